From an optimization exercise on the open Yosys and OpenROAD flow, aimed at small area and a short achievable clock period; shortcuts taken in it are not production practice.
RTL that was checked went through simulation tests only; none was proved equivalent to the original.
Runs are listed by start time; runs that overlapped did not see each other's results, and the first one shown may already differ from the original design.
Some runs may be left out. An edit can pass the tests and still lose a function that they never use.
Function not checked in runs 2 to 4 and 6: the RTL went through the layout flow alone.
Power and IR drop assume default switching activity.

### run.sh
#!/bin/bash
# synth_recipe.tcl (not shown) runs the flow's synth.tcl, then flattens the netlist and writes it again
# the make line also repeats each setting of config.mk as NAME=value (left out here)
make -C /OpenROAD-flow-scripts/flow DESIGN_CONFIG=/design/flow/config.mk WORK_HOME=/design/flow/orfs CLKGATE_MAP_FILE= SYNTH_SCRIPT=/design/flow/synth_recipe.tcl finish
### config.mk
export PLATFORM = sky130hd
export DESIGN_NAME = Parallel_filter
export DESIGN_NICKNAME = Parallel_filter
export VERILOG_FILES = /design/flow/design.v
export SDC_FILE = /design/flow/constraint.sdc
export NUM_CORES = 4
export LEC_CHECK = 0
export CAP_MARGIN = 20
export CORE_MARGIN = 2
export CORE_UTILIZATION = 40
export SLEW_MARGIN = 20
### constraint.sdc
create_clock -name core_clock -period 30.0 [get_ports {clk}]
set_input_delay 6.0000 -clock core_clock [delete_from_list [all_inputs] [get_ports {clk}]]
set_output_delay 6.0000 -clock core_clock [all_outputs]
set_load 0.01 [all_outputs]
### design.v
`timescale 1ns / 1ps
module Compare_and_Swap
(
input [7:0] Pixel_1,Pixel_2,Pixel_3,  
output [7:0] H,M,L  
    );
wire [7:0] temp[2:0];  
assign temp[0] = (Pixel_1 > Pixel_2) ? Pixel_1 : Pixel_2;
assign temp[1] = (Pixel_1 > Pixel_2) ? Pixel_2 : Pixel_1;
assign temp[2] = (temp[1] > Pixel_3) ? temp[1] : Pixel_3;
assign L = (temp[1] > Pixel_3) ? Pixel_3 : temp[1];
assign H = (temp[0] > temp[2]) ? temp[0] : temp[2];
assign M = (temp[0] > temp[2]) ? temp[2] : temp[0];
endmodule
`timescale 1ns / 1ps
module Systolic_Array
(
input [7:0] X1,X2,X3,X4,X5,X6,X7,X8,X9,  
output [7:0] Median  
    );
wire [7:0] temp[10:0];  
assign temp[0] = (X1 > X4) ? X1 : X4;
assign temp[1] = (X2 > X5) ? X2 : X5;
assign temp[2] = (X2 > X5) ? X5 : X2;
assign temp[3] = (X9 > X6) ? X6 : X9;
assign temp[4] = (temp[0] > X7) ? temp[0] : X7;
assign temp[5] = (temp[2] < X8) ? X8 : temp[2];
assign temp[6] = (temp[3] < X3) ? temp[3] : X3;
assign temp[7] = (temp[1] > temp[5]) ? temp[5] : temp[1];
assign temp[8] = (temp[4] < temp[7]) ? temp[7] : temp[4];
assign temp[9] = (temp[4] < temp[7]) ? temp[4] : temp[7];
assign temp[10] = (temp[9] < temp[6]) ? temp[6] : temp[9];
assign Median = (temp[8] < temp[10]) ? temp[8] : temp[10];
endmodule
`timescale 1ns / 1ps
module Parallel_filter
(
input [7:0] I_00,I_01,I_02,I_03,I_10,I_11,I_12,I_13,  
input clk,rst, 
output [7:0] P1,P2,P3,P4  
    );
reg [7:0] H_0,M_0,L_0,H_1,M_1,L_1,H_2,M_2,L_2,H_3,M_3,L_3;  
wire [7:0] Hw_0,Mw_0,Lw_0,Hw_1,Mw_1,Lw_1,Hw_2,Mw_2,Lw_2,Hw_3,Mw_3,Lw_3;   
Compare_and_Swap E0(I_00,I_01,I_02,Hw_0,Mw_0,Lw_0);
Compare_and_Swap E1(I_10,I_11,I_12,Hw_1,Mw_1,Lw_1);
Compare_and_Swap E2(I_01,I_02,I_03,Hw_2,Mw_2,Lw_2);
Compare_and_Swap E3(I_11,I_12,I_13,Hw_3,Mw_3,Lw_3);
always @(posedge clk)
begin
H_0 <= Hw_0;
M_0 <= Mw_0;
L_0 <= Lw_0;
H_1 <= Hw_1;
M_1 <= Mw_1;
L_1 <= Lw_1;
H_2 <= Hw_2;
M_2 <= Mw_2;
L_2 <= Lw_2;
H_3 <= Hw_3;
M_3 <= Mw_3;
L_3 <= Lw_3;
end
Systolic_Array N4(L_3,M_3,H_3, L_2, M_2, H_2,Lw_2,Mw_2,Hw_2,P3);  
Systolic_Array N3(L_1,M_1,H_1, L_0, M_0, H_0,Lw_0,Mw_0,Hw_0,P1);  
Systolic_Array N2(L_3,M_3,H_3,Lw_3,Mw_3,Hw_3,Lw_2,Mw_2,Hw_2,P4);  
Systolic_Array N1(L_1,M_1,H_1,Lw_1,Mw_1,Hw_1,Lw_0,Mw_0,Hw_0,P2);  
endmodule
==> flow_metrics.env, run 1 <==
export IMPL_status="timing/DRC/antenna clean"
export IMPL_hold_depth=3
export IMPL_clock_path_buffers=2
export IMPL_async_flop_share_pct=0
export IMPL_port_buffers=96
export IMPL_netlist_area_sq_mm=0.01934
export IMPL_drt_wirelength_per_cell_um=18.40
export IMPL_area_delta_synth_final_pct=14.51
export IMPL_rsz0062_at_grt="yes"
export IMPL_syn_nets=3103
export IMPL_vias=19620
export IMPL_cts_buffers=9
export IMPL_synth_ff_type="dfxtp_1"
export IMPL_fmax_ghz=0.03457
export IMPL_drive_gt1_share_pct=10.77
export IMPL_cts_sinks=96
export IMPL_io_pin_count=98
export IMPL_startpoint_type="input port"
export IMPL_drc=0
export IMPL_grt_start_max_net_pins=30
export IMPL_crit_type="in2out"
export IMPL_yosysUniqueCellTypes=100
export IMPL_start_util_pct=40.52
export IMPL_whs_ns=6.223
export IMPL_cp_max_fo=17
export IMPL_min_to="L_1[1]$_DFF_P_"
export IMPL_min_from="I_12[1]"
export IMPL_slowest_delay_ns=0.55
export IMPL_ys_ff_latch=96
export IMPL_root_buffer="clkbuf_16"
export IMPL_required_ns=24.00
export IMPL_drv_slew=0
export IMPL_num_rows=80
export IMPL_synth_enable_flop_cells=0
export IMPL_htree_levels=3
export IMPL_period_needed_ns=28.92
export IMPL_slew_headroom_pct=28.06
export IMPL_initialDrtViolationCount=1346
export IMPL_hp_class="in2reg"
export IMPL_gp_congestion=0.9499
export IMPL_overflow=0
export IMPL_avgSynthCellArea_sq_um=7.286
export IMPL_path_clk_slew_ns=0.08
export IMPL_synthCells=2655
export IMPL_grt_first_pass_wirelength_mm=97.31
export IMPL_path_depth=82
export IMPL_dr_pass1_iters=7
export IMPL_end_kind="output pin"
export IMPL_vias_per_cell=5.770
export IMPL_fin_crit_sh_pct=96.42
export IMPL_ant_nets=0
export IMPL_dp_slack_ns=-0.2684
export IMPL_hpwl_mm=52.61
export IMPL_die_y_um=223.9
export IMPL_grt_use_total_pct=24.26
export IMPL_arrival_ns=22.92
export IMPL_diodes=0
export IMPL_yosys_warnings=3
export IMPL_hold_buffers=0
export IMPL_grt_pass1_vias=18290
export IMPL_setup_ws_ns=1.075
export IMPL_cts_tree="yes"
export IMPL_die_area_sq_mm=0.05014
export IMPL_antenna_found_initial=0
export IMPL_hold_violations=0
export IMPL_tightest_slew_ns=1.072
export IMPL_final_nets=3229
export IMPL_routed_wl_mm=62.56
export IMPL_cp_num_buf_inv=10
export IMPL_die_w_um=223.9
export IMPL_ys_seq_area_share_pct=9.935
export IMPL_maxCapViolations=0
export IMPL_crit_slowest_cell="clkdlybuf4s50_1"
export IMPL_coreArea_sq_mm=0.04775
export IMPL_crit_family="compound AO/OA/AOI/OAI gates"
export IMPL_setup_viol=0
cells by family (layout without fill, tap and decap cells):
logic type	Yosys count	after routing	share of synthesized area, %
buf+inv	405	536	8.059
mux	240	240	12.99
simple gates	721	721	17.75
flops	96	96	9.935
compound gates	803	803	26.17
fa+ha+maj	385	385	24.87
xor+xnor	5	5	0.2264
worst max path at each step:
stage                     startpoint  endpoint  slack [ns]
after floorplan              I_11[1]     P2[3]        0.68
after global placement       I_12[1]     P4[0]        0.09
after detailed placement     I_12[1]     P4[0]       -0.27
after CTS                    I_11[5]     P2[0]        0.02
after global routing         I_12[7]     P4[0]       -0.14
final                        I_12[3]     P4[0]        1.08
sequential cells by signal, indices dropped and copies added, names as in the netlist:
signal	count
H_0	8
H_1	8
H_2	8
H_3	8
L_0	8
L_1	8
L_2	8
L_3	8
M_0	8
M_1	8
M_2	8
M_3	8
Yosys cell counts, drive strengths merged (8+ instances only):
library cell	n	area, sq um
ha	382	4780
inv	319	1197
o21ai	264	1325
a21oi	234	1194
nand2	233	874.6
nor2	189	711.9
mux2i	160	1602
dfxtp	96	1922
mux2	80	912.1
a21o	74	555.5
nand3	64	320.3
o21a	58	435.4
clkbuf	56	210.2
nor2b	41	256.5
nand2b	38	237.7
nand4	36	225.2
buf	29	147.6
nor3	26	130.1
and3	24	150.1
a31oi	19	140.1
a211oi	18	150.2
o211ai	18	135.1
a21boi	15	116.4
or3	12	80.08
a211o	11	96.34
and4	11	98.84
o31ai	11	101.3
or2	11	68.82
and2	10	62.56
nor4	10	62.56
a2111oi	8	113.9
layout make-up:
| cell class | instances | area [sq um] |
|---|---|---|
| multi-input combinational | 2154 | 16160 |
| sequential | 96 | 1922 |
| inverter | 320 | 1201 |
| clock buffer | 9 | 225.2 |
| tap | 615 | 769.5 |
| timing repair buffer | 200 | 1782 |
| fill | 4819 | 25590 |
| clock inverter | 7 | 96.34 |
metrics by stage:
step	setup TNS (ns)	cell area [sq um]	utilization [%]	std cells
after floorplan	0	19340	-	2655
after global placement	0	21360	44.73	3357
after detailed placement	-1.241	21360	44.73	3357
after CTS	0	21680	45.41	3373
after global routing	-0.5713	22150	46.39	3401
final	0	22150	46.39	3401
layer usage:
metal | vias to the layer above | GRT usage [%] | share of wire (%)
li1 | 9819 | - | -
met1 | 9312 | 33.05 | 47
met2 | 423 | 40.97 | 46
met3 | 69 | 2.361 | 4.5
met4 | 0 | 6.000 | 1.8
met5 | - | 0 | 0
what timing repair did:
item | in CTS | in global routing
endpoints found under the setup margin | 16 | 24
pin swaps | 0 | 13
gates resized for setup | 5 | 75
buffers inserted | 0 | 26
cloned | 0 | 1
cells in the final DEF (no fill, tap or decap), types with 23 or more instances in the layout:
cell type	n
mux2_2	74
a21o_1	74
a21oi_1	215
o21ai_0	232
nor3_1	23
clkdlybuf4s50_1	90
ha_1	382
buf_4	98
inv_1	317
nor2b_1	40
o21a_1	58
and3_1	24
nand4_1	36
nand2b_1	38
mux2i_1	158
nand2_1	228
o21ai_1	28
nand3_1	63
dfxtp_1	96
nor2_1	184
Power of run 1 is not shown: default switching activity piles up to over one toggle a cycle in this logic, so the estimate is an artifact.
==> run 2: changes to the inputs <==
==> design.v (replaced) <==
module Compare_and_Swap
(
input  [7:0] a, b,
output       gt
);
wire [7:0] g = a & ~b;     
wire [7:0] e = ~(a ^ b);   
assign gt = g[7] | e[7] & (g[6] | e[6] & (g[5] | e[5] & (g[4] | e[4] &
           (g[3] | e[3] & (g[2] | e[2] & (g[1] | e[1] & g[0]))))));
endmodule
module Systolic_Array
(
input        clk,
input  [7:0] LC, MC, HC, LD, MD, HD,
output [7:0] Pa, Pb
);
reg [7:0] LAB, HAB, mAB, MAB, LB, MB, HB;
wire c_lcd, c_hcd, c_mcd;
Compare_and_Swap k0 (LC, LD, c_lcd);    
Compare_and_Swap k1 (HC, HD, c_hcd);    
Compare_and_Swap k2 (MC, MD, c_mcd);    
wire [7:0] LCD = c_lcd ? LC : LD;       
wire [7:0] HCD = c_hcd ? HD : HC;       
wire [7:0] mCD = c_mcd ? MD : MC;
wire [7:0] MCD = c_mcd ? MC : MD;
always @(posedge clk) begin
  LAB <= LCD; HAB <= HCD; mAB <= mCD; MAB <= MCD;
  LB <= LD; MB <= MD; HB <= HD;
end
wire bl_c, bl_d;
Compare_and_Swap k3 (LB, LC, bl_c);
Compare_and_Swap k4 (LB, LD, bl_d);
wire [7:0] lo_b = (bl_c & bl_d) ? LB : LCD;
wire bh_c, bh_d;
Compare_and_Swap k5 (HC, HB, bh_c);     
Compare_and_Swap k6 (HD, HB, bh_d);     
wire [7:0] hi_b = (bh_c & bh_d) ? HB : HCD;
wire bm_c, bm_d;
Compare_and_Swap k7 (MB, MC, bm_c);
Compare_and_Swap k8 (MB, MD, bm_d);
wire [7:0] md_b = (bm_c ^ bm_d) ? MB : ((bm_c & bm_d) ? MCD : mCD);
med3 f0 (lo_b, md_b, hi_b, Pb);
wire al, ah, am_lo, am_hi;
Compare_and_Swap k9  (LAB, LC, al);      
Compare_and_Swap k10 (HC, HAB, ah);      
Compare_and_Swap k11 (mAB, MC, am_lo);   
Compare_and_Swap k12 (MC, MAB, am_hi);   
wire [7:0] lo_a = al ? LAB : LC;
wire [7:0] hi_a = ah ? HAB : HC;
wire [7:0] md_a = am_lo ? mAB : (am_hi ? MAB : MC);
med3 f1 (lo_a, md_a, hi_a, Pa);
endmodule
module med3
(
input  [7:0] x, y, z,
output [7:0] m
);
wire xy, yz, xz;
Compare_and_Swap c0 (x, y, xy);
Compare_and_Swap c1 (y, z, yz);
Compare_and_Swap c2 (x, z, xz);
wire sel_y = ~(xy ^ yz);
wire sel_x = ~sel_y & ~(xz ^ yz);
assign m = sel_y ? y : (sel_x ? x : z);
endmodule
module Parallel_filter
(
input [7:0] I_00,I_01,I_02,I_03,I_10,I_11,I_12,I_13,
input clk,rst,
output [7:0] P1,P2,P3,P4
);
wire [7:0] LC0, MC0, HC0, LC1, MC1, HC1, LD0, MD0, HD0, LD1, MD1, HD1;
sort_col sc (I_00, I_01, I_02, I_03, LC0, MC0, HC0, LC1, MC1, HC1);
sort_col sd (I_10, I_11, I_12, I_13, LD0, MD0, HD0, LD1, MD1, HD1);
Systolic_Array top (clk, LC0, MC0, HC0, LD0, MD0, HD0, P1, P2);
Systolic_Array bot (clk, LC1, MC1, HC1, LD1, MD1, HD1, P3, P4);
endmodule
module sort_col
(
input  [7:0] r0, r1, r2, r3,
output [7:0] L0, M0, H0, L1, M1, H1
);
wire g01, g02, g12, g31, g32;
Compare_and_Swap c0 (r0, r1, g01);
Compare_and_Swap c1 (r0, r2, g02);
Compare_and_Swap c2 (r1, r2, g12);
Compare_and_Swap c3 (r3, r1, g31);
Compare_and_Swap c4 (r3, r2, g32);
sort3 s0 (r0, r1, r2, g01, g02, g12, L0, M0, H0);
sort3 s1 (r3, r1, r2, g31, g32, g12, L1, M1, H1);
endmodule
module sort3
(
input  [7:0] x, y, z,
input        gxy, gxz, gyz,
output [7:0] L, M, H
);
wire x_hi = gxy & gxz;
wire x_lo = ~gxy & ~gxz;
wire y_hi = ~gxy & gyz;
wire y_lo = gxy & ~gyz;
assign H = x_hi ? x : (y_hi ? y : z);
assign L = x_lo ? x : (y_lo ? y : z);
assign M = (~x_hi & ~x_lo) ? x : ((~y_hi & ~y_lo) ? y : z);
endmodule
==> flow_metrics.env, run 2 <==
export IMPL_yosys_area_top_type="ha_1"
export IMPL_maxCapViolations=0
export IMPL_end_kind="output pin"
export IMPL_final_common_cell="ha_1"
export IMPL_fin_crit_sh_pct=73.04
export IMPL_crit_slowest_cell="a21oi_1"
export IMPL_slowest_delay_ns=0.76
export IMPL_cts_buffers=9
export IMPL_cts_resized=0
export IMPL_root_buffer="clkbuf_16"
export IMPL_rsz0062_at_grt="no"
export IMPL_hold_buffers=0
export IMPL_synth_enable_flop_cells=0
export IMPL_final_nets=2410
export IMPL_die_y_um=201.4
export IMPL_diodes=0
export IMPL_yosys_warnings=1
export IMPL_slew_headroom_pct=21.14
export IMPL_path_clk_slew_ns=0.08
export IMPL_hpwl_mm=39.35
export IMPL_avgSynthCellArea_sq_um=8.076
export IMPL_arrival_ns=15.91
export IMPL_die_area_sq_mm=0.04056
export IMPL_synthCells=1930
export IMPL_coreArea_sq_mm=0.03856
export IMPL_clock_path_buffers=2
export IMPL_cp_num_buf_inv=5
export IMPL_grt_use_total_pct=23.44
export IMPL_area_delta_synth_final_pct=10.65
export IMPL_gp_congestion=0.9030
export IMPL_drive_gt1_share_pct=4.332
export IMPL_ant_nets=0
export IMPL_cp_max_fo=16
export IMPL_yosysUniqueCellTypes=92
export IMPL_initialDrtViolationCount=1104
export IMPL_overflow=0
export IMPL_synth_ff_type="dfxtp_1"
export IMPL_ys_seq_area_share_pct=14.39
export IMPL_ys_ff_latch=112
export IMPL_hold_violations=0
export IMPL_routed_wl_mm=48.18
export IMPL_async_flop_share_pct=0
export IMPL_final_cell_mix="ha_1, inv_1, mux2i_1"
export IMPL_netlist_area_sq_mm=0.01559
export IMPL_syn_nets=2360
export IMPL_num_rows=72
export IMPL_drv_slew=0
export IMPL_synthTopCellsByCount="ha_1, inv_1, mux2i_1"
export IMPL_grt_first_pass_wirelength_mm=74.98
export IMPL_drc=0
export IMPL_cts_sinks=112
export IMPL_dr_pass1_iters=9
export IMPL_synth_area_leaders="ha_1, dfxtp_1, mux2i_1"
export IMPL_cts_setup_buffers=0
export IMPL_min_to="top.HB[4]$_DFF_P_"
export IMPL_io_pin_count=98
export IMPL_start_util_pct=40.42
export IMPL_fmax_ghz=0.04564
export IMPL_vias_per_cell=5.630
export IMPL_cp_common_cell="ha_1"
export IMPL_crit_type="in2out"
export IMPL_htree_levels=3
export IMPL_period_needed_ns=21.91
export IMPL_port_buffers=96
export IMPL_startpoint_type="input port"
export IMPL_yosysTopAreaCellShare_pct=29.22
export IMPL_tightest_slew_ns=1.171
export IMPL_grt_start_max_net_pins=25
export IMPL_die_w_um=201.4
export IMPL_drt_wirelength_per_cell_um=19.25
export IMPL_required_ns=24.00
export IMPL_final_util_pct=44.73
export IMPL_vias=14090
export IMPL_hp_class="in2reg"
export IMPL_status="timing/DRC/antenna clean"
export IMPL_hold_depth=3
export IMPL_setup_viol=0
export IMPL_grt_pass1_vias=13870
export IMPL_cts_tree="yes"
export IMPL_antenna_found_initial=0
export IMPL_synth_most_common_cell="ha_1"
export IMPL_min_from="I_10[4]"
export IMPL_setup_tns_ns=0
export IMPL_crit_family="compound AO/OA/AOI/OAI gates"
-- run 2: cell count changes after synthesis, moves of 29 or more --
cell     delta
nand3_1    -40
inv_1      -85
o21ai_0    -99
nor2_1     -51
a21o_1     -29
nand2_1    -99
mux2_2     -57
a21oi_1    -82
-- run 2: cells by family after synthesis --
logic type	after synthesis	share of synthesized area, %
flops	112	14.39
compound gates	534	22.53
mux	197	13.36
simple gates	422	12.58
xor+xnor	5	0.4255
buf+inv	295	7.434
fa+ha+maj	365	29.28
-- run 2: layout make-up --
| type | instances | area (sq um) |
|---|---|---|
| clock inverter | 6 | 68.82 |
| inverter | 235 | 882.1 |
| sequential | 112 | 2242 |
| tap | 518 | 648.1 |
| multi-input combinational | 1523 | 12190 |
| clock buffer | 10 | 229.0 |
| fill | 3898 | 21310 |
| timing repair buffer | 99 | 983.4 |
-- run 2: how the worst max path moves through the flow --
| stage | from | to | slack, ns | cells after the start |
|---|---|---|---|---|
| final | I_12[1] | P4[1] | 8.09 | 36 |
| after global routing | I_12[1] | P4[1] | 7.44 | 36 |
| after CTS | I_12[1] | P4[1] | 8.21 | 36 |
| after detailed placement | I_12[1] | P4[0] | 8.22 | 36 |
| after global placement | I_12[1] | P4[0] | 8.44 | 36 |
| after floorplan | I_02[1] | P4[0] | 10.96 | 41 |
-- run 2: tightest hold or removal path: stages --
cell             delay, ns
clkdlybuf4s50_1       0.60
a21oi_1               0.14
inv_1                 0.10
-- run 2: layer usage --
metal	global-route usage [%]	up-vias	routed length, um
met5	0	-	0
met2	36.56	413	20560
met4	7.537	0	1256
li1	-	7036	-
met3	3.272	64	2862
met1	33.16	6580	23500
-- run 2: metrics by stage --
step | hold slack, ns | setup WS (ns) | instance area [sq um] | std cells
CTS | 6.506 | 8.211 | 17240 | 2503
global placement | 6.870 | 8.439 | 16940 | 2487
floorplan | 6.126 | 10.96 | 15590 | 1930
finish | 6.515 | 8.088 | 17250 | 2503
detailed placement | 6.894 | 8.219 | 16940 | 2487
global route | 6.535 | 7.438 | 17250 | 2503
Power of run 2 is not shown: the default activity estimate is doubtful for this run.
==> run 3: changes to the inputs <==
==> design.v (replaced) <==
module Compare_and_Swap
(
input  [7:0] a, b,
output       gt
);
wire [7:0] g = a & ~b;    
wire [7:0] p = a | ~b;    
assign gt = g[7] | p[7] & (g[6] | p[6] & (g[5] | p[5] & (g[4] | p[4] &
           (g[3] | p[3] & (g[2] | p[2] & (g[1] | p[1] & g[0]))))));
endmodule
module Systolic_Array
(
input        clk,
input  [7:0] LC, MC, HC, LD, MD, HD,
output [7:0] Pa, Pb
);
reg [7:0] LA, MA, HA, LB, MB, HB;
always @(posedge clk) begin
  LA <= LC; MA <= MC; HA <= HC;
  LB <= LD; MB <= MD; HB <= HD;
end
wire g_l, g_h, g_m;
Compare_and_Swap k0 (LB, LC, g_l);
Compare_and_Swap k1 (HB, HC, g_h);
Compare_and_Swap k2 (MB, MC, g_m);
wire [7:0] Lx = g_l ? LB : LC;    
wire [7:0] Hn = g_h ? HC : HB;    
wire [7:0] Mn = g_m ? MC : MB;    
wire [7:0] Mx = g_m ? MB : MC;    
win3 wa (LA, MA, HA, Lx, Hn, Mn, Mx, Pa);
win3 wb (LD, MD, HD, Lx, Hn, Mn, Mx, Pb);
endmodule
module win3
(
input  [7:0] L, M, H, Lx, Hn, Mn, Mx,
output [7:0] P
);
wire gl, gh, m_lo, m_hi;
Compare_and_Swap c0 (L, Lx, gl);
Compare_and_Swap c1 (Hn, H, gh);
Compare_and_Swap c2 (Mn, M, m_lo);    
Compare_and_Swap c3 (M, Mx, m_hi);    
wire [7:0] lo = gl ? L : Lx;
wire [7:0] hi = gh ? H : Hn;
wire [7:0] md = m_lo ? Mn : (m_hi ? Mx : M);
med3 f (lo, md, hi, P);
endmodule
module med3
(
input  [7:0] x, y, z,
output [7:0] m
);
wire xy, yz, xz;
Compare_and_Swap c0 (x, y, xy);
Compare_and_Swap c1 (y, z, yz);
Compare_and_Swap c2 (x, z, xz);
wire sel_y = ~(xy ^ yz);
wire sel_x = ~sel_y & ~(xz ^ yz);
assign m = sel_y ? y : (sel_x ? x : z);
endmodule
module Parallel_filter
(
input [7:0] I_00,I_01,I_02,I_03,I_10,I_11,I_12,I_13,
input clk,rst,
output [7:0] P1,P2,P3,P4
);
wire [7:0] LC0, MC0, HC0, LC1, MC1, HC1, LD0, MD0, HD0, LD1, MD1, HD1;
sort_col sc (I_00, I_01, I_02, I_03, LC0, MC0, HC0, LC1, MC1, HC1);
sort_col sd (I_10, I_11, I_12, I_13, LD0, MD0, HD0, LD1, MD1, HD1);
Systolic_Array top (clk, LC0, MC0, HC0, LD0, MD0, HD0, P1, P2);
Systolic_Array bot (clk, LC1, MC1, HC1, LD1, MD1, HD1, P3, P4);
endmodule
module sort_col
(
input  [7:0] r0, r1, r2, r3,
output [7:0] L0, M0, H0, L1, M1, H1
);
wire g01, g02, g12, g31, g32;
Compare_and_Swap c0 (r0, r1, g01);
Compare_and_Swap c1 (r0, r2, g02);
Compare_and_Swap c2 (r1, r2, g12);
Compare_and_Swap c3 (r3, r1, g31);
Compare_and_Swap c4 (r3, r2, g32);
sort3 s0 (r0, r1, r2, g01, g02, g12, L0, M0, H0);
sort3 s1 (r3, r1, r2, g31, g32, g12, L1, M1, H1);
endmodule
module sort3
(
input  [7:0] x, y, z,
input        gxy, gxz, gyz,
output [7:0] L, M, H
);
wire x_hi = gxy & gxz;
wire x_lo = ~gxy & ~gxz;
wire y_hi = ~gxy & gyz;
wire y_lo = gxy & ~gyz;
assign H = x_hi ? x : (y_hi ? y : z);
assign L = x_lo ? x : (y_lo ? y : z);
assign M = (~x_hi & ~x_lo) ? x : ((~y_hi & ~y_lo) ? y : z);
endmodule
--- a/config.mk
+++ b/config.mk
@@ -5,6 +5,7 @@
 export SDC_FILE = /design/flow/constraint.sdc
 export NUM_CORES = 4
 export LEC_CHECK = 0
+export ABC_AREA = 1
 export CAP_MARGIN = 20
 export CORE_MARGIN = 2
 export CORE_UTILIZATION = 40
==> flow_metrics.env, run 3 <==
export IMPL_status="timing/DRC/antenna clean"
export IMPL_setup_tns_ns=0
export IMPL_cp_common_cell="nand2_1"
export IMPL_ys_ff_latch=96
export IMPL_antenna_found_initial=2
export IMPL_cts_resized=0
export IMPL_grt_pass1_vias=13760
export IMPL_drv_slew=0
export IMPL_coreArea_sq_mm=0.03262
export IMPL_required_ns=24.00
export IMPL_tightest_slew_ns=1.143
export IMPL_initialDrtViolationCount=1507
export IMPL_post_place_cells=2903
export IMPL_use_met2_pct=40.09
export IMPL_port_buffers=96
export IMPL_end_kind="output pin"
export IMPL_rsz0062_at_grt="no"
export IMPL_drt_wirelength_per_cell_um=15.62
export IMPL_cp_max_fo=14
export IMPL_grt_start_max_net_pins=21
export IMPL_cp_num_buf_inv=9
export IMPL_area_delta_synth_final_pct=10.91
export IMPL_fin_crit_sh_pct=65.13
export IMPL_crit_family="simple AND/OR/NAND/NOR gates"
export IMPL_grt_use_total_pct=26.03
export IMPL_synth_most_common_cell="nand2_1"
export IMPL_hold_buffers=0
export IMPL_io_pin_count=98
export IMPL_final_cell_mix="nand2_1, inv_1, nand3_1"
export IMPL_dr_pass1_iters=6
export IMPL_hp_class="in2reg"
export IMPL_gp_congestion=0.9652
export IMPL_synthTopCellsByCount="nand2_1, inv_1, nand3_1"
export IMPL_cts_buffers=9
export IMPL_regArea_sq_mm=0.001922
export IMPL_slew_headroom_pct=22.97
export IMPL_yosysUniqueCellTypes=45
export IMPL_grt_first_pass_wirelength_mm=71.26
export IMPL_vias_per_cell=5.370
export IMPL_yosysTopAreaCellShare_pct=26.12
export IMPL_crit_slowest_cell="o21ai_0"
export IMPL_period_needed_ns=19.54
export IMPL_async_flop_share_pct=0
export IMPL_root_buffer="clkbuf_16"
export IMPL_synthCells=2425
export IMPL_ant_nets=0
export IMPL_num_rows=66
export IMPL_ys_seq_area_share_pct=14.48
export IMPL_synth_ff_type="dfxtp_1"
export IMPL_vias=15680
export IMPL_grt_use_met1_pct=39.08
export IMPL_yosys_area_top_type="nand2_1"
export IMPL_htree_levels=3
export IMPL_top_usage_layer="met2"
export IMPL_drive_gt1_share_pct=8.962
export IMPL_die_y_um=186.2
export IMPL_yosys_warnings=1
export IMPL_clock_path_buffers=2
export IMPL_netlist_area_sq_mm=0.01328
export IMPL_synth_enable_flop_cells=0
export IMPL_synth_area_leaders="nand2_1, dfxtp_1, inv_1"
export IMPL_routed_wl_mm=45.61
export IMPL_crit_type="in2out"
export IMPL_maxCapViolations=0
export IMPL_cts_tree="yes"
export IMPL_cts_setup_buffers=0
export IMPL_die_w_um=186.2
export IMPL_fmax_ghz=0.05118
export IMPL_hold_violations=0
export IMPL_multi_input_area_sq_mm=0.009276
export IMPL_hpwl_mm=36.67
export IMPL_start_util_pct=40.70
export IMPL_n_fill_cell=3534
export IMPL_path_clk_slew_ns=0.07
export IMPL_final_common_cell="nand2_1"
export IMPL_use_met3_pct=3.271
export IMPL_avgSynthCellArea_sq_um=5.475
export IMPL_cts_sinks=96
export IMPL_final_nets=2554
export IMPL_fin_cells=2920
export IMPL_drc=0
export IMPL_die_area_sq_mm=0.03466
export IMPL_slowest_delay_ns=0.80
export IMPL_arrival_ns=13.54
export IMPL_overflow=0
export IMPL_syn_nets=2507
export IMPL_setup_viol=0
export IMPL_startpoint_type="input port"
-- run 3: changes by cell type after synthesis, sizes merged, moves of 54 or more --
cell and delta:
nand3 +279, o21ai +71, inv +195, mux2i -173, o211ai +72, nand2 +839, a21oi -136, ha -348
o22ai +54, nor2 -115
-- run 3: metrics by stage --
step                      cell area (sq um)  hold WS [ns]  utilization, %  setup slack [ns]
after global routing                  14720         6.410           45.14             9.863
final                                 14730         6.404           45.14             10.46
after global placement                14390         6.770           44.12             10.74
after floorplan                       13280         6.121               -             13.31
after detailed placement              14390         6.761           44.12             10.67
after CTS                             14720         6.387           45.14             10.66
-- run 3: area by class of cell --
| cell class | count | share of cell area [%] |
|---|---|---|
| sequential | 96 | 13.05 |
| inverter | 439 | 11.34 |
| clock buffer | 12 | 1.742 |
| multi-input combinational | 1829 | 63.00 |
| tap | 442 | 3.756 |
| antenna | 1 | 0.01699 |
| timing repair buffer | 97 | 6.577 |
| clock inverter | 4 | 0.5183 |
-- run 3: cell families after synthesis --
| family | Yosys count | share of synthesized area (%) |
|---|---|---|
| flops | 96 | 14.48 |
| simple gates | 1363 | 45.81 |
| fa+ha+maj | 16 | 1.508 |
| compound gates | 450 | 22.55 |
| buf+inv | 500 | 15.65 |
-- run 3: tightest hold or removal path: stages --
cell	delay, ns
clkdlybuf4s50_1	0.48
nand2_1	0.11
nand2_1	0.10
-- run 3: worst paths after layout --
path | startpoint | to | slack (ns) | depth (start not counted)
max | I_01[1] | P3[5] | 10.46 | 52
min | I_03[2] | bot.MA[2]$_DFF_P_ | 6.40 | 3
-- run 3: layer usage --
layer	part of all wire [%]	wire length, um
met5	0.029	13
met2	42	19270
met3	7.8	3541
met4	0.91	413
met1	49	22370
Power of run 3 is not shown: the default activity estimate is doubtful for this run.
==> run 4: changes to the inputs <==
--- a/config.mk
+++ b/config.mk
@@ -8,5 +8,5 @@
 export ABC_AREA = 1
 export CAP_MARGIN = 20
 export CORE_MARGIN = 2
-export CORE_UTILIZATION = 40
+export CORE_UTILIZATION = 70
 export SLEW_MARGIN = 20
==> flow_metrics.env, run 4 <==
export IMPL_area_delta_synth_final_pct=8.652
export IMPL_syn_nets=2507
export IMPL_gp_congestion=1.008
export IMPL_diodes=0
export IMPL_hpwl_mm=34.26
export IMPL_async_flop_share_pct=0
export IMPL_fin_crit_sh_pct=64.82
export IMPL_avgSynthCellArea_sq_um=5.475
export IMPL_rsz0062_at_grt="no"
export IMPL_drc=0
export IMPL_cp_common_cell="nand2_1"
export IMPL_drt_wirelength_per_cell_um=16.00
export IMPL_initialDrtViolationCount=1979
export IMPL_antenna_found_initial=0
export IMPL_path_clk_slew_ns=0.07
export IMPL_cts_buffers=9
export IMPL_cts_resized=0
export IMPL_startpoint="I_01[1]"
export IMPL_status="timing/DRC/antenna clean"
export IMPL_synthTopCellsByCount="nand2_1, inv_1, nand3_1"
export IMPL_cp_max_fo=20
export IMPL_grt_start_max_net_pins=21
export IMPL_final_nets=2553
export IMPL_hp_class="in2reg"
export IMPL_port_buffers=96
export IMPL_arrival_ns=13.45
export IMPL_dr_pass1_iters=7
export IMPL_die_w_um=141.7
export IMPL_vias=16380
export IMPL_grt_first_pass_wirelength_mm=68.17
export IMPL_grt_pass1_vias=14310
export IMPL_hold_buffers=0
export IMPL_whs_ns=6.345
export IMPL_final_common_cell="nand2_1"
export IMPL_routed_wl_mm=43.35
export IMPL_setup_tns_ns=0
export IMPL_tightest_slew_ns=1.094
export IMPL_post_place_cells=2694
export IMPL_start_util_pct=71.21
export IMPL_period_needed_ns=19.45
export IMPL_crit_slowest_cell="clkdlybuf4s50_1"
export IMPL_slowest_delay_ns=0.72
export IMPL_grt_use_total_pct=41.64
export IMPL_fin_cells=2709
export IMPL_synthCells=2425
export IMPL_coreArea_sq_mm=0.01864
export IMPL_yosysTopAreaCellShare_pct=26.12
export IMPL_drv_slew=0
export IMPL_ys_ff_latch=96
export IMPL_final_cell_mix="nand2_1, inv_1, nand3_1"
export IMPL_slew_headroom_pct=26.32
export IMPL_root_buffer="clkbuf_16"
export IMPL_crit_type="in2out"
export IMPL_htree_levels=3
export IMPL_vias_per_cell=6.047
export IMPL_fmax_ghz=0.05142
export IMPL_required_ns=24.00
export IMPL_synth_enable_flop_cells=0
export IMPL_hold_violations=0
export IMPL_overflow=0
export IMPL_hold_depth=3
export IMPL_clock_path_buffers=2
export IMPL_yosysUniqueCellTypes=45
export IMPL_num_rows=50
export IMPL_synth_most_common_cell="nand2_1"
export IMPL_die_area_sq_mm=0.02008
export IMPL_startpoint_type="input port"
export IMPL_synth_ff_type="dfxtp_1"
export IMPL_setup_viol=0
export IMPL_yosys_warnings=1
export IMPL_synth_area_leaders="nand2_1, dfxtp_1, inv_1"
export IMPL_end_kind="output pin"
export IMPL_ant_nets=0
export IMPL_io_pin_count=98
export IMPL_yosys_area_top_type="nand2_1"
export IMPL_cts_sinks=96
export IMPL_crit_end="P4[2]"
export IMPL_die_y_um=141.7
export IMPL_maxCapViolations=0
export IMPL_drive_gt1_share_pct=8.929
export IMPL_cts_setup_buffers=0
export IMPL_cts_tree="yes"
export IMPL_netlist_area_sq_mm=0.01328
export IMPL_ys_seq_area_share_pct=14.48
[run 4: cell counts after synthesis]
Identical to the previous run, type by type.
[run 4: metal layers]
layer	vias to the layer above	share of wire (%)	GRT usage, %
li1	7944	-	-
met1	7259	41	57.84
met2	1046	42	63.16
met3	131	14	9.821
met4	0	2.7	14.42
met5	-	0	0
[run 4: metrics by stage]
step	utilization, %	area (sq um)	setup WS [ns]
floorplan	-	13280	13.31
global placement	75.75	14120	10.97
detailed placement	75.75	14120	10.79
CTS	77.38	14430	10.76
global route	77.38	14430	9.855
finish	77.38	14430	10.55
[run 4: critical path: cells and delay by family]
family          cells  cell delay (ns)
compound gates     13             2.06
buf+inv            10             2.61
fa+ha+maj           1             0.37
simple gates       25             2.40
[run 4: area by class of cell]
class / count / area, sq um
Sequential cell: 96 / 1922
Inverter: 439 / 1670
Clock buffer: 10 / 239.0
Tap cell: 234 / 292.8
Multi-Input combinational cell: 1829 / 9276
Timing Repair Buffer: 96 / 960.9
Clock inverter: 5 / 63.81
Fill cell: 1566 / 4218
[run 4: worst min-delay path by stage]
stage | slack [ns] | startpoint | end
2_1_floorplan | 6.12 | I_00[0] | top.HA[0]$_DFF_P_
3_3_place_gp | 6.72 | I_03[2] | bot.MA[2]$_DFF_P_
3_5_place_dp | 6.71 | I_03[2] | bot.MA[2]$_DFF_P_
4_1_cts | 6.34 | I_03[2] | bot.MA[2]$_DFF_P_
5_1_grt | 6.38 | I_03[2] | bot.MA[2]$_DFF_P_
6_report | 6.34 | I_03[2] | bot.MA[2]$_DFF_P_
[run 4: kinds of logic (layout without fill, tap and decap cells)]
family          count (synthesis)  count (layout)  share of synthesized area, %
flops                          96              96                         14.48
buf+inv                       500             550                         15.65
compound gates                450             450                         22.55
simple gates                 1363            1363                         45.81
fa+ha+maj                      16              16                         1.508
Power of run 4 is not shown: the default activity estimate is doubtful for this run.
==> run 5: changes to the inputs <==
--- a/design.v
+++ b/design.v
@@ -15,35 +15,43 @@
 output [7:0] Pa, Pb
 );
 reg [7:0] LA, MA, HA, LB, MB, HB;
+reg       lAB, mAB, hAB;              
+wire lCD, mCD, hCD;
+Compare_and_Swap k0 (LC, LD, lCD);
+Compare_and_Swap k1 (MC, MD, mCD);
+Compare_and_Swap k2 (HC, HD, hCD);
 always @(posedge clk) begin
   LA <= LC; MA <= MC; HA <= HC;
   LB <= LD; MB <= MD; HB <= HD;
+  lAB <= lCD; mAB <= mCD; hAB <= hCD;
 end
-wire g_l, g_h, g_m;
-Compare_and_Swap k0 (LB, LC, g_l);
-Compare_and_Swap k1 (HB, HC, g_h);
-Compare_and_Swap k2 (MB, MC, g_m);
-wire [7:0] Lx = g_l ? LB : LC;    
-wire [7:0] Hn = g_h ? HC : HB;    
-wire [7:0] Mn = g_m ? MC : MB;    
-wire [7:0] Mx = g_m ? MB : MC;    
-win3 wa (LA, MA, HA, Lx, Hn, Mn, Mx, Pa);
-win3 wb (LD, MD, HD, Lx, Hn, Mn, Mx, Pb);
+wire lAC, lBC, lBD, mAC, mBC, mBD, hAC, hBC, hBD;
+Compare_and_Swap k3 (LA, LC, lAC);
+Compare_and_Swap k4 (LB, LC, lBC);
+Compare_and_Swap k5 (LB, LD, lBD);
+Compare_and_Swap k6 (MA, MC, mAC);
+Compare_and_Swap k7 (MB, MC, mBC);
+Compare_and_Swap k8 (MB, MD, mBD);
+Compare_and_Swap k9 (HA, HC, hAC);
+Compare_and_Swap k10 (HB, HC, hBC);
+Compare_and_Swap k11 (HB, HD, hBD);
+wire [7:0] loa, mda, hia, lob, mdb, hib;
+sel3 sa (LA, MA, HA, LB, MB, HB, LC, MC, HC, lAB, lAC, lBC, mAB, mAC, mBC, hAB, hAC, hBC, loa, mda, hia);
+sel3 sb (LB, MB, HB, LC, MC, HC, LD, MD, HD, lBC, lBD, lCD, mBC, mBD, mCD, hBC, hBD, hCD, lob, mdb, hib);
+med3 fa (loa, mda, hia, Pa);
+med3 fb (lob, mdb, hib, Pb);
 endmodule
-module win3
+module sel3
 (
-input  [7:0] L, M, H, Lx, Hn, Mn, Mx,
-output [7:0] P
+input  [7:0] Lx, Mx, Hx, Ly, My, Hy, Lz, Mz, Hz,
+input        lxy, lxz, lyz, mxy, mxz, myz, hxy, hxz, hyz,
+output [7:0] lo, md, hi
 );
-wire gl, gh, m_lo, m_hi;
-Compare_and_Swap c0 (L, Lx, gl);
-Compare_and_Swap c1 (Hn, H, gh);
-Compare_and_Swap c2 (Mn, M, m_lo);    
-Compare_and_Swap c3 (M, Mx, m_hi);    
-wire [7:0] lo = gl ? L : Lx;
-wire [7:0] hi = gh ? H : Hn;
-wire [7:0] md = m_lo ? Mn : (m_hi ? Mx : M);
-med3 f (lo, md, hi, P);
+assign lo = (lxy & lxz) ? Lx : ((~lxy & lyz) ? Ly : Lz);
+assign hi = (~hxy & ~hxz) ? Hx : ((hxy & ~hyz) ? Hy : Hz);
+wire sy = ~(mxy ^ myz);
+wire sx = ~(mxz ^ myz);
+assign md = sy ? My : (sx ? Mx : Mz);
 endmodule
 module med3
 (
@@ -55,7 +63,7 @@
 Compare_and_Swap c1 (y, z, yz);
 Compare_and_Swap c2 (x, z, xz);
 wire sel_y = ~(xy ^ yz);
-wire sel_x = ~sel_y & ~(xz ^ yz);
+wire sel_x = ~(xz ^ yz);
 assign m = sel_y ? y : (sel_x ? x : z);
 endmodule
 module Parallel_filter
--- a/config.mk
+++ b/config.mk
@@ -8,5 +8,5 @@
 export ABC_AREA = 1
 export CAP_MARGIN = 20
 export CORE_MARGIN = 2
-export CORE_UTILIZATION = 70
+export CORE_UTILIZATION = 40
 export SLEW_MARGIN = 20
==> flow_metrics.env, run 5 <==
export IMPL_fin_crit_sh_pct=62.67
export IMPL_dr_pass1_iters=5
export IMPL_vias_per_cell=5.423
export IMPL_netlist_area_sq_mm=0.01426
export IMPL_min_from="I_10[2]"
export IMPL_coreArea_sq_mm=0.03531
export IMPL_ant_nets=0
export IMPL_path_clk_slew_ns=0.07
export IMPL_end_kind="output pin"
export IMPL_initialDrtViolationCount=1390
export IMPL_hold_violations=0
export IMPL_cts_setup_buffers=0
export IMPL_crit_type="in2out"
export IMPL_maxCapViolations=0
export IMPL_hold_buffers=0
export IMPL_drive_gt1_share_pct=12.17
export IMPL_num_rows=69
export IMPL_use_met2_pct=49.19
export IMPL_cp_max_fo=14
export IMPL_vias=16410
export IMPL_use_met3_pct=2.837
export IMPL_cts_sinks=102
export IMPL_setup_tns_ns=0
export IMPL_cts_resized=0
export IMPL_htree_levels=3
export IMPL_synthTopCellsByCount="nand2_1, inv_1, nand3_1"
export IMPL_cts_tree="yes"
export IMPL_arrival_ns=12.80
export IMPL_grt_use_total_pct=27.80
export IMPL_final_nets=2642
export IMPL_crit_slowest_cell="o21ai_0"
export IMPL_required_ns=24.00
export IMPL_synth_most_common_cell="nand2_1"
export IMPL_grt_first_pass_wirelength_mm=81.11
export IMPL_syn_nets=2593
export IMPL_die_w_um=192.8
export IMPL_yosys_area_top_type="nand2_1"
export IMPL_synthCells=2511
export IMPL_drc=0
export IMPL_die_y_um=192.8
export IMPL_routed_wl_mm=51.99
export IMPL_synth_ff_type="dfxtp_1"
export IMPL_ys_seq_area_share_pct=14.32
export IMPL_tightest_slew_ns=1.050
export IMPL_period_needed_ns=18.80
export IMPL_yosysUniqueCellTypes=52
export IMPL_ys_ff_latch=102
export IMPL_root_buffer="clkbuf_16"
export IMPL_hpwl_mm=42.04
export IMPL_yosysTopAreaCellShare_pct=24.11
export IMPL_status="timing/DRC/antenna clean"
export IMPL_io_pin_count=98
export IMPL_slowest_delay_ns=0.98
export IMPL_antenna_found_initial=0
export IMPL_grt_use_met1_pct=35.29
export IMPL_rsz0062_at_grt="no"
export IMPL_slew_headroom_pct=29.26
export IMPL_drt_wirelength_per_cell_um=17.19
export IMPL_grt_pass1_vias=14800
export IMPL_synth_enable_flop_cells=0
export IMPL_gp_congestion=0.9260
export IMPL_cts_buffers=9
export IMPL_die_area_sq_mm=0.03717
export IMPL_synth_area_leaders="nand2_1, dfxtp_1, nand3_1"
export IMPL_drv_slew=0
export IMPL_top_usage_layer="met2"
export IMPL_startpoint="I_02[2]"
export IMPL_hp_class="in2reg"
export IMPL_clock_path_buffers=2
export IMPL_diodes=0
export IMPL_yosys_warnings=1
export IMPL_startpoint_type="input port"
export IMPL_fmax_ghz=0.05319
export IMPL_grt_start_max_net_pins=18
export IMPL_start_util_pct=40.38
export IMPL_cp_common_cell="nand2_1"
export IMPL_final_cell_mix="nand2_1, inv_1, nand3_1"
export IMPL_n_fill_cell=3835
export IMPL_setup_viol=0
export IMPL_async_flop_share_pct=0
export IMPL_avgSynthCellArea_sq_um=5.678
export IMPL_area_delta_synth_final_pct=9.486
export IMPL_final_common_cell="nand2_1"
export IMPL_overflow=0
export IMPL_port_buffers=96
[run 5: cell count changes after synthesis, sizes merged, moves of 13 or more]
| cell | delta |
|---|---|
| nand2 | +16 |
| clkbuf | -18 |
| o22ai | +13 |
| buf | +15 |
| nor2 | +13 |
| inv | +14 |
| or2 | -30 |
| nand3 | +61 |
[run 5: worst paths after layout]
check / end / depth (start not counted)
setup / recovery: P3[0] / 33
hold / removal: top.MB[2]$_DFF_P_ / 3
[run 5: critical path: cells and delay by family]
kind | cells | cell delay, ns
AOI/OAI and AO/OA | 13 | 2.92
buffers and inverters | 7 | 1.96
and+or+nand+nor | 12 | 1.50
adders and majority gates | 1 | 0.39
[run 5: per-stage QoR]
| stage | instances | util [%] | cell area, sq um | setup slack, ns | hold WS (ns) |
|---|---|---|---|---|---|
| 2_1_floorplan | 2511 | - | 14260 | 14.01 | 6.125 |
| 3_3_place_gp | 3010 | 43.34 | 15300 | 11.43 | 6.780 |
| 3_5_place_dp | 3010 | 43.34 | 15300 | 11.32 | 6.789 |
| 4_1_cts | 3025 | 44.21 | 15610 | 11.30 | 6.389 |
| 5_1_grt | 3025 | 44.21 | 15610 | 10.67 | 6.445 |
| 6_report | 3025 | 44.21 | 15610 | 11.20 | 6.415 |
[run 5: layer usage]
| layer | wire length (um) | vias up |
|---|---|---|
| met5 | 0 | - |
| met4 | 1349 | 0 |
| met3 | 2584 | 65 |
| met2 | 25410 | 526 |
| met1 | 22650 | 7514 |
| li1 | - | 8300 |
[run 5: cells by family (layout without fill, tap and decap cells)]
family / after synthesis / after routing / share of synthesized area [%]
DFF: 102 / 102 / 14.32
and+or+nand+nor: 1423 / 1423 / 46.15
AOI/OAI and AO/OA: 463 / 463 / 22.67
muxes: 3 / 3 / 0.2106
buffers and inverters: 504 / 557 / 15.25
adders and majority gates: 16 / 16 / 1.404
[run 5: layout make-up]
| cell class | instances | area, sq um | area share, % |
|---|---|---|---|
| clock inverters | 4 | 55.05 | 0.3526 |
| clock buffers | 11 | 252.7 | 1.619 |
| well taps | 461 | 576.8 | 3.695 |
| repair buffers | 96 | 960.9 | 6.155 |
| multi-input cells | 1905 | 10040 | 64.33 |
| flip-flops and latches | 102 | 2042 | 13.08 |
| inverters | 446 | 1682 | 10.77 |
Power of run 5 is not shown: the default activity estimate is doubtful for this run.
==> run 6: changes to the inputs <==
--- a/design.v
+++ b/design.v
@@ -15,43 +15,35 @@
 output [7:0] Pa, Pb
 );
 reg [7:0] LA, MA, HA, LB, MB, HB;
-reg       lAB, mAB, hAB;              
-wire lCD, mCD, hCD;
-Compare_and_Swap k0 (LC, LD, lCD);
-Compare_and_Swap k1 (MC, MD, mCD);
-Compare_and_Swap k2 (HC, HD, hCD);
 always @(posedge clk) begin
   LA <= LC; MA <= MC; HA <= HC;
   LB <= LD; MB <= MD; HB <= HD;
-  lAB <= lCD; mAB <= mCD; hAB <= hCD;
 end
-wire lAC, lBC, lBD, mAC, mBC, mBD, hAC, hBC, hBD;
-Compare_and_Swap k3 (LA, LC, lAC);
-Compare_and_Swap k4 (LB, LC, lBC);
-Compare_and_Swap k5 (LB, LD, lBD);
-Compare_and_Swap k6 (MA, MC, mAC);
-Compare_and_Swap k7 (MB, MC, mBC);
-Compare_and_Swap k8 (MB, MD, mBD);
-Compare_and_Swap k9 (HA, HC, hAC);
-Compare_and_Swap k10 (HB, HC, hBC);
-Compare_and_Swap k11 (HB, HD, hBD);
-wire [7:0] loa, mda, hia, lob, mdb, hib;
-sel3 sa (LA, MA, HA, LB, MB, HB, LC, MC, HC, lAB, lAC, lBC, mAB, mAC, mBC, hAB, hAC, hBC, loa, mda, hia);
-sel3 sb (LB, MB, HB, LC, MC, HC, LD, MD, HD, lBC, lBD, lCD, mBC, mBD, mCD, hBC, hBD, hCD, lob, mdb, hib);
-med3 fa (loa, mda, hia, Pa);
-med3 fb (lob, mdb, hib, Pb);
+wire g_l, g_h, g_m;
+Compare_and_Swap k0 (LB, LC, g_l);
+Compare_and_Swap k1 (HB, HC, g_h);
+Compare_and_Swap k2 (MB, MC, g_m);
+wire [7:0] Lx = g_l ? LB : LC;    
+wire [7:0] Hn = g_h ? HC : HB;    
+wire [7:0] Mn = g_m ? MC : MB;    
+wire [7:0] Mx = g_m ? MB : MC;    
+win3 wa (LA, MA, HA, Lx, Hn, Mn, Mx, Pa);
+win3 wb (LD, MD, HD, Lx, Hn, Mn, Mx, Pb);
 endmodule
-module sel3
+module win3
 (
-input  [7:0] Lx, Mx, Hx, Ly, My, Hy, Lz, Mz, Hz,
-input        lxy, lxz, lyz, mxy, mxz, myz, hxy, hxz, hyz,
-output [7:0] lo, md, hi
+input  [7:0] L, M, H, Lx, Hn, Mn, Mx,
+output [7:0] P
 );
-assign lo = (lxy & lxz) ? Lx : ((~lxy & lyz) ? Ly : Lz);
-assign hi = (~hxy & ~hxz) ? Hx : ((hxy & ~hyz) ? Hy : Hz);
-wire sy = ~(mxy ^ myz);
-wire sx = ~(mxz ^ myz);
-assign md = sy ? My : (sx ? Mx : Mz);
+wire gl, gh, m_lo, m_hi;
+Compare_and_Swap c0 (L, Lx, gl);
+Compare_and_Swap c1 (Hn, H, gh);
+Compare_and_Swap c2 (Mn, M, m_lo);    
+Compare_and_Swap c3 (M, Mx, m_hi);    
+wire [7:0] lo = gl ? L : Lx;
+wire [7:0] hi = gh ? H : Hn;
+wire [7:0] md = m_lo ? Mn : (m_hi ? Mx : M);
+med3 f (lo, md, hi, P);
 endmodule
 module med3
 (
@@ -63,7 +55,7 @@
 Compare_and_Swap c1 (y, z, yz);
 Compare_and_Swap c2 (x, z, xz);
 wire sel_y = ~(xy ^ yz);
-wire sel_x = ~(xz ^ yz);
+wire sel_x = ~sel_y & ~(xz ^ yz);
 assign m = sel_y ? y : (sel_x ? x : z);
 endmodule
 module Parallel_filter
==> flow/run.sh (new file) <==
#!/bin/bash
set -euo pipefail
W=$PWD
export MY_ABC_SCRIPT=$W/flow/area.abc
sed "s#SYNTH_SCRIPT=[^ ]*#SYNTH_SCRIPT=$W/flow/my_synth.tcl#" standard.sh > my_standard.sh
grep -q "SYNTH_SCRIPT=$W/flow/my_synth.tcl" my_standard.sh
bash my_standard.sh > make_flow.log 2>&1
==> flow/area.abc (new file) <==
strash
dch
map -a -B 0.9
topo
dnsize
==> flow/my_synth.tcl (new file) <==
proc synth {args} { yosys synth -nofsm -noshare {*}$args }
proc extract_fa {args} { puts "my_synth: extract_fa skipped" }
proc abc {args} {
  set out {}
  set skip 0
  foreach a $args {
    if {$skip} { lappend out $::env(MY_ABC_SCRIPT); set skip 0; continue }
    if {$a eq "-script"} { set skip 1 }
    lappend out $a
  }
  puts "my_synth: abc $out"
  yosys abc {*}$out
}
source $::env(SCRIPTS_DIR)/synth.tcl
# left out here: clear keep_hierarchy, flatten, clean up, hide names made inside functions, write 1_2_yosys.v
==> standard.sh (new file) <==
#!/bin/bash
# synth_recipe.tcl (not shown) runs the flow's synth.tcl, then flattens the netlist and writes it again
# the make line also repeats each setting of config.mk as NAME=value (left out here)
make -C /OpenROAD-flow-scripts/flow DESIGN_CONFIG=/design/flow/config.mk WORK_HOME=/design/flow/orfs CLKGATE_MAP_FILE= SYNTH_SCRIPT=/design/flow/synth_recipe.tcl "${@:-finish}"
--- a/config.mk
+++ b/config.mk
@@ -5,7 +5,6 @@
 export SDC_FILE = /design/flow/constraint.sdc
 export NUM_CORES = 4
 export LEC_CHECK = 0
-export ABC_AREA = 1
 export CAP_MARGIN = 20
 export CORE_MARGIN = 2
 export CORE_UTILIZATION = 40
removed: run.sh
==> flow_metrics.env, run 6 <==
export IMPL_status="timing/DRC/antenna clean"
export IMPL_drv_slew=0
export IMPL_vias=12690
export IMPL_arrival_ns=17.99
export IMPL_routed_wl_mm=36.97
export IMPL_required_ns=24.00
export IMPL_netlist_area_sq_mm=0.01000
export IMPL_dr_pass1_iters=6
export IMPL_crit_family="compound AO/OA/AOI/OAI gates"
export IMPL_hpwl_mm=29.76
export IMPL_end_kind="output pin"
export IMPL_yosysUniqueCellTypes=22
export IMPL_yosys_warnings=1
export IMPL_die_y_um=162.2
export IMPL_avgSynthCellArea_sq_um=5.830
export IMPL_final_nets=1894
export IMPL_cts_tree="yes"
export IMPL_final_cell_mix="o21ai_0, clkinv_1, nand2_1"
export IMPL_setup_tns_ns=0
export IMPL_overflow=0
export IMPL_num_rows=57
export IMPL_synth_ff_type="dfxtp_1"
export IMPL_synth_most_common_cell="o21ai_0"
export IMPL_fin_crit_sh_pct=79.96
export IMPL_slowest_delay_ns=0.81
export IMPL_path_clk_slew_ns=0.07
export IMPL_grt_pass1_vias=11060
export IMPL_synthCells=1716
export IMPL_dp_slack_ns=6.294
export IMPL_cp_common_cell="o21ai_0"
export IMPL_grt_start_max_net_pins=18
export IMPL_cts_sinks=96
export IMPL_crit_slowest_cell="clkdlybuf4s50_1"
export IMPL_period_needed_ns=23.99
export IMPL_coreArea_sq_mm=0.02446
export IMPL_drive_gt1_share_pct=1.309
export IMPL_diodes=0
export IMPL_vias_per_cell=5.884
export IMPL_port_buffers=96
export IMPL_initialDrtViolationCount=1066
export IMPL_syn_nets=1782
export IMPL_setup_viol=0
export IMPL_fmax_ghz=0.04169
export IMPL_io_pin_count=98
export IMPL_cp_num_buf_inv=13
export IMPL_clock_path_buffers=2
export IMPL_die_w_um=162.2
export IMPL_ant_nets=0
export IMPL_synth_enable_flop_cells=0
export IMPL_whs_ns=6.368
export IMPL_tightest_slew_ns=1.046
export IMPL_cts_resized=0
export IMPL_ys_seq_area_share_pct=19.21
export IMPL_antenna_found_initial=0
export IMPL_die_area_sq_mm=0.02629
export IMPL_yosys_area_top_type="o21ai_0"
export IMPL_grt_use_total_pct=27.48
export IMPL_area_delta_synth_final_pct=17.06
export IMPL_cp_max_fo=16
export IMPL_cts_setup_buffers=0
export IMPL_synth_area_leaders="o21ai_0, dfxtp_1, clkinv_1"
export IMPL_grt_first_pass_wirelength_mm=58.26
export IMPL_async_flop_share_pct=0
export IMPL_hold_buffers=0
export IMPL_start_util_pct=40.90
export IMPL_drc=0
export IMPL_synthTopCellsByCount="o21ai_0, clkinv_1, nand2_1"
export IMPL_hold_violations=0
export IMPL_htree_levels=3
export IMPL_maxCapViolations=0
export IMPL_root_buffer="clkbuf_16"
export IMPL_crit_type="in2out"
export IMPL_rsz0062_at_grt="no"
export IMPL_startpoint_type="input port"
export IMPL_ys_ff_latch=96
export IMPL_hp_class="in2reg"
export IMPL_final_common_cell="o21ai_0"
export IMPL_final_util_pct=47.87
export IMPL_cts_buffers=9
export IMPL_drt_wirelength_per_cell_um=17.14
export IMPL_setup_ws_ns=6.013
export IMPL_gp_congestion=0.9559
export IMPL_yosysTopAreaCellShare_pct=22.21
export IMPL_slew_headroom_pct=29.54
## run 6: cell count changes after synthesis, sizes merged, moves of 34 or more
cell / change
clkinv: +348
a31oi: +34
nand3: -361
a21oi: +51
buf: -54
o211ai: -41
o221ai: +73
inv: -444
o21ai: +224
nand2: -657
## run 6: logic make-up (layout without fill, tap and decap cells)
kind of cell | count (synthesis) | after routing | synth area share (%)
flip-flops | 96 | 96 | 19.21
AO/OA/AOI/OAI | 851 | 851 | 50.88
AND/OR/NAND/NOR | 404 | 404 | 15.33
XOR/XNOR | 4 | 4 | 0.3502
adder cells (fa/ha/maj) | 11 | 11 | 1.101
buffers and inverters | 350 | 467 | 13.13
## run 6: path summary, 6_finish.rpt
path | from | to | slack [ns] | cells after the start
worst max-delay path | I_02[2] | P4[0] | 6.01 | 62
worst min-delay path | I_03[0] | bot.LA[0]$_DFF_P_ | 6.37 | 3
## run 6: layer usage
metal  routed length, um  GRT usage, %  part of all wire [%]
met5                   0             0                     0
met4                1094         9.091                   3.0
met3                1908         3.218                   5.2
met2               18040         49.65                    49
met1               15920         33.82                    43
## run 6: cell type report
cell class | instances | area, sq um
Tap cell | 324 | 405.4
Inverter | 350 | 1314
Multi-Input combinational cell | 1270 | 6769
Clock buffer | 10 | 229.0
Timing Repair Buffer | 101 | 998.5
Sequential cell | 96 | 1922
Fill cell | 2552 | 12750
Clock inverter | 6 | 73.82
## run 6: worst min-delay path, stage by stage
cell	delay (ns)
clkdlybuf4s50_1	0.51
a221oi_1	0.12
clkinv_1	0.06
## run 6: stage by stage
stage / area, sq um / cells
6_report: 11710 / 2157
5_1_grt: 11710 / 2157
4_1_cts: 11710 / 2157
3_5_place_dp: 11410 / 2141
3_3_place_gp: 11410 / 2141
2_1_floorplan: 10000 / 1716
Power of run 6 is not shown: the default activity estimate is doubtful for this run.
==> run 7: changes to the inputs <==
--- a/design.v
+++ b/design.v
@@ -15,35 +15,43 @@
 output [7:0] Pa, Pb
 );
 reg [7:0] LA, MA, HA, LB, MB, HB;
+reg       lAB, mAB, hAB;              
+wire lCD, mCD, hCD;
+Compare_and_Swap k0 (LC, LD, lCD);
+Compare_and_Swap k1 (MC, MD, mCD);
+Compare_and_Swap k2 (HC, HD, hCD);
 always @(posedge clk) begin
   LA <= LC; MA <= MC; HA <= HC;
   LB <= LD; MB <= MD; HB <= HD;
+  lAB <= lCD; mAB <= mCD; hAB <= hCD;
 end
-wire g_l, g_h, g_m;
-Compare_and_Swap k0 (LB, LC, g_l);
-Compare_and_Swap k1 (HB, HC, g_h);
-Compare_and_Swap k2 (MB, MC, g_m);
-wire [7:0] Lx = g_l ? LB : LC;    
-wire [7:0] Hn = g_h ? HC : HB;    
-wire [7:0] Mn = g_m ? MC : MB;    
-wire [7:0] Mx = g_m ? MB : MC;    
-win3 wa (LA, MA, HA, Lx, Hn, Mn, Mx, Pa);
-win3 wb (LD, MD, HD, Lx, Hn, Mn, Mx, Pb);
+wire lAC, lBC, lBD, mAC, mBC, mBD, hAC, hBC, hBD;
+Compare_and_Swap k3 (LA, LC, lAC);
+Compare_and_Swap k4 (LB, LC, lBC);
+Compare_and_Swap k5 (LB, LD, lBD);
+Compare_and_Swap k6 (MA, MC, mAC);
+Compare_and_Swap k7 (MB, MC, mBC);
+Compare_and_Swap k8 (MB, MD, mBD);
+Compare_and_Swap k9 (HA, HC, hAC);
+Compare_and_Swap k10 (HB, HC, hBC);
+Compare_and_Swap k11 (HB, HD, hBD);
+wire [7:0] loa, mda, hia, lob, mdb, hib;
+sel3 sa (LA, MA, HA, LB, MB, HB, LC, MC, HC, lAB, lAC, lBC, mAB, mAC, mBC, hAB, hAC, hBC, loa, mda, hia);
+sel3 sb (LB, MB, HB, LC, MC, HC, LD, MD, HD, lBC, lBD, lCD, mBC, mBD, mCD, hBC, hBD, hCD, lob, mdb, hib);
+med3 fa (loa, mda, hia, Pa);
+med3 fb (lob, mdb, hib, Pb);
 endmodule
-module win3
+module sel3
 (
-input  [7:0] L, M, H, Lx, Hn, Mn, Mx,
-output [7:0] P
+input  [7:0] Lx, Mx, Hx, Ly, My, Hy, Lz, Mz, Hz,
+input        lxy, lxz, lyz, mxy, mxz, myz, hxy, hxz, hyz,
+output [7:0] lo, md, hi
 );
-wire gl, gh, m_lo, m_hi;
-Compare_and_Swap c0 (L, Lx, gl);
-Compare_and_Swap c1 (Hn, H, gh);
-Compare_and_Swap c2 (Mn, M, m_lo);    
-Compare_and_Swap c3 (M, Mx, m_hi);    
-wire [7:0] lo = gl ? L : Lx;
-wire [7:0] hi = gh ? H : Hn;
-wire [7:0] md = m_lo ? Mn : (m_hi ? Mx : M);
-med3 f (lo, md, hi, P);
+assign lo = (lxy & lxz) ? Lx : ((~lxy & lyz) ? Ly : Lz);
+assign hi = (~hxy & ~hxz) ? Hx : ((hxy & ~hyz) ? Hy : Hz);
+wire sy = ~(mxy ^ myz);
+wire sx = ~(mxz ^ myz);
+assign md = sy ? My : (sx ? Mx : Mz);
 endmodule
 module med3
 (
@@ -55,7 +63,7 @@
 Compare_and_Swap c1 (y, z, yz);
 Compare_and_Swap c2 (x, z, xz);
 wire sel_y = ~(xy ^ yz);
-wire sel_x = ~sel_y & ~(xz ^ yz);
+wire sel_x = ~(xz ^ yz);
 assign m = sel_y ? y : (sel_x ? x : z);
 endmodule
 module Parallel_filter
==> flow_metrics.env, run 7 <==
export IMPL_tightest_slew_ns=1.149
export IMPL_synth_xor_area_share_pct=0.2551
export IMPL_startpoint_type="input port"
export IMPL_async_flop_share_pct=0
export IMPL_final_cell_mix="o21ai_0, clkinv_1, nand2_1"
export IMPL_yosys_warnings=1
export IMPL_fmax_ghz=0.04525
export IMPL_grt_pass1_vias=11350
export IMPL_synthTopCellsByCount="o21ai_0, clkinv_1, nand2_1"
export IMPL_drv_slew=0
export IMPL_routed_wl_mm=39.12
export IMPL_synth_area_leaders="dfxtp_1, o21ai_0, clkinv_1"
export IMPL_io_pin_count=98
export IMPL_use_met3_pct=6.002
export IMPL_cp_common_cell="o21ai_0"
export IMPL_grt_use_total_pct=28.65
export IMPL_status="timing/DRC/antenna clean"
export IMPL_required_ns=24.00
export IMPL_port_buffers=96
export IMPL_cp_max_fo=15
export IMPL_setup_viol=0
export IMPL_yosys_area_share_simple_pct=11.88
export IMPL_crit_type="in2out"
export IMPL_gp_congestion=0.9801
export IMPL_top_usage_layer="met1"
export IMPL_hold_violations=0
export IMPL_initialDrtViolationCount=1334
export IMPL_cts_resized=0
export IMPL_root_buffer="clkbuf_16"
export IMPL_fin_crit_sh_pct=73.66
export IMPL_synth_most_common_cell="o21ai_0"
export IMPL_use_met2_pct=40.70
export IMPL_grt_first_pass_wirelength_mm=61.22
export IMPL_coreArea_sq_mm=0.02525
export IMPL_grt_start_max_net_pins=18
export IMPL_hold_buffers=0
export IMPL_final_common_cell="o21ai_0"
export IMPL_syn_nets=1751
export IMPL_dr_pass1_iters=6
export IMPL_synthCells=1685
export IMPL_whs_ns=6.500
export IMPL_hp_class="in2reg"
export IMPL_setup_tns_ns=0
export IMPL_regArea_sq_mm=0.002042
export IMPL_antenna_found_initial=2
export IMPL_crit_slowest_cell="o21ai_0"
export IMPL_synth_enable_flop_cells=0
export IMPL_vias_per_cell=6.173
export IMPL_maxCapViolations=0
export IMPL_path_clk_slew_ns=0.07
export IMPL_slowest_delay_ns=0.81
export IMPL_htree_levels=3
export IMPL_drc=0
export IMPL_cts_setup_buffers=0
export IMPL_cts_buffers=9
export IMPL_die_w_um=164.5
export IMPL_yosys_area_top_type="dfxtp_1"
export IMPL_drive_gt1_share_pct=2.374
export IMPL_post_place_cells=2125
export IMPL_synth_top_family_by_area="compound AO/OA/AOI/OAI gates"
export IMPL_cts_sinks=102
export IMPL_yosysUniqueCellTypes=22
export IMPL_end_kind="output pin"
export IMPL_fin_cells=2142
export IMPL_ys_ff_latch=102
export IMPL_overflow=0
export IMPL_synth_compound_area_share_pct=54.31
export IMPL_ant_nets=0
export IMPL_area_delta_synth_final_pct=17.51
export IMPL_n_fill_cell=2640
export IMPL_hpwl_mm=31.89
export IMPL_cts_tree="yes"
export IMPL_netlist_area_sq_mm=0.01030
export IMPL_vias=13220
export IMPL_synth_ff_type="dfxtp_1"
export IMPL_num_rows=58
export IMPL_final_nets=1873
export IMPL_rsz0062_at_grt="no"
export IMPL_grt_use_met1_pct=42.02
export IMPL_muxShareOfSynthArea_pct=0
export IMPL_synthAdderAreaFrac_pct=0.9718
export IMPL_period_needed_ns=22.10
export IMPL_die_area_sq_mm=0.02705
export IMPL_avgSynthCellArea_sq_um=6.113
export IMPL_slew_headroom_pct=22.58
export IMPL_ys_seq_area_share_pct=19.83
export IMPL_die_y_um=164.5
export IMPL_arrival_ns=16.10
export IMPL_clock_path_buffers=2
export IMPL_yosysTopAreaCellShare_pct=19.83
export IMPL_multi_input_area_sq_mm=0.006949
export IMPL_start_util_pct=40.78
export IMPL_drt_wirelength_per_cell_um=18.26
## run 7: cell types whose count changed after synthesis, moves of 6 or more
cell | before | now
nand2_1 | 333 | 237
o21ai_0 | 444 | 397
o211ai_1 | 49 | 93
o221ai_1 | 108 | 137
a21oi_1 | 73 | 87
a22oi_1 | 18 | 28
or2_2 | 4 | 13
o21a_1 | 8 | 16
o2bb2ai_1 | 8 | 0
dfxtp_1 | 96 | 102
## run 7: worst max-delay path, delay by kind of cell
kind	cells	cell delay, ns
adders and majority gates	1	0.18
and+or+nand+nor	7	1.91
AOI/OAI and AO/OA	29	4.95
buffers and inverters	10	3.05
## run 7: final timing paths
kind,from,end,cells after the start,slack [ns]
worst min-delay path,I_10[7],top.HB[7]$_DFF_P_,2,6.50
worst max-delay path,I_11[2],P2[0],47,7.90
## run 7: layer usage
layer	share of wire, %	vias up	wire, um
met3	8.6	78	3382
met2	40	525	15710
met5	0	-	0
met4	3.5	0	1388
li1	-	6561	-
met1	48	6059	18640
## run 7: cells by family after synthesis
group / after synthesis
adder cells (fa/ha/maj): 10
buffers and inverters: 350
AO/OA/AOI/OAI: 905
flip-flops: 102
AND/OR/NAND/NOR: 315
XOR/XNOR: 3
## run 7: layout make-up
type	count	area share, %
clock buffers	10	1.892
well taps	330	3.412
repair buffers	111	8.849
clock inverters	5	0.6823
multi-input cells	1233	57.42
flip-flops and latches	102	16.87
diodes	1	0.02068
inverters	350	10.85
## run 7: stage by stage
step	setup slack (ns)	utilization, %	instance area [sq um]
detailed placement	8.144	46.64	11780
floorplan	11.26	-	10300
global route	6.810	47.91	12100
global placement	8.171	46.64	11780
finish	7.901	47.92	12100
CTS	8.141	47.87	12090
Power of run 7 is not shown: the default activity estimate is doubtful for this run.
==> run 8: changes to the inputs <==
==> flow/run.sh (replaced) <==
#!/bin/bash
set -euo pipefail
W=$PWD
export MY_ABC_SCRIPT=$W/flow/area.abc
sed "s#SYNTH_SCRIPT=[^ ]*#SYNTH_SCRIPT=$W/flow/my_synth.tcl#" standard.sh > my_standard.sh
grep -q "SYNTH_SCRIPT=$W/flow/my_synth.tcl" my_standard.sh
bash my_standard.sh BUFFER_PORTS_ARGS='-buffer_cell sky130_fd_sc_hd__buf_1' finish > make_flow.log 2>&1
==> flow_metrics.env, run 8 <==
export IMPL_synth_enable_flop_cells=0
export IMPL_die_area_sq_mm=0.02705
export IMPL_syn_nets=1751
export IMPL_slowest_delay_ns=0.76
export IMPL_grt_use_total_pct=27.78
export IMPL_area_delta_synth_final_pct=11.30
export IMPL_cts_sinks=102
export IMPL_grt_pass1_vias=11270
export IMPL_cp_common_cell="o21ai_0"
export IMPL_coreArea_sq_mm=0.02525
export IMPL_period_needed_ns=21.31
export IMPL_die_y_um=164.5
export IMPL_setup_viol=0
export IMPL_rsz0062_at_grt="no"
export IMPL_antenna_found_initial=1
export IMPL_path_depth=49
export IMPL_drt_wirelength_per_cell_um=17.91
export IMPL_hold_depth=2
export IMPL_drv_slew=0
export IMPL_overflow=0
export IMPL_n_fill_cell=2762
export IMPL_cts_resized=0
export IMPL_drc=0
export IMPL_hpwl_mm=30.98
export IMPL_yosysUniqueCellTypes=22
export IMPL_multi_input_area_sq_mm=0.006944
export IMPL_hp_class="in2reg"
export IMPL_final_common_cell="o21ai_0"
export IMPL_htree_levels=3
export IMPL_path_clk_slew_ns=0.07
export IMPL_grt_start_max_net_pins=18
export IMPL_grt_first_pass_wirelength_mm=59.97
export IMPL_netlist_area_sq_mm=0.01030
export IMPL_clock_path_buffers=2
export IMPL_fin_crit_sh_pct=71.03
export IMPL_yosys_area_top_type="dfxtp_1"
export IMPL_hold_buffers=0
export IMPL_crit_type="in2out"
export IMPL_vias=13260
export IMPL_slew_headroom_pct=23.66
export IMPL_yosys_warnings=1
export IMPL_arrival_ns=15.31
export IMPL_io_pin_count=98
export IMPL_die_w_um=164.5
export IMPL_avgSynthCellArea_sq_um=6.113
export IMPL_start_util_pct=40.78
export IMPL_final_cell_mix="o21ai_0, clkinv_1, nand2_1"
export IMPL_regArea_sq_mm=0.002042
export IMPL_ys_ff_latch=102
export IMPL_initialDrtViolationCount=1208
export IMPL_ys_seq_area_share_pct=19.83
export IMPL_num_rows=58
export IMPL_root_buffer="clkbuf_16"
export IMPL_end_kind="output pin"
export IMPL_port_buffers=96
export IMPL_hold_violations=0
export IMPL_drive_gt1_share_pct=2.104
export IMPL_status="timing/DRC/antenna clean"
export IMPL_required_ns=24.00
export IMPL_yosysTopAreaCellShare_pct=19.83
export IMPL_synth_area_leaders="dfxtp_1, o21ai_0, clkinv_1"
export IMPL_cp_num_buf_inv=10
export IMPL_vias_per_cell=6.200
export IMPL_crit_family="compound AO/OA/AOI/OAI gates"
export IMPL_dr_pass1_iters=5
export IMPL_synthCells=1685
export IMPL_maxCapViolations=0
export IMPL_cp_max_fo=15
export IMPL_cts_buffers=9
export IMPL_fmax_ghz=0.04693
export IMPL_gp_congestion=0.9503
export IMPL_crit_slowest_cell="o21ai_0"
export IMPL_tightest_slew_ns=1.133
export IMPL_routed_wl_mm=38.30
export IMPL_synth_most_common_cell="o21ai_0"
export IMPL_startpoint_type="input port"
export IMPL_setup_tns_ns=0
export IMPL_ant_nets=0
export IMPL_synth_ff_type="dfxtp_1"
export IMPL_synthTopCellsByCount="o21ai_0, clkinv_1, nand2_1"
export IMPL_cts_tree="yes"
export IMPL_async_flop_share_pct=0
export IMPL_final_nets=1867
export IMPL_cts_setup_buffers=0
==> run 8: cell count changes in the layout (fill, tap and decap cells not counted), sizes merged <==
cell / previous run / this run
clkdlybuf4s50: 96 / 0
buf: 15 / 105
clkbuf: 10 / 12
bufinv: 2 / 1
clkinv: 352 / 351
clkinvlp: 0 / 1
diode: 1 / 2
==> run 8: cell families after synthesis <==
family	count (synthesis)	synth area share [%]
xor gates and xnor gates	3	0.2551
buffers and inverters	350	12.76
DFF	102	19.83
adders and majority gates	10	0.9719
and+or+nand+nor	315	11.88
AOI/OAI and AO/OA	905	54.31
==> run 8: per-layer routing <==
metal  track usage, %  up-vias  part of all wire, %
li1                 -     6580                    -
met1            41.49     6024                   48
met2            41.52      591                   41
met3            4.495       60                  8.7
met4            6.403        0                  2.0
met5                0        -                    0
==> run 8: final timing paths <==
path | startpoint | end | slack (ns)
worst min-delay path | I_10[7] | top.HB[7]$_DFF_P_ | 6.11
worst max-delay path | I_12[2] | P2[7] | 8.69
==> run 8: layout make-up <==
cell class / count / share of cell area (%)
inverters: 350 / 11.46
well taps: 330 / 3.602
repair buffers: 105 / 3.733
flip-flops and latches: 102 / 17.81
diodes: 2 / 0.04366
multi-input cells: 1233 / 60.58
clock buffers: 12 / 2.325
clock inverters: 4 / 0.4475
==> run 8: through the flow <==
stage          cells  cell area (sq um)  worst slack [ns]  util, %  hold WS (ns)
3_5_place_dp    2120              11140             8.958    44.11         6.468
5_1_grt         2136              11460             7.585    45.37         6.119
3_3_place_gp    2120              11140             9.024    44.11         6.476
6_report        2138              11460             8.691    45.39         6.112
2_1_floorplan   1685              10300             11.26        -         6.159
4_1_cts         2136              11460             8.913    45.37         6.093
Power of run 8 is not shown: the default activity estimate is doubtful for this run.
==> run 9: changes to the inputs <==
==> flow/run.sh (replaced) <==
#!/bin/bash
set -euo pipefail
W=$PWD
export MY_ABC_SCRIPT=$W/flow/area.abc
sed "s#SYNTH_SCRIPT=[^ ]*#SYNTH_SCRIPT=$W/flow/my_synth.tcl#" standard.sh > my_standard.sh
grep -q "SYNTH_SCRIPT=$W/flow/my_synth.tcl" my_standard.sh
bash my_standard.sh BUFFER_PORTS_ARGS='-buffer_cell sky130_fd_sc_hd__buf_2' finish > make_flow.log 2>&1
==> flow_metrics.env, run 9 <==
export IMPL_status="timing/DRC/antenna clean"
export IMPL_final_util_pct=45.95
export IMPL_min_to="top.HB[7]$_DFF_P_"
export IMPL_vias_per_cell=6.099
export IMPL_port_buffers=96
export IMPL_hold_buffers=0
export IMPL_io_pin_count=98
export IMPL_synth_ff_type="dfxtp_1"
export IMPL_antenna_found_initial=2
export IMPL_ant_nets=0
export IMPL_cts_tree="yes"
export IMPL_hp_class="in2reg"
export IMPL_area_delta_synth_final_pct=12.66
export IMPL_cts_sinks=102
export IMPL_required_ns=24.00
export IMPL_yosys_warnings=1
export IMPL_yosys_area_top_type="dfxtp_1"
export IMPL_startpoint_type="input port"
export IMPL_synth_most_common_cell="o21ai_0"
export IMPL_cts_buffers=9
export IMPL_netlist_area_sq_mm=0.01030
export IMPL_rsz0062_at_grt="no"
export IMPL_coreArea_sq_mm=0.02525
export IMPL_arrival_ns=15.08
export IMPL_ys_seq_area_share_pct=19.83
export IMPL_slowest_delay_ns=0.77
export IMPL_fmax_ghz=0.04745
export IMPL_final_common_cell="o21ai_0"
export IMPL_crit_type="in2out"
export IMPL_clock_path_buffers=2
export IMPL_die_y_um=164.5
export IMPL_cp_max_fo=15
export IMPL_drc=0
export IMPL_yosysUniqueCellTypes=22
export IMPL_grt_pass1_vias=11130
export IMPL_htree_levels=3
export IMPL_gp_congestion=0.9598
export IMPL_ys_ff_latch=102
export IMPL_grt_start_max_net_pins=21
export IMPL_hold_violations=0
export IMPL_syn_nets=1751
export IMPL_maxCapViolations=0
export IMPL_setup_viol=0
export IMPL_yosysTopAreaCellShare_pct=19.83
export IMPL_period_needed_ns=21.08
export IMPL_initialDrtViolationCount=1132
export IMPL_num_rows=58
export IMPL_end_kind="output pin"
export IMPL_tightest_slew_ns=1.096
export IMPL_synthCells=1685
export IMPL_setup_tns_ns=0
export IMPL_final_cell_mix="o21ai_0, clkinv_1, nand2_1"
export IMPL_die_w_um=164.5
export IMPL_n_fill_cell=2708
export IMPL_cts_resized=0
export IMPL_cts_setup_buffers=0
export IMPL_slew_headroom_pct=26.46
export IMPL_hold_depth=2
export IMPL_avgSynthCellArea_sq_um=6.113
export IMPL_grt_first_pass_wirelength_mm=59.24
export IMPL_synth_enable_flop_cells=0
export IMPL_cp_num_buf_inv=10
export IMPL_min_from="I_10[7]"
export IMPL_crit_slowest_cell="o21ai_0"
export IMPL_root_buffer="clkbuf_16"
export IMPL_synthTopCellsByCount="o21ai_0, clkinv_1, nand2_1"
export IMPL_overflow=0
export IMPL_drive_gt1_share_pct=7.526
export IMPL_dr_pass1_iters=6
export IMPL_synth_area_leaders="dfxtp_1, o21ai_0, clkinv_1"
export IMPL_start_util_pct=40.78
export IMPL_fin_crit_sh_pct=70.25
export IMPL_path_clk_slew_ns=0.08
export IMPL_crit_family="compound AO/OA/AOI/OAI gates"
export IMPL_drt_wirelength_per_cell_um=17.87
export IMPL_async_flop_share_pct=0
export IMPL_drv_slew=0
export IMPL_grt_use_total_pct=27.69
export IMPL_cp_common_cell="o21ai_0"
export IMPL_final_nets=1868
export IMPL_routed_wl_mm=38.20
export IMPL_hpwl_mm=30.92
export IMPL_die_area_sq_mm=0.02705
export IMPL_vias=13040
-- run 9: layout make-up --
cell class | count | area (sq um) | share of cell area [%]
Multi-Input combinational cell | 1233 | 6949 | 59.89
Sequential cell | 102 | 2042 | 17.60
Inverter | 350 | 1314 | 11.32
Timing Repair Buffer | 106 | 555.5 | 4.788
Tap cell | 330 | 412.9 | 3.558
Clock buffer | 9 | 225.2 | 1.941
Clock inverter | 7 | 102.6 | 0.8842
Antenna cell | 1 | 2.502 | 0.02157
-- run 9: cells by family after synthesis --
logic type	synth area share [%]
and+or+nand+nor	11.88
xor gates and xnor gates	0.2551
adders and majority gates	0.9719
buffers and inverters	12.76
AOI/OAI and AO/OA	54.31
DFF	19.83
-- run 9: per-layer routing --
layer | global-route usage (%) | vias up | part of all wire (%)
met1 | 40.60 | 5911 | 48
met5 | 0 | - | 0.045
met4 | 8.893 | 2 | 2.9
met2 | 39.71 | 512 | 40
met3 | 6.328 | 62 | 9.1
li1 | - | 6552 | -
-- run 9: worst max path at each step --
stage	end	start	slack [ns]	depth (start not counted)
2_1_floorplan	P2[7]	I_11[2]	11.26	47
3_3_place_gp	P2[0]	I_11[2]	9.23	47
3_5_place_dp	P2[7]	I_11[2]	9.17	49
4_1_cts	P2[7]	I_11[2]	9.17	49
5_1_grt	P2[7]	I_11[2]	7.68	49
6_report	P2[7]	I_11[2]	8.92	49
-- run 9: stage by stage --
step	hold WS (ns)	setup WS [ns]	cell area [sq um]	instances
after detailed placement	6.397	9.172	11270	2121
final	6.022	8.924	11600	2138
after floorplan	6.159	11.26	10300	1685
after global placement	6.400	9.226	11270	2121
after CTS	6.027	9.174	11600	2137
after global routing	6.045	7.681	11600	2137
Power of run 9 is not shown: the default activity estimate is doubtful for this run.
==> run 10: changes to the inputs <==
==> flow/run.sh (replaced) <==
#!/bin/bash
set -euo pipefail
W=$PWD
export MY_ABC_SCRIPT=$W/flow/area.abc
sed "s#SYNTH_SCRIPT=[^ ]*#SYNTH_SCRIPT=$W/flow/my_synth.tcl#" standard.sh > my_standard.sh
grep -q "SYNTH_SCRIPT=$W/flow/my_synth.tcl" my_standard.sh
bash my_standard.sh BUFFER_PORTS_ARGS='-buffer_cell sky130_fd_sc_hd__buf_1' SETUP_SLACK_MARGIN=11 finish > make_flow.log 2>&1
==> flow_metrics.env, run 10 <==
export IMPL_yosysUniqueCellTypes=22
export IMPL_hold_buffers=0
export IMPL_wl_met2_mm=18.70
export IMPL_crit_slowest_cell="a31oi_1"
export IMPL_wl_met1_mm=19.34
export IMPL_final_common_cell="o21ai_0"
export IMPL_tightest_slew_ns=1.187
export IMPL_drv_slew=0
export IMPL_synth_most_common_cell="o21ai_0"
export IMPL_ys_ff_latch=102
export IMPL_required_ns=24.00
export IMPL_synth_enable_flop_cells=0
export IMPL_routed_wl_met3_mm=3.857
export IMPL_gp_congestion=0.9503
export IMPL_coreArea_sq_mm=0.02525
export IMPL_avgSynthCellArea_sq_um=6.113
export IMPL_end_kind="output pin"
export IMPL_cp_common_cell="o21ai_0"
export IMPL_muxShareOfSynthArea_pct=0
export IMPL_cts_sinks=102
export IMPL_routed_wl_mm=42.72
export IMPL_cts_buffers=9
export IMPL_drc=0
export IMPL_async_flop_share_pct=0
export IMPL_synth_compound_area_share_pct=54.31
export IMPL_grt_use_total_pct=28.84
export IMPL_area_delta_synth_final_pct=35.19
export IMPL_yosysTopAreaCellShare_pct=19.83
export IMPL_crit_family="compound AO/OA/AOI/OAI gates"
export IMPL_hpwl_mm=30.98
export IMPL_num_rows=58
export IMPL_drive_gt1_share_pct=24.16
export IMPL_maxCapViolations=0
export IMPL_synth_area_leaders="dfxtp_1, o21ai_0, clkinv_1"
export IMPL_hold_depth=3
export IMPL_syn_nets=1751
export IMPL_synth_xor_area_share_pct=0.2551
export IMPL_htree_levels=3
export IMPL_setup_viol=0
export IMPL_clock_path_buffers=2
export IMPL_path_clk_slew_ns=0.08
export IMPL_path_depth=43
export IMPL_cp_num_buf_inv=10
export IMPL_drt_wirelength_per_cell_um=18.63
export IMPL_die_area_sq_mm=0.02705
export IMPL_vias=14230
export IMPL_synthTopCellsByCount="o21ai_0, clkinv_1, nand2_1"
export IMPL_hp_class="in2reg"
export IMPL_arrival_ns=12.69
export IMPL_synth_top_family_by_area="compound AO/OA/AOI/OAI gates"
export IMPL_port_buffers=96
export IMPL_synthCells=1685
export IMPL_n_fill_cell=2501
export IMPL_fin_cells=2293
export IMPL_grt_first_pass_wirelength_mm=62.23
export IMPL_yosys_area_share_simple_pct=11.88
export IMPL_synthAdderAreaFrac_pct=0.9718
export IMPL_final_cell_mix="o21ai_0, clkinv_1, nand2_1"
export IMPL_yosys_area_top_type="dfxtp_1"
export IMPL_startpoint_type="input port"
export IMPL_overflow=0
export IMPL_root_buffer="clkbuf_16"
export IMPL_status="timing/DRC/antenna clean"
export IMPL_yosys_warnings=1
export IMPL_fmax_ghz=0.05351
export IMPL_dr_pass1_iters=6
export IMPL_ys_seq_area_share_pct=19.83
export IMPL_grt_pass1_vias=11670
export IMPL_post_place_cells=2120
export IMPL_fin_crit_sh_pct=62.29
export IMPL_synth_ff_type="dfxtp_1"
export IMPL_initialDrtViolationCount=1501
export IMPL_slew_headroom_pct=20.36
export IMPL_cts_tree="yes"
export IMPL_setup_tns_ns=0
export IMPL_antenna_found_initial=1
export IMPL_io_pin_count=98
export IMPL_cp_max_fo=11
export IMPL_final_nets=2023
export IMPL_grt_start_max_net_pins=18
export IMPL_rsz0062_at_grt="no"
export IMPL_netlist_area_sq_mm=0.01030
export IMPL_hold_violations=0
export IMPL_start_util_pct=40.78
export IMPL_ant_nets=0
export IMPL_crit_type="in2out"
export IMPL_vias_per_cell=6.207
export IMPL_die_w_um=164.5
export IMPL_period_needed_ns=18.69
export IMPL_die_y_um=164.5
export IMPL_slowest_delay_ns=0.52
export IMPL_dr_max_layer_used="met4"
run 10: cell counts after synthesis:
No cell type changed its count.
run 10: what timing repair did:
action,in CTS,in global routing
gates resized for setup,209,308
setup buffers,36,110
endpoints found under the setup margin,32,32
cloned,0,10
pin swaps,14,52
run 10: path summary, 6_finish.rpt:
kind / endpoint / startpoint / slack (ns)
worst max-delay path: P4[4] / I_01[2] / 11.31
worst min-delay path: bot.HB[1]$_DFF_P_ / I_12[1] / 6.01
run 10: worst min-delay path: cells and delay by family:
kind / cells / cell delay (ns)
buffers and inverters: 2 / 0.22
AOI/OAI and AO/OA: 1 / 0.12
run 10: cell families after synthesis:
| kind of cell | count (synthesis) |
|---|---|
| compound gates | 905 |
| simple gates | 315 |
| fa+ha+maj | 10 |
| buf+inv | 350 |
| xor+xnor | 3 |
| flops | 102 |
run 10: area by class of cell:
cell class                      count  area (sq um)  area share [%]
Antenna cell                        1         2.502         0.01797
Clock buffer                       12         266.5           1.914
Clock inverter                      4         51.30          0.3684
Inverter                          350          1436           10.32
Multi-Input combinational cell   1241          8048           57.79
Sequential cell                   102          2042           14.66
Tap cell                          330         412.9           2.965
Timing Repair Buffer              252          1660           11.92
Timing Repair inverter              1         5.005         0.03594
run 10: routing by layer:
layer  vias up  track usage [%]
li1       6896                -
met1      6550            42.35
met2       709            43.76
met3        77            4.822
met4         0            6.917
met5         -                0
run 10: per-stage QoR:
step	setup slack, ns	hold WS, ns	instance area, sq um	util, %
after floorplan	11.26	6.159	10300	-
after global placement	9.024	6.476	11140	44.11
after detailed placement	8.958	6.468	11140	44.11
after CTS	10.99	6.004	12350	48.91
after global routing	10.79	6.024	13920	55.13
final	11.31	6.014	13920	55.14
Power of run 10 is not shown: the default activity estimate is doubtful for this run.
==> run 11: changes to the inputs <==
==> flow/run.sh (replaced) <==
#!/bin/bash
set -euo pipefail
W=$PWD
export MY_ABC_SCRIPT=$W/flow/area.abc
sed "s#SYNTH_SCRIPT=[^ ]*#SYNTH_SCRIPT=$W/flow/my_synth.tcl#" standard.sh > my_standard.sh
grep -q "SYNTH_SCRIPT=$W/flow/my_synth.tcl" my_standard.sh
bash my_standard.sh BUFFER_PORTS_ARGS='-buffer_cell sky130_fd_sc_hd__buf_1' SETUP_SLACK_MARGIN=9.5 finish > make_flow.log 2>&1
==> flow_metrics.env, run 11 <==
export IMPL_netlist_area_sq_mm=0.01030
export IMPL_fin_crit_sh_pct=66.18
export IMPL_synth_most_common_cell="o21ai_0"
export IMPL_root_buffer="clkbuf_16"
export IMPL_slew_headroom_pct=23.31
export IMPL_path_clk_slew_ns=0.07
export IMPL_startpoint_type="input port"
export IMPL_initialDrtViolationCount=1284
export IMPL_cts_sinks=102
export IMPL_ys_ff_latch=102
export IMPL_io_pin_count=98
export IMPL_yosys_warnings=1
export IMPL_drive_gt1_share_pct=8.932
export IMPL_dr_pass1_iters=6
export IMPL_async_flop_share_pct=0
export IMPL_cts_tree="yes"
export IMPL_drv_slew=0
export IMPL_hp_class="in2reg"
export IMPL_antenna_found_initial=1
export IMPL_cp_max_fo=12
export IMPL_synthTopCellsByCount="o21ai_0, clkinv_1, nand2_1"
export IMPL_grt_pass1_vias=11290
export IMPL_tightest_slew_ns=1.138
export IMPL_synth_enable_flop_cells=0
export IMPL_gp_congestion=0.9503
export IMPL_synth_area_leaders="dfxtp_1, o21ai_0, clkinv_1"
export IMPL_hpwl_mm=30.98
export IMPL_syn_nets=1751
export IMPL_final_nets=1897
export IMPL_grt_first_pass_wirelength_mm=60.01
export IMPL_drt_wirelength_per_cell_um=18.10
export IMPL_start_util_pct=40.78
export IMPL_rsz0062_at_grt="yes"
export IMPL_yosysUniqueCellTypes=22
export IMPL_final_cell_mix="o21ai_0, clkinv_1, nand2_1"
export IMPL_hold_violations=0
export IMPL_fmax_ghz=0.05037
export IMPL_synthCells=1685
export IMPL_ant_nets=0
export IMPL_synth_ff_type="dfxtp_1"
export IMPL_period_needed_ns=19.85
export IMPL_hold_depth=3
export IMPL_slowest_delay_ns=0.38
export IMPL_port_buffers=96
export IMPL_routed_wl_mm=39.22
export IMPL_final_common_cell="o21ai_0"
export IMPL_area_delta_synth_final_pct=17.15
export IMPL_arrival_ns=13.85
export IMPL_grt_use_total_pct=27.79
export IMPL_drc=0
export IMPL_required_ns=24.00
export IMPL_avgSynthCellArea_sq_um=6.113
export IMPL_yosysTopAreaCellShare_pct=19.83
export IMPL_setup_tns_ns=0
export IMPL_crit_end="P4[6]"
export IMPL_startpoint="I_01[0]"
export IMPL_crit_type="in2out"
export IMPL_die_w_um=164.5
export IMPL_vias=13360
export IMPL_setup_viol=0
export IMPL_grt_start_max_net_pins=18
export IMPL_num_rows=58
export IMPL_die_area_sq_mm=0.02705
export IMPL_ys_seq_area_share_pct=19.83
export IMPL_regArea_sq_mm=0.002042
export IMPL_htree_levels=3
export IMPL_multi_input_area_sq_mm=0.007282
export IMPL_cp_common_cell="o21ai_0"
export IMPL_clock_path_buffers=2
export IMPL_die_y_um=164.5
export IMPL_cts_buffers=9
export IMPL_status="timing/DRC/antenna clean"
export IMPL_vias_per_cell=6.165
export IMPL_whs_ns=6.061
export IMPL_end_kind="output pin"
export IMPL_crit_slowest_cell="a31oi_2"
export IMPL_hold_buffers=0
export IMPL_yosys_area_top_type="dfxtp_1"
export IMPL_n_fill_cell=2727
export IMPL_maxCapViolations=0
export IMPL_overflow=0
export IMPL_coreArea_sq_mm=0.02525
## run 11: timing repair
action | in CTS | in global routing
endpoints found under the hold margin | 0 | 0
pin swaps | 0 | 8
resized for setup | 23 | 114
cloned | 0 | 2
buffers inserted | 0 | 28
setup endpoints to repair | 25 | 32
## run 11: cell type report
cell class / instances / area share [%]
inverters: 350 / 11.27
repair buffers: 133 / 5.382
multi-input cells: 1235 / 60.35
diodes: 1 / 0.02074
well taps: 330 / 3.422
clock inverters: 4 / 0.4251
clock buffers: 12 / 2.209
flip-flops and latches: 102 / 16.92
## run 11: layer usage
metal / up-vias / global-route usage, % / share of wire (%)
met5: - / 0 / 0
met4: 0 / 6.798 / 1.9
met3: 58 / 4.621 / 8.6
met2: 600 / 41.37 / 42
met1: 6090 / 41.41 / 47
li1: 6611 / - / -
## run 11: critical path, delay by kind of cell
family	cells	cell delay, ns
simple gates	5	0.83
buf+inv	10	1.94
compound gates	35	5.03
## run 11: worst min-delay path by stage
stage	start	endpoint	slack [ns]
global placement	I_10[7]	top.HB[7]$_DFF_P_	6.48
detailed placement	I_10[7]	top.HB[7]$_DFF_P_	6.47
CTS	I_10[7]	top.HB[7]$_DFF_P_	6.09
global route	I_00[1]	top.MA[1]$_DFF_P_	6.10
floorplan	I_12[0]	top.LB[0]$_DFF_P_	6.16
finish	I_00[1]	top.MA[1]$_DFF_P_	6.06
## run 11: logic make-up (layout without fill, tap and decap cells)
| kind of cell | Yosys count | in the layout | share of synthesized area [%] |
|---|---|---|---|
| AO/OA/AOI/OAI | 905 | 905 | 54.31 |
| XOR/XNOR | 3 | 3 | 0.2551 |
| adder cells (fa/ha/maj) | 10 | 10 | 0.9719 |
| buffers and inverters | 350 | 499 | 12.76 |
| flip-flops | 102 | 102 | 19.83 |
| other | 0 | 1 | 0 |
| AND/OR/NAND/NOR | 315 | 317 | 11.88 |
## run 11: stage by stage
step	area (sq um)	cells	setup WS, ns	utilization (%)
floorplan	10300	1685	11.26	-
global placement	11140	2120	9.024	44.11
detailed placement	11140	2120	8.958	44.11
CTS	11490	2136	9.526	45.51
global route	12060	2166	9.355	47.77
finish	12070	2167	10.15	47.78
Power of run 11 is not shown: the default activity estimate is doubtful for this run.
==> run 12: changes to the inputs <==
==> flow/run.sh (replaced) <==
#!/bin/bash
set -euo pipefail
W=$PWD
export MY_ABC_SCRIPT=$W/flow/area.abc
sed "s#SYNTH_SCRIPT=[^ ]*#SYNTH_SCRIPT=$W/flow/my_synth.tcl#" standard.sh > my_standard.sh
grep -q "SYNTH_SCRIPT=$W/flow/my_synth.tcl" my_standard.sh
bash my_standard.sh BUFFER_PORTS_ARGS='-buffer_cell sky130_fd_sc_hd__buf_1' finish > make_flow.log 2>&1
==> flow/area.abc (replaced) <==
strash
dch
map -a
topo
buffer -p
upsize -c -D 5000
dnsize -c -D 5000
==> flow_metrics.env, run 12 <==
export IMPL_hold_buffers=0
export IMPL_fin_area_sq_mm=0.01239
export IMPL_synth_ff_type="dfxtp_1"
export IMPL_routed_wl_mm=39.72
export IMPL_num_rows=61
export IMPL_synth_area_leaders="dfxtp_1, nand2_1, inv_1"
export IMPL_crit_family="compound AO/OA/AOI/OAI gates"
export IMPL_yosys_area_top_type="dfxtp_1"
export IMPL_muxShareOfSynthArea_pct=0
export IMPL_synth_most_common_cell="nand2_1"
export IMPL_fin_cells=2298
export IMPL_die_w_um=172.8
export IMPL_yosysTopAreaCellShare_pct=17.91
export IMPL_final_common_cell="nand2_1"
export IMPL_drc=0
export IMPL_grt_use_total_pct=25.46
export IMPL_setup_ws_ns=10.36
export IMPL_fmax_ghz=0.05092
export IMPL_ys_ff_latch=102
export IMPL_io_pin_count=98
export IMPL_final_nets=1980
export IMPL_dp_slack_ns=10.53
export IMPL_rsz0062_at_grt="no"
export IMPL_yosysUniqueCellTypes=55
export IMPL_drt_wirelength_per_cell_um=17.28
export IMPL_cts_setup_buffers=0
export IMPL_hpwl_mm=32.19
export IMPL_tightest_slew_ns=1.085
export IMPL_htree_levels=3
export IMPL_cp_num_buf_inv=7
export IMPL_setup_tns_ns=0
export IMPL_dr_pass1_iters=7
export IMPL_final_cell_mix="nand2_1, inv_1, o21ai_1"
export IMPL_cts_buffers=9
export IMPL_netlist_area_sq_mm=0.01140
export IMPL_async_flop_share_pct=0
export IMPL_hold_violations=0
export IMPL_dpl_cell_area_sq_mm=0.01205
export IMPL_avgSynthCellArea_sq_um=6.210
export IMPL_initialDrtViolationCount=1439
export IMPL_path_clk_slew_ns=0.07
export IMPL_vias=13400
export IMPL_coreArea_sq_mm=0.02793
export IMPL_crit_type="in2out"
export IMPL_min_to="bot.HB[3]$_DFF_P_"
export IMPL_synthAdderAreaFrac_pct=0.8341
export IMPL_synthTopCellsByCount="nand2_1, inv_1, o21ai_1"
export IMPL_cts_resized=0
export IMPL_fin_crit_sh_pct=65.46
export IMPL_syn_nets=1902
export IMPL_antenna_found_initial=1
export IMPL_vias_per_cell=5.830
export IMPL_synth_top_family_by_area="compound AO/OA/AOI/OAI gates"
export IMPL_setup_viol=0
export IMPL_arrival_ns=13.64
export IMPL_required_ns=24.00
export IMPL_drv_slew=0
export IMPL_status="timing/DRC/antenna clean"
export IMPL_clock_path_buffers=2
export IMPL_cts_tree="yes"
export IMPL_yosys_warnings=1
export IMPL_grt_start_max_net_pins=17
export IMPL_crit_slowest_cell="a311oi_1"
export IMPL_ys_seq_area_share_pct=17.91
export IMPL_synth_xor_area_share_pct=0.4280
export IMPL_die_y_um=172.8
export IMPL_slew_headroom_pct=27.18
export IMPL_cts_sinks=102
export IMPL_slowest_delay_ns=0.80
export IMPL_overflow=0
export IMPL_synth_enable_flop_cells=0
export IMPL_die_area_sq_mm=0.02987
export IMPL_cp_max_fo=12
export IMPL_synthCells=1836
export IMPL_yosys_area_share_simple_pct=19.17
export IMPL_grt_first_pass_wirelength_mm=61.98
export IMPL_port_buffers=96
export IMPL_period_needed_ns=19.64
export IMPL_drive_gt1_share_pct=10.95
export IMPL_hold_depth=3
export IMPL_min_from="I_13[3]"
export IMPL_hp_class="in2reg"
export IMPL_start_util_pct=40.81
export IMPL_post_place_cells=2280
export IMPL_grt_pass1_vias=11640
export IMPL_ant_nets=0
export IMPL_synth_compound_area_share_pct=48.01
export IMPL_gp_congestion=0.9241
export IMPL_maxCapViolations=0
export IMPL_startpoint_type="input port"
export IMPL_root_buffer="clkbuf_16"
export IMPL_end_kind="output pin"
export IMPL_area_delta_synth_final_pct=8.681
## run 12: cell count changes after synthesis, moves of 34 or more
| cell | before | now |
|---|---|---|
| o21ai_1 | 0 | 167 |
| nand2_1 | 237 | 280 |
| o211ai_1 | 93 | 59 |
| nor2_1 | 58 | 139 |
| inv_2 | 0 | 76 |
| inv_1 | 0 | 268 |
| o221ai_1 | 137 | 68 |
| a21oi_1 | 87 | 148 |
| clkinv_1 | 350 | 3 |
| o21ai_0 | 397 | 119 |
## run 12: stage by stage
stage,hold WS [ns],utilization (%)
floorplan,6.165,-
global placement,6.433,43.12
detailed placement,6.426,43.15
CTS,6.048,44.30
global route,6.081,44.34
finish,6.064,44.36
## run 12: logic make-up after synthesis
group	count (synthesis)
AO/OA/AOI/OAI	840
adder cells (fa/ha/maj)	9
XOR/XNOR	3
flip-flops	102
buffers and inverters	387
AND/OR/NAND/NOR	495
## run 12: cell type report
type | count | area, sq um
fill | 3041 | 15540
multi-input combinational | 1347 | 7809
sequential | 102 | 2042
inverter | 350 | 1321
tap | 378 | 473.0
timing repair buffer | 104 | 417.9
clock buffer | 10 | 239.0
clock inverter | 5 | 83.83
antenna | 2 | 5.005
## run 12: how the worst max path moves through the flow
stage / start / endpoint / slack, ns / cells past startpoint
2_1_floorplan: I_01[1] / P3[6] / 12.64 / 51
3_3_place_gp: I_12[1] / P2[3] / 10.52 / 45
3_5_place_dp: I_12[1] / P2[3] / 10.53 / 45
4_1_cts: I_12[1] / P2[3] / 10.52 / 45
5_1_grt: I_12[1] / P2[5] / 9.60 / 46
6_report: I_12[1] / P2[5] / 10.36 / 45
## run 12: routing by layer
metal	wire length, um	global-route usage, %
met5	0	0
met4	646	6.638
met3	2855	4.156
met2	16680	37.97
met1	19530	37.74
Power of run 12 is not shown: the default activity estimate is doubtful for this run.
==> run 13: changes to the inputs <==
==> flow/run.sh (replaced) <==
#!/bin/bash
# Own flow: the standard layout (standard.sh) with these changes:
#  - port buffers: buf_1 instead of the default pick.
#  - clock tree: no dummy loads, smaller clock buffers.
# Every tool's output stays in orfs/logs/ and make_flow.log.
set -euo pipefail
W=$PWD
export MY_ABC_SCRIPT=$W/flow/area.abc
sed "s#SYNTH_SCRIPT=[^ ]*#SYNTH_SCRIPT=$W/flow/my_synth.tcl#" standard.sh > my_standard.sh
grep -q "SYNTH_SCRIPT=$W/flow/my_synth.tcl" my_standard.sh
EXTRA=(
  "BUFFER_PORTS_ARGS=-buffer_cell sky130_fd_sc_hd__buf_1"
  "CTS_ARGS=-sink_clustering_enable -repair_clock_nets -dont_use_dummy_load -buf_list {sky130_fd_sc_hd__clkbuf_4 sky130_fd_sc_hd__clkbuf_8}"
)
[[ -f flow/extra.txt ]] && mapfile -t -O ${#EXTRA[@]} EXTRA < flow/extra.txt
bash my_standard.sh "${EXTRA[@]}" finish > make_flow.log 2>&1
==> flow/area.abc (replaced) <==
strash
dch
map -a -B 0.9
topo
dnsize
==> flow_metrics.env, run 13 <==
export IMPL_setup_tns_ns=0
export IMPL_grt_start_max_net_pins=18
export IMPL_antenna_found_initial=1
export IMPL_period_needed_ns=21.36
export IMPL_hpwl_mm=30.98
export IMPL_synthTopCellsByCount="o21ai_0, clkinv_1, nand2_1"
export IMPL_yosysUniqueCellTypes=22
export IMPL_hold_depth=3
export IMPL_grt_first_pass_wirelength_mm=59.75
export IMPL_die_y_um=164.5
export IMPL_maxCapViolations=0
export IMPL_num_rows=58
export IMPL_avgSynthCellArea_sq_um=6.113
export IMPL_clock_path_buffers=2
export IMPL_fin_crit_sh_pct=71.21
export IMPL_io_pin_count=98
export IMPL_drc=0
export IMPL_area_delta_synth_final_pct=9.391
export IMPL_synth_ff_type="dfxtp_1"
export IMPL_drv_slew=0
export IMPL_slowest_delay_ns=0.78
export IMPL_root_buffer="clkbuf_8"
export IMPL_required_ns=24.00
export IMPL_final_nets=1867
export IMPL_htree_levels=3
export IMPL_cts_setup_buffers=0
export IMPL_gp_congestion=0.9503
export IMPL_vias=13110
export IMPL_vias_per_cell=6.154
export IMPL_cts_buffers=9
export IMPL_dr_pass1_iters=6
export IMPL_final_common_cell="o21ai_0"
export IMPL_hp_class="in2reg"
export IMPL_yosys_area_top_type="dfxtp_1"
export IMPL_synthCells=1685
export IMPL_dp_slack_ns=8.958
export IMPL_die_w_um=164.5
export IMPL_drive_gt1_share_pct=1.723
export IMPL_netlist_area_sq_mm=0.01030
export IMPL_grt_use_total_pct=27.71
export IMPL_hold_buffers=0
export IMPL_overflow=0
export IMPL_routed_wl_mm=38.07
export IMPL_coreArea_sq_mm=0.02525
export IMPL_min_to="top.LA[4]$_DFF_P_"
export IMPL_path_clk_slew_ns=0.10
export IMPL_slew_headroom_pct=26.78
export IMPL_synth_most_common_cell="o21ai_0"
export IMPL_cts_sinks=102
export IMPL_rsz0062_at_grt="no"
export IMPL_final_cell_mix="o21ai_0, clkinv_1, nand2_1"
export IMPL_crit_type="in2out"
export IMPL_synth_area_leaders="dfxtp_1, o21ai_0, clkinv_1"
export IMPL_hold_violations=0
export IMPL_drt_wirelength_per_cell_um=17.87
export IMPL_tightest_slew_ns=1.087
export IMPL_startpoint_type="input port"
export IMPL_yosys_warnings=1
export IMPL_end_kind="output pin"
export IMPL_cp_common_cell="o21ai_0"
export IMPL_status="timing/DRC/antenna clean"
export IMPL_arrival_ns=15.36
export IMPL_synth_enable_flop_cells=0
export IMPL_cp_max_fo=15
export IMPL_initialDrtViolationCount=1102
export IMPL_port_buffers=96
export IMPL_ant_nets=0
export IMPL_ys_seq_area_share_pct=19.83
export IMPL_crit_slowest_cell="o21ai_0"
export IMPL_cts_resized=0
export IMPL_fmax_ghz=0.04681
export IMPL_setup_ws_ns=8.636
export IMPL_die_area_sq_mm=0.02705
export IMPL_cts_tree="yes"
export IMPL_grt_pass1_vias=11240
export IMPL_yosysTopAreaCellShare_pct=19.83
export IMPL_ys_ff_latch=102
export IMPL_syn_nets=1751
export IMPL_min_from="I_00[4]"
export IMPL_setup_viol=0
export IMPL_async_flop_share_pct=0
export IMPL_start_util_pct=40.78
## run 13: area by class of cell
cell class              count  area [sq um]
well taps                 330         412.9
repair buffers            105         427.9
fillers                  2793         13990
diodes                      1         2.502
flip-flops and latches    102          2042
inverters                 350          1314
clock buffers               9         123.9
multi-input cells        1233          6944
## run 13: worst max-delay path, delay by kind of cell
kind	cells	cell delay, ns
buffers and inverters	10	2.47
and+or+nand+nor	7	1.75
AOI/OAI and AO/OA	32	4.78
adders and majority gates	1	0.35
## run 13: worst max-delay path by stage
stage,startpoint,end,slack (ns),cells after the start
6_report,I_12[2],P2[7],8.64,50
4_1_cts,I_12[2],P2[7],8.94,49
2_1_floorplan,I_11[2],P2[7],11.26,47
3_3_place_gp,I_12[2],P2[7],9.02,49
5_1_grt,I_12[2],P2[7],7.59,49
3_5_place_dp,I_12[2],P2[7],8.96,49
## run 13: cells by family after synthesis
logic type	Yosys count	share of synthesized area, %
compound gates	905	54.31
xor+xnor	3	0.2551
fa+ha+maj	10	0.9719
buf+inv	350	12.76
flops	102	19.83
simple gates	315	11.88
## run 13: per-stage QoR
stage,util [%],instances,cell area [sq um],hold WS [ns]
after floorplan,-,1685,10300,6.159
after global placement,44.11,2120,11140,6.476
after detailed placement,44.11,2120,11140,6.468
after CTS,44.60,2129,11260,6.060
after global routing,44.60,2129,11260,6.085
final,44.61,2130,11270,6.087
## run 13: layer usage
layer,part of all wire [%],track usage [%],vias up
li1,-,-,6565
met1,48,41.51,5950
met2,42,41.14,543
met3,8.4,4.470,50
met4,1.8,6.680,0
met5,0,0,-
Power of run 13 is not shown: the default activity estimate is doubtful for this run.
==> run 14: changes to the inputs <==
==> flow/run.sh (replaced) <==
#!/bin/bash
set -euo pipefail
W=$PWD
export MY_ABC_SCRIPT=$W/flow/area.abc
sed "s#SYNTH_SCRIPT=[^ ]*#SYNTH_SCRIPT=$W/flow/my_synth.tcl#" standard.sh > my_standard.sh
grep -q "SYNTH_SCRIPT=$W/flow/my_synth.tcl" my_standard.sh
bash my_standard.sh BUFFER_PORTS_ARGS='-buffer_cell sky130_fd_sc_hd__buf_1' finish > make_flow.log 2>&1
==> flow/area.abc (replaced) <==
strash
dch
map -a
topo
buffer -p
upsize -c -D 6000
dnsize -c -D 6000
==> flow_metrics.env, run 14 <==
export IMPL_die_area_sq_mm=0.02842
export IMPL_vias=13430
export IMPL_crit_slowest_cell="nor2_1"
export IMPL_cts_setup_buffers=0
export IMPL_overflow=0
export IMPL_root_buffer="clkbuf_16"
export IMPL_ys_ff_latch=102
export IMPL_cp_common_cell="o21ai_0"
export IMPL_cts_buffers=9
export IMPL_crit_type="in2out"
export IMPL_tightest_slew_ns=1.092
export IMPL_cts_resized=0
export IMPL_whs_ns=5.998
export IMPL_io_pin_count=98
export IMPL_startpoint_type="input port"
export IMPL_hold_depth=3
export IMPL_syn_nets=1902
export IMPL_yosys_warnings=1
export IMPL_drc=0
export IMPL_cts_sinks=102
export IMPL_setup_tns_ns=0
export IMPL_drt_wirelength_per_cell_um=17.42
export IMPL_grt_use_total_pct=27.06
export IMPL_fin_area_sq_mm=0.01183
export IMPL_rsz0062_at_grt="no"
export IMPL_final_cell_mix="inv_1, nand2_1, o21ai_0"
export IMPL_synth_ff_type="dfxtp_1"
export IMPL_num_rows=60
export IMPL_dp_slack_ns=9.852
export IMPL_avgSynthCellArea_sq_um=5.901
export IMPL_diodes=0
export IMPL_dr_pass1_iters=6
export IMPL_synth_area_leaders="dfxtp_1, o21ai_0, inv_1"
export IMPL_clock_path_buffers=2
export IMPL_end_kind="output pin"
export IMPL_hold_buffers=0
export IMPL_coreArea_sq_mm=0.02680
export IMPL_arrival_ns=14.31
export IMPL_cp_max_fo=16
export IMPL_ys_seq_area_share_pct=18.85
export IMPL_fin_crit_sh_pct=67.71
export IMPL_setup_ws_ns=9.686
export IMPL_cts_tree="yes"
export IMPL_vias_per_cell=5.926
export IMPL_grt_first_pass_wirelength_mm=62.13
export IMPL_hold_violations=0
export IMPL_yosysUniqueCellTypes=46
export IMPL_period_needed_ns=20.31
export IMPL_setup_viol=0
export IMPL_synthCells=1836
export IMPL_async_flop_share_pct=0
export IMPL_path_depth=56
export IMPL_crit_family="compound AO/OA/AOI/OAI gates"
export IMPL_fmax_ghz=0.04923
export IMPL_netlist_area_sq_mm=0.01083
export IMPL_synthTopCellsByCount="inv_1, nand2_1, o21ai_0"
export IMPL_yosys_area_top_type="dfxtp_1"
export IMPL_hpwl_mm=32.02
export IMPL_drv_slew=0
export IMPL_dpl_cell_area_sq_mm=0.01154
export IMPL_routed_wl_mm=39.48
export IMPL_grt_pass1_vias=11840
export IMPL_area_delta_synth_final_pct=9.158
export IMPL_die_y_um=168.6
export IMPL_port_buffers=96
export IMPL_synth_most_common_cell="inv_1"
export IMPL_ant_nets=0
export IMPL_required_ns=24.00
export IMPL_n_fill_cell=2874
export IMPL_status="timing/DRC/antenna clean"
export IMPL_yosysTopAreaCellShare_pct=18.85
export IMPL_slew_headroom_pct=26.40
export IMPL_die_w_um=168.6
export IMPL_maxCapViolations=0
export IMPL_final_common_cell="inv_1"
export IMPL_final_nets=1986
export IMPL_hp_class="in2reg"
export IMPL_drive_gt1_share_pct=4.987
export IMPL_start_util_pct=40.42
export IMPL_grt_start_max_net_pins=19
export IMPL_synth_enable_flop_cells=0
export IMPL_htree_levels=3
export IMPL_cp_num_buf_inv=9
export IMPL_path_clk_slew_ns=0.08
export IMPL_slowest_delay_ns=0.53
export IMPL_initialDrtViolationCount=1210
export IMPL_gp_congestion=0.9833
export IMPL_antenna_found_initial=0
[run 14: stage by stage]
stage / utilization [%] / instances
after floorplan: - / 1836
after global placement: 43.08 / 2250
after detailed placement: 43.08 / 2250
after CTS: 44.13 / 2266
after global routing: 44.13 / 2266
final: 44.13 / 2266
[run 14: worst paths after layout]
kind,start,to,slack (ns)
setup / recovery,I_01[1],P1[3],9.69
hold / removal,I_10[7],top.MB[7]$_DFF_P_,6.00
[run 14: metal layers]
metal / share of wire, % / vias up / global-route usage, %
li1: - / 6713 / -
met1: 42 / 6143 / 33.85
met2: 48 / 500 / 47.04
met3: 5.8 / 73 / 3.554
met4: 3.9 / 0 / 10.98
met5: 0 / - / 0
[run 14: tightest hold or removal path, delay by kind of cell]
family                 cells  cell delay [ns]
buffers and inverters      1             0.11
and+or+nand+nor            1             0.11
AOI/OAI and AO/OA          1             0.09
[run 14: logic make-up after synthesis]
group / share of synthesized area (%)
AOI/OAI and AO/OA: 47.86
buffers and inverters: 13.80
adders and majority gates: 0.8546
xor gates and xnor gates: 0.2426
and+or+nand+nor: 18.40
DFF: 18.85
[run 14: cell type report]
| cell class | instances | area, sq um | share of cell area, % |
|---|---|---|---|
| Clock buffer | 9 | 225.2 | 1.904 |
| Clock inverter | 7 | 56.30 | 0.4761 |
| Inverter | 350 | 1314 | 11.11 |
| Multi-Input combinational cell | 1347 | 7297 | 61.70 |
| Sequential cell | 102 | 2042 | 17.27 |
| Tap cell | 341 | 426.7 | 3.608 |
| Timing Repair Buffer | 110 | 465.4 | 3.936 |
Power of run 14 is not shown: the default activity estimate is doubtful for this run.
==> run 15: changes to the inputs <==
==> flow/run.sh (replaced) <==
#!/bin/bash
# Own flow: the standard layout (standard.sh) with these changes:
#  - port buffers: buf_1 instead of the default pick.
#  - clock tree: no dummy loads, smaller clock buffers.
# Every tool's output stays in orfs/logs/ and make_flow.log.
set -euo pipefail
W=$PWD
export MY_ABC_SCRIPT=$W/flow/area.abc
sed "s#SYNTH_SCRIPT=[^ ]*#SYNTH_SCRIPT=$W/flow/my_synth.tcl#" standard.sh > my_standard.sh
grep -q "SYNTH_SCRIPT=$W/flow/my_synth.tcl" my_standard.sh
EXTRA=(
  "BUFFER_PORTS_ARGS=-buffer_cell sky130_fd_sc_hd__buf_1"
  "CTS_ARGS=-sink_clustering_enable -repair_clock_nets -dont_use_dummy_load -buf_list {sky130_fd_sc_hd__clkbuf_4 sky130_fd_sc_hd__clkbuf_8}"
)
[[ -f flow/extra.txt ]] && mapfile -t -O ${#EXTRA[@]} EXTRA < flow/extra.txt
bash my_standard.sh "${EXTRA[@]}" finish > make_flow.log 2>&1
==> flow/area.abc (replaced) <==
strash
dch
map -a -B 0.9
topo
dnsize
==> flow/extra.txt (new file) <==
SETUP_SLACK_MARGIN=9.5
==> flow_metrics.env, run 15 <==
export IMPL_num_rows=58
export IMPL_hold_depth=3
export IMPL_synthCells=1685
export IMPL_min_to="top.MA[1]$_DFF_P_"
export IMPL_overflow=0
export IMPL_hp_class="in2reg"
export IMPL_initialDrtViolationCount=1249
export IMPL_synth_top_family_by_area="compound AO/OA/AOI/OAI gates"
export IMPL_synth_area_leaders="dfxtp_1, o21ai_0, clkinv_1"
export IMPL_grt_start_max_net_pins=18
export IMPL_whs_ns=6.017
export IMPL_die_y_um=164.5
export IMPL_end_kind="output pin"
export IMPL_drc=0
export IMPL_synth_enable_flop_cells=0
export IMPL_synth_xor_area_share_pct=0.2551
export IMPL_crit_slowest_cell="a31oi_1"
export IMPL_cp_common_cell="o21ai_0"
export IMPL_min_from="I_00[1]"
export IMPL_ant_nets=0
export IMPL_grt_first_pass_wirelength_mm=59.80
export IMPL_muxShareOfSynthArea_pct=0
export IMPL_required_ns=24.00
export IMPL_coreArea_sq_mm=0.02525
export IMPL_tightest_slew_ns=1.117
export IMPL_synthTopCellsByCount="o21ai_0, clkinv_1, nand2_1"
export IMPL_drt_wirelength_per_cell_um=18.06
export IMPL_gp_congestion=0.9503
export IMPL_dr_pass1_iters=6
export IMPL_vias_per_cell=6.180
export IMPL_maxCapViolations=0
export IMPL_cts_sinks=102
export IMPL_fin_crit_sh_pct=65.94
export IMPL_setup_viol=0
export IMPL_syn_nets=1751
export IMPL_cts_tree="yes"
export IMPL_clock_path_buffers=2
export IMPL_ys_seq_area_share_pct=19.83
export IMPL_cp_max_fo=12
export IMPL_fmax_ghz=0.05055
export IMPL_area_delta_synth_final_pct=15.09
export IMPL_yosysUniqueCellTypes=22
export IMPL_grt_pass1_vias=11240
export IMPL_startpoint_type="input port"
export IMPL_port_buffers=96
export IMPL_yosys_area_top_type="dfxtp_1"
export IMPL_synthAdderAreaFrac_pct=0.9718
export IMPL_antenna_found_initial=1
export IMPL_vias=13340
export IMPL_hold_violations=0
export IMPL_final_nets=1895
export IMPL_synth_compound_area_share_pct=54.31
export IMPL_crit_type="in2out"
export IMPL_root_buffer="clkbuf_8"
export IMPL_routed_wl_mm=38.98
export IMPL_slew_headroom_pct=24.72
export IMPL_ys_ff_latch=102
export IMPL_htree_levels=3
export IMPL_period_needed_ns=19.78
export IMPL_final_common_cell="o21ai_0"
export IMPL_hpwl_mm=30.98
export IMPL_synth_ff_type="dfxtp_1"
export IMPL_status="timing/DRC/antenna clean"
export IMPL_grt_use_total_pct=27.73
export IMPL_async_flop_share_pct=0
export IMPL_arrival_ns=13.78
export IMPL_avgSynthCellArea_sq_um=6.113
export IMPL_die_area_sq_mm=0.02705
export IMPL_drive_gt1_share_pct=8.484
export IMPL_io_pin_count=98
export IMPL_synth_most_common_cell="o21ai_0"
export IMPL_netlist_area_sq_mm=0.01030
export IMPL_slowest_delay_ns=0.45
export IMPL_path_clk_slew_ns=0.11
export IMPL_cts_buffers=9
export IMPL_drv_slew=0
export IMPL_final_cell_mix="o21ai_0, clkinv_1, nand2_1"
export IMPL_yosys_area_share_simple_pct=11.88
export IMPL_yosys_warnings=1
export IMPL_rsz0062_at_grt="yes"
export IMPL_setup_tns_ns=0
export IMPL_start_util_pct=40.78
export IMPL_hold_buffers=0
export IMPL_yosysTopAreaCellShare_pct=19.83
export IMPL_die_w_um=164.5
run 15: cell types whose count changed in the layout (fill, tap and decap cells not counted), moves of 33 or more:
cell / previous run / this run
a21oi_1: 154 / 87
o211ai_1: 60 / 93
clkinv_1: 2 / 324
inv_1: 325 / 0
nor2_1: 150 / 41
o21ai_1: 45 / 12
nand2_1: 287 / 219
o221ai_1: 69 / 136
o21ai_0: 253 / 375
run 15: worst max-delay path: cells and delay by family:
kind	cells	cell delay (ns)
adder cells (fa/ha/maj)	1	0.38
AO/OA/AOI/OAI	29	4.29
AND/OR/NAND/NOR	6	1.39
buffers and inverters	8	1.72
run 15: logic make-up (layout without fill, tap and decap cells):
kind of cell,count (synthesis),in the layout
AOI/OAI and AO/OA,905,905
xor gates and xnor gates,3,3
adders and majority gates,10,10
buffers and inverters,350,490
DFF,102,102
other,0,1
and+or+nand+nor,315,317
run 15: layout make-up:
class                      instances  area, sq um
fill                            2739        13400
multi-input combinational       1235         7278
sequential                       102         2042
timing repair buffer             131        634.4
inverter                         350         1360
antenna                            1        2.502
tap                              330        412.9
clock buffer                       9        123.9
run 15: metal layers:
layer / part of all wire [%] / wire [um] / up-vias / GRT usage [%]
met5: 0 / 0 / - / 0
met4: 1.9 / 757 / 0 / 6.166
met3: 8.7 / 3392 / 54 / 4.445
met2: 42 / 16280 / 582 / 41.42
met1: 48 / 18550 / 6077 / 41.54
li1: - / - / 6623 / -
run 15: how the worst max path moves through the flow:
stage                  from     to  depth (start not counted)
CTS                 I_01[0]  P4[5]                         50
finish              I_02[1]  P2[0]                         44
global placement    I_12[2]  P2[7]                         49
floorplan           I_11[2]  P2[7]                         47
detailed placement  I_12[2]  P2[7]                         49
global route        I_01[0]  P1[1]                         50
run 15: through the flow:
stage | setup slack [ns] | util [%] | instance area [sq um] | std cells
6_report | 10.22 | 46.94 | 11850 | 2158
5_1_grt | 9.357 | 46.93 | 11850 | 2157
4_1_cts | 9.526 | 44.73 | 11300 | 2129
3_5_place_dp | 8.958 | 44.11 | 11140 | 2120
3_3_place_gp | 9.024 | 44.11 | 11140 | 2120
2_1_floorplan | 11.26 | - | 10300 | 1685
run 15: repair_timing:
item                                    in CTS  in global routing
endpoints found under the setup margin      25                 32
pin swaps                                    0                  7
gates resized for setup                     21                116
gates cloned                                 0                  2
setup buffers                                0                 26
Power of run 15 is not shown: the default activity estimate is doubtful for this run.
==> run 16: changes to the inputs <==
--- a/design.v
+++ b/design.v
@@ -47,11 +47,12 @@
 input        lxy, lxz, lyz, mxy, mxz, myz, hxy, hxz, hyz,
 output [7:0] lo, md, hi
 );
-assign lo = (lxy & lxz) ? Lx : ((~lxy & lyz) ? Ly : Lz);
-assign hi = (~hxy & ~hxz) ? Hx : ((hxy & ~hyz) ? Hy : Hz);
-wire sy = ~(mxy ^ myz);
-wire sx = ~(mxz ^ myz);
-assign md = sy ? My : (sx ? Mx : Mz);
+wire ax = lxy & lxz,    ay = ~lxy & lyz,    az = ~lxz & ~lyz;    
+wire bx = ~hxy & ~hxz,  by = hxy & ~hyz,    bz = hxz & hyz;      
+wire cx = mxy ^ mxz,    cy = ~mxy ^ myz,    cz = mxz ^ myz;      
+assign lo = ({8{ax}} & Lx) | ({8{ay}} & Ly) | ({8{az}} & Lz);
+assign hi = ({8{bx}} & Hx) | ({8{by}} & Hy) | ({8{bz}} & Hz);
+assign md = ({8{cx}} & Mx) | ({8{cy}} & My) | ({8{cz}} & Mz);
 endmodule
 module med3
 (
@@ -62,9 +63,8 @@
 Compare_and_Swap c0 (x, y, xy);
 Compare_and_Swap c1 (y, z, yz);
 Compare_and_Swap c2 (x, z, xz);
-wire sel_y = ~(xy ^ yz);
-wire sel_x = ~(xz ^ yz);
-assign m = sel_y ? y : (sel_x ? x : z);
+wire sx = xy ^ xz, sy = ~xy ^ yz, sz = xz ^ yz;
+assign m = ({8{sx}} & x) | ({8{sy}} & y) | ({8{sz}} & z);
 endmodule
 module Parallel_filter
 (
@@ -98,11 +98,10 @@
 input        gxy, gxz, gyz,
 output [7:0] L, M, H
 );
-wire x_hi = gxy & gxz;
-wire x_lo = ~gxy & ~gxz;
-wire y_hi = ~gxy & gyz;
-wire y_lo = gxy & ~gyz;
-assign H = x_hi ? x : (y_hi ? y : z);
-assign L = x_lo ? x : (y_lo ? y : z);
-assign M = (~x_hi & ~x_lo) ? x : ((~y_hi & ~y_lo) ? y : z);
+wire hx = gxy & gxz,    hy = ~gxy & gyz,    hz = ~gxz & ~gyz;
+wire lx = ~gxy & ~gxz,  ly = gxy & ~gyz,    lz = gxz & gyz;
+wire mx = gxy ^ gxz,    my = ~gxy ^ gyz,    mz = gxz ^ gyz;
+assign H = ({8{hx}} & x) | ({8{hy}} & y) | ({8{hz}} & z);
+assign L = ({8{lx}} & x) | ({8{ly}} & y) | ({8{lz}} & z);
+assign M = ({8{mx}} & x) | ({8{my}} & y) | ({8{mz}} & z);
 endmodule
==> flow/area.abc (replaced) <==
strash
dch -f
amap
topo
upsize -D 6000
dnsize -D 6000
removed: flow/extra.txt
==> flow_metrics.env, run 16 <==
export IMPL_synth_most_common_cell="clkinv_1"
export IMPL_path_depth=46
export IMPL_ys_ff_latch=102
export IMPL_powerDensity_mw_per_mm2=101.7
export IMPL_n_fill_cell=2626
export IMPL_dpl_cell_area_sq_mm=0.01075
export IMPL_max_vdd_ir_drop_v=0.00004662
export IMPL_synth_ff_type="dfxtp_1"
export IMPL_multi_input_area_sq_mm=0.006656
export IMPL_maxCapViolations=0
export IMPL_synthCells=1441
export IMPL_root_buffer="clkbuf_8"
export IMPL_cts_sinks=102
export IMPL_coreArea_sq_mm=0.02425
export IMPL_post_place_cells=1878
export IMPL_die_y_um=161.0
export IMPL_drc=0
export IMPL_hpwl_mm=30.95
export IMPL_area_delta_synth_final_pct=10.53
export IMPL_hp_class="in2reg"
export IMPL_die_area_sq_mm=0.02591
export IMPL_avgSynthCellArea_sq_um=6.839
export IMPL_port_buffers=96
export IMPL_end_kind="output pin"
export IMPL_routed_wl_mm=38.76
export IMPL_ys_seq_area_share_pct=20.72
export IMPL_final_nets=1634
export IMPL_grt_use_total_pct=28.84
export IMPL_startpoint_type="input port"
export IMPL_path_clk_slew_ns=0.09
export IMPL_arrival_ns=14.31
export IMPL_regArea_sq_mm=0.002042
export IMPL_yosysTopAreaCellShare_pct=20.72
export IMPL_slew_headroom_pct=21.02
export IMPL_hold_buffers=0
export IMPL_io_pin_count=98
export IMPL_synth_area_leaders="dfxtp_1, clkinv_1, a21oi_1"
export IMPL_overflow=0
export IMPL_yosys_area_top_type="dfxtp_1"
export IMPL_cp_num_buf_inv=6
export IMPL_final_cell_mix="clkinv_1, a21oi_1, nand2_1"
export IMPL_cp_common_cell="a21oi_1"
export IMPL_cts_resized=0
export IMPL_fmax_ghz=0.04924
export IMPL_crit_slowest_cell="a222oi_1"
export IMPL_num_rows=57
export IMPL_cp_max_fo=9
export IMPL_netlist_area_sq_mm=0.009854
export IMPL_status="timing/DRC/antenna clean"
export IMPL_setup_tns_ns=0
export IMPL_grt_start_max_net_pins=17
export IMPL_hold_depth=3
export IMPL_fin_total_pwr_mw=1.107
export IMPL_hold_violations=0
export IMPL_leakagePower_nw=3.735
export IMPL_final_common_cell="clkinv_1"
export IMPL_dr_pass1_iters=9
export IMPL_fin_area_sq_mm=0.01089
export IMPL_cts_buffers=9
export IMPL_rsz0062_at_grt="no"
export IMPL_htree_levels=3
export IMPL_crit_family="compound AO/OA/AOI/OAI gates"
export IMPL_fin_cells=1890
export IMPL_clock_path_buffers=2
export IMPL_period_needed_ns=20.31
export IMPL_setup_viol=0
export IMPL_drv_slew=0
export IMPL_antenna_found_initial=0
export IMPL_cts_setup_buffers=0
export IMPL_initialDrtViolationCount=1964
export IMPL_ant_nets=0
export IMPL_required_ns=24.00
export IMPL_diodes=0
export IMPL_synthTopCellsByCount="clkinv_1, a21oi_1, nand2_1"
export IMPL_start_util_pct=40.64
export IMPL_die_w_um=161.0
export IMPL_drt_wirelength_per_cell_um=20.51
export IMPL_syn_nets=1507
export IMPL_slowest_delay_ns=0.90
export IMPL_final_util_pct=44.92
export IMPL_grt_pass1_vias=11070
export IMPL_drive_gt1_share_pct=7.727
export IMPL_fin_crit_sh_pct=67.70
export IMPL_synth_enable_flop_cells=0
export IMPL_grt_first_pass_wirelength_mm=60.84
export IMPL_yosys_warnings=1
export IMPL_vias=12620
export IMPL_vias_per_cell=6.675
export IMPL_tightest_slew_ns=1.185
export IMPL_crit_type="in2out"
export IMPL_gp_congestion=0.9798
export IMPL_cts_tree="yes"
export IMPL_yosysUniqueCellTypes=33
export IMPL_async_flop_share_pct=0
run 16: routing by layer:
| metal | global-route usage (%) | vias to the layer above | part of all wire, % |
|---|---|---|---|
| met5 | 0 | - | 0 |
| met4 | 7.062 | 0 | 1.8 |
| met3 | 4.416 | 48 | 9.2 |
| met2 | 44.97 | 661 | 44 |
| met1 | 41.60 | 5969 | 45 |
| li1 | - | 5937 | - |
run 16: worst paths after layout:
kind,from,slack (ns),to
setup / recovery,I_12[2],9.69,P2[0]
hold / removal,I_13[0],6.06,bot.LB[0]$_DFF_P_
run 16: stage by stage:
step | setup WS (ns) | hold WS (ns)
after floorplan | 12.19 | 6.163
after global placement | 10.10 | 6.451
after detailed placement | 10.07 | 6.444
after CTS | 10.03 | 6.021
after global routing | 8.990 | 6.061
final | 9.689 | 6.060
run 16: final cells by class:
class                   instances  area share (%)
repair buffers                116           4.664
inverters                     308           10.61
clock buffers                   9           1.137
multi-input cells            1031           61.11
well taps                     324           3.722
flip-flops and latches        102           18.75
run 16: kinds of logic after synthesis:
| kind of cell | Yosys count | share of synthesized area [%] |
|---|---|---|
| compound gates | 793 | 57.83 |
| simple gates | 238 | 9.713 |
| buf+inv | 308 | 11.73 |
| flops | 102 | 20.72 |
run 16: tightest hold or removal path, stage by stage:
cell and delay (ns):
buf_1 0.16, a222oi_1 0.18, clkinv_1 0.07
run 16: power breakdown:
part / total [mW] / switching, mW / internal, mW
combinational: 0.851 / 0.569 / 0.282
clock: 0.0736 / 0.0465 / 0.0271
sequential: 0.183 / 0.0207 / 0.162
total: 1.11 / 0.636 / 0.471
==> run 17: changes to the inputs <==
--- a/design.v
+++ b/design.v
@@ -47,12 +47,11 @@
 input        lxy, lxz, lyz, mxy, mxz, myz, hxy, hxz, hyz,
 output [7:0] lo, md, hi
 );
-wire ax = lxy & lxz,    ay = ~lxy & lyz,    az = ~lxz & ~lyz;    
-wire bx = ~hxy & ~hxz,  by = hxy & ~hyz,    bz = hxz & hyz;      
-wire cx = mxy ^ mxz,    cy = ~mxy ^ myz,    cz = mxz ^ myz;      
-assign lo = ({8{ax}} & Lx) | ({8{ay}} & Ly) | ({8{az}} & Lz);
-assign hi = ({8{bx}} & Hx) | ({8{by}} & Hy) | ({8{bz}} & Hz);
-assign md = ({8{cx}} & Mx) | ({8{cy}} & My) | ({8{cz}} & Mz);
+assign lo = (lxy & lxz) ? Lx : ((~lxy & lyz) ? Ly : Lz);
+assign hi = (~hxy & ~hxz) ? Hx : ((hxy & ~hyz) ? Hy : Hz);
+wire sy = ~(mxy ^ myz);
+wire sx = ~(mxz ^ myz);
+assign md = sy ? My : (sx ? Mx : Mz);
 endmodule
 module med3
 (
@@ -63,8 +62,9 @@
 Compare_and_Swap c0 (x, y, xy);
 Compare_and_Swap c1 (y, z, yz);
 Compare_and_Swap c2 (x, z, xz);
-wire sx = xy ^ xz, sy = ~xy ^ yz, sz = xz ^ yz;
-assign m = ({8{sx}} & x) | ({8{sy}} & y) | ({8{sz}} & z);
+wire sel_y = ~(xy ^ yz);
+wire sel_x = ~(xz ^ yz);
+assign m = sel_y ? y : (sel_x ? x : z);
 endmodule
 module Parallel_filter
 (
@@ -98,10 +98,11 @@
 input        gxy, gxz, gyz,
 output [7:0] L, M, H
 );
-wire hx = gxy & gxz,    hy = ~gxy & gyz,    hz = ~gxz & ~gyz;
-wire lx = ~gxy & ~gxz,  ly = gxy & ~gyz,    lz = gxz & gyz;
-wire mx = gxy ^ gxz,    my = ~gxy ^ gyz,    mz = gxz ^ gyz;
-assign H = ({8{hx}} & x) | ({8{hy}} & y) | ({8{hz}} & z);
-assign L = ({8{lx}} & x) | ({8{ly}} & y) | ({8{lz}} & z);
-assign M = ({8{mx}} & x) | ({8{my}} & y) | ({8{mz}} & z);
+wire x_hi = gxy & gxz;
+wire x_lo = ~gxy & ~gxz;
+wire y_hi = ~gxy & gyz;
+wire y_lo = gxy & ~gyz;
+assign H = x_hi ? x : (y_hi ? y : z);
+assign L = x_lo ? x : (y_lo ? y : z);
+assign M = (~x_hi & ~x_lo) ? x : ((~y_hi & ~y_lo) ? y : z);
 endmodule
==> flow/extra.txt (new file) <==
SETUP_SLACK_MARGIN=10.5
==> flow_metrics.env, run 17 <==
export IMPL_setup_ws_ns=10.75
export IMPL_overflow=0
export IMPL_dp_slack_ns=10.13
export IMPL_root_buffer="clkbuf_8"
export IMPL_start_util_pct=40.40
export IMPL_yosys_area_top_type="o22ai_1"
export IMPL_htree_levels=3
export IMPL_cp_max_fo=9
export IMPL_setup_viol=0
export IMPL_synth_most_common_cell="o22ai_1"
export IMPL_slowest_delay_ns=0.65
export IMPL_final_common_cell="o22ai_1"
export IMPL_setup_tns_ns=0
export IMPL_cts_buffers=9
export IMPL_yosysTopAreaCellShare_pct=22.08
export IMPL_area_delta_synth_final_pct=25.99
export IMPL_antenna_found_initial=0
export IMPL_crit_type="in2out"
export IMPL_avgSynthCellArea_sq_um=6.586
export IMPL_hold_buffers=0
export IMPL_hp_class="in2reg"
export IMPL_final_cell_mix="o22ai_1, clkinv_1, nor2_1"
export IMPL_ys_ff_latch=102
export IMPL_multi_input_area_sq_mm=0.007745
export IMPL_status="timing/DRC/antenna clean"
export IMPL_syn_nets=1602
export IMPL_grt_pass1_vias=11200
export IMPL_maxCapViolations=0
export IMPL_ant_nets=0
export IMPL_yosysUniqueCellTypes=42
export IMPL_cp_num_buf_inv=8
export IMPL_n_fill_cell=2533
export IMPL_cp_common_cell="a21oi_1"
export IMPL_ys_seq_area_share_pct=20.19
export IMPL_cts_tree="yes"
export IMPL_drv_slew=0
export IMPL_tightest_slew_ns=1.172
export IMPL_drive_gt1_share_pct=22.49
export IMPL_fin_crit_sh_pct=64.16
export IMPL_grt_start_max_net_pins=17
export IMPL_routed_wl_mm=41.44
export IMPL_final_nets=1811
export IMPL_regArea_sq_mm=0.002042
export IMPL_diodes=0
export IMPL_cts_sinks=102
export IMPL_synth_enable_flop_cells=0
export IMPL_dr_pass1_iters=9
export IMPL_coreArea_sq_mm=0.02504
export IMPL_hold_violations=0
export IMPL_vias=13510
export IMPL_rsz0062_at_grt="yes"
export IMPL_synthTopCellsByCount="o22ai_1, clkinv_1, nor2_1"
export IMPL_die_w_um=163.0
export IMPL_drt_wirelength_per_cell_um=19.99
export IMPL_crit_slowest_cell="a222oi_1"
export IMPL_drc=0
export IMPL_period_needed_ns=19.25
export IMPL_die_y_um=163.0
export IMPL_hpwl_mm=31.38
export IMPL_crit_family="compound AO/OA/AOI/OAI gates"
export IMPL_yosys_warnings=1
export IMPL_io_pin_count=98
export IMPL_synth_area_leaders="o22ai_1, dfxtp_1, clkinv_1"
export IMPL_port_buffers=96
export IMPL_slew_headroom_pct=21.89
export IMPL_synth_ff_type="dfxtp_1"
export IMPL_gp_congestion=0.9734
export IMPL_path_clk_slew_ns=0.11
export IMPL_startpoint_type="input port"
export IMPL_fmax_ghz=0.05195
export IMPL_grt_use_total_pct=28.25
export IMPL_end_kind="output pin"
export IMPL_synthCells=1536
export IMPL_vias_per_cell=6.518
export IMPL_initialDrtViolationCount=1660
export IMPL_async_flop_share_pct=0
export IMPL_num_rows=58
export IMPL_netlist_area_sq_mm=0.01012
export IMPL_die_area_sq_mm=0.02658
export IMPL_grt_first_pass_wirelength_mm=60.38
export IMPL_clock_path_buffers=2
export IMPL_required_ns=24.00
export IMPL_arrival_ns=13.25
[run 17: cell types whose count changed after synthesis, sizes merged, moves of 44 or more]
cell	change
o22ai	+278
o21ai	-86
nor2	+82
nand2	-54
a222oi	-53
o22a	-49
o221ai	-44
[run 17: cell families after synthesis]
group / count (synthesis) / synth area share [%]
compound gates: 845 / 56.40
buf+inv: 325 / 12.11
flops: 102 / 20.19
simple gates: 264 / 11.30
[run 17: per-stage QoR]
step / cell area [sq um] / util, % / hold WS, ns / instances
6_report: 12740 / 50.90 / 6.003 / 2073
5_1_grt: 12740 / 50.90 / 5.987 / 2073
4_1_cts: 11200 / 44.74 / 6.055 / 1977
3_5_place_dp: 10900 / 43.55 / 6.451 / 1964
3_3_place_gp: 10900 / 43.55 / 6.429 / 1964
2_1_floorplan: 10120 / - / 6.163 / 1536
[run 17: routing by layer]
layer | wire length (um) | vias up | global-route usage [%]
met5 | 0 | - | 0
met4 | 1479 | 0 | 10.94
met3 | 2645 | 95 | 3.073
met2 | 19580 | 674 | 47.28
met1 | 17740 | 6247 | 37.31
li1 | - | 6495 | -
[run 17: area by class of cell]
| cell class | count | area share, % |
|---|---|---|
| multi-input cells | 1112 | 60.77 |
| flip-flops and latches | 102 | 16.02 |
| inverters | 325 | 10.08 |
| repair buffers | 194 | 8.875 |
| well taps | 330 | 3.240 |
| clock buffers | 9 | 0.9719 |
| repair inverters | 1 | 0.03927 |
[run 17: repair_timing]
action | CTS | global route
setup endpoints to repair | 32 | 32
pin swaps | 2 | 47
setup buffers | 4 | 91
gates cloned | 0 | 4
gates resized for setup | 28 | 192
[run 17: path summary, 6_finish.rpt]
check / start / to / slack, ns / cells after the start
setup / recovery: I_01[1] / P2[4] / 10.75 / 48
hold / removal: I_03[0] / bot.MA[0]$_DFF_P_ / 6.00 / 3
Power of run 17 is not shown: the default activity estimate is doubtful for this run.
==> run 18: changes to the inputs <==
removed: flow/extra.txt
==> flow_metrics.env, run 18 <==
export IMPL_end_kind="output pin"
export IMPL_root_buffer="clkbuf_8"
export IMPL_cts_resized=0
export IMPL_path_clk_slew_ns=0.08
export IMPL_grt_use_total_pct=28.11
export IMPL_cts_sinks=102
export IMPL_status="timing/DRC/antenna clean"
export IMPL_synth_enable_flop_cells=0
export IMPL_yosys_warnings=1
export IMPL_final_util_pct=44.07
export IMPL_cts_buffers=9
export IMPL_drv_slew=0
export IMPL_die_w_um=163.0
export IMPL_fin_area_sq_mm=0.01103
export IMPL_dr_pass1_iters=6
export IMPL_synth_ff_type="dfxtp_1"
export IMPL_vias=12800
export IMPL_clock_path_buffers=2
export IMPL_synth_most_common_cell="o22ai_1"
export IMPL_drc=0
export IMPL_die_y_um=163.0
export IMPL_setup_tns_ns=0
export IMPL_netlist_area_sq_mm=0.01012
export IMPL_yosys_area_top_type="o22ai_1"
export IMPL_coreArea_sq_mm=0.02504
export IMPL_vias_per_cell=6.482
export IMPL_drt_wirelength_per_cell_um=19.81
export IMPL_slowest_delay_ns=0.70
export IMPL_cts_tree="yes"
export IMPL_cp_num_buf_inv=8
export IMPL_overflow=0
export IMPL_grt_start_max_net_pins=17
export IMPL_gp_congestion=0.9734
export IMPL_fin_crit_sh_pct=66.98
export IMPL_final_nets=1712
export IMPL_num_rows=58
export IMPL_post_place_cells=1964
export IMPL_required_ns=24.00
export IMPL_cp_common_cell="inv_2"
export IMPL_tightest_slew_ns=1.135
export IMPL_synthTopCellsByCount="o22ai_1, clkinv_1, nor2_1"
export IMPL_diodes=0
export IMPL_yosysTopAreaCellShare_pct=22.08
export IMPL_fin_cells=1974
export IMPL_antenna_found_initial=0
export IMPL_start_util_pct=40.40
export IMPL_synth_area_leaders="o22ai_1, dfxtp_1, clkinv_1"
export IMPL_maxCapViolations=0
export IMPL_slew_headroom_pct=24.35
export IMPL_crit_slowest_cell="o22ai_1"
export IMPL_ant_nets=0
export IMPL_port_buffers=96
export IMPL_period_needed_ns=20.09
export IMPL_area_delta_synth_final_pct=9.066
export IMPL_crit_family="compound AO/OA/AOI/OAI gates"
export IMPL_avgSynthCellArea_sq_um=6.586
export IMPL_hold_buffers=0
export IMPL_htree_levels=3
export IMPL_rsz0062_at_grt="no"
export IMPL_cp_max_fo=12
export IMPL_hold_violations=0
export IMPL_yosysUniqueCellTypes=42
export IMPL_setup_viol=0
export IMPL_ys_seq_area_share_pct=20.19
export IMPL_drive_gt1_share_pct=8.333
export IMPL_hpwl_mm=31.38
export IMPL_dpl_cell_area_sq_mm=0.01090
export IMPL_final_common_cell="o22ai_1"
export IMPL_cts_setup_buffers=0
export IMPL_async_flop_share_pct=0
export IMPL_syn_nets=1602
export IMPL_ys_ff_latch=102
export IMPL_hp_class="in2reg"
export IMPL_grt_pass1_vias=11080
export IMPL_crit_type="in2out"
export IMPL_routed_wl_mm=39.11
export IMPL_synthCells=1536
export IMPL_final_cell_mix="o22ai_1, clkinv_1, nor2_1"
export IMPL_initialDrtViolationCount=1659
export IMPL_grt_first_pass_wirelength_mm=60.06
export IMPL_die_area_sq_mm=0.02658
export IMPL_arrival_ns=14.09
export IMPL_startpoint_type="input port"
export IMPL_fmax_ghz=0.04977
export IMPL_io_pin_count=98
-- run 18: path summary, 6_finish.rpt --
kind | from | to | slack (ns) | cells after the start
min | I_13[3] | bot.MB[3]$_DFF_P_ | 6.06 | 3
max | I_02[2] | P3[5] | 9.91 | 44
-- run 18: layer usage --
metal | vias to the layer above | track usage, % | share of wire, %
met3 | 68 | 2.996 | 6.4
li1 | 6299 | - | -
met2 | 598 | 47.71 | 47
met5 | - | 0 | 0
met1 | 5831 | 37.43 | 44
met4 | 0 | 8.769 | 2.8
-- run 18: through the flow --
stage                     worst slack (ns)  hold slack (ns)
after floorplan                      12.13            6.163
after global placement               10.19            6.429
after detailed placement             10.13            6.451
after CTS                            10.08            6.055
after global routing                 9.256            6.099
final                                9.907            6.065
-- run 18: cell type report --
class | instances | area (sq um)
Multi-Input combinational cell | 1109 | 6849
Inverter | 325 | 1225
Timing Repair Buffer | 99 | 380.4
Clock buffer | 9 | 123.9
Fill cell | 2684 | 14000
Tap cell | 330 | 412.9
Sequential cell | 102 | 2042
-- run 18: tightest hold or removal path, stage by stage --
cell,delay [ns]
buf_1,0.13
o22ai_1,0.20
clkinv_1,0.07
-- run 18: cell families (layout without fill, tap and decap cells) --
family / Yosys count / after routing / synth area share [%]
flops: 102 / 102 / 20.19
compound gates: 845 / 845 / 56.40
buf+inv: 325 / 433 / 12.11
simple gates: 264 / 264 / 11.30
Power of run 18 is not shown: the default activity estimate is doubtful for this run.
==> run 19: changes to the inputs <==
--- a/design.v
+++ b/design.v
@@ -47,11 +47,12 @@
 input        lxy, lxz, lyz, mxy, mxz, myz, hxy, hxz, hyz,
 output [7:0] lo, md, hi
 );
-assign lo = (lxy & lxz) ? Lx : ((~lxy & lyz) ? Ly : Lz);
-assign hi = (~hxy & ~hxz) ? Hx : ((hxy & ~hyz) ? Hy : Hz);
-wire sy = ~(mxy ^ myz);
-wire sx = ~(mxz ^ myz);
-assign md = sy ? My : (sx ? Mx : Mz);
+wire ax = lxy & lxz,    ay = ~lxy & lyz,    az = ~lxz & ~lyz;    
+wire bx = ~hxy & ~hxz,  by = hxy & ~hyz,    bz = hxz & hyz;      
+wire cx = mxy ^ mxz,    cy = ~mxy ^ myz,    cz = mxz ^ myz;      
+assign lo = ({8{ax}} & Lx) | ({8{ay}} & Ly) | ({8{az}} & Lz);
+assign hi = ({8{bx}} & Hx) | ({8{by}} & Hy) | ({8{bz}} & Hz);
+assign md = ({8{cx}} & Mx) | ({8{cy}} & My) | ({8{cz}} & Mz);
 endmodule
 module med3
 (
@@ -62,9 +63,8 @@
 Compare_and_Swap c0 (x, y, xy);
 Compare_and_Swap c1 (y, z, yz);
 Compare_and_Swap c2 (x, z, xz);
-wire sel_y = ~(xy ^ yz);
-wire sel_x = ~(xz ^ yz);
-assign m = sel_y ? y : (sel_x ? x : z);
+wire sx = xy ^ xz, sy = ~xy ^ yz, sz = xz ^ yz;
+assign m = ({8{sx}} & x) | ({8{sy}} & y) | ({8{sz}} & z);
 endmodule
 module Parallel_filter
 (
@@ -98,11 +98,10 @@
 input        gxy, gxz, gyz,
 output [7:0] L, M, H
 );
-wire x_hi = gxy & gxz;
-wire x_lo = ~gxy & ~gxz;
-wire y_hi = ~gxy & gyz;
-wire y_lo = gxy & ~gyz;
-assign H = x_hi ? x : (y_hi ? y : z);
-assign L = x_lo ? x : (y_lo ? y : z);
-assign M = (~x_hi & ~x_lo) ? x : ((~y_hi & ~y_lo) ? y : z);
+wire hx = gxy & gxz,    hy = ~gxy & gyz,    hz = ~gxz & ~gyz;
+wire lx = ~gxy & ~gxz,  ly = gxy & ~gyz,    lz = gxz & gyz;
+wire mx = gxy ^ gxz,    my = ~gxy ^ gyz,    mz = gxz ^ gyz;
+assign H = ({8{hx}} & x) | ({8{hy}} & y) | ({8{hz}} & z);
+assign L = ({8{lx}} & x) | ({8{ly}} & y) | ({8{lz}} & z);
+assign M = ({8{mx}} & x) | ({8{my}} & y) | ({8{mz}} & z);
 endmodule
==> flow/area.abc (replaced) <==
strash
dc2
dch -f
amap
topo
upsize -D 6000
dnsize -D 6000
==> flow_metrics.env, run 19 <==
export IMPL_status="timing/DRC/antenna clean"
export IMPL_dr_pass1_iters=15
export IMPL_netlist_area_sq_mm=0.009769
export IMPL_ys_seq_area_share_pct=20.90
export IMPL_maxCapViolations=0
export IMPL_syn_nets=1451
export IMPL_cts_sinks=102
export IMPL_hp_class="in2reg"
export IMPL_dp_slack_ns=10.11
export IMPL_fin_area_sq_mm=0.01090
export IMPL_hold_violations=0
export IMPL_grt_first_pass_wirelength_mm=59.59
export IMPL_cp_max_fo=9
export IMPL_clock_path_buffers=2
export IMPL_pwr_share_comb_pct=76.7
export IMPL_synthTopCellsByCount="clkinv_1, a21oi_1, dfxtp_1"
export IMPL_crit_type="in2out"
export IMPL_final_cell_mix="clkinv_1, a21oi_1, dfxtp_1"
export IMPL_synth_enable_flop_cells=0
export IMPL_cp_common_cell="a21oi_1"
export IMPL_max_vdd_ir_drop_v=0.00007644
export IMPL_num_rows=57
export IMPL_routed_wl_mm=37.38
export IMPL_yosys_area_top_type="dfxtp_1"
export IMPL_cts_buffers=9
export IMPL_overflow=0
export IMPL_setup_ws_ns=9.837
export IMPL_io_pin_count=98
export IMPL_root_buffer="clkbuf_8"
export IMPL_drv_slew=0
export IMPL_powerDensity_mw_per_mm2=101.7
export IMPL_switching_power_mw=0.6333
export IMPL_synth_area_leaders="dfxtp_1, a222oi_1, a21oi_1"
export IMPL_arrival_ns=14.16
export IMPL_slew_headroom_pct=21.86
export IMPL_path_clk_slew_ns=0.11
export IMPL_yosysTopAreaCellShare_pct=20.90
export IMPL_vias=12140
export IMPL_cts_resized=0
export IMPL_required_ns=24.00
export IMPL_vias_per_cell=6.570
export IMPL_diodes=0
export IMPL_fin_crit_sh_pct=67.21
export IMPL_setup_tns_ns=0
export IMPL_fin_total_pwr_mw=1.109
export IMPL_period_needed_ns=20.16
export IMPL_gp_congestion=0.9642
export IMPL_whs_ns=6.045
export IMPL_grt_pass1_vias=10970
export IMPL_routed_wl_met3_mm=3.022
export IMPL_internal_power_mw=0.4753
export IMPL_fmax_ghz=0.04960
export IMPL_p_clk_share_pct=6.6
export IMPL_wl_met1_mm=16.59
export IMPL_synth_ff_type="dfxtp_1"
export IMPL_slowest_delay_ns=0.78
export IMPL_yosysUniqueCellTypes=42
export IMPL_initialDrtViolationCount=1918
export IMPL_ys_ff_latch=102
export IMPL_drive_gt1_share_pct=9.186
export IMPL_avgSynthCellArea_sq_um=7.054
export IMPL_startpoint_type="input port"
export IMPL_grt_use_total_pct=28.30
export IMPL_rsz0062_at_grt="no"
export IMPL_seqPwrFrac_pct=16.6
export IMPL_coreArea_sq_mm=0.02418
export IMPL_end_kind="output pin"
export IMPL_leakagePower_nw=3.734
export IMPL_drc=0
export IMPL_dpl_cell_area_sq_mm=0.01074
export IMPL_die_w_um=160.3
export IMPL_sw_frac_of_total_pct=57.13
export IMPL_port_buffers=96
export IMPL_die_y_um=160.3
export IMPL_grt_start_max_net_pins=19
export IMPL_ant_nets=0
export IMPL_area_delta_synth_final_pct=11.54
export IMPL_cts_tree="yes"
export IMPL_final_common_cell="clkinv_1"
export IMPL_htree_levels=3
export IMPL_synth_most_common_cell="clkinv_1"
export IMPL_final_nets=1592
export IMPL_crit_slowest_cell="a222oi_1"
export IMPL_tightest_slew_ns=1.172
export IMPL_hold_buffers=0
export IMPL_dr_max_layer_used="met4"
export IMPL_cts_setup_buffers=0
export IMPL_start_util_pct=40.41
export IMPL_synthCells=1385
export IMPL_drt_wirelength_per_cell_um=20.23
export IMPL_setup_viol=0
export IMPL_yosys_warnings=1
export IMPL_antenna_found_initial=0
export IMPL_wl_met2_mm=17.15
export IMPL_async_flop_share_pct=0
export IMPL_die_area_sq_mm=0.02569
export IMPL_hpwl_mm=29.83
-- run 19: kinds of logic after synthesis --
logic type / count (synthesis) / synth area share [%]
compound gates: 769 / 58.30
flops: 102 / 20.90
simple gates: 225 / 9.670
buf+inv: 289 / 11.13
-- run 19: worst paths after layout --
check / startpoint / to / cells past startpoint
worst max-delay path: I_02[1] / P4[2] / 45
worst min-delay path: I_13[0] / bot.HB[0]$_DFF_P_ / 3
-- run 19: cell type report --
class,instances,area [sq um]
fill,2571,13280
multi-input combinational,994,6640
sequential,102,2042
inverter,289,1087
timing repair buffer,130,598.1
tap,324,405.4
clock buffer,9,123.9
-- run 19: metal layers --
layer	vias to the layer above	GRT usage, %
met5	-	0
met4	0	6.757
met1	5677	38.85
li1	5828	-
met3	50	4.442
met2	586	46.58
-- run 19: power groups by stage --
stage	registers [mW]	clock network (mW)	logic, mW
floorplan	0.181	0	0.598
global placement	0.186	0	0.818
detailed placement	0.187	0	0.827
CTS	0.184	0.0755	0.830
global route	0.188	0.0810	0.932
finish	0.185	0.0736	0.851
-- run 19: per-stage QoR --
step,std cells,util (%)
2_1_floorplan,1385,-
3_3_place_gp,1832,44.41
3_5_place_dp,1833,44.43
4_1_cts,1842,44.95
5_1_grt,1848,45.07
6_report,1848,45.07
-- run 19: critical path, delay by kind of cell --
family / cells / cell delay (ns)
and+or+nand+nor: 6 / 1.27
AOI/OAI and AO/OA: 34 / 5.85
buffers and inverters: 5 / 1.02
==> run 20: changes to the inputs <==
==> flow/area.abc (replaced) <==
strash
dc2
dch -f
amap -F 20 -A 40
topo
upsize -D 5500
dnsize -D 5500
==> flow_metrics.env, run 20 <==
export IMPL_startpoint="I_11[3]"
export IMPL_yosys_warnings=1
export IMPL_final_cell_mix="a222oi_1, clkinv_1, o221ai_1"
export IMPL_crit_slowest_cell="a222oi_1"
export IMPL_ys_ff_latch=102
export IMPL_tightest_slew_ns=1.250
export IMPL_fmax_ghz=0.05099
export IMPL_dpl_cell_area_sq_mm=0.01013
export IMPL_yosysTopAreaCellShare_pct=22.72
export IMPL_final_nets=1411
export IMPL_antenna_found_initial=0
export IMPL_slew_headroom_pct=16.65
export IMPL_hp_class="in2reg"
export IMPL_synth_ff_type="dfxtp_1"
export IMPL_die_y_um=156.5
export IMPL_cts_resized=0
export IMPL_cts_sinks=102
export IMPL_area_delta_synth_final_pct=10.28
export IMPL_n_fill_cell=2333
export IMPL_startpoint_type="input port"
export IMPL_period_needed_ns=19.61
export IMPL_die_w_um=156.5
export IMPL_cp_max_fo=10
export IMPL_hpwl_mm=27.25
export IMPL_clock_path_buffers=2
export IMPL_status="timing/DRC/antenna clean"
export IMPL_max_vdd_ir_drop_v=0.00005554
export IMPL_initialDrtViolationCount=2413
export IMPL_syn_nets=1288
export IMPL_drc=0
export IMPL_path_clk_slew_ns=0.07
export IMPL_synthCells=1222
export IMPL_yosys_area_top_type="a222oi_1"
export IMPL_synth_enable_flop_cells=0
export IMPL_drv_slew=0
export IMPL_yosysUniqueCellTypes=31
export IMPL_netlist_area_sq_mm=0.009296
export IMPL_setup_viol=0
export IMPL_io_pin_count=98
export IMPL_rsz0062_at_grt="no"
export IMPL_fin_cells=1628
export IMPL_async_flop_share_pct=0
export IMPL_crit_type="in2out"
export IMPL_grt_pass1_vias=10280
export IMPL_crit_end="P2[7]"
export IMPL_num_rows=55
export IMPL_cp_common_cell="o221ai_1"
export IMPL_final_common_cell="a222oi_1"
export IMPL_arrival_ns=13.61
export IMPL_avgSynthCellArea_sq_um=7.608
export IMPL_drive_gt1_share_pct=9.456
export IMPL_overflow=0
export IMPL_coreArea_sq_mm=0.02271
export IMPL_dp_slack_ns=10.59
export IMPL_fin_area_sq_mm=0.01025
export IMPL_routed_wl_mm=35.37
export IMPL_cts_setup_buffers=0
export IMPL_root_buffer="clkbuf_8"
export IMPL_vias_per_cell=7.273
export IMPL_start_util_pct=40.94
export IMPL_slowest_delay_ns=0.73
export IMPL_powerDensity_mw_per_mm2=105.4
export IMPL_gp_congestion=0.9869
export IMPL_maxCapViolations=0
export IMPL_ant_nets=0
export IMPL_diodes=0
export IMPL_htree_levels=3
export IMPL_port_buffers=96
export IMPL_leakagePower_nw=3.400
export IMPL_grt_use_total_pct=27.93
export IMPL_cts_tree="yes"
export IMPL_drt_wirelength_per_cell_um=21.73
export IMPL_ys_seq_area_share_pct=21.97
export IMPL_cts_buffers=9
export IMPL_setup_tns_ns=0
export IMPL_synth_area_leaders="a222oi_1, dfxtp_1, o221ai_1"
export IMPL_hold_violations=0
export IMPL_synthTopCellsByCount="a222oi_1, clkinv_1, o221ai_1"
export IMPL_synth_most_common_cell="a222oi_1"
export IMPL_setup_ws_ns=10.39
export IMPL_grt_start_max_net_pins=17
export IMPL_post_place_cells=1619
export IMPL_dr_pass1_iters=12
export IMPL_hold_buffers=0
export IMPL_die_area_sq_mm=0.02448
export IMPL_end_kind="output pin"
export IMPL_grt_first_pass_wirelength_mm=54.90
export IMPL_required_ns=24.00
export IMPL_fin_crit_sh_pct=65.37
export IMPL_whs_ns=6.130
export IMPL_vias=11840
-- run 20: cell types whose count changed after synthesis, moves of 36 or more --
cell      delta
o221ai_1    +68
a221oi_1    -76
a222oi_1   +123
nand2_1     -74
o22ai_1     -36
a21oi_1    -132
-- run 20: critical path: cells and delay by family --
family                 cells  cell delay, ns
AO/OA/AOI/OAI             28            5.34
buffers and inverters      8            1.49
AND/OR/NAND/NOR            3            0.78
-- run 20: routing by layer --
metal	vias to the layer above	GRT usage, %	share of wire (%)
li1	5476	-	-
met1	5556	42.41	45
met2	757	39.94	42
met3	51	5.456	12
met4	0	6.903	1.5
met5	-	0	0
-- run 20: how the worst min path moves through the flow --
stage	from	depth (start not counted)	slack [ns]	endpoint
6_report	I_10[0]	3	6.13	top.HB[0]$_DFF_P_
4_1_cts	I_10[0]	3	6.09	top.HB[0]$_DFF_P_
2_1_floorplan	I_12[0]	2	6.15	bot.HB[0]$_DFF_P_
3_5_place_dp	I_10[0]	3	6.46	top.HB[0]$_DFF_P_
5_1_grt	I_10[0]	3	6.13	top.HB[0]$_DFF_P_
3_3_place_gp	I_10[0]	3	6.47	top.HB[0]$_DFF_P_
-- run 20: per-stage QoR --
step | utilization (%) | power, mW
2_1_floorplan | - | 0.7637
3_3_place_gp | 44.56 | 0.9895
3_5_place_dp | 44.60 | 0.9938
4_1_cts | 45.15 | 1.066
5_1_grt | 45.15 | 1.171
6_report | 45.15 | 1.081
-- run 20: where the power goes --
part | switching, mW | internal [mW]
logic | 0.544 | 0.276
clock network | 0.0438 | 0.0270
registers | 0.0274 | 0.162
-- run 20: final cells by class --
cell class                      count  area, sq um  share of cell area (%)
Clock buffer                        9        123.9                   1.208
Inverter                          282         1061                   10.35
Multi-Input combinational cell    838         6193                   60.41
Sequential cell                   102         2042                   19.92
Tap cell                          285        356.6                   3.478
Timing Repair Buffer              112        475.5                   4.638
-- run 20: cells by family after synthesis --
family                 after synthesis  share of synthesized area [%]
buffers and inverters              282                          11.41
AO/OA/AOI/OAI                      686                          59.29
AND/OR/NAND/NOR                    152                          7.335
flip-flops                         102                          21.97
==> run 21: changes to the inputs <==
--- a/config.mk
+++ b/config.mk
@@ -7,5 +7,6 @@
 export LEC_CHECK = 0
 export CAP_MARGIN = 20
 export CORE_MARGIN = 2
-export CORE_UTILIZATION = 40
+export CORE_UTILIZATION = 55
+export PLACE_DENSITY = 0.7
 export SLEW_MARGIN = 20
==> flow_metrics.env, run 21 <==
export IMPL_final_util_pct=61.28
export IMPL_crit_end="P2[3]"
export IMPL_yosys_area_share_simple_pct=7.335
export IMPL_initialDrtViolationCount=2489
export IMPL_hold_buffers=0
export IMPL_whs_ns=6.097
export IMPL_yosysTopAreaCellShare_pct=22.72
export IMPL_hpwl_mm=26.34
export IMPL_final_common_cell="a222oi_1"
export IMPL_leakagePower_nw=3.374
export IMPL_path_depth=42
export IMPL_ant_nets=0
export IMPL_fin_crit_sh_pct=65.86
export IMPL_crit_family="compound AO/OA/AOI/OAI gates"
export IMPL_drt_wirelength_per_cell_um=22.48
export IMPL_cts_resized=0
export IMPL_htree_levels=3
export IMPL_antenna_found_initial=0
export IMPL_muxShareOfSynthArea_pct=0
export IMPL_fmax_ghz=0.05061
export IMPL_coreArea_sq_mm=0.01652
export IMPL_vias=11820
export IMPL_final_cell_mix="a222oi_1, clkinv_1, o221ai_1"
export IMPL_die_y_um=134.0
export IMPL_drive_gt1_share_pct=9.118
export IMPL_avgSynthCellArea_sq_um=7.608
export IMPL_drc=0
export IMPL_fin_total_pwr_mw=1.078
export IMPL_synth_most_common_cell="a222oi_1"
export IMPL_slowest_delay_ns=0.85
export IMPL_die_w_um=134.0
export IMPL_synth_area_leaders="a222oi_1, dfxtp_1, o221ai_1"
export IMPL_cp_num_buf_inv=7
export IMPL_synth_top_family_by_area="compound AO/OA/AOI/OAI gates"
export IMPL_synthCells=1222
export IMPL_tightest_slew_ns=1.126
export IMPL_status="timing/DRC/antenna clean"
export IMPL_grt_pass1_vias=10700
export IMPL_fin_cells=1558
export IMPL_yosysUniqueCellTypes=31
export IMPL_arrival_ns=13.76
export IMPL_num_rows=47
export IMPL_async_flop_share_pct=0
export IMPL_cts_buffers=9
export IMPL_cts_sinks=102
export IMPL_path_clk_slew_ns=0.10
export IMPL_period_needed_ns=19.76
export IMPL_gp_congestion=0.9940
export IMPL_synth_ff_type="dfxtp_1"
export IMPL_powerDensity_mw_per_mm2=106.4
export IMPL_post_place_cells=1546
export IMPL_rsz0062_at_grt="no"
export IMPL_start_util_pct=56.26
export IMPL_synthAdderAreaFrac_pct=0
export IMPL_hold_violations=0
export IMPL_drv_slew=0
export IMPL_ys_seq_area_share_pct=21.97
export IMPL_yosys_warnings=1
export IMPL_synth_xor_area_share_pct=0
export IMPL_grt_start_max_net_pins=16
export IMPL_required_ns=24.00
export IMPL_slew_headroom_pct=24.95
export IMPL_port_buffers=96
export IMPL_netlist_area_sq_mm=0.009296
export IMPL_synth_compound_area_share_pct=59.29
export IMPL_setup_tns_ns=0
export IMPL_yosys_area_top_type="a222oi_1"
export IMPL_diodes=0
export IMPL_io_pin_count=98
export IMPL_die_area_sq_mm=0.01796
export IMPL_grt_use_total_pct=38.02
export IMPL_overflow=0
export IMPL_dr_pass1_iters=13
export IMPL_synthTopCellsByCount="a222oi_1, clkinv_1, o221ai_1"
export IMPL_syn_nets=1288
export IMPL_startpoint="I_11[1]"
export IMPL_crit_slowest_cell="a222oi_1"
export IMPL_synth_enable_flop_cells=0
export IMPL_cp_max_fo=9
export IMPL_clock_path_buffers=2
export IMPL_cts_tree="yes"
export IMPL_startpoint_type="input port"
export IMPL_routed_wl_mm=35.02
export IMPL_max_vdd_ir_drop_v=0.0001219
export IMPL_area_delta_synth_final_pct=8.924
export IMPL_root_buffer="clkbuf_8"
export IMPL_vias_per_cell=7.589
export IMPL_setup_viol=0
export IMPL_hp_class="in2reg"
export IMPL_cp_common_cell="o221ai_1"
export IMPL_end_kind="output pin"
export IMPL_crit_type="in2out"
export IMPL_grt_first_pass_wirelength_mm=55.77
export IMPL_maxCapViolations=0
export IMPL_cts_setup_buffers=0
export IMPL_ys_ff_latch=102
export IMPL_final_nets=1406
[run 21: cell counts after synthesis]
Identical to the previous run, type by type.
[run 21: cell families (layout without fill, tap and decap cells)]
family	after synthesis	after routing
AOI/OAI and AO/OA	686	686
and+or+nand+nor	152	152
DFF	102	102
buffers and inverters	282	398
[run 21: how the worst min path moves through the flow]
stage / end / slack, ns / cells after the start / start
finish: top.HB[0]$_DFF_P_ / 6.10 / 3 / I_10[0]
global route: top.HB[0]$_DFF_P_ / 6.12 / 3 / I_10[0]
CTS: top.HB[0]$_DFF_P_ / 6.08 / 3 / I_10[0]
detailed placement: top.HB[0]$_DFF_P_ / 6.48 / 3 / I_10[0]
global placement: top.HB[0]$_DFF_P_ / 6.48 / 3 / I_10[0]
floorplan: bot.HB[0]$_DFF_P_ / 6.15 / 2 / I_12[0]
[run 21: per-stage QoR]
step / setup WS (ns) / instance area (sq um)
after global routing: 9.393 / 10130
after global placement: 10.63 / 9977
after detailed placement: 10.54 / 9987
final: 10.24 / 10130
after floorplan: 12.63 / 9296
after CTS: 10.50 / 10110
[run 21: cell type report]
cell class	count	area, sq um
clock buffer	9	123.9
fill	1597	6399
inverter	282	1061
multi-input combinational	838	6193
sequential	102	2042
tap	220	275.3
timing repair buffer	107	430.4
[run 21: where the power goes]
group	total (mW)	switching, mW	internal (mW)
logic	0.815	0.541	0.274
registers	0.189	0.0274	0.162
clock network	0.0732	0.0461	0.0271
[run 21: worst min-delay path, delay by kind of cell]
family / cells / cell delay [ns]
AOI/OAI and AO/OA: 1 / 0.13
buffers and inverters: 2 / 0.32
[run 21: per-layer routing]
metal / wire length, um / track usage, % / vias to the layer above
li1: - / - / 5453
met1: 13280 / 46.38 / 5408
met2: 16050 / 62.54 / 812
met3: 3523 / 5.971 / 150
met4: 2167 / 24.33 / 0
met5: 0 / 0 / -
==> run 22: changes to the inputs <==
==> flow/area.abc (replaced) <==
strash
&get -n
&deepsyn -T 30
&put
dch -f
amap -F 20 -A 40
topo
upsize -D 5500
dnsize -D 5500
--- a/config.mk
+++ b/config.mk
@@ -7,6 +7,5 @@
 export LEC_CHECK = 0
 export CAP_MARGIN = 20
 export CORE_MARGIN = 2
-export CORE_UTILIZATION = 55
-export PLACE_DENSITY = 0.7
+export CORE_UTILIZATION = 40
 export SLEW_MARGIN = 20
==> flow_metrics.env, run 22 <==
export IMPL_rsz0062_at_grt="no"
export IMPL_final_common_cell="a222oi_1"
export IMPL_grt_start_max_net_pins=17
export IMPL_netlist_area_sq_mm=0.009165
export IMPL_max_vdd_ir_drop_v=0.00008933
export IMPL_ys_seq_area_share_pct=22.28
export IMPL_startpoint_type="input port"
export IMPL_port_buffers=96
export IMPL_sw_frac_of_total_pct=55.40
export IMPL_overflow=0
export IMPL_synth_ff_type="dfxtp_1"
export IMPL_fin_area_sq_mm=0.01016
export IMPL_htree_levels=3
export IMPL_num_rows=55
export IMPL_grt_pass1_vias=10050
export IMPL_drv_slew=0
export IMPL_grt_first_pass_wirelength_mm=56.72
export IMPL_syn_nets=1265
export IMPL_synthCells=1199
export IMPL_setup_ws_ns=10.05
export IMPL_dp_slack_ns=10.28
export IMPL_end_kind="output pin"
export IMPL_ys_ff_latch=102
export IMPL_top_usage_layer="met2"
export IMPL_clock_path_buffers=2
export IMPL_maxCapViolations=0
export IMPL_yosys_area_top_type="a222oi_1"
export IMPL_ant_nets=0
export IMPL_setup_viol=0
export IMPL_dr_pass1_iters=13
export IMPL_cts_resized=0
export IMPL_slew_headroom_pct=22.83
export IMPL_synth_enable_flop_cells=0
export IMPL_period_needed_ns=19.95
export IMPL_final_nets=1393
export IMPL_n_fill_cell=2364
export IMPL_grt_use_total_pct=29.31
export IMPL_drc=0
export IMPL_yosys_warnings=1
export IMPL_min_from="I_13[7]"
export IMPL_grt_use_met1_pct=39.30
export IMPL_die_w_um=155.4
export IMPL_cp_max_fo=9
export IMPL_cts_sinks=102
export IMPL_root_buffer="clkbuf_8"
export IMPL_routed_wl_mm=36.50
export IMPL_crit_type="in2out"
export IMPL_hp_class="in2reg"
export IMPL_path_clk_slew_ns=0.10
export IMPL_area_delta_synth_final_pct=10.84
export IMPL_hold_buffers=0
export IMPL_drive_gt1_share_pct=10.72
export IMPL_vias=11550
export IMPL_powerDensity_mw_per_mm2=104.0
export IMPL_arrival_ns=13.95
export IMPL_cp_common_cell="o221ai_1"
export IMPL_final_cell_mix="a222oi_1, clkinv_1, dfxtp_1"
export IMPL_die_y_um=155.4
export IMPL_drt_wirelength_per_cell_um=22.67
export IMPL_hold_violations=0
export IMPL_internal_power_mw=0.4710
export IMPL_pwr_share_comb_pct=75.1
export IMPL_coreArea_sq_mm=0.02257
export IMPL_cts_tree="yes"
export IMPL_status="timing/DRC/antenna clean"
export IMPL_gp_congestion=0.9578
export IMPL_slowest_delay_ns=0.97
export IMPL_leakagePower_nw=3.444
export IMPL_seqPwrFrac_pct=18.0
export IMPL_switching_power_mw=0.5850
export IMPL_fmax_ghz=0.05012
export IMPL_hpwl_mm=29.16
export IMPL_tightest_slew_ns=1.158
export IMPL_fin_crit_sh_pct=66.51
export IMPL_antenna_found_initial=0
export IMPL_async_flop_share_pct=0
export IMPL_synth_area_leaders="a222oi_1, dfxtp_1, o221ai_1"
export IMPL_synthTopCellsByCount="a222oi_1, clkinv_1, dfxtp_1"
export IMPL_start_util_pct=40.60
export IMPL_use_met3_pct=3.343
export IMPL_synth_most_common_cell="a222oi_1"
export IMPL_startpoint="I_01[4]"
export IMPL_yosysTopAreaCellShare_pct=24.14
export IMPL_hold_depth=3
export IMPL_vias_per_cell=7.173
export IMPL_cts_setup_buffers=0
export IMPL_yosysUniqueCellTypes=42
export IMPL_avgSynthCellArea_sq_um=7.644
export IMPL_whs_ns=6.003
export IMPL_setup_tns_ns=0
export IMPL_fin_total_pwr_mw=1.056
export IMPL_p_clk_share_pct=7.0
export IMPL_use_met2_pct=48.29
export IMPL_diodes=0
export IMPL_required_ns=24.00
export IMPL_io_pin_count=98
export IMPL_die_area_sq_mm=0.02414
export IMPL_crit_slowest_cell="a222oi_1"
export IMPL_initialDrtViolationCount=2499
export IMPL_dpl_cell_area_sq_mm=0.01002
export IMPL_cts_buffers=9
## run 22: area by class of cell
class	instances	area (sq um)	area share [%]
multi-input combinational	840	6158	60.62
clock buffer	9	123.9	1.219
timing repair buffer	117	513.0	5.050
inverter	257	964.7	9.496
sequential	102	2042	20.10
tap	285	356.6	3.510
## run 22: layer usage
metal	routed length, um	share of wire (%)
met4	1299	3.6
met3	3141	8.6
met5	0	0
met2	16960	46
met1	15100	41
## run 22: logic make-up after synthesis
| kind of cell | Yosys count | share of synthesized area, % |
|---|---|---|
| AO/OA/AOI/OAI | 636 | 56.22 |
| buffers and inverters | 257 | 10.53 |
| AND/OR/NAND/NOR | 204 | 10.98 |
| flip-flops | 102 | 22.28 |
## run 22: metrics by stage
step                utilization (%)  instances
global route                  45.01       1610
CTS                           44.96       1608
finish                        45.01       1610
detailed placement            44.41       1599
global placement              44.41       1599
floorplan                         -       1199
## run 22: worst max-delay path, delay by kind of cell
family	cells	cell delay, ns
buf+inv	5	1.13
simple gates	7	1.20
compound gates	25	5.59
## run 22: path summary, 6_finish.rpt
path | slack [ns] | endpoint
max | 10.05 | P2[3]
min | 6.00 | bot.LB[7]$_DFF_P_
## run 22: power by group through the flow
stage	Combinational (mW)	Sequential, mW	Clock, mW
floorplan	0.565	0.183	0
CTS	0.778	0.188	0.0736
global placement	0.771	0.192	0
detailed placement	0.774	0.191	0
finish	0.793	0.190	0.0734
global route	0.870	0.193	0.0773
==> run 23: changes to the inputs <==
==> flow/area.abc (replaced) <==
strash
dc2
dch -f
amap -F 20 -A 40
topo
upsize -D 5000
dnsize -D 5000
==> flow_metrics.env, run 23 <==
export IMPL_avgSynthCellArea_sq_um=7.608
export IMPL_async_flop_share_pct=0
export IMPL_internal_power_mw=0.4654
export IMPL_yosysUniqueCellTypes=31
export IMPL_hold_buffers=0
export IMPL_syn_nets=1288
export IMPL_die_area_sq_mm=0.02448
export IMPL_synth_enable_flop_cells=0
export IMPL_startpoint_type="input port"
export IMPL_fmax_ghz=0.05099
export IMPL_cp_common_cell="o221ai_1"
export IMPL_clock_path_buffers=2
export IMPL_hold_violations=0
export IMPL_synth_most_common_cell="a222oi_1"
export IMPL_cp_max_fo=10
export IMPL_p_clk_share_pct=6.6
export IMPL_slew_headroom_pct=16.65
export IMPL_io_pin_count=98
export IMPL_crit_slowest_cell="a222oi_1"
export IMPL_final_common_cell="a222oi_1"
export IMPL_synthCells=1222
export IMPL_drc=0
export IMPL_final_nets=1411
export IMPL_area_delta_synth_final_pct=10.28
export IMPL_setup_tns_ns=0
export IMPL_powerDensity_mw_per_mm2=105.4
export IMPL_max_vdd_ir_drop_v=0.00005554
export IMPL_yosysTopAreaCellShare_pct=22.72
export IMPL_arrival_ns=13.61
export IMPL_maxCapViolations=0
export IMPL_cts_buffers=9
export IMPL_coreArea_sq_mm=0.02271
export IMPL_synthTopCellsByCount="a222oi_1, clkinv_1, o221ai_1"
export IMPL_grt_use_total_pct=27.93
export IMPL_die_w_um=156.5
export IMPL_yosys_area_top_type="a222oi_1"
export IMPL_n_fill_cell=2333
export IMPL_final_cell_mix="a222oi_1, clkinv_1, o221ai_1"
export IMPL_pwr_share_comb_pct=75.9
export IMPL_grt_pass1_vias=10280
export IMPL_start_util_pct=40.94
export IMPL_status="timing/DRC/antenna clean"
export IMPL_port_buffers=96
export IMPL_whs_ns=6.130
export IMPL_cts_tree="yes"
export IMPL_hp_class="in2reg"
export IMPL_seqPwrFrac_pct=17.5
export IMPL_switching_power_mw=0.6156
export IMPL_vias_per_cell=7.273
export IMPL_overflow=0
export IMPL_grt_first_pass_wirelength_mm=54.90
export IMPL_hpwl_mm=27.25
export IMPL_num_rows=55
export IMPL_setup_viol=0
export IMPL_drive_gt1_share_pct=9.456
export IMPL_ys_ff_latch=102
export IMPL_antenna_found_initial=0
export IMPL_yosys_warnings=1
export IMPL_root_buffer="clkbuf_8"
export IMPL_cts_setup_buffers=0
export IMPL_initialDrtViolationCount=2413
export IMPL_grt_start_max_net_pins=17
export IMPL_rsz0062_at_grt="no"
export IMPL_ys_seq_area_share_pct=21.97
export IMPL_tightest_slew_ns=1.250
export IMPL_slowest_delay_ns=0.73
export IMPL_netlist_area_sq_mm=0.009296
export IMPL_synth_ff_type="dfxtp_1"
export IMPL_crit_type="in2out"
export IMPL_routed_wl_mm=35.37
export IMPL_period_needed_ns=19.61
export IMPL_vias=11840
export IMPL_ant_nets=0
export IMPL_die_y_um=156.5
export IMPL_cts_sinks=102
export IMPL_synth_area_leaders="a222oi_1, dfxtp_1, o221ai_1"
export IMPL_gp_congestion=0.9869
export IMPL_drt_wirelength_per_cell_um=21.73
export IMPL_cts_resized=0
export IMPL_sw_frac_of_total_pct=56.95
export IMPL_fin_crit_sh_pct=65.37
export IMPL_leakagePower_nw=3.400
export IMPL_drv_slew=0
export IMPL_htree_levels=3
export IMPL_end_kind="output pin"
export IMPL_required_ns=24.00
export IMPL_path_clk_slew_ns=0.07
export IMPL_dr_pass1_iters=12
export IMPL_diodes=0
[run 23: cell types whose count changed after synthesis, moves of 8 or more]
cell      change
a21oi_1       -8
a222oi_1     -10
a22oi_1      +27
clkinv_1     +10
inv_2        +14
nand2_1      -25
nor2_2       -15
o21ai_0       -9
o21ai_1      +19
o221ai_1     +34
o22a_1        +9
o22ai_1      -10
[run 23: final timing paths]
kind,slack [ns],cells past startpoint,from,end
setup / recovery,10.39,39,I_11[3],P2[7]
hold / removal,6.13,3,I_10[0],top.HB[0]$_DFF_P_
[run 23: power groups by stage]
stage	Combinational (mW)	Sequential, mW	Clock, mW
after global placement	0.799	0.191	0
final	0.821	0.189	0.0708
after global routing	0.901	0.193	0.0767
after floorplan	0.580	0.184	0
after CTS	0.806	0.188	0.0721
after detailed placement	0.803	0.191	0
[run 23: cell families after synthesis]
logic type	share of synthesized area, %
and+or+nand+nor	7.335
AOI/OAI and AO/OA	59.29
buffers and inverters	11.41
DFF	21.97
[run 23: through the flow]
step                utilization (%)  instances  cell area, sq um  setup WS (ns)  total power [mW]
finish                        45.15       1628             10250          10.39             1.081
global route                  45.15       1628             10250          9.736             1.171
CTS                           45.15       1628             10250          10.56             1.066
detailed placement            44.60       1619             10130          10.59            0.9938
global placement              44.56       1617             10120          10.66            0.9895
floorplan                         -       1222              9296          12.63            0.7637
[run 23: worst max-delay path: cells and delay by family]
family / cells / cell delay, ns
buf+inv: 8 / 1.49
compound gates: 28 / 5.34
simple gates: 3 / 0.78
[run 23: per-layer routing]
metal / GRT usage [%] / part of all wire (%) / up-vias
li1: - / - / 5476
met3: 5.456 / 12 / 51
met1: 42.41 / 45 / 5556
met5: 0 / 0 / -
met4: 6.903 / 1.5 / 0
met2: 39.94 / 42 / 757
[run 23: area by class of cell]
type,count,area (sq um),share of cell area [%]
Timing Repair Buffer,112,475.5,4.638
Multi-Input combinational cell,838,6193,60.41
Inverter,282,1061,10.35
Clock buffer,9,123.9,1.208
Sequential cell,102,2042,19.92
Tap cell,285,356.6,3.478
==> run 24: changes to the inputs <==
--- a/flow/run.sh
+++ b/flow/run.sh
@@ -10,7 +10,7 @@
 grep -q "SYNTH_SCRIPT=$W/flow/my_synth.tcl" my_standard.sh
 EXTRA=(
   "BUFFER_PORTS_ARGS=-buffer_cell sky130_fd_sc_hd__buf_1"
-  "CTS_ARGS=-sink_clustering_enable -repair_clock_nets -dont_use_dummy_load -buf_list {sky130_fd_sc_hd__clkbuf_4 sky130_fd_sc_hd__clkbuf_8}"
+  "CTS_ARGS=-sink_clustering_enable -repair_clock_nets -dont_use_dummy_load -buf_list {sky130_fd_sc_hd__clkbuf_8} -sink_clustering_size 25"
 )
 [[ -f flow/extra.txt ]] && mapfile -t -O ${#EXTRA[@]} EXTRA < flow/extra.txt
 bash my_standard.sh "${EXTRA[@]}" finish > make_flow.log 2>&1
==> flow/area.abc (replaced) <==
strash
dc2
dch -f
amap -F 20 -A 40
topo
upsize -D 5500
dnsize -D 5500
==> flow_metrics.env, run 24 <==
export IMPL_final_cell_mix="a222oi_1, clkinv_1, o221ai_1"
export IMPL_drive_gt1_share_pct=9.456
export IMPL_drt_wirelength_per_cell_um=21.73
export IMPL_cts_sinks=102
export IMPL_crit_type="in2out"
export IMPL_n_fill_cell=2333
export IMPL_antenna_found_initial=0
export IMPL_vias=11840
export IMPL_clock_path_buffers=2
export IMPL_drv_slew=0
export IMPL_ant_nets=0
export IMPL_internal_power_mw=0.4654
export IMPL_tightest_slew_ns=1.250
export IMPL_cts_setup_buffers=0
export IMPL_final_nets=1411
export IMPL_crit_slowest_cell="a222oi_1"
export IMPL_slowest_delay_ns=0.73
export IMPL_crit_end="P2[7]"
export IMPL_maxCapViolations=0
export IMPL_hp_class="in2reg"
export IMPL_multi_input_area_sq_mm=0.006193
export IMPL_yosys_area_top_type="a222oi_1"
export IMPL_coreArea_sq_mm=0.02271
export IMPL_end_kind="output pin"
export IMPL_setup_viol=0
export IMPL_htree_levels=3
export IMPL_max_vdd_ir_drop_v=0.00005554
export IMPL_path_clk_slew_ns=0.07
export IMPL_arrival_ns=13.61
export IMPL_final_common_cell="a222oi_1"
export IMPL_cts_buffers=9
export IMPL_startpoint="I_11[3]"
export IMPL_post_place_cells=1619
export IMPL_synth_ff_type="dfxtp_1"
export IMPL_routed_wl_mm=35.37
export IMPL_powerDensity_mw_per_mm2=105.4
export IMPL_grt_start_max_net_pins=17
export IMPL_die_y_um=156.5
export IMPL_hpwl_mm=27.25
export IMPL_vias_per_cell=7.273
export IMPL_setup_tns_ns=0
export IMPL_pwr_share_comb_pct=75.9
export IMPL_yosys_warnings=1
export IMPL_status="timing/DRC/antenna clean"
export IMPL_synth_enable_flop_cells=0
export IMPL_fmax_ghz=0.05099
export IMPL_grt_use_total_pct=27.93
export IMPL_startpoint_type="input port"
export IMPL_ys_ff_latch=102
export IMPL_dr_pass1_iters=12
export IMPL_overflow=0
export IMPL_dpl_cell_area_sq_mm=0.01013
export IMPL_yosysUniqueCellTypes=31
export IMPL_ys_seq_area_share_pct=21.97
export IMPL_syn_nets=1288
export IMPL_cts_tree="yes"
export IMPL_avgSynthCellArea_sq_um=7.608
export IMPL_slew_headroom_pct=16.65
export IMPL_regArea_sq_mm=0.002042
export IMPL_die_w_um=156.5
export IMPL_area_delta_synth_final_pct=10.28
export IMPL_diodes=0
export IMPL_netlist_area_sq_mm=0.009296
export IMPL_leakagePower_nw=3.400
export IMPL_hold_buffers=0
export IMPL_dp_slack_ns=10.59
export IMPL_synth_area_leaders="a222oi_1, dfxtp_1, o221ai_1"
export IMPL_grt_pass1_vias=10280
export IMPL_port_buffers=96
export IMPL_period_needed_ns=19.61
export IMPL_switching_power_mw=0.6156
export IMPL_p_clk_share_pct=6.6
export IMPL_async_flop_share_pct=0
export IMPL_synth_most_common_cell="a222oi_1"
export IMPL_cts_resized=0
export IMPL_synthCells=1222
export IMPL_required_ns=24.00
export IMPL_fin_area_sq_mm=0.01025
export IMPL_gp_congestion=0.9869
export IMPL_hold_violations=0
export IMPL_start_util_pct=40.94
export IMPL_yosysTopAreaCellShare_pct=22.72
export IMPL_seqPwrFrac_pct=17.5
export IMPL_cp_common_cell="o221ai_1"
export IMPL_setup_ws_ns=10.39
export IMPL_whs_ns=6.130
export IMPL_cp_max_fo=10
export IMPL_root_buffer="clkbuf_8"
export IMPL_synthTopCellsByCount="a222oi_1, clkinv_1, o221ai_1"
export IMPL_initialDrtViolationCount=2413
export IMPL_fin_cells=1628
export IMPL_grt_first_pass_wirelength_mm=54.90
export IMPL_rsz0062_at_grt="no"
export IMPL_sw_frac_of_total_pct=56.95
export IMPL_io_pin_count=98
export IMPL_die_area_sq_mm=0.02448
export IMPL_fin_crit_sh_pct=65.37
export IMPL_num_rows=55
export IMPL_drc=0
[run 24: cell counts after synthesis]
Identical to the previous run, type by type.
[run 24: layout make-up]
class	instances	share of cell area, %
sequential	102	19.92
multi-input combinational	838	60.41
clock buffer	9	1.208
inverter	282	10.35
tap	285	3.478
timing repair buffer	112	4.638
[run 24: how the worst min path moves through the flow]
| stage | from | end | slack [ns] | cells after the start |
|---|---|---|---|---|
| CTS | I_10[0] | top.HB[0]$_DFF_P_ | 6.09 | 3 |
| global route | I_10[0] | top.HB[0]$_DFF_P_ | 6.13 | 3 |
| floorplan | I_12[0] | bot.HB[0]$_DFF_P_ | 6.15 | 2 |
| detailed placement | I_10[0] | top.HB[0]$_DFF_P_ | 6.46 | 3 |
| finish | I_10[0] | top.HB[0]$_DFF_P_ | 6.13 | 3 |
| global placement | I_10[0] | top.HB[0]$_DFF_P_ | 6.47 | 3 |
[run 24: cells by family after synthesis]
| group | Yosys count | synth area share (%) |
|---|---|---|
| AO/OA/AOI/OAI | 686 | 59.29 |
| buffers and inverters | 282 | 11.41 |
| AND/OR/NAND/NOR | 152 | 7.335 |
| flip-flops | 102 | 21.97 |
[run 24: power groups by stage]
stage | clock, mW | combinational [mW] | sequential (mW)
after floorplan | 0 | 0.580 | 0.184
after global placement | 0 | 0.799 | 0.191
after detailed placement | 0 | 0.803 | 0.191
after CTS | 0.0721 | 0.806 | 0.188
after global routing | 0.0767 | 0.901 | 0.193
final | 0.0708 | 0.821 | 0.189
[run 24: worst max-delay path, delay by kind of cell]
family	cells	cell delay, ns
buf+inv	8	1.49
simple gates	3	0.78
compound gates	28	5.34
[run 24: metrics by stage]
| stage | utilization, % | power, mW |
|---|---|---|
| after floorplan | - | 0.7637 |
| after global placement | 44.56 | 0.9895 |
| after detailed placement | 44.60 | 0.9938 |
| after CTS | 45.15 | 1.066 |
| after global routing | 45.15 | 1.171 |
| final | 45.15 | 1.081 |
[run 24: routing by layer]
layer  vias up  track usage, %  wire (um)
li1       5476               -          -
met1      5556           42.41      16000
met2       757           39.94      14700
met3        51           5.456       4144
met4         0           6.903        531
met5         -               0          0
==> run 25: changes to the inputs <==
--- a/flow/run.sh
+++ b/flow/run.sh
@@ -9,8 +9,8 @@
 sed "s#SYNTH_SCRIPT=[^ ]*#SYNTH_SCRIPT=$W/flow/my_synth.tcl#" standard.sh > my_standard.sh
 grep -q "SYNTH_SCRIPT=$W/flow/my_synth.tcl" my_standard.sh
 EXTRA=(
-  "BUFFER_PORTS_ARGS=-buffer_cell sky130_fd_sc_hd__buf_1"
-  "CTS_ARGS=-sink_clustering_enable -repair_clock_nets -dont_use_dummy_load -buf_list {sky130_fd_sc_hd__clkbuf_8} -sink_clustering_size 25"
+  "BUFFER_PORTS_ARGS=-buffer_cell sky130_fd_sc_hd__buf_2"
+  "CTS_ARGS=-sink_clustering_enable -repair_clock_nets -dont_use_dummy_load -buf_list {sky130_fd_sc_hd__clkbuf_4 sky130_fd_sc_hd__clkbuf_8}"
 )
 [[ -f flow/extra.txt ]] && mapfile -t -O ${#EXTRA[@]} EXTRA < flow/extra.txt
 bash my_standard.sh "${EXTRA[@]}" finish > make_flow.log 2>&1
==> flow_metrics.env, run 25 <==
export IMPL_n_fill_cell=2328
export IMPL_cts_sinks=102
export IMPL_drv_slew=0
export IMPL_root_buffer="clkbuf_8"
export IMPL_vias=11760
export IMPL_final_nets=1409
export IMPL_netlist_area_sq_mm=0.009296
export IMPL_setup_tns_ns=0
export IMPL_slowest_delay_ns=1.08
export IMPL_die_w_um=156.5
export IMPL_final_util_pct=45.63
export IMPL_maxCapViolations=0
export IMPL_dr_pass1_iters=14
export IMPL_yosys_warnings=1
export IMPL_clock_path_buffers=2
export IMPL_final_common_cell="a222oi_1"
export IMPL_grt_start_max_net_pins=17
export IMPL_final_cell_mix="a222oi_1, clkinv_1, o221ai_1"
export IMPL_synth_area_leaders="a222oi_1, dfxtp_1, o221ai_1"
export IMPL_yosys_area_top_type="a222oi_1"
export IMPL_period_needed_ns=19.84
export IMPL_async_flop_share_pct=0
export IMPL_antenna_found_initial=0
export IMPL_drc=0
export IMPL_synth_top_family_by_area="compound AO/OA/AOI/OAI gates"
export IMPL_required_ns=24.00
export IMPL_powerDensity_mw_per_mm2=106.5
export IMPL_max_vdd_ir_drop_v=0.00005615
export IMPL_syn_nets=1288
export IMPL_synthAdderAreaFrac_pct=0
export IMPL_overflow=0
export IMPL_cts_resized=0
export IMPL_grt_first_pass_wirelength_mm=55.27
export IMPL_diodes=0
export IMPL_arrival_ns=13.84
export IMPL_synth_enable_flop_cells=0
export IMPL_slew_headroom_pct=13.74
export IMPL_hold_buffers=0
export IMPL_cts_tree="yes"
export IMPL_synth_most_common_cell="a222oi_1"
export IMPL_cp_common_cell="o221ai_1"
export IMPL_hold_violations=0
export IMPL_initialDrtViolationCount=2677
export IMPL_hpwl_mm=27.33
export IMPL_ys_ff_latch=102
export IMPL_die_area_sq_mm=0.02448
export IMPL_end_kind="output pin"
export IMPL_vias_per_cell=7.234
export IMPL_start_util_pct=40.94
export IMPL_drive_gt1_share_pct=16.48
export IMPL_port_buffers=96
export IMPL_fin_cells=1626
export IMPL_synth_compound_area_share_pct=59.29
export IMPL_ys_seq_area_share_pct=21.97
export IMPL_cts_buffers=9
export IMPL_cts_setup_buffers=0
export IMPL_yosys_area_share_simple_pct=7.335
export IMPL_avgSynthCellArea_sq_um=7.608
export IMPL_synth_xor_area_share_pct=0
export IMPL_synthTopCellsByCount="a222oi_1, clkinv_1, o221ai_1"
export IMPL_yosysTopAreaCellShare_pct=22.72
export IMPL_fin_total_pwr_mw=1.104
export IMPL_muxShareOfSynthArea_pct=0
export IMPL_io_pin_count=98
export IMPL_status="timing/DRC/antenna clean"
export IMPL_crit_type="in2out"
export IMPL_post_place_cells=1616
export IMPL_ant_nets=0
export IMPL_gp_congestion=1.003
export IMPL_area_delta_synth_final_pct=11.47
export IMPL_tightest_slew_ns=1.294
export IMPL_coreArea_sq_mm=0.02271
export IMPL_grt_use_total_pct=28.17
export IMPL_leakagePower_nw=3.676
export IMPL_die_y_um=156.5
export IMPL_hp_class="in2reg"
export IMPL_synthCells=1222
export IMPL_num_rows=55
export IMPL_rsz0062_at_grt="no"
export IMPL_grt_pass1_vias=10200
export IMPL_setup_viol=0
export IMPL_htree_levels=3
export IMPL_crit_slowest_cell="a222oi_1"
export IMPL_path_clk_slew_ns=0.07
export IMPL_synth_ff_type="dfxtp_1"
export IMPL_cp_max_fo=9
export IMPL_startpoint_type="input port"
export IMPL_fin_crit_sh_pct=66.14
export IMPL_drt_wirelength_per_cell_um=21.94
export IMPL_yosysUniqueCellTypes=31
export IMPL_routed_wl_mm=35.67
export IMPL_fmax_ghz=0.05039
## run 25: area by class of cell
type / instances / area, sq um / share of cell area [%]
flip-flops and latches: 102 / 2042 / 19.71
well taps: 285 / 356.6 / 3.441
repair buffers: 110 / 585.6 / 5.651
clock buffers: 9 / 123.9 / 1.195
inverters: 282 / 1061 / 10.24
multi-input cells: 838 / 6193 / 59.77
## run 25: routing by layer
| layer | up-vias | global-route usage (%) | part of all wire (%) |
|---|---|---|---|
| met3 | 69 | 7.643 | 13 |
| met4 | 0 | 7.208 | 2.1 |
| met5 | - | 0 | 0 |
| li1 | 5466 | - | - |
| met1 | 5428 | 41.49 | 44 |
| met2 | 800 | 40.15 | 41 |
## run 25: kinds of logic after synthesis
| kind of cell | count (synthesis) |
|---|---|
| buffers and inverters | 282 |
| AND/OR/NAND/NOR | 152 |
| flip-flops | 102 |
| AO/OA/AOI/OAI | 686 |
## run 25: path summary, 6_finish.rpt
check	start	slack, ns	cells after the start	to
max	I_11[1]	10.16	39	P2[3]
min	I_10[0]	6.03	3	top.HB[0]$_DFF_P_
## run 25: stage by stage
step | area, sq um | worst slack (ns) | hold WS [ns]
2_1_floorplan | 9296 | 12.63 | 6.150
3_3_place_gp | 10230 | 10.84 | 6.370
3_5_place_dp | 10230 | 10.72 | 6.366
4_1_cts | 10350 | 10.70 | 5.987
5_1_grt | 10360 | 9.672 | 6.013
6_report | 10360 | 10.16 | 6.027
## run 25: critical path: cells and delay by family
family                 cells  cell delay (ns)
AOI/OAI and AO/OA         29             5.89
buffers and inverters      7             1.09
and+or+nand+nor            3             0.86
## run 25: report_power, final
part / total [mW] / switching, mW / internal [mW]
Sequential: 0.189 / 0.0273 / 0.162
Clock: 0.0713 / 0.0442 / 0.0271
Combinational: 0.843 / 0.548 / 0.295
==> run 26: changes to the inputs <==
--- a/flow/run.sh
+++ b/flow/run.sh
@@ -9,7 +9,7 @@
 sed "s#SYNTH_SCRIPT=[^ ]*#SYNTH_SCRIPT=$W/flow/my_synth.tcl#" standard.sh > my_standard.sh
 grep -q "SYNTH_SCRIPT=$W/flow/my_synth.tcl" my_standard.sh
 EXTRA=(
-  "BUFFER_PORTS_ARGS=-buffer_cell sky130_fd_sc_hd__buf_2"
+  "BUFFER_PORTS_ARGS=-buffer_cell sky130_fd_sc_hd__buf_1"
   "CTS_ARGS=-sink_clustering_enable -repair_clock_nets -dont_use_dummy_load -buf_list {sky130_fd_sc_hd__clkbuf_4 sky130_fd_sc_hd__clkbuf_8}"
 )
 [[ -f flow/extra.txt ]] && mapfile -t -O ${#EXTRA[@]} EXTRA < flow/extra.txt
--- a/config.mk
+++ b/config.mk
@@ -8,4 +8,5 @@
 export CAP_MARGIN = 20
 export CORE_MARGIN = 2
 export CORE_UTILIZATION = 40
+export GPL_TIMING_DRIVEN = 0
 export SLEW_MARGIN = 20
==> flow_metrics.env, run 26 <==
export IMPL_root_buffer="clkbuf_8"
export IMPL_synthTopCellsByCount="a222oi_1, clkinv_1, o221ai_1"
export IMPL_synth_top_family_by_area="compound AO/OA/AOI/OAI gates"
export IMPL_dpl_cell_area_sq_mm=0.01004
export IMPL_multi_input_area_sq_mm=0.006193
export IMPL_gp_congestion=0.9923
export IMPL_cp_max_fo=10
export IMPL_die_area_sq_mm=0.02448
export IMPL_htree_levels=3
export IMPL_slew_headroom_pct=19.78
export IMPL_netlist_area_sq_mm=0.009296
export IMPL_regArea_sq_mm=0.002042
export IMPL_yosysTopAreaCellShare_pct=22.72
export IMPL_synth_compound_area_share_pct=59.29
export IMPL_vias_per_cell=7.216
export IMPL_final_nets=1407
export IMPL_cts_buffers=9
export IMPL_avgSynthCellArea_sq_um=7.608
export IMPL_ys_ff_latch=102
export IMPL_muxShareOfSynthArea_pct=0
export IMPL_setup_viol=0
export IMPL_grt_first_pass_wirelength_mm=54.79
export IMPL_max_vdd_ir_drop_v=0.00005411
export IMPL_path_clk_slew_ns=0.07
export IMPL_vias=11720
export IMPL_cts_sinks=102
export IMPL_crit_slowest_cell="a222oi_1"
export IMPL_port_buffers=96
export IMPL_required_ns=24.00
export IMPL_drt_wirelength_per_cell_um=21.75
export IMPL_cp_common_cell="o221ai_1"
export IMPL_synth_area_leaders="a222oi_1, dfxtp_1, o221ai_1"
export IMPL_async_flop_share_pct=0
export IMPL_antenna_found_initial=0
export IMPL_final_common_cell="a222oi_1"
export IMPL_synth_xor_area_share_pct=0
export IMPL_initialDrtViolationCount=2381
export IMPL_area_delta_synth_final_pct=9.718
export IMPL_fin_crit_sh_pct=65.70
export IMPL_drc=0
export IMPL_hold_buffers=0
export IMPL_n_fill_cell=2374
export IMPL_crit_type="in2out"
export IMPL_status="timing/DRC/antenna clean"
export IMPL_ant_nets=0
export IMPL_drive_gt1_share_pct=9.186
export IMPL_leakagePower_nw=3.371
export IMPL_io_pin_count=98
export IMPL_synthCells=1222
export IMPL_die_y_um=156.5
export IMPL_synth_enable_flop_cells=0
export IMPL_cts_setup_buffers=0
export IMPL_powerDensity_mw_per_mm2=106.2
export IMPL_maxCapViolations=0
export IMPL_rsz0062_at_grt="no"
export IMPL_fin_area_sq_mm=0.01020
export IMPL_synth_ff_type="dfxtp_1"
export IMPL_tightest_slew_ns=1.203
export IMPL_ys_seq_area_share_pct=21.97
export IMPL_cts_tree="yes"
export IMPL_fmax_ghz=0.05074
export IMPL_hpwl_mm=27.23
export IMPL_coreArea_sq_mm=0.02271
export IMPL_startpoint_type="input port"
export IMPL_grt_start_max_net_pins=17
export IMPL_dr_pass1_iters=13
export IMPL_setup_tns_ns=0
export IMPL_period_needed_ns=19.71
export IMPL_end_kind="output pin"
export IMPL_overflow=0
export IMPL_start_util_pct=40.94
export IMPL_crit_family="compound AO/OA/AOI/OAI gates"
export IMPL_yosys_warnings=1
export IMPL_num_rows=55
export IMPL_final_cell_mix="a222oi_1, clkinv_1, o221ai_1"
export IMPL_synthAdderAreaFrac_pct=0
export IMPL_hold_violations=0
export IMPL_cp_num_buf_inv=7
export IMPL_yosys_area_top_type="a222oi_1"
export IMPL_grt_pass1_vias=10280
export IMPL_slowest_delay_ns=0.85
export IMPL_drv_slew=0
export IMPL_syn_nets=1288
export IMPL_grt_use_total_pct=27.98
export IMPL_clock_path_buffers=2
export IMPL_arrival_ns=13.71
export IMPL_diodes=0
export IMPL_cts_resized=0
export IMPL_yosysUniqueCellTypes=31
export IMPL_yosys_area_share_simple_pct=7.335
export IMPL_routed_wl_mm=35.32
export IMPL_hp_class="in2reg"
export IMPL_die_w_um=156.5
export IMPL_synth_most_common_cell="a222oi_1"
## run 26: per-layer routing
layer / up-vias / GRT usage [%] / part of all wire (%)
met1: 5468 / 41.05 / 45
met3: 61 / 8.142 / 12
li1: 5474 / - / -
met4: 0 / 8.038 / 1.9
met2: 716 / 39.25 / 41
met5: - / 0 / 0
## run 26: power by group
part	leakage [nW]	switching (mW)	internal [mW]
combinational	2.45	0.548	0.274
sequential	0.857	0.0273	0.162
clock	0.0647	0.0447	0.0271
## run 26: final timing paths
check	end	start	cells past startpoint
max	P2[5]	I_11[3]	42
min	top.HB[0]$_DFF_P_	I_10[0]	3
## run 26: per-stage QoR
step                std cells  hold WS (ns)  setup WS [ns]  power, mW  utilization (%)
global route             1624         6.143          9.690      1.171            44.91
global placement         1603         6.472          10.64     0.9849            44.09
floorplan                1222         6.150          12.63     0.7637                -
CTS                      1618         6.075          10.59      1.064            44.77
finish                   1624         6.129          10.29      1.083            44.91
detailed placement       1609         6.458          10.60     0.9909            44.23
## run 26: cell families (layout without fill, tap and decap cells)
family                 Yosys count  after routing
AO/OA/AOI/OAI                  686            686
AND/OR/NAND/NOR                152            152
flip-flops                     102            102
buffers and inverters          282            399
## run 26: area by class of cell
type                       count  share of cell area (%)
tap                          285                   3.496
inverter                     282                   10.40
clock buffer                   9                   1.214
timing repair buffer         108                   4.146
multi-input combinational    838                   60.72
sequential                   102                   20.02
## run 26: tightest hold or removal path, stage by stage
cell	delay [ns]
buf_1	0.21
a222oi_1	0.13
clkinv_1	0.11
==> run 27: changes to the inputs <==
--- a/config.mk
+++ b/config.mk
@@ -8,5 +8,4 @@
 export CAP_MARGIN = 20
 export CORE_MARGIN = 2
 export CORE_UTILIZATION = 40
-export GPL_TIMING_DRIVEN = 0
-export SLEW_MARGIN = 20
+export SLEW_MARGIN = 60
==> flow_metrics.env, run 27 <==
export IMPL_synth_area_leaders="a222oi_1, dfxtp_1, o221ai_1"
export IMPL_crit_slowest_cell="a222oi_1"
export IMPL_grt_pass1_vias=10840
export IMPL_yosys_warnings=1
export IMPL_final_common_cell="buf_1"
export IMPL_coreArea_sq_mm=0.02271
export IMPL_cts_setup_buffers=0
export IMPL_root_buffer="clkbuf_8"
export IMPL_hold_buffers=0
export IMPL_drive_gt1_share_pct=10.73
export IMPL_max_vdd_ir_drop_v=0.00005882
export IMPL_arrival_ns=13.16
export IMPL_setup_tns_ns=0
export IMPL_netlist_area_sq_mm=0.009296
export IMPL_yosysTopAreaCellShare_pct=22.72
export IMPL_io_pin_count=98
export IMPL_syn_nets=1288
export IMPL_grt_start_max_net_pins=17
export IMPL_min_to="top.LB[0]$_DFF_P_"
export IMPL_async_flop_share_pct=0
export IMPL_powerDensity_mw_per_mm2=102.6
export IMPL_required_ns=24.00
export IMPL_cp_max_fo=9
export IMPL_synthCells=1222
export IMPL_leakagePower_nw=3.936
export IMPL_num_rows=55
export IMPL_synth_enable_flop_cells=0
export IMPL_maxCapViolations=0
export IMPL_status="timing/DRC/antenna clean"
export IMPL_synthTopCellsByCount="a222oi_1, clkinv_1, o221ai_1"
export IMPL_setup_viol=0
export IMPL_dr_pass1_iters=11
export IMPL_startpoint="I_11[1]"
export IMPL_synth_most_common_cell="a222oi_1"
export IMPL_cts_tree="yes"
export IMPL_min_from="I_10[0]"
export IMPL_cts_buffers=9
export IMPL_gp_congestion=0.9869
export IMPL_path_clk_slew_ns=0.10
export IMPL_final_nets=1587
export IMPL_period_needed_ns=19.16
export IMPL_overflow=0
export IMPL_die_area_sq_mm=0.02448
export IMPL_fin_total_pwr_mw=1.152
export IMPL_routed_wl_mm=36.22
export IMPL_end_kind="output pin"
export IMPL_rsz0062_at_grt="no"
export IMPL_initialDrtViolationCount=2552
export IMPL_drv_slew=0
export IMPL_drt_wirelength_per_cell_um=20.08
export IMPL_crit_type="in2out"
export IMPL_die_w_um=156.5
export IMPL_slew_headroom_pct=58.31
export IMPL_vias_per_cell=6.927
export IMPL_cp_common_cell="o221ai_1"
export IMPL_cts_resized=0
export IMPL_htree_levels=3
export IMPL_diodes=0
export IMPL_hpwl_mm=27.80
export IMPL_yosysUniqueCellTypes=31
export IMPL_hold_depth=3
export IMPL_port_buffers=96
export IMPL_slowest_delay_ns=0.53
export IMPL_vias=12500
export IMPL_die_y_um=156.5
export IMPL_ant_nets=0
export IMPL_hp_class="in2reg"
export IMPL_grt_use_total_pct=28.10
export IMPL_startpoint_type="input port"
export IMPL_area_delta_synth_final_pct=20.87
export IMPL_fin_crit_sh_pct=63.86
export IMPL_avgSynthCellArea_sq_um=7.608
export IMPL_grt_first_pass_wirelength_mm=55.95
export IMPL_hold_violations=0
export IMPL_start_util_pct=40.94
export IMPL_synth_ff_type="dfxtp_1"
export IMPL_final_cell_mix="buf_1, a222oi_1, clkinv_1"
export IMPL_fmax_ghz=0.05220
export IMPL_ys_ff_latch=102
export IMPL_drc=0
export IMPL_cts_sinks=102
export IMPL_yosys_area_top_type="a222oi_1"
export IMPL_tightest_slew_ns=0.6254
export IMPL_clock_path_buffers=2
export IMPL_antenna_found_initial=0
export IMPL_ys_seq_area_share_pct=21.97
## run 27: cell counts after synthesis
No cell type changed its count.
## run 27: worst max path at each step
stage	to	slack (ns)
4_1_cts	P2[7]	10.94
6_report	P2[7]	10.84
2_1_floorplan	P1[7]	12.63
3_5_place_dp	P2[7]	10.94
5_1_grt	P2[4]	10.20
3_3_place_gp	P2[7]	10.66
## run 27: routing by layer
layer	wire [um]	up-vias	track usage (%)	part of all wire (%)
met5	0	-	0	0
met3	4599	54	5.871	13
met2	15250	810	40.97	42
li1	-	5840	-	-
met4	652	0	7.776	1.8
met1	15720	5793	41.49	43
## run 27: cell type report
type	count	area [sq um]
fillers	2279	11470
multi-input cells	838	6238
flip-flops and latches	102	2042
repair buffers	288	1415
inverters	282	1061
well taps	285	356.6
clock buffers	9	123.9
## run 27: cell families (layout without fill, tap and decap cells)
| family | after synthesis | count (layout) | synth area share [%] |
|---|---|---|---|
| AO/OA/AOI/OAI | 686 | 686 | 59.29 |
| buffers and inverters | 282 | 579 | 11.41 |
| AND/OR/NAND/NOR | 152 | 152 | 7.335 |
| flip-flops | 102 | 102 | 21.97 |
## run 27: critical path, delay by kind of cell
family	cells	cell delay, ns
buf+inv	10	1.75
compound gates	32	4.46
simple gates	5	0.91
## run 27: where the power goes
| group | switching, mW | internal, mW | total, mW |
|---|---|---|---|
| Clock | 0.0442 | 0.0271 | 0.0713 |
| Sequential | 0.0278 | 0.162 | 0.190 |
| Combinational | 0.567 | 0.325 | 0.891 |
| Total | 0.639 | 0.514 | 1.15 |
## run 27: metrics by stage
step / hold WS [ns] / cell area (sq um) / utilization, % / setup slack [ns] / cells
4_1_cts: 6.082 / 10910 / 48.06 / 10.94 / 1781
3_5_place_dp: 6.467 / 10790 / 47.52 / 10.94 / 1772
3_3_place_gp: 6.470 / 10120 / 44.56 / 10.66 / 1617
5_1_grt: 6.118 / 11240 / 49.48 / 10.20 / 1804
6_report: 6.147 / 11240 / 49.48 / 10.84 / 1804
2_1_floorplan: 6.150 / 9296 / - / 12.63 / 1222

==> afterwards: timing with drivers on the ports <==
In the flow no input, the clock included, has a driving cell. The finished layouts below were timed again as built, in two steps.
Step 1 sets driving cells, clkbuf_16 on the clock port and buf_2 on the other inputs (assumed; they add their load-dependent delay and slew).
Step 2 times the ports against the registers' clock, not the clock port: input delays grow and output delays shrink by t, the midpoint of the rising clock arrivals with the driver on.
a / b / c = ideal ports / drivers / drivers and shift; a / b = the first two.
run	shift t [ns]	slack for setup (ns)	worst setup path after step 2	worst data-port slew with drivers (ns)
run 1	0.444	1.075 / 1.049 / 1.049	input to output	0.06
run 2	0.408	8.088 / 8.057 / 8.057	input to output	0.06
run 3	0.408	10.461 / 10.423 / 10.423	input to output	0.04
run 4	0.409	10.553 / 10.528 / 10.528	input to output	0.04
run 5	0.426	11.199 / 11.172 / 11.172	input to output	0.07
run 6	0.403	6.013 / 5.986 / 5.986	input to output	0.07
run 7	0.403	7.901 / 7.879 / 7.879	input to output	0.09
run 8	0.401	8.691 / 8.666 / 8.666	input to output	0.09
run 9	0.410	8.924 / 8.902 / 8.902	input to output	0.08
run 10	0.404	11.312 / 11.229 / 11.229	input to output	0.09
run 11	0.403	10.145 / 10.086 / 10.086	input to output	0.08
run 12	0.406	10.362 / 10.312 / 10.312	input to output	0.05
run 13	0.421	8.636 / 8.611 / 8.611	input to output	0.08
run 14	0.408	9.686 / 9.628 / 9.628	input to output	0.06
run 15	0.429	10.219 / 10.160 / 10.160	input to output	0.09
run 16	0.430	9.689 / 9.650 / 9.650	input to output	0.07
run 17	0.425	10.751 / 10.720 / 10.720	input to output	0.04
run 18	0.422	9.907 / 9.865 / 9.865	input to output	0.04
run 19	0.428	9.837 / 9.815 / 9.815	input to output	0.07
run 20	0.415	10.389 / 10.359 / 10.359	input to output	0.04
run 21	0.420	10.242 / 10.219 / 10.219	input to output	0.04
run 22	0.417	10.047 / 10.022 / 10.022	input to output	0.07
run 23	0.415	10.389 / 10.359 / 10.359	input to output	0.04
run 24	0.415	10.389 / 10.359 / 10.359	input to output	0.04
run 25	0.411	10.157 / 10.130 / 10.130	input to output	0.04
run 26	0.417	10.291 / 10.260 / 10.260	input to output	0.04
run 27	0.407	10.841 / 10.816 / 10.816	input to output	0.04
After both steps every run listed still meets setup and hold. The setup slack of run 10, which loses most, moves by -0.083 ns with the drivers and by -0.083 ns with both steps.
